Source: an optimization exercise on an open RTL-to-GDS flow (aim: small area, a short achievable clock period and few clock cycles). Production flows keep margins and buffers that such runs may drop.
Function was checked by simulation only, so behaviour that the tests miss may differ from the original.
Runs are listed by start time; runs that overlapped did not see each other's results, and the first one shown may already differ from the original design.
Some runs may be left out. An edit can pass the tests and still lose a function that they never use.
No activity file was given, so power comes from the tool's default toggle rates.

$ cat design/flow/config.mk
export PLATFORM = sky130hd
export DESIGN_NAME = cpu_top
export DESIGN_NICKNAME = cpu_top
export VERILOG_FILES = /design/flow/design.v
export SDC_FILE = /design/flow/constraint.sdc
export NUM_CORES = 4
export LEC_CHECK = 0
export CAP_MARGIN = 20
export CORE_MARGIN = 2
export CORE_UTILIZATION = 30
export PLACE_DENSITY = 0.45
export SLEW_MARGIN = 20
$ cat design/flow/constraint.sdc
create_clock -name core_clock -period 10.0 [get_ports {clk}]
set_input_delay 2.0000 -clock core_clock [delete_from_list [all_inputs] [get_ports {clk}]]
set_output_delay 2.0000 -clock core_clock [all_outputs]
set_load 0.01 [all_outputs]
$ cat design/flow/design.v
`timescale 1ns / 1ps
module instruction_fetch (
    input   [32-1:0]     pc,          
    output  [11-1:0]  pc_aligned   
);
reg [11-1:0]  pc_aligned_reg;
reg [32-1:0]     pc_mask;
assign pc_aligned = pc_aligned_reg >> 2;
always @(*) begin
    pc_mask         =   (pc & 32'hfffffffc);
    pc_aligned_reg  =   pc_mask[0+:11];
end
endmodule
`timescale 1ns / 1ps
module program_counter (
    input                       clk,
    input                       rst_n,
    input   [32-1:0]     target_pc,
    input                       pc_src,
    input                       stall,
    output  [32-1:0]     pc
);
reg [32-1:0] pc_reg;
assign pc = pc_reg;
always @(posedge clk or negedge rst_n) begin
    if (rst_n == 1'd0) begin
        pc_reg  <=  32'h00000000;
    end
    else if (stall == 1'b1) begin
        pc_reg  <=  pc_reg;
    end
    else if (pc_src == 1'b1) begin
        pc_reg  <=  target_pc;
    end
    else begin
        pc_reg  <=  pc_reg + 32'd4;
    end
end
endmodule
`timescale 1ns / 1ps
module stage_ifid (
    input                       clk,
    input                       rst_n,
    input   [32-1:0]     current_pc_i,
    input   [32-1:0]   instruction_i,
    input                       stall,
    input                       flush,
    output  [32-1:0]     current_pc_o,
    output  [32-1:0]   instruction_o
);
reg [32-1:0]     current_pc_o_reg;
reg [32-1:0]   instruction_o_reg;
assign current_pc_o = current_pc_o_reg;
assign instruction_o = instruction_o_reg;
always @(posedge clk or negedge rst_n) begin
    if (rst_n == 1'd0) begin
        current_pc_o_reg    <=  32'h00000000;
    end
    else if (stall == 1'b1 || flush == 1'b1) begin
        current_pc_o_reg    <=  current_pc_o_reg;
    end
    else begin
        current_pc_o_reg    <=  current_pc_i;
    end
end
always @(posedge clk or negedge rst_n) begin
    if (rst_n == 1'd0) begin
        instruction_o_reg   <=  32'h00000000;
    end
    else if (stall == 1'b1) begin
        instruction_o_reg   <=  instruction_o_reg;
    end
    else if (flush == 1'b1) begin
        instruction_o_reg   <=  32'h00000013;
    end
    else begin
        instruction_o_reg   <=  instruction_i;
    end
end
endmodule
`timescale 1ns / 1ps
module instruction_decode (
    input   [32-1:0]       instruction,
    output                          branch_jump,
    output                          alu_src,
    output  [4-1:0]      alu_op,
    output                          mem_write,
    output                          mem_read,
    output  [3-1:0]   mem_mode,
    output                          mem_to_reg,
    output                          reg_write,
    output  [5-1:0]      reg_dest,
    output  [5-1:0]      reg_rs1,
    output                          reg_read1,
    output  [5-1:0]      reg_rs2,
    output                          reg_read2,
    output  [32-1:0]       imm,
    output                          env_exception,
    output                          bp_exception
);
reg                             branch_jump_reg;
reg                             alu_src_reg;
reg     [4-1:0]      alu_op_reg;
reg                             mem_write_reg;
reg                             mem_read_reg;
reg     [3-1:0]   mem_mode_reg;
reg                             mem_to_reg_reg;
reg                             reg_write_reg;
reg     [5-1:0]      reg_dest_reg;
reg     [5-1:0]      reg_rs1_reg;
reg                             reg_read1_reg;
reg     [5-1:0]      reg_rs2_reg;
reg                             reg_read2_reg;
reg     [32-1:0]       imm_reg;
reg                             env_exception_reg;
reg                             bp_exception_reg;
wire    [7-1:0]         opcode;
wire    [3-1:0]      funct3;
wire    [7-1:0]      funct7;
wire    [5-1:0]      rs1;
wire    [5-1:0]      rs2;
wire    [5-1:0]      rd;
wire    [32-1:0]       i_imm;       
wire    [32-1:0]       s_imm;       
wire    [32-1:0]       b_imm;       
wire    [32-1:0]       u_imm;       
wire    [32-1:0]       j_imm;       
assign  branch_jump     = branch_jump_reg;
assign  alu_src         = alu_src_reg;
assign  alu_op          = alu_op_reg;
assign  mem_write       = mem_write_reg;
assign  mem_read        = mem_read_reg;
assign  mem_mode        = mem_mode_reg;
assign  mem_to_reg      = mem_to_reg_reg;
assign  reg_write       = reg_write_reg;
assign  reg_dest        = reg_dest_reg;
assign  reg_rs1         = reg_rs1_reg;
assign  reg_read1       = reg_read1_reg;
assign  reg_rs2         = reg_rs2_reg;
assign  reg_read2       = reg_read2_reg;
assign  imm             = imm_reg;
assign  env_exception   = env_exception_reg;
assign  bp_exception    = bp_exception_reg;
assign  opcode          =   instruction[6:0];
assign  funct3          =   instruction[14:12];
assign  funct7          =   instruction[31:25];
assign  rs1             =   instruction[19:15];
assign  rs2             =   instruction[24:20];
assign  rd              =   instruction[11:7];
assign  i_imm           =   {{20{instruction[31]}},instruction[31:20]};
assign  s_imm           =   {{20{instruction[31]}},instruction[31:25],
                            instruction[11:7]};
assign  b_imm           =   {{20{instruction[31]}},instruction[7],
                            instruction[30:25],instruction[11:8],1'b0};
assign  u_imm           =   {instruction[31:12],12'd0};
assign  j_imm           =   {{12{instruction[31]}},instruction[19:12],
                            instruction[20],instruction[30:21],1'b0};
always @(*) begin
    if (opcode == 7'b1101111 || opcode == 7'b1100111 || opcode == 7'b1100011) begin
        branch_jump_reg =   1'b1;
    end
    else begin
        branch_jump_reg =   1'b0;
    end
end
always @(*) begin
    if (opcode == 7'b1100011 || opcode == 7'b0110011) begin
        alu_src_reg     =   1'b0;
    end
    else begin
        alu_src_reg     =   1'b1;
    end
end
always @(*) begin
    case (opcode)
        7'b0110111:                        alu_op_reg  =   4'd0;
        7'b0010111:                      alu_op_reg  =   4'd14;
        7'b1101111:                        alu_op_reg  =   4'd14;
        7'b1100111:                       alu_op_reg  =   4'd14;
        7'b1100011:      begin
            case (funct3)
                3'b000:             alu_op_reg  =   4'd10;
                3'b001:             alu_op_reg  =   4'd11;
                3'b100:             alu_op_reg  =   4'd8;
                3'b101:             alu_op_reg  =   4'd12;
                3'b110:            alu_op_reg  =   4'd9;
                3'b111:            alu_op_reg  =   4'd13;
                default :               alu_op_reg  =   4'd0;
            endcase
        end
        7'b0000011:                          alu_op_reg  =   4'd0;
        7'b0100011:                          alu_op_reg  =   4'd0;
        7'b0010011:      begin
            case (funct3)    
                3'b000:            alu_op_reg  =   4'd0;
                3'b010:            alu_op_reg  =   4'd8;
                3'b011:           alu_op_reg  =   4'd9;
                3'b100:            alu_op_reg  =   4'd4;
                3'b110:             alu_op_reg  =   4'd3;
                3'b111:            alu_op_reg  =   4'd2;
                3'b001:            alu_op_reg  =   4'd5;
                3'b101:    begin    
                    case (funct7)
                        7'b0000000:    alu_op_reg  =   4'd6;
                        7'b0100000:    alu_op_reg  =   4'd7;
                        default :       alu_op_reg  =   4'd0;
                    endcase
                end
            endcase
        end
        7'b0110011:      begin
            case (funct3)    
                3'b000: begin
                    case (funct7)
                        7'b0000000:     alu_op_reg  =   4'd0;
                        7'b0100000:     alu_op_reg  =   4'd1;
                        default :       alu_op_reg  =   4'd0;
                    endcase
                end
                3'b001:             alu_op_reg  =   4'd5;
                3'b010:             alu_op_reg  =   4'd8;
                3'b011:            alu_op_reg  =   4'd9;
                3'b100:             alu_op_reg  =   4'd4;
                3'b101:     begin
                    case (funct7)
                        7'b0000000:     alu_op_reg  =   4'd6;
                        7'b0100000:     alu_op_reg  =   4'd7;
                        default :       alu_op_reg  =   4'd0;
                    endcase
                end
                3'b110:              alu_op_reg  =   4'd3;
                3'b111:             alu_op_reg  =   4'd2;
            endcase
        end
        7'b0001111:                      alu_op_reg  =   4'd0;
        7'b1110011:                          alu_op_reg  =   4'd0;
        default :                       alu_op_reg  =   4'd0;
    endcase
end
always @(*) begin
    if (opcode == 7'b0100011) begin
        mem_write_reg   =   1'b1;
    end
    else begin
        mem_write_reg   =   1'b0;
    end
end
always @(*) begin
    if (opcode == 7'b0000011) begin
        mem_read_reg    =   1'b1;
    end
    else begin
        mem_read_reg    =   1'b0;
    end
end
always @(*) begin
    if (opcode == 7'b0000011 || opcode == 7'b0100011) begin
        case (funct3)
            3'b000: mem_mode_reg    =   3'd0;
            3'b001: mem_mode_reg    =   3'd1;
            3'b010: mem_mode_reg    =   3'd2;
            3'b100: mem_mode_reg    =   3'd3;
            3'b101: mem_mode_reg    =   3'd4;
            default :   mem_mode_reg    =   3'd0;
        endcase
    end
    else begin
        mem_mode_reg    =   3'd0;
    end
end
always @(*) begin
    if (opcode == 7'b0000011) begin
        mem_to_reg_reg  =   1'b1;
    end
    else begin
        mem_to_reg_reg  =   1'b0;
    end
end
always @(*) begin
    case (opcode)
        7'b0110111:    reg_write_reg   =   1'b1;
        7'b0010111:  reg_write_reg   =   1'b1;
        7'b1101111:    reg_write_reg   =   1'b1;
        7'b1100111:   reg_write_reg   =   1'b1;
        7'b0000011:      reg_write_reg   =   1'b1;
        7'b0010011:      reg_write_reg   =   1'b1;
        7'b0110011:      reg_write_reg   =   1'b1;
        7'b0001111:  reg_write_reg   =   1'b1;
        default :   reg_write_reg   =   1'b0;
    endcase
end
always @(*) begin
    case (opcode)
        7'b0110111:    reg_dest_reg    =   rd;
        7'b0010111:  reg_dest_reg    =   rd;
        7'b1101111:    reg_dest_reg    =   rd;
        7'b1100111:   reg_dest_reg    =   rd;
        7'b0000011:      reg_dest_reg    =   rd;
        7'b0010011:      reg_dest_reg    =   rd;
        7'b0110011:      reg_dest_reg    =   rd;
        7'b0001111:  reg_dest_reg    =   rd;
        default :   reg_dest_reg    =   5'd0;
    endcase
end
always @(*) begin
    case (opcode)
        7'b1100111:   reg_rs1_reg =   rs1;
        7'b1100011:      reg_rs1_reg =   rs1;
        7'b0000011:      reg_rs1_reg =   rs1;
        7'b0100011:      reg_rs1_reg =   rs1;
        7'b0010011:      reg_rs1_reg =   rs1;
        7'b0110011:      reg_rs1_reg =   rs1;
        7'b0001111:  reg_rs1_reg =   rs1;
        default :   reg_rs1_reg =   5'd0;
    endcase
end
always @(*) begin
    case (opcode)
        7'b1100111:   reg_read1_reg   =   1'b1;
        7'b1100011:      reg_read1_reg   =   1'b1;
        7'b0000011:      reg_read1_reg   =   1'b1;
        7'b0100011:      reg_read1_reg   =   1'b1;
        7'b0010011:      reg_read1_reg   =   1'b1;
        7'b0110011:      reg_read1_reg   =   1'b1;
        7'b0001111:  reg_read1_reg   =   1'b1;
        default :   reg_read1_reg   =   1'b0;
    endcase
end
always @(*) begin
    case (opcode)
        7'b1100011:      reg_rs2_reg =   rs2;
        7'b0100011:      reg_rs2_reg =   rs2;
        7'b0110011:      reg_rs2_reg =   rs2;
        default :   reg_rs2_reg =   5'd0;
    endcase
end
always @(*) begin
    case (opcode)
        7'b1100011:      reg_read2_reg   =   1'b1;
        7'b0100011:      reg_read2_reg   =   1'b1;
        7'b0110011:      reg_read2_reg   =   1'b1;
        default :   reg_read2_reg   =   1'b0;
    endcase
end
always @(*) begin
    case (opcode)
        7'b0110111:    imm_reg =   u_imm;
        7'b0010111:  imm_reg =   u_imm;
        7'b1101111:    imm_reg =   j_imm;
        7'b1100111:   imm_reg =   i_imm;
        7'b1100011:      imm_reg =   b_imm;
        7'b0000011:      imm_reg =   i_imm;
        7'b0100011:      imm_reg =   s_imm;
        7'b0010011:      imm_reg =   i_imm;
        default :   imm_reg =   32'h00000000;
    endcase
end
always @(*) begin
    if (instruction == 32'h00000073) begin
        env_exception_reg   =   1'b1;
    end
    else begin
        env_exception_reg   =   1'b0;
    end
end
always @(*) begin
    if (instruction == 32'h00100073) begin
        bp_exception_reg    =   1'b1;
    end
    else begin
        bp_exception_reg    =   1'b0;
    end
end
endmodule
`timescale 1ns / 1ps
module hazard_detection (
    input   [5-1:0]  id_rs1,
    input                       id_read1,
    input   [5-1:0]  id_rs2,
    input                       id_read2,
    input   [5-1:0]  idex_reg_rd,
    input                       idex_mem_read,
    input                       idex_reg_write,
    input   [5-1:0]  exmem_reg_rd,
    input                       exmem_mem_read,
    input   [32-1:0]   instruction,
    input                       env_exception,
    input                       bp_exception,
    output                      stall
);
reg                     stall_reg;
wire    [7-1:0] opcode;
assign stall    = stall_reg;
assign opcode   = instruction[6:0];
always @(*) begin
    if (env_exception == 1'b1) begin
        stall_reg   =   1'b1;
    end
    else if (bp_exception == 1'b1) begin
        stall_reg   =   1'b1;
    end
    else if (idex_mem_read == 1'b1 && 
            ((id_rs1 == idex_reg_rd && id_read1 == 1'b1) ||
             (id_rs2 == idex_reg_rd && id_read2 == 1'b1))) begin
        stall_reg   =   1'b1;
    end
    else if (opcode == 7'b1100111 || opcode == 7'b1100011) begin
        if (idex_reg_write == 1'b1 &&
            ((id_rs1 == idex_reg_rd && id_read1 == 1'b1) ||
            (id_rs2 == idex_reg_rd && id_read2 == 1'b1))) begin
            stall_reg   =   1'b1;
        end
        else if (exmem_mem_read == 1'b1 &&
            ((id_rs1 == exmem_reg_rd && id_read1 == 1'b1) ||
            (id_rs2 == exmem_reg_rd && id_read2 == 1'b1))) begin
            stall_reg   =   1'b1;
        end
        else begin
            stall_reg   =   1'b0;
        end
    end
    else begin
        stall_reg   =   1'b0;
    end
end
endmodule
`timescale 1ns / 1ps
module id_branch_jump (
    input                       alu_src,
    input   [4-1:0]  alu_op,
    input                       branch_jump,
    input   [32-1:0]     current_pc,
    input                       id_reg_read1,
    input   [5-1:0]  id_reg_rs1,
    input   [5-1:0]  id_reg_rs2,
    input   [5-1:0]  exmem_reg_dest,
    input   [5-1:0]  memwb_reg_dest,
    input                       exmem_reg_write,
    input                       memwb_reg_write,
    input   [32-1:0]   exmem_reg_wdata,
    input   [32-1:0]   wb_reg_wdata,
    input   [32-1:0]   reg_rdata1,
    input   [32-1:0]   reg_rdata2,
    input   [32-1:0]   imm,
    output  [32-1:0]     target_pc,
    output                      flush_pipeline,
    output                      pc_src
);
reg     [32-1:0]     target_pc_reg;
reg                         flush_pipeline_reg;
reg                         pc_src_reg;
wire    [32-1:0]   operand1;
reg     [32-1:0]   operand2;
reg     [32-1:0]   forwarding_rs1;
reg     [32-1:0]   forwarding_rs2;
reg     [32-1:0]   alu_result;
reg                         branch_flag;
assign target_pc        = target_pc_reg;
assign flush_pipeline   = flush_pipeline_reg;
assign pc_src           = pc_src_reg;
always @(*) begin
    if (exmem_reg_write == 1'b1 && 
        (exmem_reg_dest != 5'd0) &&
        (exmem_reg_dest == id_reg_rs1)) begin
        forwarding_rs1  =   exmem_reg_wdata;
    end
    else if (memwb_reg_write == 1'b1 && 
            (memwb_reg_dest != 5'd0) &&
            (memwb_reg_dest == id_reg_rs1)) begin
        forwarding_rs1  =   wb_reg_wdata;
    end
    else begin
        forwarding_rs1  =   reg_rdata1;
    end
end
always @(*) begin
    if (exmem_reg_write == 1'b1 && 
        (exmem_reg_dest != 5'd0) &&
        (exmem_reg_dest == id_reg_rs2)) begin
        forwarding_rs2  =   exmem_reg_wdata;
    end
    else if (memwb_reg_write == 1'b1 && 
            (memwb_reg_dest != 5'd0) &&
            (memwb_reg_dest == id_reg_rs2)) begin
        forwarding_rs2  =   wb_reg_wdata;
    end
    else begin
        forwarding_rs2  =   reg_rdata2;
    end
end
assign operand1 = forwarding_rs1;
always @(*) begin
    if (alu_src == 1'b1) begin
        operand2    =   imm;
    end
    else begin
        operand2    =   forwarding_rs2;
    end
end
always @(*) begin
    case (alu_op)
        4'd10:    branch_flag =   (operand1 == operand2);
        4'd11:   branch_flag =   (operand1 != operand2);
        4'd8:    begin    
                    branch_flag =   ({~operand1[31],operand1[30:0]} <
                                    {~operand2[31],operand2[30:0]});
        end
        4'd12:    begin    
                    branch_flag =   ({~operand1[31],operand1[30:0]} >=
                                    {~operand2[31],operand2[30:0]});
        end
        4'd9:   branch_flag =   (operand1 < operand2);
        4'd13:   branch_flag =   (operand1 >= operand2);
        default :   branch_flag =   1'b0;
    endcase
end
always @(*) begin
    if (branch_jump == 1'b1) begin
        if (alu_op == 4'd14 && id_reg_read1 == 1'b1) begin
            target_pc_reg   =   (operand1 + imm) & 32'hfffffffe;
        end
        else begin
            target_pc_reg   =   current_pc + imm;
        end
    end
    else begin
        target_pc_reg   =   32'h00000000;
    end
end
always @(*) begin
    if (branch_jump == 1'b1) begin
        if (alu_op == 4'd14) begin
            flush_pipeline_reg  =   1'b1;       
        end
        else begin
            flush_pipeline_reg  =   branch_flag;     
        end
    end
    else begin
        flush_pipeline_reg  =   1'b0;
    end
end
always @(*) begin
    if (branch_jump == 1'b1) begin
        if (alu_op == 4'd14) begin
            pc_src_reg  =   1'b1;   
        end
        else begin
            pc_src_reg  =   branch_flag;     
        end
    end
    else begin
        pc_src_reg  =   1'b0;
    end
end
endmodule
`timescale 1ns / 1ps
module id_control (
    input                           id_alu_src,
    input   [4-1:0]      id_alu_op,
    input                           id_mem_write,
    input                           id_mem_read,
    input   [3-1:0]   id_mem_mode,
    input                           id_mem_to_reg,
    input                           id_reg_write,
    input                           stall,
    output                          alu_src,
    output  [4-1:0]      alu_op,
    output                          mem_write,
    output                          mem_read,
    output  [3-1:0]   mem_mode,
    output                          mem_to_reg,
    output                          reg_write
);
reg                         alu_src_reg;
reg [4-1:0]      alu_op_reg;
reg                         mem_write_reg;
reg                         mem_read_reg;
reg [3-1:0]   mem_mode_reg;
reg                         mem_to_reg_reg;
reg                         reg_write_reg;
assign alu_src      = alu_src_reg;
assign alu_op       = alu_op_reg;
assign mem_write    = mem_write_reg;
assign mem_read     = mem_read_reg;
assign mem_mode     = mem_mode_reg;
assign mem_to_reg   = mem_to_reg_reg;
assign reg_write    = reg_write_reg;
always @(*) begin
    if (stall == 1'b1) begin
        alu_src_reg     =   1'b0;    
        alu_op_reg      =   4'd0;        
        mem_write_reg   =   1'b0;     
        mem_read_reg    =   1'b0;     
        mem_mode_reg    =   3'd0;       
        mem_to_reg_reg  =   1'b0;     
        reg_write_reg   =   1'b0;     
    end
    else begin
        alu_src_reg     =   id_alu_src;      
        alu_op_reg      =   id_alu_op;       
        mem_write_reg   =   id_mem_write;    
        mem_read_reg    =   id_mem_read;     
        mem_mode_reg    =   id_mem_mode;     
        mem_to_reg_reg  =   id_mem_to_reg;   
        reg_write_reg   =   id_reg_write;    
    end
end
endmodule
`timescale 1ns / 1ps
module stage_idex (
    input                           clk,     
    input                           rst_n,   
    input   [32-1:0]         pc_i,
    input                           branch_jump_i,
    input                           alu_src_i,
    input   [4-1:0]      alu_op_i,
    input                           mem_write_i,
    input                           mem_read_i,
    input   [3-1:0]   mem_mode_i,
    input                           mem_to_reg_i,
    input                           reg_write_i,
    input   [32-1:0]       reg_rdata1_i,    
    input   [32-1:0]       reg_rdata2_i,    
    input   [32-1:0]       imm_i,          
    input   [5-1:0]      rs1_i,           
    input   [5-1:0]      rs2_i,           
    input   [5-1:0]      rd_i,            
    output  [32-1:0]         pc_o,
    output                          branch_jump_o,
    output                          alu_src_o,
    output  [4-1:0]      alu_op_o,
    output                          mem_write_o,
    output                          mem_read_o,
    output  [3-1:0]   mem_mode_o,
    output                          mem_to_reg_o,
    output                          reg_write_o,
    output  [32-1:0]       reg_rdata1_o,    
    output  [32-1:0]       reg_rdata2_o,    
    output  [32-1:0]       imm_o,          
    output  [5-1:0]      rs1_o,           
    output  [5-1:0]      rs2_o,           
    output  [5-1:0]      rd_o            
);
reg [32-1:0]         pc_o_reg;
reg                         branch_jump_o_reg;
reg                         alu_src_o_reg;
reg [4-1:0]      alu_op_o_reg;
reg                         mem_write_o_reg;
reg                         mem_read_o_reg;
reg [3-1:0]   mem_mode_o_reg;
reg                         mem_to_reg_o_reg;
reg                         reg_write_o_reg;
reg [32-1:0]       reg_rdata1_o_reg;
reg [32-1:0]       reg_rdata2_o_reg;
reg [32-1:0]       imm_o_reg;
reg [5-1:0]      rs1_o_reg;
reg [5-1:0]      rs2_o_reg;
reg [5-1:0]      rd_o_reg;
assign pc_o             =  pc_o_reg;
assign branch_jump_o    =  branch_jump_o_reg;
assign alu_src_o        =  alu_src_o_reg;
assign alu_op_o         =  alu_op_o_reg;
assign mem_write_o      =  mem_write_o_reg;
assign mem_read_o       =  mem_read_o_reg;
assign mem_mode_o       =  mem_mode_o_reg;
assign mem_to_reg_o     =  mem_to_reg_o_reg;
assign reg_write_o      =  reg_write_o_reg;
assign reg_rdata1_o     =  reg_rdata1_o_reg;
assign reg_rdata2_o     =  reg_rdata2_o_reg;
assign imm_o            =  imm_o_reg;
assign rs1_o            =  rs1_o_reg;
assign rs2_o            =  rs2_o_reg;
assign rd_o             =  rd_o_reg;
always @(posedge clk or negedge rst_n) begin
    if (rst_n == 1'd0) begin
        pc_o_reg            <=  32'h00000000;
        branch_jump_o_reg   <=  1'b0;
        alu_src_o_reg       <=  1'b0;
        alu_op_o_reg        <=  4'd0;
        mem_write_o_reg     <=  1'b0;
        mem_read_o_reg      <=  1'b0;
        mem_mode_o_reg      <=  3'd0;
        mem_to_reg_o_reg    <=  1'b0;
        reg_write_o_reg     <=  1'b0;
        reg_rdata1_o_reg    <=  1'b0;
        reg_rdata2_o_reg    <=  1'b0;
        imm_o_reg           <=  32'h00000000;
        rs1_o_reg           <=  5'd0;
        rs2_o_reg           <=  5'd0;
        rd_o_reg            <=  5'd0;
    end
    else begin
        pc_o_reg            <=  pc_i;
        branch_jump_o_reg   <=  branch_jump_i;
        alu_src_o_reg       <=  alu_src_i;
        alu_op_o_reg        <=  alu_op_i;
        mem_write_o_reg     <=  mem_write_i;
        mem_read_o_reg      <=  mem_read_i;
        mem_mode_o_reg      <=  mem_mode_i;
        mem_to_reg_o_reg    <=  mem_to_reg_i;
        reg_write_o_reg     <=  reg_write_i;
        reg_rdata1_o_reg    <=  reg_rdata1_i;
        reg_rdata2_o_reg    <=  reg_rdata2_i;
        imm_o_reg           <=  imm_i;
        rs1_o_reg           <=  rs1_i;
        rs2_o_reg           <=  rs2_i;
        rd_o_reg            <=  rd_i;
    end
end
endmodule
`timescale 1ns / 1ps
module execution (
    input   [32-1:0]     pc,
    input                       branch_jump,
    input                       alu_src,     
    input   [4-1:0]  alu_op,
    input   [32-1:0]   imm,
    input   [32-1:0]   reg_rdata1,
    input   [32-1:0]   reg_rdata2,
    input   [5-1:0]  rs1,
    input   [5-1:0]  rs2,
    input                       exmem_reg_write,
    input                       memwb_reg_write,
    input   [5-1:0]  exmem_reg_rd,
    input   [5-1:0]  memwb_reg_rd,
    input   [32-1:0]   exmem_reg_wdata,
    input   [32-1:0]   wb_reg_wdata,
    output  [32-1:0]   alu_result,  
    output  [32-1:0]   mem_wdata    
);
reg     [32-1:0]   alu_result_reg;  
wire    [32-1:0]   operand1;
reg     [32-1:0]   operand2;
reg     [32-1:0]   forwarding_rs1;
reg     [32-1:0]   forwarding_rs2;
assign  alu_result  = alu_result_reg;
always @(*) begin
    if (exmem_reg_write == 1'b1 && 
        (exmem_reg_rd != 5'd0) &&
        (exmem_reg_rd == rs1)) begin
        forwarding_rs1  =   exmem_reg_wdata;
    end
    else if (memwb_reg_write == 1'b1 && 
            (memwb_reg_rd != 5'd0) &&
            (memwb_reg_rd == rs1)) begin
        forwarding_rs1  =   wb_reg_wdata;
    end
    else begin
        forwarding_rs1  =   reg_rdata1;
    end
end
always @(*) begin
    if (exmem_reg_write == 1'b1 && 
        (exmem_reg_rd != 5'd0) &&
        (exmem_reg_rd == rs2)) begin
        forwarding_rs2  =   exmem_reg_wdata;
    end
    else if (memwb_reg_write == 1'b1 && 
            (memwb_reg_rd != 5'd0) &&
            (memwb_reg_rd == rs2)) begin
        forwarding_rs2  =   wb_reg_wdata;
    end
    else begin
        forwarding_rs2  =   reg_rdata2;
    end
end
assign  operand1    = forwarding_rs1;
always @(*) begin
    if (alu_src == 1'b1) begin
        operand2    =   imm;
    end
    else begin
        operand2    =   forwarding_rs2;
    end
end
always @(*) begin
    case (alu_op)
        4'd0:   alu_result_reg  =   operand1 + operand2;
        4'd1:   alu_result_reg  =   operand1 - operand2;
        4'd2:   alu_result_reg  =   operand1 & operand2;
        4'd3:    alu_result_reg  =   operand1 | operand2;
        4'd4:   alu_result_reg  =   operand1 ^ operand2;
        4'd5:   alu_result_reg  =   operand1 << operand2[4:0];
        4'd6:   alu_result_reg  =   operand1 >> operand2[4:0];
        4'd7:   alu_result_reg  =   (operand1 >> operand2[4:0]) | 
                                ({32{operand1[31]}} << (32 - operand2[4:0]));
        4'd8:    begin
                    alu_result_reg  =   ({~operand1[31],operand1[30:0]} <
                                        {~operand2[31],operand2[30:0]});
        end
        4'd9:   alu_result_reg  =   (operand1 < operand2);
        4'd14: begin
            if (branch_jump) begin
                    alu_result_reg  =   pc + 4;          
            end
            else begin
                    alu_result_reg  =   pc + operand2;   
            end
        end
        default :   alu_result_reg  =   32'h00000000;
    endcase
end
assign  mem_wdata   = forwarding_rs2;
endmodule
`timescale 1ns / 1ps
module stage_exmem (
    input                           clk,     
    input                           rst_n,   
    input                           mem_write_i,
    input                           mem_read_i,
    input   [3-1:0]   mem_mode_i,
    input                           mem_to_reg_i,
    input   [32-1:0]       alu_result_i,
    input   [32-1:0]       mem_wdata_i,
    input   [5-1:0]      rd_i,
    input                           reg_write_i,
    output                          mem_write_o,
    output                          mem_read_o,
    output  [3-1:0]   mem_mode_o,
    output                          mem_to_reg_o,
    output  [32-1:0]       alu_result_o,
    output  [32-1:0]       mem_wdata_o,
    output  [5-1:0]      rd_o,
    output                          reg_write_o
);
reg                         mem_write_o_reg;
reg                         mem_read_o_reg;
reg [3-1:0]   mem_mode_o_reg;
reg                         mem_to_reg_o_reg;
reg [32-1:0]       alu_result_o_reg;
reg [32-1:0]       mem_wdata_o_reg;
reg [5-1:0]      rd_o_reg;
reg                         reg_write_o_reg;
assign mem_write_o  =   mem_write_o_reg;
assign mem_read_o   =   mem_read_o_reg;
assign mem_mode_o   =   mem_mode_o_reg;
assign mem_to_reg_o =   mem_to_reg_o_reg;
assign alu_result_o =   alu_result_o_reg;
assign mem_wdata_o  =   mem_wdata_o_reg;
assign rd_o         =   rd_o_reg;
assign reg_write_o  =   reg_write_o_reg;
always @(posedge clk or negedge rst_n) begin
    if (rst_n == 1'd0) begin
        mem_write_o_reg     <=  1'b0;
        mem_read_o_reg      <=  1'b0;
        mem_mode_o_reg      <=  3'd0;
        mem_to_reg_o_reg    <=  1'b0;
        alu_result_o_reg    <=  32'h00000000;
        mem_wdata_o_reg     <=  32'h00000000;
        rd_o_reg            <=  5'd0;
        reg_write_o_reg     <=  1'b0;
    end
    else begin
        mem_write_o_reg     <=  mem_write_i;
        mem_read_o_reg      <=  mem_read_i;
        mem_mode_o_reg      <=  mem_mode_i;
        mem_to_reg_o_reg    <=  mem_to_reg_i;
        alu_result_o_reg    <=  alu_result_i;
        mem_wdata_o_reg     <=  mem_wdata_i;
        rd_o_reg            <=  rd_i;
        reg_write_o_reg     <=  reg_write_i;
    end
end
endmodule
`timescale 1ns / 1ps
module memory_access (
    input   [32-1:0]       mem_wdata,
    input   [32-1:0]       mem_addr,
    input   [3-1:0]   mem_mode,
    input                           mem_write,
    input                           mem_read,
    output  [9-1:0]      dcache_addr,
    output                          dcache_ceb,
    output  [4-1:0]      dcache_bweb,
    output  [32-1:0]       dcache_wdata
);
reg [9-1:0]  dcache_addr_reg;
reg                     dcache_ceb_reg;
reg [4-1:0]  dcache_bweb_reg;
reg [32-1:0]   dcache_wdata_reg;
assign  dcache_addr     =   dcache_addr_reg;
assign  dcache_ceb      =   dcache_ceb_reg;
assign  dcache_bweb     =   dcache_bweb_reg;
assign  dcache_wdata    =   dcache_wdata_reg;
always @(*) begin
    if (mem_write == 1'b1 || mem_read == 1'b1) begin
        dcache_addr_reg =   (mem_addr[9-1:0] >> 2);
    end
    else begin
        dcache_addr_reg =   9'd0;
    end
end
always @(*) begin
    if (mem_write == 1'b1 || mem_read == 1'b1) begin
        dcache_ceb_reg  =   1'b1;
    end
    else begin
        dcache_ceb_reg  =   1'b0;
    end
end
always @(*) begin
    if (mem_write == 1'b1) begin
        case (mem_mode)
            3'd0:  begin
                case (mem_addr[1:0])     
                    2'b00:      dcache_bweb_reg     =   4'b0001;
                    2'b01:      dcache_bweb_reg     =   4'b0010;
                    2'b10:      dcache_bweb_reg     =   4'b0100;
                    2'b11:      dcache_bweb_reg     =   4'b1000;
                endcase
            end
            3'd1: begin
                case (mem_addr[1:0])     
                    2'b00:      dcache_bweb_reg     =   4'b0011;
                    2'b10:      dcache_bweb_reg     =   4'b1100;
                    default :   dcache_bweb_reg     =   4'b0000;
                endcase
            end
            3'd2:  dcache_bweb_reg =   4'b1111;
            default :   dcache_bweb_reg =   4'b0000;
        endcase
    end
    else begin
        dcache_bweb_reg =   4'b0000;
    end
end
always @(*) begin
    if (mem_write == 1'b1) begin
        case (mem_mode)
            3'd0:  begin
                case (mem_addr[1:0])
                    2'b00:  dcache_wdata_reg    =   mem_wdata;
                    2'b01:  dcache_wdata_reg    =   mem_wdata << 8;
                    2'b10:  dcache_wdata_reg    =   mem_wdata << 16;
                    2'b11:  dcache_wdata_reg    =   mem_wdata << 24;
                endcase
            end
            3'd1: begin
                case (mem_addr[1:0])
                    2'b00:  dcache_wdata_reg    =   mem_wdata;
                    2'b10:  dcache_wdata_reg    =   mem_wdata << 16;
                    default : dcache_wdata_reg  =   32'h00000000;
                endcase
            end
            3'd2:  begin
                dcache_wdata_reg    =   mem_wdata;
            end
            default :   dcache_wdata_reg    =   32'h00000000;
        endcase
    end
    else begin
        dcache_wdata_reg    =   32'h00000000;
    end
end
endmodule
`timescale 1ns / 1ps
module stage_memwb (
    input                           clk,     
    input                           rst_n,   
    input                           mem_read_i,
    input   [3-1:0]   mem_mode_i,
    input                           mem_to_reg_i,
    input   [5-1:0]      rd_i,
    input   [32-1:0]       alu_result_i,
    input                           reg_write_i,
    output                          mem_read_o,
    output  [3-1:0]   mem_mode_o,
    output                          mem_to_reg_o,
    output  [5-1:0]      rd_o,
    output  [32-1:0]       alu_result_o,
    output                          reg_write_o
);
reg                         mem_read_o_reg;
reg [3-1:0]   mem_mode_o_reg;
reg                         mem_to_reg_o_reg;
reg [5-1:0]      rd_o_reg;
reg [32-1:0]       alu_result_o_reg;
reg                         reg_write_o_reg;
assign mem_read_o   =   mem_read_o_reg;
assign mem_mode_o   =   mem_mode_o_reg;
assign mem_to_reg_o =   mem_to_reg_o_reg;
assign rd_o         =   rd_o_reg;
assign alu_result_o =   alu_result_o_reg;
assign reg_write_o  =   reg_write_o_reg;
always @(posedge clk or negedge rst_n) begin
    if (rst_n == 1'd0) begin
        mem_read_o_reg      <=  1'b0;
        mem_mode_o_reg      <=  3'd0;
        mem_to_reg_o_reg    <=  1'b0;
        rd_o_reg            <=  5'd0;
        alu_result_o_reg    <=  32'h00000000;
        reg_write_o_reg     <=  1'b0;
    end
    else begin
        mem_read_o_reg      <=  mem_read_i;
        mem_mode_o_reg      <=  mem_mode_i;
        mem_to_reg_o_reg    <=  mem_to_reg_i;
        rd_o_reg            <=  rd_i;
        alu_result_o_reg    <=  alu_result_i;
        reg_write_o_reg     <=  reg_write_i;
    end
end
endmodule
`timescale 1ns / 1ps
module writeback (
    input                           mem_read,
    input   [3-1:0]   mem_mode,    
    input                           mem_to_reg,
    input   [5-1:0]      rd,
    input   [32-1:0]       alu_result,
    input                           reg_web,
    input   [32-1:0]       mem_rdata,
    output                          reg_write,   
    output  [5-1:0]      reg_waddr,   
    output  [32-1:0]       reg_wdata
);
reg                     reg_write_reg;
reg [5-1:0]  reg_waddr_reg;
reg [32-1:0]   reg_wdata_reg;
assign reg_write = reg_write_reg;
assign reg_waddr = reg_waddr_reg;
assign reg_wdata = reg_wdata_reg;
always @(*) begin
    if (reg_web == 1'b1) begin
        reg_write_reg   =   1'b1;
    end
    else begin
        reg_write_reg   =   1'b0;
    end
end
always @(*) begin
    if (reg_web == 1'b1) begin
        reg_waddr_reg   =   rd;
    end
    else begin
        reg_waddr_reg   =   5'd0;
    end
end
always @(*) begin
    if (reg_web == 1'b1) begin
        if (mem_to_reg == 1'b1 && mem_read == 1'b1) begin
            case (mem_mode)
                3'd0:      begin
                    case (alu_result[1:0])  
                        2'b00:  reg_wdata_reg   =
                                    {{24{mem_rdata[7]}},mem_rdata[7:0]};
                        2'b01:  reg_wdata_reg   =
                                    {{24{mem_rdata[15]}},mem_rdata[15:8]};
                        2'b10:  reg_wdata_reg   =
                                    {{24{mem_rdata[23]}},mem_rdata[23:16]};
                        2'b11:  reg_wdata_reg   =
                                    {{24{mem_rdata[31]}},mem_rdata[31:24]};
                    endcase
                end
                3'd1:     begin
                    case (alu_result[1:0])  
                        2'b00:  reg_wdata_reg   =
                                    {{16{mem_rdata[15]}},mem_rdata[15:0]};
                        2'b10:  reg_wdata_reg   =
                                    {{16{mem_rdata[31]}},mem_rdata[31:16]};
                        default : reg_wdata_reg =   32'h00000000;
                    endcase
                end
                3'd2:      begin
                                reg_wdata_reg   =   mem_rdata;
                end
                3'd3:     begin
                    case (alu_result[1:0])  
                        2'b00:  reg_wdata_reg   =   {24'd0,mem_rdata[7:0]};
                        2'b01:  reg_wdata_reg   =   {24'd0,mem_rdata[15:8]};
                        2'b10:  reg_wdata_reg   =   {24'd0,mem_rdata[23:16]};
                        2'b11:  reg_wdata_reg   =   {24'd0,mem_rdata[31:24]};
                    endcase
                end
                3'd4:    begin
                    case (alu_result[1:0])  
                        2'b00:  reg_wdata_reg   =   {16'd0,mem_rdata[15:0]};
                        2'b10:  reg_wdata_reg   =   {16'd0,mem_rdata[31:16]};
                        default : reg_wdata_reg =   32'h00000000;
                    endcase
                end
                default :       reg_wdata_reg   =   32'h00000000;
            endcase
        end
        else begin
            reg_wdata_reg   =   alu_result;
        end
    end
    else begin
        reg_wdata_reg   =   32'h00000000;
    end
end
endmodule
`timescale 1ns / 1ps
module regfile (
    input                       clk,     
    input                       rst_n,   
    input   [5-1:0]  rs1_addr,
    input   [5-1:0]  rs2_addr,
    input                       rs1_en,  
    input                       rs2_en,
    input   [5-1:0]  waddr,
    input   [32-1:0]   wdata,
    input                       wen,  
    output  [32-1:0]   rs1_data,
    output  [32-1:0]   rs2_data
);
reg [32-1:0]   rf_mem [0:32-1];
reg [32-1:0]   rs1_data_reg;
reg [32-1:0]   rs2_data_reg;
integer                 i;   
assign rs1_data = rs1_data_reg;
assign rs2_data = rs2_data_reg;
always @(posedge clk or negedge rst_n) begin
    if (rst_n == 1'd0) begin
        for ( i = 0; i < 32; i = i + 1) begin
            rf_mem[i] <= 32'h00000000;
        end
    end
    else if ((wen == 1'b1) && (waddr != 5'd0)) begin
        rf_mem[waddr] <= wdata;
    end
end
always @(*) begin
    if (rs1_en == 1'b1) begin
        if ((wen == 1'b1) && (waddr != 5'd0) && 
            (waddr == rs1_addr)) begin
            rs1_data_reg    =   wdata;
        end
        else begin
            rs1_data_reg    =   rf_mem[rs1_addr];
        end
    end
    else begin
        rs1_data_reg = 32'h00000000;
    end
end
always @(*) begin
    if (rs2_en == 1'b1) begin
        if ((wen == 1'b1) && (waddr != 5'd0) && 
            (waddr == rs2_addr)) begin
            rs2_data_reg    =   wdata;
        end
        else begin
            rs2_data_reg    =   rf_mem[rs2_addr];
        end
    end
    else begin
        rs2_data_reg = 32'h00000000;
    end
end
endmodule
`timescale 1ns / 1ps
module cpu_top (
    input                       clk,
    input                       rst_n,
    output  [32-1:0]     ext_pc,
    input   [32-1:0]   imem_rdata,
    output  [9-1:0]  dmem_addr,
    output                      dmem_en,
    output  [4-1:0]  dmem_we,
    output  [32-1:0]   dmem_wdata,
    input   [32-1:0]   dmem_rdata
);
wire    [32-1:0]         target_pc;
wire                            pc_src;
wire                            stall;
wire    [32-1:0]         pc;
wire    [11-1:0]      pc_aligned;
wire    [32-1:0]       instruction;
wire                            flush;
wire    [32-1:0]         ifid_pc;
wire    [32-1:0]       ifid_instruction;
wire                            id_branch_jump;
wire                            id_alu_src;
wire    [4-1:0]      id_alu_op;
wire                            id_mem_write;
wire                            id_mem_read;
wire    [3-1:0]   id_mem_mode;
wire                            id_mem_to_reg;
wire                            id_reg_write;
wire    [5-1:0]      id_reg_dest;
wire    [5-1:0]      id_reg_rs1;
wire                            id_reg_read1;
wire    [5-1:0]      id_reg_rs2;
wire                            id_reg_read2;
wire    [32-1:0]       id_imm;
wire                            env_exception;
wire                            bp_exception;
wire                            control_alu_src;
wire    [4-1:0]      control_alu_op;
wire                            control_mem_write;
wire                            control_mem_read;
wire    [3-1:0]   control_mem_mode;
wire                            control_mem_to_reg;
wire                            control_reg_write;
wire    [32-1:0]         idex_pc;
wire                            idex_branch_jump;
wire                            idex_alu_src;
wire    [4-1:0]      idex_alu_op;
wire                            idex_mem_write;
wire                            idex_mem_read;
wire    [3-1:0]   idex_mem_mode;
wire                            idex_mem_to_reg;
wire                            idex_reg_write;
wire    [32-1:0]       idex_reg_rdata1;
wire    [32-1:0]       idex_reg_rdata2;
wire    [32-1:0]       idex_imm;
wire    [5-1:0]      idex_rs1;
wire    [5-1:0]      idex_rs2;
wire    [5-1:0]      idex_reg_rd;
wire    [32-1:0]       alu_result;
wire    [32-1:0]       mem_wdata;
wire                            exmem_mem_write;
wire                            exmem_mem_read;
wire    [3-1:0]   exmem_mem_mode;
wire                            exmem_mem_to_reg;
wire    [32-1:0]       exmem_alu_result;
wire    [32-1:0]       exmem_mem_wdata;
wire    [5-1:0]      exmem_reg_dest;
wire                            exmem_reg_write;
wire    [9-1:0]      mem_dcache_addr;
wire                            mem_dcache_ceb;
wire                            mem_dcache_web;
wire    [4-1:0]      mem_dcache_bweb;
wire    [32-1:0]       mem_dcache_wdata;
wire    [32-1:0]       mem_rdata;
wire                            memwb_mem_read;
wire    [3-1:0]   memwb_mem_mode;
wire                            memwb_mem_to_reg;
wire    [5-1:0]      memwb_reg_dest;
wire    [32-1:0]       memwb_alu_result;
wire                            memwb_reg_write;
wire    [32-1:0]       memwb_mem_rdata;
wire                            wb_reg_write;
wire    [5-1:0]      wb_reg_waddr;
wire    [32-1:0]       wb_reg_wdata;
wire    [32-1:0]       rs1_data;
wire    [32-1:0]       rs2_data;
wire    [32-1:0]       dcache_dout;
wire                            clk_cpu;
assign ext_pc       = pc;
program_counter u_program_counter(
    .clk       ( clk_cpu   ),
    .rst_n     ( rst_n     ),
    .target_pc ( target_pc ),
    .pc_src    ( pc_src    ),
    .stall     ( stall     ),
    .pc        ( pc        )
);
instruction_fetch u_instruction_fetch(
    .pc         ( pc            ),
    .pc_aligned ( pc_aligned    )
);
stage_ifid u_stage_ifid(
    .clk           ( clk_cpu          ),
    .rst_n         ( rst_n            ),
    .current_pc_i  ( pc               ),
    .instruction_i ( instruction      ),
    .stall         ( stall            ),
    .flush         ( flush            ),
    .current_pc_o  ( ifid_pc          ),
    .instruction_o ( ifid_instruction )
);
instruction_decode u_instruction_decode(
    .instruction   ( ifid_instruction ),
    .branch_jump   ( id_branch_jump   ),
    .alu_src       ( id_alu_src       ),
    .alu_op        ( id_alu_op        ),
    .mem_write     ( id_mem_write     ),
    .mem_read      ( id_mem_read      ),
    .mem_mode      ( id_mem_mode      ),
    .mem_to_reg    ( id_mem_to_reg    ),
    .reg_write     ( id_reg_write     ),
    .reg_dest      ( id_reg_dest      ),
    .reg_rs1       ( id_reg_rs1       ),
    .reg_read1     ( id_reg_read1     ),
    .reg_rs2       ( id_reg_rs2       ),
    .reg_read2     ( id_reg_read2     ),
    .imm           ( id_imm           ),
    .env_exception ( env_exception    ),
    .bp_exception  ( bp_exception     )
);
hazard_detection u_hazard_detection(
    .id_rs1         ( id_reg_rs1       ),
    .id_read1       ( id_reg_read1     ),
    .id_rs2         ( id_reg_rs2       ),
    .id_read2       ( id_reg_read2     ),
    .idex_reg_rd    ( idex_reg_rd      ),
    .idex_mem_read  ( idex_mem_read    ),
    .idex_reg_write ( idex_reg_write   ),
    .exmem_reg_rd   ( exmem_reg_dest   ),
    .exmem_mem_read ( exmem_mem_read   ),
    .instruction    ( ifid_instruction ),
    .env_exception  ( env_exception    ),
    .bp_exception   ( bp_exception     ),
    .stall          ( stall            )
);
id_branch_jump u_id_branch_jump(
    .alu_src         ( id_alu_src       ),
    .alu_op          ( id_alu_op        ),
    .branch_jump     ( id_branch_jump   ),
    .current_pc      ( ifid_pc          ),
    .id_reg_read1    ( id_reg_read1     ),
    .id_reg_rs1      ( id_reg_rs1       ),
    .id_reg_rs2      ( id_reg_rs2       ),
    .exmem_reg_dest  ( exmem_reg_dest   ),
    .memwb_reg_dest  ( memwb_reg_dest   ),
    .exmem_reg_write ( exmem_reg_write  ),
    .memwb_reg_write ( memwb_reg_write  ),
    .exmem_reg_wdata ( exmem_alu_result ),
    .wb_reg_wdata    ( wb_reg_wdata     ),
    .reg_rdata1      ( rs1_data         ),
    .reg_rdata2      ( rs2_data         ),
    .imm             ( id_imm           ),
    .target_pc       ( target_pc        ),
    .flush_pipeline  ( flush            ),
    .pc_src          ( pc_src           )
);
id_control u_id_control(
    .id_alu_src     ( id_alu_src          ),
    .id_alu_op      ( id_alu_op           ),
    .id_mem_write   ( id_mem_write        ),
    .id_mem_read    ( id_mem_read         ),
    .id_mem_mode    ( id_mem_mode         ),
    .id_mem_to_reg  ( id_mem_to_reg       ),
    .id_reg_write   ( id_reg_write        ),
    .stall          ( stall               ),
    .alu_src        ( control_alu_src     ),
    .alu_op         ( control_alu_op      ),
    .mem_write      ( control_mem_write   ),
    .mem_read       ( control_mem_read    ),
    .mem_mode       ( control_mem_mode    ),
    .mem_to_reg     ( control_mem_to_reg  ),
    .reg_write      ( control_reg_write   )
);
stage_idex u_stage_idex(
    .clk           ( clk_cpu            ),
    .rst_n         ( rst_n              ),
    .pc_i          ( ifid_pc            ),
    .branch_jump_i ( id_branch_jump     ),
    .alu_src_i     ( control_alu_src    ),
    .alu_op_i      ( control_alu_op     ),
    .mem_write_i   ( control_mem_write  ),
    .mem_read_i    ( control_mem_read   ),
    .mem_mode_i    ( control_mem_mode   ),
    .mem_to_reg_i  ( control_mem_to_reg ),
    .reg_write_i   ( control_reg_write  ),
    .reg_rdata1_i  ( rs1_data           ),
    .reg_rdata2_i  ( rs2_data           ),
    .imm_i         ( id_imm             ),
    .rs1_i         ( id_reg_rs1         ),
    .rs2_i         ( id_reg_rs2         ),
    .rd_i          ( id_reg_dest        ),
    .pc_o          ( idex_pc            ),
    .branch_jump_o ( idex_branch_jump   ),
    .alu_src_o     ( idex_alu_src       ),
    .alu_op_o      ( idex_alu_op        ),
    .mem_write_o   ( idex_mem_write     ),
    .mem_read_o    ( idex_mem_read      ),
    .mem_mode_o    ( idex_mem_mode      ),
    .mem_to_reg_o  ( idex_mem_to_reg    ),
    .reg_write_o   ( idex_reg_write     ),
    .reg_rdata1_o  ( idex_reg_rdata1    ),
    .reg_rdata2_o  ( idex_reg_rdata2    ),
    .imm_o         ( idex_imm           ),
    .rs1_o         ( idex_rs1           ),
    .rs2_o         ( idex_rs2           ),
    .rd_o          ( idex_reg_rd        )
);
execution u_execution(
    .pc              ( idex_pc          ),
    .branch_jump     ( idex_branch_jump ),
    .alu_src         ( idex_alu_src     ),
    .alu_op          ( idex_alu_op      ),
    .imm             ( idex_imm         ),
    .reg_rdata1      ( idex_reg_rdata1  ),
    .reg_rdata2      ( idex_reg_rdata2  ),
    .rs1             ( idex_rs1         ),
    .rs2             ( idex_rs2         ),
    .exmem_reg_write ( exmem_reg_write  ),
    .memwb_reg_write ( memwb_reg_write  ),
    .exmem_reg_rd    ( exmem_reg_dest   ),
    .memwb_reg_rd    ( memwb_reg_dest   ),
    .exmem_reg_wdata ( exmem_alu_result ),
    .wb_reg_wdata    ( wb_reg_wdata     ),
    .alu_result      ( alu_result       ),
    .mem_wdata       ( mem_wdata        )
);
stage_exmem u_stage_exmem(
    .clk          ( clk_cpu          ),
    .rst_n        ( rst_n            ),
    .mem_write_i  ( idex_mem_write   ),
    .mem_read_i   ( idex_mem_read    ),
    .mem_mode_i   ( idex_mem_mode    ),
    .mem_to_reg_i ( idex_mem_to_reg  ),
    .alu_result_i ( alu_result       ),
    .mem_wdata_i  ( mem_wdata        ),
    .rd_i         ( idex_reg_rd      ),
    .reg_write_i  ( idex_reg_write   ),
    .mem_write_o  ( exmem_mem_write  ),
    .mem_read_o   ( exmem_mem_read   ),
    .mem_mode_o   ( exmem_mem_mode   ),
    .mem_to_reg_o ( exmem_mem_to_reg ),
    .alu_result_o ( exmem_alu_result ),
    .mem_wdata_o  ( exmem_mem_wdata  ),
    .rd_o         ( exmem_reg_dest   ),
    .reg_write_o  ( exmem_reg_write  )
);
memory_access u_memory_access(
    .mem_wdata    ( exmem_mem_wdata  ),
    .mem_addr     ( exmem_alu_result ),
    .mem_mode     ( exmem_mem_mode   ),
    .mem_write    ( exmem_mem_write  ),
    .mem_read     ( exmem_mem_read   ),
    .dcache_addr  ( mem_dcache_addr  ),
    .dcache_ceb   ( mem_dcache_ceb   ),
    .dcache_bweb  ( mem_dcache_bweb  ),
    .dcache_wdata ( mem_dcache_wdata )
);
stage_memwb u_stage_memwb(
    .clk          ( clk_cpu          ),
    .rst_n        ( rst_n            ),
    .mem_read_i   ( exmem_mem_read   ),
    .mem_mode_i   ( exmem_mem_mode   ),
    .mem_to_reg_i ( exmem_mem_to_reg ),
    .rd_i         ( exmem_reg_dest   ),
    .alu_result_i ( exmem_alu_result ),
    .reg_write_i  ( exmem_reg_write  ),
    .mem_read_o   ( memwb_mem_read   ),
    .mem_mode_o   ( memwb_mem_mode   ),
    .mem_to_reg_o ( memwb_mem_to_reg ),
    .rd_o         ( memwb_reg_dest   ),
    .alu_result_o ( memwb_alu_result ),
    .reg_write_o  ( memwb_reg_write  )
);
writeback u_writeback(
    .mem_read   ( memwb_mem_read   ),
    .mem_mode   ( memwb_mem_mode   ),
    .mem_to_reg ( memwb_mem_to_reg ),
    .rd         ( memwb_reg_dest   ),
    .alu_result ( memwb_alu_result ),
    .reg_web    ( memwb_reg_write  ),
    .mem_rdata  ( dcache_dout      ),
    .reg_write  ( wb_reg_write     ),
    .reg_waddr  ( wb_reg_waddr     ),
    .reg_wdata  ( wb_reg_wdata     )
);
regfile u_regfile(
    .clk      ( clk_cpu      ),
    .rst_n    ( rst_n        ),
    .rs1_addr ( id_reg_rs1   ),
    .rs2_addr ( id_reg_rs2   ),
    .rs1_en   ( id_reg_read1 ),
    .rs2_en   ( id_reg_read2 ),
    .waddr    ( wb_reg_waddr ),
    .wdata    ( wb_reg_wdata ),
    .wen      ( wb_reg_write ),
    .rs1_data ( rs1_data     ),
    .rs2_data ( rs2_data     )
);
assign instruction      = imem_rdata;
assign dmem_addr        = mem_dcache_addr;
assign dmem_en          = mem_dcache_ceb;
assign dmem_we          = mem_dcache_bweb;
assign dmem_wdata       = mem_dcache_wdata;
assign dcache_dout      = dmem_rdata;
assign clk_cpu          = clk;
endmodule
$ cat design/flow/run.sh
#!/bin/bash
# synth_recipe.tcl (not shown) runs the flow's synth.tcl, then flattens the netlist and writes it again
# the make line also repeats each setting of config.mk as NAME=value (left out here)
make -C /OpenROAD-flow-scripts/flow DESIGN_CONFIG=/design/flow/config.mk WORK_HOME=/design/flow/orfs CLKGATE_MAP_FILE= SYNTH_SCRIPT=/design/flow/synth_recipe.tcl finish
==> summary.txt, run 1 <==
Routing
The final layout contains routed wiring with a total length of 484000 um. After detailed routing, the number of remaining DRC violations is 0. The count of vias placed by the detailed router is 81984. In this run the remaining antenna-violating nets after routing total 0. The initial DRC count is 13864. After detailed routing, the number of vias per cell comes to 6.47. The pre-antenna-repair detailed-routing pass consisted of 13 iterations. Dividing the detail-routed wire length by the instance count gives 38.3 um.

Critical path
The cell with the most instances on the worst path is o21ai_0. By startpoint and endpoint, the worst setup path is classified as flip-flop to flip-flop. The critical path data required time is 10.70 ns. The maximum fanout count along the critical path is 75. Data arrives at the worst endpoint at 10.00 ns. The count of buffer and inverter cells on the critical path is 2.

The worst setup path is launched from a flip-flop. The slowest stage of the critical path belongs to the cell nor2b_1. Grouping stages by cell kind, the critical path spends the most delay in simple AND/OR/NAND/NOR gates. On the worst path, the slowest cell contributes a delay of 0.93 ns. The worst setup path is captured at a flip-flop.

GRT
In this run the most used layer during global routing was met2. The number of global-route vias before repair came to 76572. The global routing usage on met1 is 0.474. The overall fraction of global-route tracks in use is 0.346. The initial antenna violation count is 35. The total overflow left after global routing is 0.

For met2 alone, demand over resource in global routing was 0.481. Entering global routing, the biggest net connects 151 pins. The met3 track demand over resource in global routing is 0.116. The first-pass GRT wire length is 658000 um.

Clock tree
TritonCTS built the clock tree. The CTS sink count is 1392. TritonCTS created 168 clock buffers. No sink is reached through more buffers than the 3 on the longest clock path. The clock transition at the registers of the reported paths is 0.06 ns. The post-cts repair resize count is 0. The clock tree root driver cell is clkbuf_16. Post-CTS timing repair inserted 0 buffers for setup.

The hold-fix buffer count after cts is 0. The H-tree was split into 4 levels. The worst-skew pair later-pin latency is 0.90 ns.

Pwr
The proportion of power drawn by flip-flops and latches is 0.442. Of the total power, the share spent switching nets is 0.277. The peak supply drop is 0.195 mV. Of the total power, the clock network draws 0.479.

The internal power summed over all cells is 9.86 mW. The share of total power dissipated in combinational logic is 0.079. The overall power consumption is 13.6 mW. In this run the power density over the cells is 147 nW/um^2. The switching power of the nets is 3.78 mW. For this design the static power due to leakage is 40.7 nW.

Timing
Setup repair after global routing left no endpoint under its margin. The max-slew violation count is 0. The aggregate negative setup slack is 0 ns. Headroom to the max-slew limit came out at 0.0864. The slew of the pin with the lowest slew margin is 1.37 ns.

Dividing the final minimum period by the clock period gives 0.930. The final hold violation count is 0. The worst path in the final design needs a cycle of 9.30 ns, including I/O delays and setup. Setup violations remaining at the end of the flow were counted as 0. The maximum achievable frequency is 108 MHz. The setup clock skew after layout is 0.0815 ns.

Die
The initial utilization of the core area, before any placement, comes to 0.302. After floorplanning, the core was divided into 189 placement rows. The total die area is 271000 um^2. The core area is 265000 um^2. From bottom edge to top edge, the die measures 521 um.

The I/O pin count is 144. The width of the die is 521 um.

Placed design
Buffers placed on the I/O ports in this run total 141. The placed cell count is 12346. Summed over all nets, the half-perimeter wirelength after detailed placement is 327000 um. Routability-driven placement finished with a final weighted congestion of 0.991.

Yosys
Synthesis inferred 1392 register bits. After synthesis the cells add up to 80000 um^2. For this run, the leading register cell type out of synthesis is dfrtp_1. The number of enable-type register cells in the synthesized netlist is 0. For this run, the number of Yosys warnings is 15. Dividing the synthesized area by the synthesized cell count gives 8.76 um^2. The unique cell type count in the Yosys netlist is 104. Counting every instance in the synthesized netlist gives 9141. The share of async-settable or async-resettable flops after synthesis is 1.00.

The share of the Yosys chip area taken by registers is 0.435.

Final layout
The filler-free cell count of the finished design is 12665. The fraction of layout cells with a size suffix above 1 is 0.103. The fill cell total of the finished layout is 27247. The register with the most flip-flops in the layout has 1024 of them. Ranked by flip-flop count, first place goes to u_regfile.rf_mem. The relative area change from synthesis to final layout is 15.6%. The number of nets in the layout is 9283.

Run
Max-cap violations in this run came to 0.

Status
The run finished with no timing, DRC or antenna violations.

Hold path
The min-delay analysis places its worst path in the category flip-flop to flip-flop.
## cell families after synthesis
logic type,count (synthesis),synth area share
buffers and inverters,966,0.0470
AOI/OAI and AO/OA,3336,0.275
xor gates and xnor gates,158,0.0175
other,1,0.0000468
muxes,240,0.0326
and+or+nand+nor,2817,0.156
adders and majority gates,231,0.0366
DFF,1392,0.435
## cells in the mapped netlist, drive strengths merged, types with 26 or more instances
cell / n / area (um^2)
nand2: 1529 / 5740
dfrtp: 1392 / 34800
o21ai: 1390 / 6980
clkbuf: 673 / 2530
nor2: 469 / 1760
a22oi: 403 / 3030
a21oi: 300 / 1500
a221oi: 297 / 2610
a22o: 271 / 2370
ha: 226 / 2830
nand4: 187 / 1170
inv: 161 / 609
mux2i: 150 / 1500
nor3: 142 / 722
nand3: 136 / 681
buf: 130 / 618
a21o: 108 / 811
xnor2: 101 / 900
mux2: 82 / 927
a222oi: 78 / 781
a31oi: 73 / 472
o211ai: 60 / 465
xor2: 57 / 499
nor2b: 55 / 344
a211oi: 48 / 360
a31o: 48 / 420
nand2b: 40 / 250
nor4: 38 / 268
and3: 36 / 225
and2: 34 / 213
o21a: 33 / 248
or3: 32 / 200
o21bai: 27 / 203
or4: 26 / 199
## area by class of cell
class | count | area (um^2) | share of cell area
Multi-Input combinational cell | 6784 | 42400 | 0.458
Sequential cell | 1392 | 34800 | 0.376
Clock buffer | 229 | 4730 | 0.0511
Timing Repair Buffer | 477 | 4480 | 0.0484
Tap cell | 3533 | 4420 | 0.0478
Clock inverter | 74 | 1030 | 0.0111
Inverter | 163 | 617 | 0.00666
Antenna cell | 13 | 32.5 | 0.000351
## final timing paths
check                                              startpoint                                 to  slack [ns]  cells past startpoint
max                        u_stage_ifid.instruction_o_reg[18]       u_program_counter.pc_reg[24]        0.70                     25
min                            u_stage_idex.mem_mode_o_reg[1]    u_stage_exmem.mem_mode_o_reg[1]        0.35                      0
max reg2reg                u_stage_ifid.instruction_o_reg[18]       u_program_counter.pc_reg[24]        0.70                     25
min reg2reg                    u_stage_idex.mem_mode_o_reg[1]    u_stage_exmem.mem_mode_o_reg[1]        0.35                      0
max in group asynchronous                               rst_n  u_stage_exmem.alu_result_o_reg[3]        6.64                      3
min in group asynchronous                               rst_n           u_regfile.rf_mem[23][28]        1.06                      1
## worst register-to-register path, cell delays in order, from the launching register on
cell,delay [ns]
dfrtp_1,0.54
nor2b_1,0.94
o211ai_2,0.75
nor2_4,0.88
buf_4,0.34
a22o_1,0.15
a221oi_1,0.04
and4_1,0.19
nand4_1,0.08
nor2_1,0.24
a211oi_1,0.84
nand2_1,0.10
o21ai_0,0.43
ha_1,0.26
nand4_1,0.26
nor4_1,0.75
nand2_1,0.16
and3b_1,0.23
o21ai_0,0.15
o311ai_0,0.17
nor3_2,0.33
buf_12,0.29
and2_0,0.57
o21ai_0,0.19
a21oi_1,0.18
nor3_1,0.07
## through the flow
step	cell area, um^2	setup slack [ns]	hold slack, ns	utilization
5_1_grt	92500	0.601	0.363	0.349
2_1_floorplan	80000	3.17	0.331	-
6_report	92600	0.698	0.347	0.349
3_5_place_dp	86700	1.12	0.335	0.327
4_1_cts	92500	1.18	0.348	0.348
3_3_place_gp	86700	1.11	0.338	0.327
## metal layers
metal	up-vias	wire length [um]
li1	33377	-
met1	41027	201000
met2	6062	193000
met3	1494	59800
met4	24	30200
met5	-	175
## power groups by stage
stage,clock [mW],combinational [mW],sequential (mW)
2_1_floorplan,0,0.561,5.99
3_3_place_gp,0,1.05,6.12
3_5_place_dp,0,1.05,6.12
4_1_cts,6.59,1.06,6.02
5_1_grt,6.81,1.16,6.04
6_report,6.53,1.08,6.03
## layout by cell type, fill, tap and decap left out, types with 106 or more instances in the layout
master           count
nand3_1            128
nand2_1           1506
inv_1              157
o21ai_0           1376
clkdlybuf4s50_1    140
a21oi_1            296
ha_1               226
a22oi_1            402
nor2_1             414
buf_4              293
a22o_1             271
a21o_1             106
nor3_1             119
clkbuf_16          169
dfrtp_1           1392
a221oi_1           296
mux2i_1            149
nand4_1            187
==> run 2: changes to the inputs <==
==> design/flow/design.v (replaced) <==
`timescale 1ns / 1ps
module cpu_top (
    input               clk,
    input               rst_n,
    output      [31:0]  ext_pc,
    input       [31:0]  imem_rdata,
    output      [8:0]   dmem_addr,
    output              dmem_en,
    output      [3:0]   dmem_we,
    output      [31:0]  dmem_wdata,
    input       [31:0]  dmem_rdata
);
reg  [31:0] pc_f;
reg         d_valid;
reg  [31:0] d_ins;
reg  [31:0] d_pc;
reg         e_wen, e_ld, e_mem, e_jalr;
reg  [3:0]  e_we;
reg  [4:0]  e_rd;
reg  [31:0] e_a, e_b;
reg  [11:0] e_imm;
reg         e_fa_m, e_fa_w, e_fb_m, e_fb_w;
reg  [3:0]  e_op;
reg         e_sub;
reg  [6:0]  e_ea;           
reg  [1:0]  e_off;          
reg  [2:0]  e_f3;
reg         m_wen, m_ld;
reg  [4:0]  m_rd;
reg  [31:0] m_res;
reg  [1:0]  m_off;
reg  [2:0]  m_f3;
reg         w_wen;
reg  [4:0]  w_rd;
reg  [31:0] w_res;
reg  [31:0] rf [1:31];
wire [31:0] alu_sum;
localparam OP_ADD  = 4'd0,  OP_SLT = 4'd1, OP_SLTU = 4'd2, OP_XOR = 4'd3,
           OP_OR   = 4'd4,  OP_AND = 4'd5, OP_SLL  = 4'd6, OP_SRL = 4'd7,
           OP_SRA  = 4'd8,  OP_PASSB = 4'd9;
wire [6:0] opc = d_ins[6:0];
wire [2:0] f3  = d_ins[14:12];
wire [4:0] rd  = d_ins[11:7];
wire [4:0] rs1 = d_ins[19:15];
wire [4:0] rs2 = d_ins[24:20];
wire is_lui   = (opc == 7'b0110111);
wire is_auipc = (opc == 7'b0010111);
wire is_jal   = (opc == 7'b1101111);
wire is_jalr  = (opc == 7'b1100111);
wire is_br    = (opc == 7'b1100011);
wire is_ld    = (opc == 7'b0000011);
wire is_st    = (opc == 7'b0100011);
wire is_opi   = (opc == 7'b0010011);
wire is_op    = (opc == 7'b0110011);
wire is_halt  = (d_ins == 32'h00000073) || (d_ins == 32'h00100073);
wire use1 = is_jalr | is_br | is_ld | is_st | is_opi | is_op;
wire use2 = is_br | is_st | is_op;
wire need1_d = is_br | is_ld | is_st;      
wire need2_d = is_br;                      
wire wr    = (is_lui | is_auipc | is_jal | is_jalr | is_ld | is_opi | is_op) &&
             (rd != 5'd0);
wire [31:0] imm_i = {{20{d_ins[31]}}, d_ins[31:20]};
wire [31:0] imm_s = {{20{d_ins[31]}}, d_ins[31:25], d_ins[11:7]};
wire [31:0] imm_b = {{20{d_ins[31]}}, d_ins[7], d_ins[30:25], d_ins[11:8], 1'b0};
wire [31:0] imm_u = {d_ins[31:12], 12'd0};
wire [31:0] imm_j = {{12{d_ins[31]}}, d_ins[19:12], d_ins[20], d_ins[30:21], 1'b0};
wire [31:0] rf1 = (rs1 == 5'd0) ? 32'd0 : rf[rs1];
wire [31:0] rf2 = (rs2 == 5'd0) ? 32'd0 : rf[rs2];
wire m1 = m_wen && !m_ld && (m_rd == rs1);
wire m2 = m_wen && !m_ld && (m_rd == rs2);
wire w1 = w_wen && (w_rd == rs1);
wire w2 = w_wen && (w_rd == rs2);
wire [31:0] v1 = m1 ? m_res : w1 ? w_res : rf1;
wire [31:0] v2 = m2 ? m_res : w2 ? w_res : rf2;
wire e1  = e_wen && (e_rd == rs1);
wire e2  = e_wen && (e_rd == rs2);
wire ml1 = m_wen && m_ld && (m_rd == rs1);
wire ml2 = m_wen && m_ld && (m_rd == rs2);
wire ld_use = e_ld && ((use1 && e1) || (use2 && e2));
wire d_dep  = (need1_d && (e1 || ml1)) || (need2_d && (e2 || ml2));
wire e_jr   = e_jalr;                     
wire hold   = d_valid && (ld_use || d_dep || is_halt);
wire        eq  = (v1 == v2);
wire        ltu = (v1 < v2);
wire        lts = ({~v1[31], v1[30:0]} < {~v2[31], v2[30:0]});
reg         cond;
always @(*) begin
    case (f3)
        3'b000:  cond = eq;
        3'b001:  cond = !eq;
        3'b100:  cond = lts;
        3'b101:  cond = !lts;
        3'b110:  cond = ltu;
        3'b111:  cond = !ltu;
        default: cond = 1'b0;
    endcase
end
wire [31:0] tgt     = d_pc + (is_jal ? imm_j : is_auipc ? imm_u : imm_b);
wire        d_taken = d_valid && (is_jal || (is_br && cond));
wire [8:0]  ea = v1[8:0] + (is_st ? imm_s[8:0] : imm_i[8:0]);
reg  [3:0]  we;
always @(*) begin
    case (f3[1:0])
        2'b00:   we = 4'b0001 << ea[1:0];
        2'b01:   we = (ea[1:0] == 2'b00) ? 4'b0011 :
                      (ea[1:0] == 2'b10) ? 4'b1100 : 4'b0000;
        2'b10:   we = 4'b1111;
        default: we = 4'b0001 << ea[1:0];
    endcase
end
reg [3:0] aop;
reg       asub;
always @(*) begin
    aop  = OP_ADD;
    asub = 1'b0;
    if (is_opi || is_op) begin
        case (f3)
            3'b000: begin aop = OP_ADD; asub = is_op & d_ins[30]; end
            3'b010: begin aop = OP_SLT;  asub = 1'b1; end
            3'b011: begin aop = OP_SLTU; asub = 1'b1; end
            3'b100: aop = OP_XOR;
            3'b110: aop = OP_OR;
            3'b111: aop = OP_AND;
            3'b001: aop = OP_SLL;
            3'b101: aop = d_ins[30] ? OP_SRA : OP_SRL;
        endcase
    end else begin
        aop = OP_PASSB;
    end
end
reg [31:0] bsel;
always @(*) begin
    if (is_op || is_st)            bsel = v2;
    else if (is_lui)               bsel = imm_u;
    else if (is_auipc)             bsel = tgt;
    else if (is_jal || is_jalr)    bsel = pc_f;         
    else                           bsel = imm_i;
end
wire pass = d_valid && !hold && !e_jr;
always @(posedge clk or negedge rst_n) begin
    if (!rst_n) begin
        pc_f    <= 32'd0;
        d_valid <= 1'b0;
    end else begin
        if (e_jr) begin
            pc_f    <= {alu_sum[31:1], 1'b0};
            d_valid <= 1'b0;
        end else if (!hold) begin
            if (d_taken) begin
                pc_f    <= tgt;
                d_valid <= 1'b0;
            end else begin
                pc_f    <= pc_f + 32'd4;
                d_valid <= 1'b1;
            end
        end
    end
end
always @(posedge clk) begin
    if (!hold) begin
        d_ins <= imem_rdata;
        d_pc  <= pc_f;
    end
end
always @(posedge clk or negedge rst_n) begin
    if (!rst_n) begin
        e_wen  <= 1'b0;
        e_ld   <= 1'b0;
        e_mem  <= 1'b0;
        e_jalr <= 1'b0;
        e_we   <= 4'd0;
    end else begin
        e_wen  <= pass & wr;
        e_ld   <= pass & is_ld;
        e_mem  <= pass & (is_ld | is_st);
        e_jalr <= pass & is_jalr;
        e_we   <= (pass & is_st) ? we : 4'd0;
    end
end
always @(posedge clk) begin
    e_rd   <= rd;
    e_a    <= v1;
    e_b    <= bsel;
    e_imm  <= d_ins[31:20];
    e_op   <= aop;
    e_sub  <= asub;
    e_fa_m <= use1 && e1;
    e_fa_w <= use1 && !e1 && ml1;
    e_fb_m <= (is_op || is_st) && e2;
    e_fb_w <= (is_op || is_st) && !e2 && ml2;
    e_ea   <= ea[8:2];
    e_off  <= ea[1:0];
    e_f3   <= f3;
end
wire [31:0] a = e_fa_m ? m_res : e_fa_w ? w_res : e_a;
wire [31:0] b = e_fb_m ? m_res : e_fb_w ? w_res : e_b;
wire [31:0] add_b   = e_jalr ? {{20{e_imm[11]}}, e_imm} : (e_sub ? ~b : b);
wire [32:0] alu_sum33 = {1'b0, a} + {1'b0, add_b} + {32'd0, e_sub};
assign alu_sum = alu_sum33[31:0];
wire        sltu_r  = ~alu_sum33[32];
wire        slt_r   = (a[31] ^ b[31]) ? a[31] : alu_sum[31];
wire        is_sll = (e_op == OP_SLL);
wire        fill   = (e_op == OP_SRA) & a[31];
reg  [31:0] sh_in, sh_rev;
integer k;
always @(*) begin
    for (k = 0; k < 32; k = k + 1) sh_in[k] = is_sll ? a[31-k] : a[k];
end
wire [31:0] sh1 = b[0] ? {{1{fill}},  sh_in[31:1]}  : sh_in;
wire [31:0] sh2 = b[1] ? {{2{fill}},  sh1[31:2]}    : sh1;
wire [31:0] sh4 = b[2] ? {{4{fill}},  sh2[31:4]}    : sh2;
wire [31:0] sh8 = b[3] ? {{8{fill}},  sh4[31:8]}    : sh4;
wire [31:0] shr = b[4] ? {{16{fill}}, sh8[31:16]}   : sh8;
always @(*) begin
    for (k = 0; k < 32; k = k + 1) sh_rev[k] = shr[31-k];
end
reg  [31:0] alu;
always @(*) begin
    case (e_op)
        OP_ADD:   alu = alu_sum;
        OP_SLT:   alu = {31'd0, slt_r};
        OP_SLTU:  alu = {31'd0, sltu_r};
        OP_XOR:   alu = a ^ b;
        OP_OR:    alu = a | b;
        OP_AND:   alu = a & b;
        OP_SLL:   alu = sh_rev;
        OP_SRL:   alu = shr;
        OP_SRA:   alu = shr;
        default:  alu = b;
    endcase
end
assign ext_pc     = pc_f;
assign dmem_addr  = {2'b00, e_ea};
assign dmem_en    = e_mem;
assign dmem_we    = e_we;
assign dmem_wdata = (e_f3[1:0] == 2'b00) ? {4{b[7:0]}} :
                    (e_f3[1:0] == 2'b01) ? {2{b[15:0]}} : b;
always @(posedge clk or negedge rst_n) begin
    if (!rst_n) begin
        m_wen <= 1'b0;
        m_ld  <= 1'b0;
    end else begin
        m_wen <= e_wen;
        m_ld  <= e_ld;
    end
end
always @(posedge clk) begin
    m_rd  <= e_rd;
    m_res <= alu;
    m_off <= e_off;
    m_f3  <= e_f3;
end
reg [31:0] ldata;
always @(*) begin
    case (m_f3[1:0])
        2'b00: begin
            case (m_off)
                2'b00: ldata = {{24{dmem_rdata[7]  & ~m_f3[2]}}, dmem_rdata[7:0]};
                2'b01: ldata = {{24{dmem_rdata[15] & ~m_f3[2]}}, dmem_rdata[15:8]};
                2'b10: ldata = {{24{dmem_rdata[23] & ~m_f3[2]}}, dmem_rdata[23:16]};
                2'b11: ldata = {{24{dmem_rdata[31] & ~m_f3[2]}}, dmem_rdata[31:24]};
            endcase
        end
        2'b01: begin
            case (m_off)
                2'b00:   ldata = {{16{dmem_rdata[15] & ~m_f3[2]}}, dmem_rdata[15:0]};
                2'b10:   ldata = {{16{dmem_rdata[31] & ~m_f3[2]}}, dmem_rdata[31:16]};
                default: ldata = 32'd0;
            endcase
        end
        2'b10:   ldata = dmem_rdata;
        default: begin
            case (m_off)
                2'b00: ldata = {{24{dmem_rdata[7]  & ~m_f3[2]}}, dmem_rdata[7:0]};
                2'b01: ldata = {{24{dmem_rdata[15] & ~m_f3[2]}}, dmem_rdata[15:8]};
                2'b10: ldata = {{24{dmem_rdata[23] & ~m_f3[2]}}, dmem_rdata[23:16]};
                2'b11: ldata = {{24{dmem_rdata[31] & ~m_f3[2]}}, dmem_rdata[31:24]};
            endcase
        end
    endcase
end
always @(posedge clk or negedge rst_n) begin
    if (!rst_n) w_wen <= 1'b0;
    else        w_wen <= m_wen;
end
always @(posedge clk) begin
    w_rd  <= m_rd;
    w_res <= m_ld ? ldata : m_res;
end
always @(posedge clk) begin
    if (w_wen) rf[w_rd] <= w_res;
end
endmodule
==> run 2 against run 1 <==
Against the previous run: die area fell by 13%; non-clock buffer count fell by 134; combinational power rose to 2.9 times the previous value; via count fell by 42%; sequential power rose by 7.1%; critical path depth down 7; register-to-register slack improved by 1.9 ns; first-iteration DRC count shrank 64%; maximum frequency grew 25%; synthesized cell count shrank 46%; largest cell class is now sequential cells; highest routed layer unchanged.
==> summary.txt, run 2 <==
Yosys
Counting instances in the post-synthesis netlist gives the leading cell types as edfxtp_1 (1056), mux4_2 (566), a21oi_1 (320). For this run, the number of Yosys warnings is 1. The share of async-settable or async-resettable flops after synthesis is 0.0341.

The mean post-synth cell area is 14.0 um^2. For this run, the register share of the synthesized area comes to 0.526. The cell count after synthesis came out at 4971. The count of state elements after synthesis is 1291. The combined area of all synthesized cells is 69700 um^2.

The leading cell type by number of instances after synthesis is edfxtp_1. In the post-synthesis netlist, the biggest area contributors are edfxtp_1 (46%), mux4_2 (18%), dfxtp_1 (5.5%). The leading register cell type out of synthesis is edfxtp_1. Of the post-synthesis cell area, the dominant cell type holds 0.455.

The top cell type by total area after synthesis is edfxtp_1. Yosys mapped the design onto 96 distinct sky130hd cell types. In this run, synthesis inferred 1056 flip-flops with an integrated enable.

Placed design
The sum of net half-perimeters after detailed placement is 182000 um. The number of buffers added on ports is 141. The routability-driven placement congestion ratio is 0.974. The placed cell count is 7970.

Clock tree
No sink is reached through more buffers than the 3 on the longest clock path. TritonCTS built the clock tree. The TritonCTS buffer count is 150. The depth of the CTS H-tree is 4. The hold-fix buffer count after cts is 0. At the later pin of the worst-skew pair, clock insertion delay measures 0.83 ns.

The CTS sink count is 1291. The clock transition at the registers of the reported paths is 0.06 ns. Gates resized during post-CTS repair numbered 0. The tree is rooted in a clkbuf_16. The number of buffers inserted to repair setup after CTS is 0.

Critical path
STA classifies the critical path endpoint as a flip-flop. The class of the most critical setup path is flip-flop to flip-flop. For the worst setup path, the data required time is 10.74 ns. STA puts the critical path data arrival time at 8.18 ns. The maximum fanout count along the critical path is 48.

The worst setup path is launched from a flip-flop.

Die
From bottom edge to top edge, the die measures 486 um. The die covers 236000 um^2. The I/O pin count is 144. The core area is 230000 um^2. The effective utilization at floorplan is 0.302. The initialized floorplan defines 176 standard-cell rows. The die is 486 um wide.

GRT
The largest net degree at the start of global routing is 127. The overall fraction of global-route tracks in use is 0.229. The number of global-route vias before repair was 47040.

The initial antenna violation count is 9. The remaining global-route overflow is 0. The first-pass GRT wire length is 381000 um.

Final layout
In the final layout, the share of cells above drive strength 1 is 0.226. rf holds more flip-flops than any other register. The net count of the finished layout is 5338.

The most frequent standard cell in the layout excluding fill and tap cells is edfxtp_1. Excluding fillers, the count of instances in the completed layout stands at 8246. The register with the most flip-flops in the layout has 992 of them. The fill cell total of the finished layout is 22168. The relative area change from synthesis to final layout is 15.1%. The library cells used most frequently in the layout, excluding fill and tap cells, are edfxtp_1 (1056), mux4_2 (566), a21oi_1 (320).

Pwr
The power density over cell area is 186 nW/um^2. The peak supply drop is 0.151 mV. In this run the static leakage power is 27.3 nW.

The net switching fraction of the power is 0.310. The proportion of power drawn by combinational gates is 0.206. The clock network fraction of design power is 0.361. The proportion of power drawn by flip-flops and latches is 0.433.

The analysis attributes to net switching a power of 4.63 mW. The internal power summed over all cells is 10.3 mW.

Timing
The max-slew violation count is 0. The clock period minus final worst setup slack is 7.44 ns. The slew of the pin with the lowest slew margin is 1.22 ns. The clock arrives with 0.0417 ns of skew. Setup repair after global routing left no endpoint under its margin. The relative slew slack is 0.162. Dividing the final minimum period by the clock period gives 0.744. The maximum achievable frequency is 134 MHz. After routing, the total negative slack on setup checks comes to 0 ns.

Setup violations remaining at the end of the flow were counted as 0. The final hold violation count is 0.

Routing
The detailed router finished its first iteration with 4924 violations. The final routed wire length divided by cell count is 33.4 um. The final layout contains routed wiring with a total length of 275000 um.

For this run, design rule violations remaining after detail routing come to 0. After detailed routing, the number of vias per cell comes to 5.76. The number of antenna-violating nets in the routed design is 0. The first detailed-routing pass took 6 iterations. The routed layout has 47502 vias.

Status
The run finished with no timing, DRC or antenna violations.

Run
The tool flagged a number of max-cap violations equal to 0.

Hold path
The worst hold-check path type is flip-flop to flip-flop.
[run 2: critical path, stage by stage, from the launching register on]
cell and delay, ns:
dfxtp_4 0.93, buf_4 0.47, buf_4 0.42, mux4_2 0.36
mux4_2 0.47, a21oi_1 0.47, o211ai_1 0.14, o21ai_0 0.47
ha_1 0.40, nand3_1 0.08, a21boi_0 0.10, o21bai_1 0.35
a31oi_1 0.23, o41ai_1 0.56, mux2i_1 0.34, a21boi_1 0.22
o21ai_1 0.71, mux2_2 0.41, o21ai_0 0.14
[run 2: routing by layer]
metal	share of wire	vias up	wire (um)	track usage
li1	-	20170	-	-
met1	0.42	24926	115000	0.302
met2	0.47	1935	131000	0.372
met3	0.062	463	17000	0.0361
met4	0.048	8	13300	0.101
met5	0.00019	-	53	0
[run 2: worst paths after layout]
kind,startpoint,endpoint,slack (ns),cells after the start
max,flip-flop,pc_f[2],2.56,18
min,e_f3[2],m_f3[2],0.33,0
max reg2reg,flip-flop,pc_f[2],2.56,18
min reg2reg,e_f3[2],m_f3[2],0.33,0
max in group asynchronous,rst_n,e_ld,8.22,2
min in group asynchronous,rst_n,pc_f[15],1.28,2
[run 2: cell families (layout without fill, tap and decap cells)]
family          count (synthesis)  count (layout)  synth area share
other cells                     1               6         0.0000538
buf+inv                       473             717            0.0276
flops                        1291            1291             0.526
mux                           942             942             0.239
fa+ha+maj                     177             177            0.0321
compound gates               1120            1120             0.104
simple gates                  829             829            0.0538
xor+xnor                      138             138            0.0174
[run 2: final cells by class]
| class | instances | area, um^2 | share of cell area |
|---|---|---|---|
| flip-flops and latches | 1291 | 36700 | 0.457 |
| multi-input cells | 3208 | 31500 | 0.393 |
| clock buffers | 194 | 4050 | 0.0505 |
| well taps | 3026 | 3790 | 0.0472 |
| repair buffers | 343 | 3110 | 0.0387 |
| clock inverters | 78 | 698 | 0.00871 |
| inverters | 102 | 383 | 0.00477 |
| diodes | 4 | 10.0 | 0.000125 |
[run 2: power groups by stage]
| stage | Clock [mW] | Sequential (mW) | Combinational, mW |
|---|---|---|---|
| floorplan | 0 | 6.43 | 1.72 |
| global placement | 0 | 6.57 | 3.03 |
| detailed placement | 0 | 6.57 | 3.03 |
| CTS | 5.50 | 6.46 | 3.05 |
| global route | 5.71 | 6.48 | 3.26 |
| finish | 5.39 | 6.46 | 3.08 |
[run 2: per-stage QoR]
stage,setup WS (ns),total power [mW],cell area (um^2),hold WS [ns],utilization
final,2.56,14.9,80200,0.333,0.348
after detailed placement,2.67,9.60,75400,0.319,0.327
after CTS,2.64,15.0,80200,0.336,0.348
after global placement,2.67,9.60,75400,0.330,0.327
after floorplan,4.30,8.15,69700,0.310,-
after global routing,2.24,15.4,80200,0.351,0.348
Testbench counts for the RTL of run 2, summed over its fixed seeds: cycles 73,843.
==> run 3: changes to the inputs <==
--- a/design/flow/design.v
+++ b/design/flow/design.v
@@ -15,4 +15,13 @@
 reg  [31:0] d_ins;
 reg  [31:0] d_pc;
+reg  [31:1] d_s1, d_s2;      
+reg  [31:1] f_s1, f_s2;
+integer q;
+always @(*) begin
+    for (q = 1; q < 32; q = q + 1) begin
+        f_s1[q] = (imem_rdata[19:15] == q);
+        f_s2[q] = (imem_rdata[24:20] == q);
+    end
+end
 reg         e_wen, e_ld, e_mem, e_jalr;
 reg  [3:0]  e_we;
@@ -26,4 +35,5 @@
 reg  [1:0]  e_off;          
 reg  [2:0]  e_f3;
+reg  [31:0] e_sd;           
 reg         m_wen, m_ld;
 reg  [4:0]  m_rd;
@@ -36,4 +46,5 @@
 reg  [31:0] rf [1:31];
 wire [31:0] alu_sum;
+reg  [31:0] ldata;
 localparam OP_ADD  = 4'd0,  OP_SLT = 4'd1, OP_SLTU = 4'd2, OP_XOR = 4'd3,
            OP_OR   = 4'd4,  OP_AND = 4'd5, OP_SLL  = 4'd6, OP_SRL = 4'd7,
@@ -65,6 +76,14 @@
 wire [31:0] imm_u = {d_ins[31:12], 12'd0};
 wire [31:0] imm_j = {{12{d_ins[31]}}, d_ins[19:12], d_ins[20], d_ins[30:21], 1'b0};
-wire [31:0] rf1 = (rs1 == 5'd0) ? 32'd0 : rf[rs1];
-wire [31:0] rf2 = (rs2 == 5'd0) ? 32'd0 : rf[rs2];
+reg  [31:0] rf1, rf2;
+integer r;
+always @(*) begin
+    rf1 = 32'd0;
+    rf2 = 32'd0;
+    for (r = 1; r < 32; r = r + 1) begin
+        rf1 = rf1 | ({32{d_s1[r]}} & rf[r]);
+        rf2 = rf2 | ({32{d_s2[r]}} & rf[r]);
+    end
+end
 wire m1 = m_wen && !m_ld && (m_rd == rs1);
 wire m2 = m_wen && !m_ld && (m_rd == rs2);
@@ -78,5 +97,6 @@
 wire ml2 = m_wen && m_ld && (m_rd == rs2);
 wire ld_use = e_ld && ((use1 && e1) || (use2 && e2));
-wire d_dep  = (need1_d && (e1 || ml1)) || (need2_d && (e2 || ml2));
+wire d_dep  = (need1_d && (e1 || ml1)) || (need2_d && (e2 || ml2)) ||
+              (is_st && e2);           
 wire e_jr   = e_jalr;                     
 wire hold   = d_valid && (ld_use || d_dep || is_halt);
@@ -131,5 +151,5 @@
 reg [31:0] bsel;
 always @(*) begin
-    if (is_op || is_st)            bsel = v2;
+    if (is_op)                     bsel = v2;
     else if (is_lui)               bsel = imm_u;
     else if (is_auipc)             bsel = tgt;
@@ -138,4 +158,7 @@
 end
 wire pass = d_valid && !hold && !e_jr;
+wire [31:0] sd = ml2 ? ldata : v2;
+wire        redir = d_taken && !hold && !e_jr;
+wire [31:0] pc_nt = e_jr ? {alu_sum[31:1], 1'b0} : hold ? pc_f : pc_f + 32'd4;
 always @(posedge clk or negedge rst_n) begin
     if (!rst_n) begin
@@ -143,16 +166,6 @@
         d_valid <= 1'b0;
     end else begin
-        if (e_jr) begin
-            pc_f    <= {alu_sum[31:1], 1'b0};
-            d_valid <= 1'b0;
-        end else if (!hold) begin
-            if (d_taken) begin
-                pc_f    <= tgt;
-                d_valid <= 1'b0;
-            end else begin
-                pc_f    <= pc_f + 32'd4;
-                d_valid <= 1'b1;
-            end
-        end
+        pc_f    <= redir ? tgt : pc_nt;
+        d_valid <= !e_jr && (hold ? d_valid : !redir);
     end
 end
@@ -160,4 +173,6 @@
     if (!hold) begin
         d_ins <= imem_rdata;
+        d_s1  <= f_s1;
+        d_s2  <= f_s2;
         d_pc  <= pc_f;
     end
@@ -187,6 +202,8 @@
     e_fa_m <= use1 && e1;
     e_fa_w <= use1 && !e1 && ml1;
-    e_fb_m <= (is_op || is_st) && e2;
-    e_fb_w <= (is_op || is_st) && !e2 && ml2;
+    e_fb_m <= is_op && e2;
+    e_fb_w <= is_op && !e2 && ml2;
+    e_sd   <= (f3[1:0] == 2'b00) ? {4{sd[7:0]}} :
+              (f3[1:0] == 2'b01) ? {2{sd[15:0]}} : sd;
     e_ea   <= ea[8:2];
     e_off  <= ea[1:0];
@@ -234,6 +251,5 @@
 assign dmem_en    = e_mem;
 assign dmem_we    = e_we;
-assign dmem_wdata = (e_f3[1:0] == 2'b00) ? {4{b[7:0]}} :
-                    (e_f3[1:0] == 2'b01) ? {2{b[15:0]}} : b;
+assign dmem_wdata = e_sd;
 always @(posedge clk or negedge rst_n) begin
     if (!rst_n) begin
@@ -251,5 +267,4 @@
     m_f3  <= e_f3;
 end
-reg [31:0] ldata;
 always @(*) begin
     case (m_f3[1:0])
--- a/design/flow/config.mk
+++ b/design/flow/config.mk
@@ -6,7 +6,9 @@
 export NUM_CORES = 4
 export LEC_CHECK = 0
+export ABC_AREA = 1
 export CAP_MARGIN = 20
 export CORE_MARGIN = 2
 export CORE_UTILIZATION = 30
 export PLACE_DENSITY = 0.45
+export SETUP_SLACK_MARGIN = 5
 export SLEW_MARGIN = 20
==> run 3 against run 2 <==
Against the previous run: still clean; sequential cell count rose by 84; die area rose by 2.6%; cell area is 5.5% higher; maximum frequency rose by 50%; total power grew 10%; worst hold slack lost 0.0079 ns; non-clock buffer count is 120 higher; sequential share of layout area grew 0.29 points; first-iteration DRC count grew 140%; via count grew 45%; routed wire length up 50%; count of clock-buffer cells in the layout grew 14.
==> summary.txt, run 3 <==
Yosys
After synthesis the cells add up to 71500 um^2. In the synthesized netlist the dominant register cell turns out to be edfxtp_1. Ranked by total cell area, the synthesized netlist is headed by edfxtp_1 (47%), nand2_1 (14%), dfxtp_1 (6.0%).

Dividing the synthesized area by the synthesized cell count gives 8.97 um^2. The share of synthesized area spent on multiplexers is 0.000140. Of the total synthesized cell area, the portion taken by XOR and XNOR cells is 0.0103. The cell count after synthesis is 7970. The number of enable-type register cells in the synthesized netlist is 1118. For this run, the register share of the synthesized area comes to 0.544. By count the netlist is led by nand2_1 (2584), edfxtp_1 (1118), nand3_1 (664). The top cell type by total area after synthesis is edfxtp_1. nand2_1 is the most common cell in the netlist. The number of warnings issued by yosys is 1.

The compound-gate portion of the synthesized area came to 0.112. The share of synthesized area in the top cell type comes to 0.469. The dominant combinational cell family by area after synthesis is simple AND/OR/NAND/NOR gates. The synthesized-area fraction occupied by and/or/nand/nor cells is 0.248. Yosys mapped the design onto 72 distinct sky130hd cell types. The share of async-settable or async-resettable flops after synthesis is 0.0320. The fraction of the mapped netlist area in adder cells is 0.0314. Synthesis inferred 1375 register bits.

Placed design
The number of buffers added on ports is 141. Once detailed placement completed, the half-perimeter wirelength came to 274000 um. The routability-driven placement congestion ratio is 0.975.

Hold path
The startpoint identified for the worst hold timing path is e_off[0]. The worst hold path belongs to the class flip-flop to flip-flop. The end of the worst hold path is m_off[0]. The depth of the worst hold-timing path is 0.

Timing
The setup clock skew after layout is 0.0738 ns. Setup repair after global routing could not meet its margin everywhere. The clock period minus final worst setup slack is 4.98 ns. The share of the cycle needed by the critical path after routing is 0.498.

The slew of the pin with the lowest slew margin is 1.23 ns. The aggregate negative setup slack is 0 ns. The max-slew violation count came to 0. The relative slew slack is 0.178. The maximum achievable frequency is 201 MHz.

The number of failing setup endpoints in the final timing report is 0. Hold is met by 0.325 ns. The final hold violation count is 0.

Pwr
Dividing total power by cell area gives a power density of 194 nW/um^2. IR analysis of the VDD net gives a maximum drop of 0.133 mV. For this design the static power due to leakage is 32.7 nW.

Clock tree
The CTS sink count is 1375. Clock-pin slew was measured on the worst setup and hold paths at 0.06 ns. TritonCTS built the clock tree. In this run the clock root is driven by a clkbuf_16. For the worst-skew pair, the clock arrives at the later sink with an insertion delay of 0.84 ns. The longest clock path from root to sink contains 3 buffers.

The TritonCTS buffer count is 163. Hold repair after CTS inserted 0 buffers. The depth of the CTS H-tree is 4.

Routing
The detailed-route DRC error count is 0. The number of antenna-violating nets in the routed design is 0. The number of iterations in the first detailed-routing pass is 7. For this block, the initial DRC count from the detailed router was 11610. Dividing the detail-routed wire length by the instance count gives 35.9 um. The via count normalized by instance count is 5.98.

For this block, the routed nets add up to 414000 um of wire. Summing over every cut layer, the via total after detailed routing is 68924.

Critical path
The largest single stage delay on the critical path is 0.67 ns. STA puts the critical path data arrival time at 5.70 ns. The class of the most critical setup path is flip-flop to flip-flop. Among all stages on the critical path, the largest delay is contributed by edfxtp_1.

The capturing point of the worst reg2reg path is pc_f[18]. At the worst endpoint, the required time is 10.72 ns. The cell with the most instances on the worst path is nand2_1. The startpoint of the worst-slack reg-to-reg timing path is d_s2[26]. The maximum fanout count along the critical path is 28.

The critical path endpoint category is a flip-flop. In this run the register-to-register setup slack is 5.02 ns. The path depth of the worst reg2reg path is 27. The element type at the critical path start is a flip-flop.

Die
The die covers 242000 um^2. The effective utilization at floorplan is 0.301. The floorplan step set the die height to 492 um. After floorplanning, the core was sized to cover 237000 um^2. The width of the die is 492 um.

The I/O pin count is 144. The floorplan row count is 179.

Final layout
The library cell used most frequently in the layout, excluding fill and tap cells, is nand2_1. The fill cell total of the finished layout is 24380. In the layout the commonest cells are nand2_1 (2572), edfxtp_1 (1118), nand3_1 (662). The number of flip-flops under the largest register name is 992. The fraction of layout cells with a size suffix above 1 is 0.0967.

The number of nets in the layout is 8450. Ranked by flip-flop count, first place goes to rf. From synthesis to final layout, the design area changed by 18.3%.

Run
The number of maximum-capacitance constraint violations is 0.

GRT
Across every metal layer, demand over resource in global routing totals 0.328. The initial antenna violation count is 22. The number of global-route vias before repair is 65338. The first-pass GRT wire length is 551000 um. The largest net degree at the start of global routing is 70. The remaining global-route overflow is 0.

Status
The flow ran to the end and the layout has no timing, DRC or antenna violations.
==> run 3: changes by cell type after synthesis, sizes merged, moves of 104 or more <==
cell and change:
nand2 +2322, nand3 +613, mux4 -566, inv +466
mux2i -275, nand4 +272, a221oi +166, o21ai +163
nor2 +124, a22o +104
==> run 3: area by class of cell <==
cell class / instances / area, um^2 / area share
Clock inverter: 93 / 1160 / 0.0137
Tap cell: 3167 / 3960 / 0.0468
Sequential cell: 1375 / 38900 / 0.460
Inverter: 571 / 2190 / 0.0259
Timing Repair inverter: 2 / 18.8 / 0.000222
Antenna cell: 11 / 27.5 / 0.000325
Timing Repair Buffer: 463 / 4320 / 0.0510
Multi-Input combinational cell: 5631 / 29600 / 0.350
Clock buffer: 208 / 4360 / 0.0516
==> run 3: per-layer routing <==
metal | GRT usage | routed length [um] | up-vias
met4 | 0.169 | 26600 | 14
met1 | 0.436 | 162000 | 33959
li1 | - | - | 28406
met2 | 0.487 | 174000 | 5361
met3 | 0.0893 | 51000 | 1184
met5 | 0 | 89 | -
==> run 3: critical path: cells and delay by family (launching register included) <==
family                   cells  cell delay, ns
buffers and inverters        4            1.12
adder cells (fa/ha/maj)      1            0.35
flip-flops                   1            0.67
AND/OR/NAND/NOR             19            1.85
AO/OA/AOI/OAI                3            0.78
==> run 3: worst max path at each step <==
stage / from / end / slack (ns) / depth (start not counted)
after floorplan: d_ins[3] / d_ins[0] / 5.46 / 8
after global placement: d_ins[21] / pc_f[19] / 3.16 / 24
after detailed placement: d_ins[22] / pc_f[9] / 3.20 / 24
after CTS: d_s1[30] / pc_f[9] / 5.00 / 26
after global routing: e_fb_m / m_res[12] / 4.94 / 22
final: d_s2[26] / pc_f[18] / 5.02 / 27
==> run 3: power breakdown <==
part	total, mW	internal [mW]	switching, mW
combinational	3.38	1.01	2.37
sequential	6.83	6.48	0.343
clock	6.23	3.57	2.67
==> run 3: stage by stage <==
step | total power [mW] | instance area (um^2) | instances | setup slack [ns] | utilization
global placement | 10.2 | 77300 | 11117 | 3.16 | 0.326
floorplan | 8.51 | 71500 | 7971 | 5.46 | -
CTS | 16.3 | 83700 | 11470 | 5.00 | 0.353
finish | 16.4 | 84600 | 11521 | 5.02 | 0.356
detailed placement | 10.1 | 77300 | 11119 | 3.20 | 0.326
global route | 16.9 | 84600 | 11511 | 4.94 | 0.356
==> run 3: kinds of logic (layout without fill, tap and decap cells) <==
group	count (synthesis)	after routing
xor gates and xnor gates	84	84
AOI/OAI and AO/OA	1211	1211
adders and majority gates	177	177
other	1	13
buffers and inverters	968	1337
and+or+nand+nor	4153	4156
DFF	1375	1375
muxes	1	1
==> run 3: timing repair <==
item	CTS	global route
gates resized for setup	102	139
cloned	2	6
endpoints found under the setup margin	68	68
setup buffers	48	34
pin swaps	16	24
Testbench counts for the RTL of run 3, summed over its fixed seeds: cycles 73,960.
==> run 4: changes to the inputs <==
--- a/design/flow/design.v
+++ b/design/flow/design.v
@@ -1,2 +1,11 @@
+module rf_ao222 (
+    input  [2:0]  s,
+    input  [31:0] a,
+    input  [31:0] b,
+    input  [31:0] c,
+    output [31:0] yn
+);
+assign yn = ~(({32{s[0]}} & a) | ({32{s[1]}} & b) | ({32{s[2]}} & c));
+endmodule
 `timescale 1ns / 1ps
 module cpu_top (
@@ -76,14 +85,20 @@
 wire [31:0] imm_u = {d_ins[31:12], 12'd0};
 wire [31:0] imm_j = {{12{d_ins[31]}}, d_ins[19:12], d_ins[20], d_ins[30:21], 1'b0};
-reg  [31:0] rf1, rf2;
-integer r;
-always @(*) begin
-    rf1 = 32'd0;
-    rf2 = 32'd0;
-    for (r = 1; r < 32; r = r + 1) begin
-        rf1 = rf1 | ({32{d_s1[r]}} & rf[r]);
-        rf2 = rf2 | ({32{d_s2[r]}} & rf[r]);
+wire [31:0] rf1, rf2;
+wire [31:0] yn1 [0:9];
+wire [31:0] yn2 [0:9];
+genvar gi;
+generate
+    for (gi = 0; gi < 10; gi = gi + 1) begin : g_rd
+        rf_ao222 u_r1 (.s(d_s1[3*gi+3:3*gi+1]), .a(rf[3*gi+1]), .b(rf[3*gi+2]),
+                       .c(rf[3*gi+3]), .yn(yn1[gi]));
+        rf_ao222 u_r2 (.s(d_s2[3*gi+3:3*gi+1]), .a(rf[3*gi+1]), .b(rf[3*gi+2]),
+                       .c(rf[3*gi+3]), .yn(yn2[gi]));
     end
-end
+endgenerate
+assign rf1 = ~(yn1[0] & yn1[1] & yn1[2] & yn1[3] & yn1[4] & yn1[5] & yn1[6] &
+               yn1[7] & yn1[8] & yn1[9]) | ({32{d_s1[31]}} & rf[31]);
+assign rf2 = ~(yn2[0] & yn2[1] & yn2[2] & yn2[3] & yn2[4] & yn2[5] & yn2[6] &
+               yn2[7] & yn2[8] & yn2[9]) | ({32{d_s2[31]}} & rf[31]);
 wire m1 = m_wen && !m_ld && (m_rd == rs1);
 wire m2 = m_wen && !m_ld && (m_rd == rs2);
--- a/design/flow/config.mk
+++ b/design/flow/config.mk
@@ -6,5 +6,4 @@
 export NUM_CORES = 4
 export LEC_CHECK = 0
-export ABC_AREA = 1
 export CAP_MARGIN = 20
 export CORE_MARGIN = 2
@@ -13,2 +12,3 @@
 export SETUP_SLACK_MARGIN = 5
 export SLEW_MARGIN = 20
+export SYNTH_HIERARCHICAL = 1
==> run 4 against run 3 <==
Against the previous run: still clean; global-route usage fell by 6.2 points; area after synthesis is 6.7% lower; final cell count shrank 24%; sequential power is essentially flat; worst hold slack got worse by 0.0078 ns; via count is 22% lower; cell area shrank 5.7%; combinational power rose by 3%; largest cell class unchanged; largest power group unchanged.
==> summary.txt, run 4 <==
Die
144 I/O pins were placed. The core area is 222000 um^2. The die covers 226000 um^2. From bottom edge to top edge, the die measures 476 um. The initial utilization of the core area, before any placement, comes to 0.301. Measured along the x axis, the die boundary spans 476 um. The floorplan row count is 173.

Clock tree
The clock transition at the registers of the reported paths is 0.07 ns. The H-tree generated during clock tree synthesis spans 4 levels. Clock latency on the worst-skew pair, taken at its later pin, is 0.81 ns. TritonCTS built the clock tree. The clock tree root driver cell is clkbuf_16.

Counting the buffers created by CTS gives 152. Clock tree synthesis found a total of 1375 sinks. The longest clock path from root to sink contains 3 buffers.

Pwr
The leakage power summed over all cells is 27.9 nW. The design draws 15.9 mW. The power density over cell area is 200 nW/um^2.

Across the VDD grid, the largest voltage drop is 0.185 mV.

Timing
After routing, the total negative slack on setup checks comes to 0 ns. Dividing the final minimum period by the clock period gives 0.579. The maximum achievable frequency is 173 MHz. The setup clock skew after layout is 0.0412 ns.

For the pin with the worst max-slew slack, the measured transition is 1.16 ns. The relative slew slack is 0.226. The number of failing setup endpoints in the final timing report is 0. Setup repair after global routing could not meet its margin everywhere. The clock period minus final worst setup slack is 5.79 ns. The final hold violation count is 0. The max-slew violation count is 0.

Yosys
Ranked by total cell area, the synthesized netlist is headed by edfxtp_1 (50%), a222oi_1 (9.7%), dfxtp_1 (6.4%). In the synthesized netlist, the number of instances is 5365. Of the post-synthesis cell area, the dominant cell type holds 0.503. The most used flip-flop cell after synthesis is edfxtp_1. The Yosys step of the flow raised 7 warnings. The number of enable-type register cells in the synthesized netlist is 1118. The largest total area in the synthesized netlist belongs to edfxtp_1.

Among all cell types in the netlist, the one instantiated most often is edfxtp_1. The count of state elements after synthesis is 1375. The share of synthesized area occupied by flip-flops and latches is 0.584. The share of async-settable or async-resettable flops after synthesis is 0.0320.

The synthesized netlist occupies a cell area of 66700 um^2. The unique cell type count in the Yosys netlist is 93. The mean post-synth cell area is 12.4 um^2. By count the netlist is led by edfxtp_1 (1118), a222oi_1 (646), nand2_1 (399).

Critical path
The critical path endpoint category is a flip-flop. The startpoint of the worst-slack reg-to-reg timing path is d_s1[16]. The number of buffers and inverters on the critical path is 4. The critical path's largest stage delay is 0.87 ns. The signal on the critical path passes through buf_12 > a222oi_1 > nand4_1 > a2111oi_4 > nand2_1 > o21ai_2 > a21oi_2 > ha_1 > nand4_1 > nor3_2 > a21boi_2 > o41a_1 > nor4_2 > mux2i_1 > a31o_2 > buf_6 > buf_6 > a21oi_4 > buf_6 > a311oi_2 > o211ai_1 > o211ai_1. The library cell contributing the largest single delay on the critical path is a2111oi_4. The critical path data required time is 10.72 ns. In this run the critical register-to-register path is captured at pc_f[29].

STA classifies the critical path startpoint as a flip-flop. The category of cells accounting for the largest share of critical-path delay is compound AO/OA/AOI/OAI gates. The class of the most critical setup path is flip-flop to flip-flop. In this run the worst path has a maximum fanout of 16. The minimum setup slack among reg-to-reg paths is 4.21 ns. Data arrives at the worst endpoint at 6.51 ns.

Counting cells, the worst reg-to-reg path comes to 22. The cell with the most instances on the worst path is buf_6.

Routing
The count of vias placed by the detailed router is 54010. The number of iterations in the first detailed-routing pass is 11. The count of nets left with antenna violations once routing finished came out at 0. The final routed wire length divided by cell count is 36.0 um. Dividing the detail-routed via count by the number of cells gives 6.19. Summed over all layers, the routed wires come to 314000 um. The initial DRC count is 10928. In the routed design, unresolved DRC markers number 0.

Status
The run finished with no timing, DRC or antenna violations.

Final layout
The number of nets in the layout is 5872. Compared with the post-synthesis result, the final layout area differs by 19.5%. In the layout the commonest cells are edfxtp_1 (1118), a222oi_1 (646), nand2_1 (390). The fraction of layout cells with a size suffix above 1 is 0.160.

The number of flip-flops under the largest register name is 992. Leaving out fill and tap cells, the most frequent cell in the layout is edfxtp_1. The register with the highest flop count is rf. The fill cell total of the finished layout is 21759.

Hold path
The worst hold path passes through 0 cells. The worst hold-check path type is flip-flop to flip-flop. For hold timing, the worst endpoint is m_off[0]. The source of the worst hold timing path is e_off[0].

GRT
The number of global-route vias before repair came to 51508. In the global route stage, overall resource usage came out at 0.267. The initial antenna violation count is 18. The first global-routing pass estimated 423000 um of wire.

The largest net degree at the start of global routing is 78. The remaining global-route overflow is 0.

Placed design
At the end of routability-driven placement, the weighted congestion stood at 0.961. Buffers placed on the I/O ports in this run total 141. The sum of net half-perimeters after detailed placement is 203000 um.

Run
The number of maximum-capacitance constraint violations is 0.
## run 4: cell count changes after synthesis, moves of 171 or more
cell / before / now
mux2i_1: 1 / 192
nand3_1: 664 / 54
o21ai_0: 355 / 180
inv_1: 546 / 134
a222oi_1: 0 / 646
a221oi_1: 199 / 28
nand2_1: 2584 / 399
## run 4: worst max-delay path by stage
stage | start | endpoint | slack, ns | depth (start not counted)
global route | d_s2[16] | pc_f[20] | 4.24 | 21
global placement | d_s2[17] | pc_f[25] | 3.58 | 19
detailed placement | d_s2[17] | pc_f[25] | 3.56 | 19
floorplan | w_res[0] | m_res[30] | 5.00 | 22
CTS | d_s1[25] | pc_f[23] | 4.52 | 20
finish | d_s1[16] | pc_f[29] | 4.21 | 22
## run 4: final cells by class
cell class	count	area, um^2	area share
flip-flops and latches	1375	39000	0.488
clock inverters	84	679	0.00852
diodes	4	10.0	0.000125
well taps	2975	3720	0.0467
multi-input cells	3442	26500	0.332
repair buffers	520	5140	0.0645
clock buffers	194	4220	0.0529
inverters	138	524	0.00657
## run 4: logic make-up (layout without fill, tap and decap cells)
kind of cell / Yosys count / after routing / share of synthesized area
fa+ha+maj: 177 / 177 / 0.0336
simple gates: 1201 / 1201 / 0.0825
other cells: 1 / 6 / 0.0000562
xor+xnor: 150 / 150 / 0.0197
flops: 1375 / 1375 / 0.584
compound gates: 1649 / 1649 / 0.192
buf+inv: 549 / 936 / 0.0470
mux: 263 / 263 / 0.0419
## run 4: power by group
group / total [mW] / switching [mW] / leakage (nW) / internal [mW]
clock network: 5.60 / 2.47 / 2.43 / 3.14
logic: 3.49 / 2.28 / 12.7 / 1.21
registers: 6.85 / 0.368 / 12.7 / 6.48
total: 15.9 / 5.12 / 27.9 / 10.8
## run 4: per-layer routing
metal  up-vias  routed length [um]  track usage
met5         -                 257            0
met4         8               18900        0.139
met2      3591              138000        0.408
met1     27231              123000        0.353
met3       668               33700       0.0587
li1      22512                   -            -
## run 4: Yosys stat by module, one instance, submodules excluded
| module | area (um^2) | copies in the design |
|---|---|---|
| cpu_top | 58700 | 1 |
| rf_ao222 | 403 | 20 |
## run 4: per-stage QoR
stage                     hold slack [ns]  instances  setup slack, ns  utilization  cell area [um^2]
after floorplan                     0.310       5366             5.00            -             66700
after global placement              0.312       8307             3.58        0.323             71500
after detailed placement            0.315       8308             3.56        0.323             71500
after CTS                           0.323       8677             4.52        0.354             78500
after global routing                0.337       8730             4.24        0.360             79800
final                               0.317       8732             4.21        0.360             79800
## run 4: repair_timing
item | 4_1_cts | 5_1_grt
resized for setup | 223 | 184
hold buffers | 0 | 0
setup endpoints to repair | 72 | 56
gates cloned | 11 | 8
buffers inserted | 80 | 43
pin swaps | 48 | 120
Testbench counts for the RTL of run 4, summed over its fixed seeds: cycles 73,960.
==> run 5: changes to the inputs <==
==> design/flow/flow/run.sh (new file) <==
#!/bin/bash
set -euo pipefail
MARGIN=$(cat flow/margin.txt)
bash standard.sh finish SETUP_SLACK_MARGIN=$MARGIN > flow_make.log 2>&1
==> design/flow/flow/margin.txt (new file) <==
6
==> design/flow/standard.sh (new file) <==
#!/bin/bash
# synth_recipe.tcl (not shown) runs the flow's synth.tcl, then flattens the netlist and writes it again
# the make line also repeats each setting of config.mk as NAME=value (left out here)
make -C /OpenROAD-flow-scripts/flow DESIGN_CONFIG=/design/flow/config.mk WORK_HOME=/design/flow/orfs CLKGATE_MAP_FILE= SYNTH_SCRIPT=/design/flow/synth_recipe.tcl "${@:-finish}"
--- a/design/flow/config.mk
+++ b/design/flow/config.mk
@@ -10,5 +10,4 @@
 export CORE_UTILIZATION = 30
 export PLACE_DENSITY = 0.45
-export SETUP_SLACK_MARGIN = 5
 export SLEW_MARGIN = 20
 export SYNTH_HIERARCHICAL = 1
removed: design/flow/run.sh
==> run 5 against run 4 <==
Against the previous run: area after synthesis is the same; register-to-register slack improved by 0.14 ns; still clean on timing, DRC and antenna; worst hold slack improved by 0.0084 ns; highest routed layer unchanged; non-clock buffer count grew 147; sequential power is 0.7% lower; largest cell class unchanged.
==> summary.txt, run 5 <==
Timing
The final hold violation count is 0. The maximum achievable frequency is 177 MHz. Setup violations remaining at the end of the flow were counted as 0. For the pin with the worst max-slew slack, the measured transition is 1.41 ns. Clock skew on the completed layout was measured at 0.0438 ns. The final setup slack of the worst path is 4.35 ns.

Setup repair after global routing could not meet its margin everywhere. The clock period could shrink to 5.65 ns. The max-slew violation count is 0. Summed over all failing endpoints, the final setup total negative slack is 0 ns. Measured against its own limit, the worst slew margin works out to 0.0585. The share of the cycle needed by the critical path after routing is 0.565.

Final layout
The fraction of layout cells with a size suffix above 1 is 0.219. The relative area change from synthesis to final layout is 24.9%. The register with the highest flop count is rf. The register with the most flip-flops in the layout has 992 of them. The net count of the finished layout is 6022. Fill cells in the final layout number 21399. The multi-input combinational cells in the finished layout cover a total of 28100 um^2. The most frequent standard cell in the layout excluding fill and tap cells is edfxtp_1. The sequential cell area in the final layout is 39000 um^2. The library cells used most frequently in the layout, excluding fill and tap cells, are edfxtp_1 (1118), a222oi_1 (646), nand2_1 (382).

Yosys
The fraction of post-synthesis cell area in the top cell type by area is 0.503. By count the netlist is led by edfxtp_1 (1118), a222oi_1 (646), nand2_1 (399). The portion of synthesized area spent on multiplexers is 0.0419. The compound-gate portion of the synthesized area is 0.192. Ranked by total cell area, the synthesized netlist is headed by edfxtp_1 (50%), a222oi_1 (9.7%), dfxtp_1 (6.4%). The combined area of all synthesized cells is 66700 um^2. The unique cell type count in the Yosys netlist is 93. The Yosys step of the flow raised 7 warnings.

The leading cell type by number of instances after synthesis is edfxtp_1. Counting every instance in the synthesized netlist gives 5365. The mean post-synth cell area is 12.4 um^2.

The synthesized-area fraction occupied by and/or/nand/nor cells is 0.0825. By area, the combinational part of the netlist is dominated by compound AO/OA/AOI/OAI gates. The share of synthesized area occupied by flip-flops and latches is 0.584. Of the total synthesized cell area, the portion taken by full adders, half adders and majority gates is 0.0336. After synthesis, the share of flip-flops with an asynchronous set or reset is 0.0320. For this run, the leading register cell type out of synthesis is edfxtp_1. The top cell type by total area after synthesis is edfxtp_1.

Of the total synthesized cell area, the portion taken by XOR and XNOR cells is 0.0197. Synthesis inferred 1375 register bits. The number of enable-type register cells in the synthesized netlist is 1118.

Routing
In this run the top signal layer used is met5. Wires add up to 320000 um. The count of vias placed by the detailed router is 55551. For this run, the detailed router's first-pass iteration total came to 12. The met1 routed wirelength after detailed routing is 126000 um. The final routed wire length divided by cell count is 36.0 um. The detailed-route DRC error count is 0.

The detailed route wirelength on metal3 is 34500 um. The via count normalized by instance count is 6.25. The initial DRC count is 11219.

The number of antenna-violating nets in the routed design is 0. The total met2 wirelength after detailed routing is 140000 um.

Critical path
The cell family contributing the most delay on the critical path is compound AO/OA/AOI/OAI gates. The data arrival time of the critical path is 6.35 ns. The worst register-to-register path has a depth of 22. The class of the most critical setup path is flip-flop to flip-flop. The library cell contributing the largest single delay on the critical path is nand4_1. The element type at the critical path start is a flip-flop. The critical path data required time is 10.70 ns. The number of buffers and inverters on the critical path is 6. The critical path endpoint category is a flip-flop. The critical path depth is 22.

Setup slack on the worst reg-to-reg path comes out at 4.35 ns. The startpoint of the worst-slack reg-to-reg timing path is d_s2[25]. In this design, the stage delay of the slowest critical-path cell is 0.71 ns. The capturing point of the worst reg2reg path is pc_f[18]. The critical path goes through buf_6 > buf_16 > a222oi_1 > nand4_1 > a2111oi_4 > mux2i_1 > mux2_4 > inv_4 > ha_4 > nand4_1 > buf_4 > a211oi_2 > o41a_1 > nor4_2 > mux2i_1 > a31o_2 > a21o_4 > buf_4 > buf_16 > nand2_1 > o211ai_1 > o21a_1. Along the worst path, the maximum fanout reaches 9.

Die
The floorplan row count is 173. The width of the die is 476 um. The die covers 226000 um^2. For this configuration, the core starts out at a cell density of 0.301.

The core area is 222000 um^2. The I/O pin count is 144. The die outline height is 476 um.

Placed design
The number of buffers added on ports is 141. Timing analysis after detailed placement gives a worst setup slack of 3.40 ns. The sum of net half-perimeters after detailed placement is 205000 um. The routability-driven placement congestion ratio is 0.937.

Clock tree
The clock drives 1375 sinks. The TritonCTS clock tree is yes. The clock tree root driver cell is clkbuf_16. The clock transition at the registers of the reported paths is 0.06 ns. TritonCTS created 152 clock buffers. The hold-fix buffer count after cts is 0. The worst-skew pair later-pin latency is 0.81 ns. The H-tree generated during clock tree synthesis spans 4 levels.

The worst-case clock buffer depth is 3.

Pwr
The peak supply drop is 0.178 mV. The analysis attributes to cell leakage a power of 29.2 nW. For this design the ratio of total power to cell area is 203 nW/um^2.

The overall power consumption is 16.9 mW.

Hold path
In this run the most critical hold path is launched from e_f3[2]. The worst hold path passes through 0 cells. The worst hold path terminates at m_f3[2].

The path class of the tightest hold or removal check is flip-flop to flip-flop.

Run
The number of maximum-capacitance constraint violations is 0.

GRT
Entering global routing, the biggest net connects 81 pins. The overall fraction of global-route tracks in use is 0.272. The number of global-route vias before repair is 52720. Summed over all layers, the global routing overflow is 0. The initial antenna violation count is 24. The first-pass GRT wire length is 432000 um.

Status
The run finished with no timing, DRC or antenna violations.
[run 5: cell counts after synthesis]
Identical to the previous run, type by type.
[run 5: final cells by class]
| type | instances | area share |
|---|---|---|
| timing repair inverter | 1 | 0.0000601 |
| timing repair buffer | 667 | 0.0818 |
| clock buffer | 185 | 0.0487 |
| antenna | 10 | 0.000300 |
| clock inverter | 93 | 0.0130 |
| tap | 2975 | 0.0447 |
| sequential | 1375 | 0.468 |
| multi-input combinational | 3444 | 0.337 |
| inverter | 138 | 0.00631 |
[run 5: worst max-delay path by stage]
stage	startpoint	endpoint
6_report	d_s2[25]	pc_f[18]
5_1_grt	d_s2[2]	pc_f[13]
4_1_cts	d_s2[26]	pc_f[11]
3_5_place_dp	d_s2[16]	pc_f[25]
3_3_place_gp	d_s2[8]	pc_f[25]
2_1_floorplan	d_ins[19]	pc_f[23]
[run 5: per-module statistics from Yosys (local to each module, per instance)]
| module | cells | flops+latches |
|---|---|---|
| rf_ao222 | 41 | 0 |
| cpu_top | 4545 | 1375 |
[run 5: routing by layer]
metal  GRT usage  vias to the layer above
met5           0                        -
met4       0.149                       10
met3      0.0621                      711
met2       0.413                     3719
met1       0.359                    28257
li1            -                    22854
[run 5: repair_timing]
item	in CTS	in global routing
setup buffers	196	67
pin swaps	174	168
gates cloned	25	7
endpoints found under the setup margin	187	132
gates resized for setup	565	180
[run 5: metrics by stage]
stage	instances	utilization	cell area [um^2]	hold WS, ns
2_1_floorplan	5366	-	67000	0.310
3_3_place_gp	8305	0.323	71600	0.310
3_5_place_dp	8305	0.323	71600	0.316
4_1_cts	8804	0.369	81800	0.329
5_1_grt	8880	0.376	83300	0.331
6_report	8888	0.376	83300	0.326
[run 5: kinds of logic (layout without fill, tap and decap cells)]
group | count (synthesis) | count (layout)
mux | 263 | 263
other cells | 1 | 12
xor+xnor | 150 | 150
flops | 1375 | 1375
simple gates | 1201 | 1203
buf+inv | 549 | 1084
compound gates | 1649 | 1649
fa+ha+maj | 177 | 177
[run 5: where the power goes]
| part | internal (mW) | switching (mW) | total (mW) |
|---|---|---|---|
| Combinational | 1.67 | 2.63 | 4.30 |
| Clock | 3.34 | 2.50 | 5.84 |
| Sequential | 6.49 | 0.310 | 6.80 |
| Total | 11.5 | 5.45 | 16.9 |
[run 5: worst register-to-register path, delay by kind of cell, from the launching register on]
| family | cells | cell delay, ns |
|---|---|---|
| muxes | 3 | 0.58 |
| buffers and inverters | 6 | 0.83 |
| DFF | 1 | 0.45 |
| adders and majority gates | 1 | 0.18 |
| AOI/OAI and AO/OA | 8 | 2.28 |
| and+or+nand+nor | 4 | 1.23 |
==> run 6: changes to the inputs <==
==> design/flow/design.v (replaced) <==
module rf_ao222 (
    input  [2:0]  s,
    input  [31:0] a,
    input  [31:0] b,
    input  [31:0] c,
    output [31:0] yn
);
assign yn = ~(({32{s[0]}} & a) | ({32{s[1]}} & b) | ({32{s[2]}} & c));
endmodule
`timescale 1ns / 1ps
module cpu_top (
    input               clk,
    input               rst_n,
    output      [31:0]  ext_pc,
    input       [31:0]  imem_rdata,
    output      [8:0]   dmem_addr,
    output              dmem_en,
    output      [3:0]   dmem_we,
    output      [31:0]  dmem_wdata,
    input       [31:0]  dmem_rdata
);
reg  [31:0] pc_f;
reg         d_valid;
reg  [31:0] d_ins;
reg  [31:0] d_pc;
reg  [33:1] d_s1, d_s2;
reg         e_wen, e_ld, e_mem, e_jalr;
reg         e_beq, e_bne, e_blt, e_bge, e_bltu, e_bgeu;
reg  [3:0]  e_we;
reg  [4:0]  e_rd;
reg  [31:0] e_a, e_b;
reg  [31:0] e_sd;            
reg         e_fa_m, e_fb_m;  
reg         e_sub;
reg         e_r_add, e_r_slt, e_r_sltu, e_r_xor, e_r_or, e_r_and;
reg         e_r_sll, e_r_sr, e_r_b, e_r_link;
reg         e_sra;
reg  [6:0]  e_ea;            
reg  [1:0]  e_off;           
reg  [2:0]  e_f3;
reg         m_wen, m_ld;
reg  [4:0]  m_rd;
reg  [31:0] m_res;
reg  [1:0]  m_off;
reg  [2:0]  m_f3;
reg         w_wen;
reg  [4:0]  w_rd;
reg  [31:0] w_res;
reg  [31:0] rf [1:31];
wire [31:0] alu_sum;
wire        e_jr;
reg  [31:0] ldata;
wire [6:0] opc = d_ins[6:0];
wire [2:0] f3  = d_ins[14:12];
wire [4:0] rd  = d_ins[11:7];
wire [4:0] rs1 = d_ins[19:15];
wire [4:0] rs2 = d_ins[24:20];
wire is_lui   = (opc == 7'b0110111);
wire is_auipc = (opc == 7'b0010111);
wire is_jal   = (opc == 7'b1101111);
wire is_jalr  = (opc == 7'b1100111);
wire is_br    = (opc == 7'b1100011);
wire is_ld    = (opc == 7'b0000011);
wire is_st    = (opc == 7'b0100011);
wire is_opi   = (opc == 7'b0010011);
wire is_op    = (opc == 7'b0110011);
wire is_halt  = (d_ins == 32'h00000073) || (d_ins == 32'h00100073);
wire use1    = is_jalr | is_br | is_ld | is_st | is_opi | is_op;
wire use2    = is_br | is_st | is_op;
wire need1_d = is_ld | is_st;              
wire wr      = (is_lui | is_auipc | is_jal | is_jalr | is_ld | is_opi | is_op) &&
               (rd != 5'd0);
wire [31:0] imm_i = {{20{d_ins[31]}}, d_ins[31:20]};
wire [31:0] imm_s = {{20{d_ins[31]}}, d_ins[31:25], d_ins[11:7]};
wire [31:0] imm_b = {{20{d_ins[31]}}, d_ins[7], d_ins[30:25], d_ins[11:8], 1'b0};
wire [31:0] imm_u = {d_ins[31:12], 12'd0};
wire [31:0] imm_j = {{12{d_ins[31]}}, d_ins[19:12], d_ins[20], d_ins[30:21], 1'b0};
wire [31:0] v1, v2;
wire [31:0] yn1 [0:10];
wire [31:0] yn2 [0:10];
genvar gi;
generate
    for (gi = 0; gi < 10; gi = gi + 1) begin : g_rd
        rf_ao222 u_r1 (.s(d_s1[3*gi+3:3*gi+1]), .a(rf[3*gi+1]), .b(rf[3*gi+2]),
                       .c(rf[3*gi+3]), .yn(yn1[gi]));
        rf_ao222 u_r2 (.s(d_s2[3*gi+3:3*gi+1]), .a(rf[3*gi+1]), .b(rf[3*gi+2]),
                       .c(rf[3*gi+3]), .yn(yn2[gi]));
    end
endgenerate
rf_ao222 u_r1x (.s(d_s1[33:31]), .a(rf[31]), .b(m_res), .c(w_res), .yn(yn1[10]));
rf_ao222 u_r2x (.s(d_s2[33:31]), .a(rf[31]), .b(m_res), .c(w_res), .yn(yn2[10]));
assign v1 = ~(yn1[0] & yn1[1] & yn1[2] & yn1[3] & yn1[4] & yn1[5] & yn1[6] &
              yn1[7] & yn1[8] & yn1[9] & yn1[10]);
assign v2 = ~(yn2[0] & yn2[1] & yn2[2] & yn2[3] & yn2[4] & yn2[5] & yn2[6] &
              yn2[7] & yn2[8] & yn2[9] & yn2[10]);
wire e1  = e_wen && (e_rd == rs1);
wire e2  = e_wen && (e_rd == rs2);
wire ml1 = m_wen && m_ld && (m_rd == rs1);
wire ml2 = m_wen && m_ld && (m_rd == rs2);
wire ld_use = e_ld && ((use1 && e1) || (use2 && e2));
wire d_dep  = (need1_d && (e1 || ml1)) ||
              (is_st && e2);             
wire hold   = d_valid && (ld_use || d_dep || is_halt);
wire [31:0] rv1 = ml1 ? ldata : v1;
wire [31:0] rv2 = ml2 ? ldata : v2;
wire [31:0] jal_tgt = d_pc + imm_j;
wire [31:0] br_tgt  = d_pc + imm_b;
wire        d_taken = d_valid && is_jal;
wire [8:0]  ea = v1[8:0] + (is_st ? imm_s[8:0] : imm_i[8:0]);
reg  [3:0]  we;
always @(*) begin
    case (f3[1:0])
        2'b00:   we = 4'b0001 << ea[1:0];
        2'b01:   we = (ea[1:0] == 2'b00) ? 4'b0011 :
                      (ea[1:0] == 2'b10) ? 4'b1100 : 4'b0000;
        2'b10:   we = 4'b1111;
        default: we = 4'b0001 << ea[1:0];
    endcase
end
wire alu_rr  = is_opi | is_op;
wire r_add   = (alu_rr & (f3 == 3'b000)) | is_auipc;
wire r_slt   = alu_rr & (f3 == 3'b010);
wire r_sltu  = alu_rr & (f3 == 3'b011);
wire r_xor   = alu_rr & (f3 == 3'b100);
wire r_or    = alu_rr & (f3 == 3'b110);
wire r_and   = alu_rr & (f3 == 3'b111);
wire r_sll   = alu_rr & (f3 == 3'b001);
wire r_sr    = alu_rr & (f3 == 3'b101);
wire r_b     = is_lui;
wire r_link  = is_jal | is_jalr;
wire pass = d_valid && !hold && !e_jr;     
wire        redir = d_taken && !hold;
wire [31:0] pc_nt = pc_f + {29'd0, !hold, 2'b00};
wire [31:0] pc_d  = redir ? jal_tgt : pc_nt;
wire [31:0] pc_e  = e_jalr ? {alu_sum[31:1], 1'b0} : e_sd;
always @(posedge clk or negedge rst_n) begin
    if (!rst_n) begin
        pc_f    <= 32'd0;
        d_valid <= 1'b0;
    end else begin
        pc_f    <= e_jr ? pc_e : pc_d;
        d_valid <= !e_jr && (hold ? d_valid : !redir);
    end
end
wire [4:0] n_rs1 = hold ? rs1 : imem_rdata[19:15];
wire [4:0] n_rs2 = hold ? rs2 : imem_rdata[24:20];
wire       n_e1  = e_wen && (e_rd == n_rs1);
wire       n_e2  = e_wen && (e_rd == n_rs2);
wire       n_m1  = m_wen && (m_rd == n_rs1);
wire       n_m2  = m_wen && (m_rd == n_rs2);
reg  [33:1] n_s1, n_s2;
integer q;
always @(*) begin
    for (q = 1; q < 32; q = q + 1) begin
        n_s1[q] = !n_e1 && !n_m1 && (n_rs1 == q);
        n_s2[q] = !n_e2 && !n_m2 && (n_rs2 == q);
    end
    n_s1[32] = n_e1 && !e_ld;
    n_s2[32] = n_e2 && !e_ld;
    n_s1[33] = !n_e1 && n_m1;
    n_s2[33] = !n_e2 && n_m2;
end
always @(posedge clk) begin
    if (!hold) begin
        d_ins <= imem_rdata;
        d_pc  <= pc_f;
    end
    d_s1 <= n_s1;
    d_s2 <= n_s2;
end
always @(posedge clk or negedge rst_n) begin
    if (!rst_n) begin
        e_wen  <= 1'b0;
        e_ld   <= 1'b0;
        e_mem  <= 1'b0;
        e_jalr <= 1'b0;
        e_beq  <= 1'b0;
        e_bne  <= 1'b0;
        e_blt  <= 1'b0;
        e_bge  <= 1'b0;
        e_bltu <= 1'b0;
        e_bgeu <= 1'b0;
        e_we   <= 4'd0;
    end else begin
        e_wen  <= pass & wr;
        e_ld   <= pass & is_ld;
        e_mem  <= pass & (is_ld | is_st);
        e_jalr <= pass & is_jalr;
        e_beq  <= pass & is_br & (f3 == 3'b000);
        e_bne  <= pass & is_br & (f3 == 3'b001);
        e_blt  <= pass & is_br & (f3 == 3'b100);
        e_bge  <= pass & is_br & (f3 == 3'b101);
        e_bltu <= pass & is_br & (f3 == 3'b110);
        e_bgeu <= pass & is_br & (f3 == 3'b111);
        e_we   <= (pass & is_st) ? we : 4'd0;
    end
end
always @(posedge clk) begin
    e_rd     <= rd;
    e_a      <= is_auipc ? d_pc : rv1;
    e_b      <= (is_op | is_br) ? rv2 : (is_lui | is_auipc) ? imm_u : imm_i;
    e_sd     <= is_br ? br_tgt :
                (is_jal | is_jalr) ? pc_f :               
                (f3[1:0] == 2'b00) ? {4{rv2[7:0]}} :
                (f3[1:0] == 2'b01) ? {2{rv2[15:0]}} : rv2;
    e_fa_m   <= use1 && e1;
    e_fb_m   <= (is_op | is_br) && e2;
    e_sub    <= is_op & d_ins[30] & (f3 == 3'b000);
    e_r_add  <= r_add;
    e_r_slt  <= r_slt;
    e_r_sltu <= r_sltu;
    e_r_xor  <= r_xor;
    e_r_or   <= r_or;
    e_r_and  <= r_and;
    e_r_sll  <= r_sll;
    e_r_sr   <= r_sr;
    e_r_b    <= r_b;
    e_r_link <= r_link;
    e_sra    <= d_ins[30];
    e_ea     <= ea[8:2];
    e_off    <= ea[1:0];
    e_f3     <= f3;
end
wire [31:0] a = e_fa_m ? m_res : e_a;
wire [31:0] b = e_fb_m ? m_res : e_b;
assign alu_sum = a + (b ^ {32{e_sub}}) + {31'd0, e_sub};
wire [31:0] bx = a ^ b;
wire        eq = ~|bx;
reg  [31:0] lt_l [0:5];
reg  [31:0] lt_e [0:5];
integer j, m;
always @(*) begin
    for (j = 0; j < 31; j = j + 1) begin
        lt_l[0][j] = ~a[j] & b[j];
        lt_e[0][j] = ~bx[j];
    end
    lt_l[0][31] = 1'b0;
    lt_e[0][31] = 1'b1;
    for (m = 1; m < 6; m = m + 1) begin
        for (j = 0; j < 32; j = j + 1) begin
            if (j < (32 >> m)) begin
                lt_l[m][j] = lt_l[m-1][2*j+1] | (lt_e[m-1][2*j+1] & lt_l[m-1][2*j]);
                lt_e[m][j] = lt_e[m-1][2*j+1] & lt_e[m-1][2*j];
            end else begin
                lt_l[m][j] = 1'b0;
                lt_e[m][j] = 1'b0;
            end
        end
    end
end
wire lt_lo = lt_l[5][0];
wire ltu   = (~a[31] & b[31]) | (~bx[31] & lt_lo);
wire lts   = ( a[31] & ~b[31]) | (~bx[31] & lt_lo);
assign e_jr = e_jalr | (e_beq & eq) | (e_bne & ~eq) | (e_blt & lts) |
              (e_bge & ~lts) | (e_bltu & ltu) | (e_bgeu & ~ltu);
wire        fill = e_r_sr & e_sra & a[31];
reg  [31:0] sh_in, sh_rev;
integer k;
always @(*) begin
    for (k = 0; k < 32; k = k + 1) sh_in[k] = e_r_sll ? a[31-k] : a[k];
end
wire [31:0] sh1 = b[0] ? {{1{fill}},  sh_in[31:1]}  : sh_in;
wire [31:0] sh2 = b[1] ? {{2{fill}},  sh1[31:2]}    : sh1;
wire [31:0] sh4 = b[2] ? {{4{fill}},  sh2[31:4]}    : sh2;
wire [31:0] sh8 = b[3] ? {{8{fill}},  sh4[31:8]}    : sh4;
wire [31:0] shr = b[4] ? {{16{fill}}, sh8[31:16]}   : sh8;
always @(*) begin
    for (k = 0; k < 32; k = k + 1) sh_rev[k] = shr[31-k];
end
wire [31:0] alu = ({32{e_r_add}}  & alu_sum) |
                  ({32{e_r_xor}}  & bx) |
                  ({32{e_r_or}}   & (a | b)) |
                  ({32{e_r_and}}  & (a & b)) |
                  ({32{e_r_sll}}  & sh_rev) |
                  ({32{e_r_sr}}   & shr) |
                  ({32{e_r_b}}    & b) |
                  ({32{e_r_link}} & e_sd) |
                  {31'd0, (e_r_slt & lts) | (e_r_sltu & ltu)};
assign ext_pc     = pc_f;
assign dmem_addr  = {2'b00, e_ea};
assign dmem_en    = e_mem;
assign dmem_we    = e_we;
assign dmem_wdata = e_sd;
always @(posedge clk or negedge rst_n) begin
    if (!rst_n) begin
        m_wen <= 1'b0;
        m_ld  <= 1'b0;
    end else begin
        m_wen <= e_wen;
        m_ld  <= e_ld;
    end
end
always @(posedge clk) begin
    m_rd  <= e_rd;
    m_res <= alu;
    m_off <= e_off;
    m_f3  <= e_f3;
end
always @(*) begin
    case (m_f3[1:0])
        2'b01: begin
            case (m_off)
                2'b00:   ldata = {{16{dmem_rdata[15] & ~m_f3[2]}}, dmem_rdata[15:0]};
                2'b10:   ldata = {{16{dmem_rdata[31] & ~m_f3[2]}}, dmem_rdata[31:16]};
                default: ldata = 32'd0;
            endcase
        end
        2'b10:   ldata = dmem_rdata;
        default: begin
            case (m_off)
                2'b00: ldata = {{24{dmem_rdata[7]  & ~m_f3[2]}}, dmem_rdata[7:0]};
                2'b01: ldata = {{24{dmem_rdata[15] & ~m_f3[2]}}, dmem_rdata[15:8]};
                2'b10: ldata = {{24{dmem_rdata[23] & ~m_f3[2]}}, dmem_rdata[23:16]};
                2'b11: ldata = {{24{dmem_rdata[31] & ~m_f3[2]}}, dmem_rdata[31:24]};
            endcase
        end
    endcase
end
always @(posedge clk or negedge rst_n) begin
    if (!rst_n) w_wen <= 1'b0;
    else        w_wen <= m_wen;
end
always @(posedge clk) begin
    w_rd  <= m_rd;
    w_res <= m_ld ? ldata : m_res;
end
always @(posedge clk) begin
    if (w_wen) rf[w_rd] <= w_res;
end
endmodule
==> design/flow/run.sh (new file) <==
#!/bin/bash
# synth_recipe.tcl (not shown) runs the flow's synth.tcl, then flattens the netlist and writes it again
# the make line also repeats each setting of config.mk as NAME=value (left out here)
make -C /OpenROAD-flow-scripts/flow DESIGN_CONFIG=/design/flow/config.mk WORK_HOME=/design/flow/orfs CLKGATE_MAP_FILE= SYNTH_SCRIPT=/design/flow/synth_recipe.tcl finish
--- a/design/flow/config.mk
+++ b/design/flow/config.mk
@@ -10,4 +10,5 @@
 export CORE_UTILIZATION = 30
 export PLACE_DENSITY = 0.45
+export SETUP_SLACK_MARGIN = 5
 export SLEW_MARGIN = 20
 export SYNTH_HIERARCHICAL = 1
removed: design/flow/flow/run.sh
removed: design/flow/flow/margin.txt
removed: design/flow/standard.sh
==> run 6 against run 5 <==
Against the previous run: still clean on timing, DRC and antenna; critical path depth is 8 lower; via count is 2.6% lower; routed wire length is 2.7% higher; maximum frequency is 14% higher; first-iteration DRC count is 8.7% higher; register-to-register slack better by 0.71 ns; critical path type unchanged.
==> summary.txt, run 6 <==
Yosys
For this run, the register share of the synthesized area comes to 0.574. The combined area of all synthesized cells is 66900 um^2. Ranked by instance count, the synthesized netlist is headed by edfxtp_1 (1056), a222oi_1 (707), nand2_1 (308). The Yosys step of the flow raised 11 warnings. Counting flops with a built-in enable in the synthesized netlist gives 1056. The top cell type by total area after synthesis is edfxtp_1. The share of async-settable or async-resettable flops after synthesis is 0.0363. Counting distinct cell types in the post-synthesis netlist gives 97. Averaged over all synthesized cells, the footprint is 12.8 um^2. The fraction of post-synthesis cell area in the top cell type by area is 0.474.

Synthesis produced a netlist whose cell count is 5231. Synthesis inferred 1378 register bits. By area the synthesized netlist is led by edfxtp_1 (47%), a222oi_1 (11%), dfxtp_1 (8.1%). Among all flip-flop cells after synthesis, the most frequent one is edfxtp_1. In the post-synthesis netlist, the cell with the most instances is edfxtp_1.

Routing
After detailed routing, the average wire length per cell comes to 38.8 um. The number of antenna-violating nets in the routed design is 0. The final wirelength is 329000 um.

For this run, design rule violations remaining after detail routing come to 0. The first detailed-routing pass ran for 13 iterations. Dividing the detail-routed via count by the number of cells gives 6.38. The initial DRC count is 12192.

The count of vias placed by the detailed router is 54079.

Timing
At the pin with the least slew margin, the transition time is 1.19 ns. Adding up every negative setup slack in the final design gives 0 ns. Setup repair after global routing left no endpoint under its margin. The final setup slack of the worst path is 5.06 ns. The share of the cycle needed by the critical path after routing is 0.494. Setup violations remaining at the end of the flow were counted as 0. The relative slew slack is 0.196.

The setup clock skew after layout is 0.0615 ns. The final hold violation count is 0. The max-slew violation count is 0. Derived from the worst setup path, the maximum achievable clock frequency is 202 MHz.

The smallest clock period supported by the final layout is computed as 4.94 ns.

Pwr
Across the VDD grid, the largest voltage drop is 0.189 mV. Of the total power, the clock network draws 0.376. The leakage power summed over all cells is 26.3 nW. Of the total power, the share spent switching nets is 0.319. The proportion of power drawn by combinational gates is 0.192. The power density over cell area is 209 nW/um^2. The internal power of the cells totals 10.9 mW. The share of total power dissipated in sequential elements is 0.431. Summed over all nets, the switching power comes to 5.12 mW.

Final layout
In the final layout, the registers with the most flip-flops are rf x992, d_s1 x33, d_s2 x33. In the final layout, the multi-input gates occupy 25900 um^2. The register with the most flip-flops in the layout has 992 of them. The sequential cell area in the final layout is 38500 um^2. The fill cell total of the finished layout is 21883. The fraction of layout cells with a size suffix above 1 is 0.122. The register with the most flip-flops in the final layout is rf.

The most frequent standard cell in the layout excluding fill and tap cells is edfxtp_1. The number of nets in the layout is 5611. The library cells used most frequently in the layout, excluding fill and tap cells, are edfxtp_1 (1056), a222oi_1 (707), nand2_1 (308).

The finished cells cover 76900 um^2. The relative area change from synthesis to final layout is 14.9%.

Hold path
The path class of the tightest hold or removal check is flip-flop to flip-flop.

Clock tree
Clock tree synthesis inserted a total of 158 buffers. The number of hold buffers added after CTS was 0. The worst-case clock buffer depth is 3. The worst-skew pair later-pin latency is 0.83 ns.

CTS built an H-tree with a depth of 4. The TritonCTS clock tree is yes. Counting every sink on the clock net gives 1378. The clock tree root driver cell is clkbuf_16. After clock tree synthesis, the clock-pin slew on the worst setup and hold paths is 0.06 ns.

GRT
The first-pass GRT wire length is 439000 um. Across every metal layer, demand over resource in global routing totals 0.277. The initial antenna violation count is 20. The remaining global-route overflow is 0. The number of global-route vias before repair is 50581. The largest net degree at the start of global routing is 59.

Placed design
In this run the cell area measured after placement is 71400 um^2. OpenSTA, run right after detailed placement, puts the worst setup slack at 4.64 ns. At the end of routability-driven placement, the weighted congestion stood at 0.954.

Once detailed placement completed, the half-perimeter wirelength came to 219000 um. The count of buffers added on input and output ports is 141.

Status
The run finished with no timing, DRC or antenna violations.

Critical path
The largest single stage delay on the critical path is 0.70 ns. The category of cells accounting for the largest share of critical-path delay is simple AND/OR/NAND/NOR gates. The setup path with the least slack is of type flip-flop to flip-flop. At the worst endpoint, the arrival time is 5.60 ns. The number of buffers and inverters on the critical path is 2. STA classifies the critical path endpoint as a flip-flop.

The maximum fanout count along the critical path is 58. Traced cell by cell, the critical path runs through buf_6 > mux2i_1 > inv_1 > ha_1 > nand2_1 > nor3_1 > a22o_1 > a41o_1 > a31oi_1 > or4_1 > nand2b_1 > o32ai_1 > o21ai_0 > nand3_1. The slowest stage of the critical path belongs to the cell mux2i_1. The minimum setup slack among reg-to-reg paths is 5.06 ns. The worst setup path is launched from a flip-flop.

STA puts the critical path data required time at 10.66 ns.

Die
The die outline height is 476 um. The die covers 227000 um^2. The core area is 222000 um^2. For this configuration, the core starts out at a cell density of 0.301.

The floorplan row count is 173. In this run the horizontal extent of the chip is 476 um. The I/O pin count is 144.

Run
Max-cap violations in this run came to 0.
run 6: cell count changes after synthesis, sizes merged, moves of 61 or more:
cell / before / now
a21oi: 338 / 248
edfxtp: 1118 / 1056
a222oi: 646 / 707
nand2: 399 / 309
a2111oi: 69 / 6
nor2: 383 / 298
run 6: per-module statistics from Yosys, one instance, submodules excluded:
module | flops+latches | times used | cell area (um^2)
cpu_top | 1378 | 1 | 58100
rf_ao222 | 0 | 22 | 403
run 6: per-layer routing:
metal,part of all wire,routed length (um),global-route usage,vias to the layer above
li1,-,-,-,22073
met1,0.38,126000,0.357,27532
met2,0.45,149000,0.435,3815
met3,0.11,36700,0.0680,645
met4,0.052,17100,0.130,14
met5,0.00026,84,0,-
run 6: power groups by stage:
stage	combinational (mW)	sequential, mW	clock [mW]
detailed placement	2.99	7.01	0
global placement	3.02	7.02	0
floorplan	1.66	6.69	0
CTS	3.01	6.89	6.10
finish	3.09	6.93	6.04
global route	3.24	6.91	6.32
run 6: final cells by class:
type | count | area share
Multi-Input combinational cell | 3344 | 0.337
Sequential cell | 1378 | 0.500
Antenna cell | 11 | 0.000358
Tap cell | 2975 | 0.0484
Timing Repair Buffer | 354 | 0.0391
Inverter | 119 | 0.00584
Clock inverter | 79 | 0.0125
Clock buffer | 210 | 0.0569
run 6: final timing paths:
check / startpoint / endpoint / depth (start not counted)
worst max-delay path: e_fa_m / m_res[29] / 14
worst min-delay path: e_f3[1] / m_f3[1] / 0
worst max register to register: e_fa_m / m_res[29] / 14
worst min register to register: e_f3[1] / m_f3[1] / 0
max in group asynchronous: rst_n / m_ld / 2
min in group asynchronous: rst_n / pc_f[5] / 2
run 6: cells by family after synthesis:
logic type,Yosys count,share of synthesized area
compound gates,1609,0.195
flops,1378,0.574
simple gates,1110,0.0807
buf+inv,513,0.0463
mux,243,0.0436
fa+ha+maj,190,0.0360
xor+xnor,187,0.0245
other cells,1,0.0000560
run 6: metrics by stage:
stage / power [mW] / hold slack, ns / cells / util
finish: 16.1 / 0.331 / 8470 / 0.346
floorplan: 8.35 / 0.310 / 5232 / -
CTS: 16.0 / 0.331 / 8450 / 0.346
global placement: 10.0 / 0.312 / 8155 / 0.321
global route: 16.5 / 0.335 / 8460 / 0.346
detailed placement: 10.0 / 0.314 / 8156 / 0.321
run 6: timing repair:
item | CTS | global route
buffers inserted | 2 | 9
pin swaps | 1 | 0
gates cloned | 3 | 0
endpoints found under the setup margin | 38 | 12
gates resized for setup | 7 | 4
Testbench counts for the RTL of run 6, summed over its fixed seeds: cycles 75,094.
==> run 7: changes to the inputs <==
==> design/flow/flow/run.sh (new file) <==
#!/bin/bash
set -euo pipefail
MARGIN=$(cat flow/margin.txt)
bash standard.sh finish SETUP_SLACK_MARGIN=$MARGIN > flow_make.log 2>&1
==> design/flow/flow/margin.txt (new file) <==
6.5
==> design/flow/standard.sh (new file) <==
#!/bin/bash
# synth_recipe.tcl (not shown) runs the flow's synth.tcl, then flattens the netlist and writes it again
# the make line also repeats each setting of config.mk as NAME=value (left out here)
make -C /OpenROAD-flow-scripts/flow DESIGN_CONFIG=/design/flow/config.mk WORK_HOME=/design/flow/orfs CLKGATE_MAP_FILE= SYNTH_SCRIPT=/design/flow/synth_recipe.tcl "${@:-finish}"
--- a/design/flow/config.mk
+++ b/design/flow/config.mk
@@ -10,5 +10,4 @@
 export CORE_UTILIZATION = 30
 export PLACE_DENSITY = 0.45
-export SETUP_SLACK_MARGIN = 5
 export SLEW_MARGIN = 20
 export SYNTH_HIERARCHICAL = 1
removed: design/flow/run.sh
==> run 7 against run 6 <==
Against the previous run: still clean on timing, DRC and antenna; sequential cell count unchanged; sequential power is 3.2% lower; critical path depth grew 4; sequential share of layout area shrank 3.0 points; critical endpoint is now pc_f[31]; highest routed layer unchanged.
==> summary.txt, run 7 <==
Routing
The detailed-route DRC error count is 0. Once detail routing completed, the nets flagged for antenna violations numbered 0. For this block, the via count after detailed routing is 56615.

The final routed wire length divided by cell count is 38.6 um. The via count normalized by instance count is 6.45. Wires add up to 338000 um. The initial DRC count is 12220.

The pre-antenna-repair detailed-routing pass consisted of 15 iterations.

Die
In this run the core area contains 173 standard-cell rows. The I/O pin count is 144. The effective utilization at floorplan is 0.301.

In this run the horizontal extent of the chip is 476 um. The core area is 222000 um^2. The die outline height is 476 um.

The die covers 227000 um^2.

Final layout
The number of flip-flops under the largest register name is 992. The register with the highest flop count is rf. The fraction of layout cells with a size suffix above 1 is 0.247. The relative area change from synthesis to final layout is 22.9%. In the final layout, the registers with the most flip-flops are rf x992, d_s1 x33, d_s2 x33. At the end of the flow, the number of nets in the layout was 5917. Fill cells in the final layout number 21600. The most frequent standard cell in the layout excluding fill and tap cells is edfxtp_1. The library cells used most frequently in the layout, excluding fill and tap cells, are edfxtp_1 (1056), a222oi_1 (707), buf_4 (424).

The sequential cell area in the final layout is 38700 um^2. Summing all multi-input logic gate instances after layout gives 28300 um^2.

Yosys
By area the synthesized netlist is led by edfxtp_1 (47%), a222oi_1 (11%), dfxtp_1 (8.1%). The number of enable-type register cells in the synthesized netlist is 1056. The leading register cell type out of synthesis is edfxtp_1. The combined area of all synthesized cells is 66900 um^2. Of the post-synthesis cell area, the dominant cell type holds 0.474. The number of warnings issued by yosys is 11. Counting every instance in the synthesized netlist gives 5231. The count of state elements after synthesis is 1378.

The share of synthesized area occupied by flip-flops and latches is 0.574. The unique cell type count in the Yosys netlist is 97. The leading cell type by number of instances after synthesis is edfxtp_1. A synthesized cell averages 12.8 um^2.

By count the netlist is led by edfxtp_1 (1056), a222oi_1 (707), nand2_1 (308). The share of async-settable or async-resettable flops after synthesis is 0.0363. The top cell type by total area after synthesis is edfxtp_1.

Critical path
The data arrival time of the critical path is 4.61 ns. The slowest stage of the critical path is the o31ai_1 cell. The maximum fanout count along the critical path is 7.

The category of cells accounting for the largest share of critical-path delay is compound AO/OA/AOI/OAI gates. Together, buffers and inverters on the worst path number 8. The signal on the critical path passes through buf_12 > buf_16 > buf_12 > mux2i_4 > buf_4 > ha_1 > inv_1 > a21oi_1 > o31ai_1 > a21oi_1 > a31oi_1 > or3_4 > mux2i_4 > nor2_2 > buf_6 > buf_6 > buf_16 > a221oi_1. The critical path data required time is 10.72 ns. The critical path is of the flip-flop to flip-flop type.

The element type at the critical path start is a flip-flop. For this run, the slowest stage of the critical path takes 0.42 ns. STA classifies the critical path endpoint as a flip-flop.

Placed design
The routability-driven placement congestion ratio is 0.976. The number of buffers added on ports is 141. Detailed placement ended at an HPWL of 218000 um.

Timing
The max-slew violation count is 0. The worst slack on hold paths is 0.328 ns. The slew of the pin with the lowest slew margin is 1.10 ns. The final hold violation count came to 0. The setup clock skew after layout is 0.0571 ns. The number of failing setup endpoints in the final timing report is 0. Headroom to the max-slew limit came out at 0.258. The aggregate negative setup slack is 0 ns. For this run, the top clock speed supported by timing is 257 MHz. Setup repair after global routing could not meet its margin everywhere. The share of the cycle needed by the critical path after routing is 0.389. Counting I/O delays and the setup requirement, the final critical path takes 3.89 ns.

Clock tree
The worst-case clock buffer depth is 3. For the worst-skew pair, the clock arrives at the later sink with an insertion delay of 0.84 ns. The clock tree root driver cell is clkbuf_16. The TritonCTS clock tree is yes. Buffers inserted to repair hold after CTS numbered 0. The H-tree was split into 4 levels. The clock transition at the registers of the reported paths is 0.07 ns.

Buffers inserted during clock tree synthesis total 157. The clock drives 1378 sinks.

GRT
The first-pass GRT wire length is 449000 um. The number of global-route vias before repair came to 52591. The initial antenna violation count came to 16.

Entering global routing, the biggest net connects 57 pins. The remaining global-route overflow is 0. Across every metal layer, demand over resource in global routing totals 0.282.

Pwr
The peak supply drop is 0.185 mV. The leakage power summed over all cells is 28.7 nW. The power density over cell area is 199 nW/um^2.

Status
The flow ran to the end and the layout has no timing, DRC or antenna violations.

Run
The tool flagged a number of max-cap violations equal to 0.

Hold path
The tightest min-delay check is of the flip-flop to flip-flop type.
==> run 7: cell counts after synthesis <==
Identical to the previous run, type by type.
==> run 7: repair_timing <==
action / 4_1_cts / 5_1_grt
gates cloned: 23 / 7
resized for setup: 732 / 209
buffers inserted: 204 / 83
pin swaps: 91 / 105
endpoints found under the setup margin: 341 / 170
==> run 7: path summary, 6_finish.rpt <==
| kind | startpoint | to | slack, ns | cells past startpoint |
|---|---|---|---|---|
| min in group asynchronous | rst_n | pc_f[9] | 1.35 | 2 |
| hold reg to reg | e_off[0] | m_off[0] | 0.33 | 0 |
| max in group asynchronous | rst_n | e_jalr | 8.05 | 2 |
| setup / recovery | e_fb_m | pc_f[31] | 6.11 | 18 |
| setup reg to reg | e_fb_m | pc_f[31] | 6.11 | 18 |
| hold / removal | e_off[0] | m_off[0] | 0.33 | 0 |
==> run 7: through the flow <==
step           power, mW  utilization  instances  cell area, um^2  setup WS, ns
6_report            16.4        0.370       8775            82300          6.11
5_1_grt             16.8        0.370       8767            82300          6.02
3_5_place_dp        9.92        0.323       8160            71700          4.83
4_1_cts             16.1        0.363       8676            80700          6.11
3_3_place_gp        9.94        0.323       8157            71700          4.79
2_1_floorplan       8.40            -       5232            67600          5.86
==> run 7: layer usage <==
metal | share of wire | up-vias | global-route usage | routed length [um]
met1 | 0.39 | 28779 | 0.369 | 130000
met5 | 0.00023 | - | 0 | 78
met3 | 0.11 | 851 | 0.0602 | 35800
met4 | 0.069 | 12 | 0.152 | 23400
met2 | 0.44 | 4240 | 0.435 | 149000
li1 | - | 22733 | - | -
==> run 7: worst reg2reg max path: stages (launching register included) <==
cell and delay (ns):
dfxtp_4 0.37, buf_12 0.14, buf_16 0.16, buf_12 0.12, mux2i_4 0.31, buf_4 0.17, ha_1 0.28, inv_1 0.08
a21oi_1 0.07, o31ai_1 0.42, a21oi_1 0.15, a31oi_1 0.18, or3_4 0.20, mux2i_4 0.33, nor2_2 0.08, buf_6 0.15
buf_6 0.14, buf_16 0.14, a221oi_1 0.28
==> run 7: per-module statistics from Yosys, one instance, submodules excluded <==
module    area (um^2)  flops+latches  cells
rf_ao222          403              0     41
cpu_top         58100           1378   4329
==> run 7: power breakdown <==
part | internal (mW) | switching, mW | total, mW
clock | 3.29 | 2.54 | 5.84
sequential | 6.38 | 0.326 | 6.71
combinational | 1.42 | 2.41 | 3.83
==> run 7: cells by family after synthesis <==
family          share of synthesized area
compound gates                      0.195
xor+xnor                           0.0245
fa+ha+maj                          0.0360
buf+inv                            0.0463
flops                               0.574
mux                                0.0436
other cells                     0.0000560
simple gates                       0.0807
==> run 7: layout make-up <==
class	instances	area share
clock inverters	78	0.00903
multi-input cells	3353	0.344
repair buffers	652	0.0722
flip-flops and latches	1378	0.470
inverters	119	0.00560
well taps	2975	0.0452
clock buffers	211	0.0534
diodes	9	0.000274
==> run 8: changes to the inputs <==
--- a/design/flow/config.mk
+++ b/design/flow/config.mk
@@ -9,4 +9,6 @@
 export CORE_MARGIN = 2
 export CORE_UTILIZATION = 30
+export CTS_CLUSTER_DIAMETER = 70
+export CTS_CLUSTER_SIZE = 40
 export PLACE_DENSITY = 0.45
 export SLEW_MARGIN = 20
==> run 8 against run 7 <==
Against the previous run: clock skew grew 0.013 ns; routed wire length shrank 0.82%; register-to-register slack lost 0.08 ns; highest routed layer unchanged.
==> summary.txt, run 8 <==
Status
The run finished with no timing, DRC or antenna violations.

Yosys
The unique cell type count in the Yosys netlist is 97. The fraction of post-synthesis cell area in the top cell type by area is 0.474. Among all flip-flop cells after synthesis, the most frequent one is edfxtp_1. The cell count after synthesis is 5231.

Of the synthesized area, sequential elements account for 0.574. Yosys printed 11 warnings. The leading cell type by number of instances after synthesis is edfxtp_1. Sorting the synthesized cells by how often they occur yields edfxtp_1 (1056), a222oi_1 (707), nand2_1 (308). The synthesized design contains 1378 register bits. In this run the cell area of the synthesized design comes to 66900 um^2. The average instance in the mapped netlist occupies 12.8 um^2. The share of async-settable or async-resettable flops after synthesis is 0.0363.

After synthesis, the cell types taking the most area are edfxtp_1 (47%), a222oi_1 (11%), dfxtp_1 (8.1%). Of all cell types, the one taking the most synthesized area is edfxtp_1. The number of enable-type register cells in the synthesized netlist is 1056.

Routing
The detailed-route DRC error count is 0. In this run, the number of DRC markers left after iteration 0 of detailed routing was 12333. The count of vias placed by the detailed router is 56094. The pre-antenna-repair detailed-routing pass consisted of 14 iterations.

The number of antenna-violating nets in the routed design is 0. The final routed wire length divided by cell count is 38.6 um. The routed design has 336000 um of wire. The via count normalized by instance count is 6.46.

Timing
For this run, the top clock speed supported by timing is 251 MHz. The setup clock skew after layout is 0.0698 ns. Setup repair after global routing could not meet its margin everywhere. For the pin with the worst max-slew slack, the measured transition is 1.16 ns. The number of failing setup endpoints in the final timing report is 0. Counting I/O delays and the setup requirement, the final critical path takes 3.98 ns. The share of the cycle needed by the critical path after routing is 0.398.

The final hold violation count is 0. The max-slew violation count is 0. The aggregate negative setup slack is 0 ns. The worst pin sits at a relative slew slack of 0.219.

Clock tree
The clock transition at the registers of the reported paths is 0.08 ns. The longest clock path from root to sink contains 3 buffers. The hold-fix buffer count after cts is 0.

The clock reaches the later pin of the worst-skew pair after 0.83 ns. The clock tree root driver cell is clkbuf_16. The CTS sink count is 1378. In this run the number of H-tree levels came out at 3. The TritonCTS buffer count is 103.

The TritonCTS clock tree is yes.

Die
The effective utilization at floorplan is 0.301. The total die area is 227000 um^2. After floorplanning, the core was divided into 173 placement rows. In this run the standard cell core region covers 222000 um^2. From bottom edge to top edge, the die measures 476 um.

Pin placement for this block handled 144 I/O pins. The width of the die is 476 um.

Placed design
The placed cell count is 8160. The number of buffers added on ports is 141. The routability-driven placement congestion ratio is 0.976. After legalization and detailed placement, the total HPWL measured 218000 um.

Critical path
The slowest stage of the critical path belongs to the cell dfxtp_4. The worst setup path is captured at a flip-flop. The path depth of the worst reg2reg path is 15.

The worst setup path is of the flip-flop to flip-flop kind. The cell that appears most often on the critical path is buf_12. The critical path goes through buf_12 > buf_12 > mux2i_4 > ha_4 > nor4_4 > nand3_2 > or3_4 > nor4_4 > mux2i_1 > nand2_2 > buf_12 > buf_6 > or2_4 > a211oi_2 > a21oi_2. Along the worst path, the maximum fanout reaches 7. The critical path data required time is 10.63 ns. On the worst path, the slowest cell contributes a delay of 0.47 ns. STA classifies the critical path startpoint as a flip-flop. The count of buffer and inverter cells on the critical path is 4. The critical path depth is 15.

The category of cells accounting for the largest share of critical-path delay is simple AND/OR/NAND/NOR gates. The data arrival time of the critical path is 4.61 ns.

Final layout
Of the cells placed in the final design, the portion with a size suffix greater than 1 is 0.246. At the end of the flow, the number of nets in the layout was 5874. The fill cell total of the finished layout is 21565. The filler-free cell count of the finished design is 8689.

The relative area change from synthesis to final layout is 21.7%. Leaving out fill and tap cells, the most frequent cells in the layout are edfxtp_1 (1056), a222oi_1 (707), buf_4 (418). The largest registers in the layout are rf x992, d_s1 x33, d_s2 x33. The most frequent standard cell in the layout excluding fill and tap cells is edfxtp_1. The number of flip-flops under the largest register name is 992. More flip-flops sit in one register than any other, and that register is rf.

Hold path
Along the worst hold path, the cell count comes to 0. The min-delay analysis places its worst path in the category flip-flop to flip-flop.

Pwr
The overall power consumption is 15.3 mW. The power density over cell area is 187 nW/um^2. The peak supply drop is 0.150 mV. The leakage power summed over all cells is 28.2 nW.

GRT
The initial antenna violation count is 16. The number of global-route vias before repair is 51859. The first global-routing pass estimated 447000 um of wire. The remaining global-route overflow is 0. The overall fraction of global-route tracks in use is 0.280. The largest net degree at the start of global routing is 57.

Run
The number of maximum-capacitance constraint violations is 0.
-- run 8: changes by cell type in the layout (fill, tap and decap cells not counted), moves of 21 or more --
cell,delta
clkinv_1,-24
clkinv_2,-22
clkbuf_16,-61
clkbuf_1,-34
clkdlybuf4s15_1,+34
buf_6,+21
buf_2,-37
-- run 8: layout make-up --
| type | count | area [um^2] | share of cell area |
|---|---|---|---|
| sequential | 1378 | 38700 | 0.475 |
| multi-input combinational | 3353 | 28700 | 0.352 |
| timing repair buffer | 663 | 6210 | 0.0762 |
| tap | 2975 | 3720 | 0.0457 |
| clock buffer | 110 | 2690 | 0.0330 |
| clock inverter | 85 | 1000 | 0.0123 |
| inverter | 119 | 457 | 0.00561 |
| antenna | 6 | 15.0 | 0.000184 |
-- run 8: where the power goes --
part           leakage (nW)  total [mW]  internal [mW]  switching (mW)
clock                  1.79        4.64           2.14            2.50
sequential             12.8        6.71           6.37           0.335
combinational          13.6        3.92           1.49            2.43
-- run 8: routing by layer --
layer / part of all wire / vias to the layer above / routed length, um / GRT usage
met2: 0.44 / 4126 / 149000 / 0.436
met3: 0.11 / 797 / 37000 / 0.0619
met5: 0.00029 / - / 97 / 0
met1: 0.38 / 28551 / 128000 / 0.366
met4: 0.064 / 16 / 21300 / 0.143
li1: - / 22604 / - / -
-- run 8: cell families after synthesis --
group / share of synthesized area
other: 0.0000560
AOI/OAI and AO/OA: 0.195
DFF: 0.574
adders and majority gates: 0.0360
and+or+nand+nor: 0.0807
muxes: 0.0436
buffers and inverters: 0.0463
xor gates and xnor gates: 0.0245
-- run 8: worst paths after layout --
path	to	startpoint	slack [ns]
worst max-delay path	pc_f[4]	e_fa_m	6.02
worst min-delay path	m_f3[2]	e_f3[2]	0.33
worst max register to register	pc_f[4]	e_fa_m	6.02
worst min register to register	m_f3[2]	e_f3[2]	0.33
max in group asynchronous	m_ld	rst_n	8.01
min in group asynchronous	pc_f[4]	rst_n	1.40
-- run 8: modules after synthesis (local to each module, per instance) --
module,copies in the design,area [um^2],flops+latches
rf_ao222,22,403,0
cpu_top,1,58100,1378
-- run 8: stage by stage --
stage / hold slack [ns] / utilization / area (um^2) / setup WS, ns
global placement: 0.314 / 0.323 / 71700 / 4.79
CTS: 0.333 / 0.357 / 79300 / 6.10
detailed placement: 0.315 / 0.323 / 71700 / 4.83
floorplan: 0.310 / - / 67600 / 5.86
finish: 0.332 / 0.367 / 81500 / 6.02
global route: 0.339 / 0.367 / 81400 / 6.00
-- run 8: timing repair --
action | in CTS | in global routing
gates resized for setup | 644 | 286
pin swaps | 95 | 96
buffers inserted | 208 | 94
endpoints found under the setup margin | 342 | 170
cloned | 22 | 4
==> run 9: changes to the inputs <==
==> design/flow/flow/margin.txt (replaced) <==
7
==> run 9 against run 8 <==
Against the previous run: largest cell class unchanged; utilization rose by 1.9 points; largest power group unchanged; worst hold slack improved by 0.0045 ns; highest routed layer unchanged; non-clock buffer count rose by 150; critical endpoint is now m_res[24]; total power rose by 4.4%; die area did not move; critical path depth fell by 1; critical path type unchanged; final cell count rose by 1.7%; still clean on timing, DRC and antenna; clock power rose by 1%; sequential power barely moved; clock skew rose by 0.0094 ns; combinational power rose by 15%.
==> summary.txt, run 9 <==
Clock tree
Clock latency on the worst-skew pair, taken at its later pin, is 0.83 ns. The TritonCTS clock tree is yes. The clock tree root driver cell is clkbuf_16. The H-tree generated during clock tree synthesis spans 3 levels.

The TritonCTS buffer count is 101. The longest clock path from root to sink contains 3 buffers. After clock tree synthesis, the clock-pin slew on the worst setup and hold paths is 0.08 ns. The CTS sink count is 1378. For this design, the CTS-stage hold fixing added 0 buffers.

Yosys
Ranked by instance count, the synthesized netlist is headed by edfxtp_1 (1056), a222oi_1 (707), nand2_1 (308). The number of warnings issued by yosys is 11. The unique cell type count in the Yosys netlist is 97. Of all cell types, the one taking the most synthesized area is edfxtp_1.

The leading cell type by number of instances after synthesis is edfxtp_1. Of the post-synthesis cell area, the dominant cell type holds 0.474. For this run, the register share of the synthesized area comes to 0.574.

The cell count after synthesis is 5231. In this run, synthesis inferred 1056 flip-flops with an integrated enable. After synthesis the netlist holds a flip-flop and latch count of 1378. The mean post-synth cell area is 12.8 um^2. In this run the cell area of the synthesized design comes to 66900 um^2. For this run, asynchronously set or reset flops after synthesis account for 0.0363.

By area the synthesized netlist is led by edfxtp_1 (47%), a222oi_1 (11%), dfxtp_1 (8.1%). The leading register cell type out of synthesis is edfxtp_1.

Routing
The number of antenna-violating nets in the routed design is 0. The number of iterations in the first detailed-routing pass is 14. After detailed routing, the number of vias per cell comes to 6.44. The count of vias placed by the detailed router is 56936.

For this run, design rule violations remaining after detail routing come to 0. After the first detailed-routing iteration, the DRC count stood at 12227. The final wirelength is 353000 um. Dividing the detail-routed wire length by the instance count gives 39.9 um.

Pwr
Of the total power, the share spent switching nets is 0.347. The internal power summed over all cells is 10.4 mW. For this design the ratio of total power to cell area is 186 nW/um^2. The clock network fraction of design power is 0.295. The share of total power dissipated in sequential elements is 0.423. The switching power of the nets is 5.52 mW. The overall power consumption is 15.9 mW. The worst-case IR drop observed on VDD is 0.143 mV. For this design the static power due to leakage is 29.7 nW.

Of the total power, combinational logic draws 0.282.

GRT
The overall fraction of global-route tracks in use is 0.296. Entering global routing, the biggest net connects 57 pins. The remaining global-route overflow is 0.

The number of global-route vias before repair is 53451. The first global-routing pass estimated 468000 um of wire. The initial antenna violation count was 11.

Timing
Setup repair after global routing could not meet its margin everywhere. The share of the cycle needed by the critical path after routing is 0.397. The worst pin sits at a relative slew slack of 0.248. For the pin with the worst max-slew slack, the measured transition is 1.12 ns. The setup clock skew after layout is 0.0792 ns. Static timing analysis puts the maximum clock frequency at 252 MHz. The number of failing setup endpoints in the final timing report is 0. The smallest clock period supported by the final layout is computed as 3.97 ns. The max-slew violation count came to 0.

Across all setup checks in the final design, the least slack found is 6.03 ns. The worst slack on hold paths is 0.337 ns. The aggregate negative setup slack is 0 ns. The final hold violation count is 0.

Critical path
The cell with the most instances on the worst path is a21oi_1. The minimum setup slack among reg-to-reg paths is 6.03 ns. The path depth of the worst reg2reg path is 14. The startpoint of the worst-slack reg-to-reg timing path is e_fa_m. At the worst endpoint, the arrival time is 4.59 ns. STA puts the critical path data required time at 10.62 ns.

The library cell contributing the largest single delay on the critical path is dfxtp_4. The worst setup path is captured at a flip-flop. The endpoint identified for the worst register-to-register timing path is m_res[24]. In this run the worst path has a maximum fanout of 12. The worst setup path is launched from a flip-flop.

The worst setup path is of the flip-flop to flip-flop kind. On the worst path, the slowest cell contributes a delay of 0.43 ns. The critical path goes through bufbuf_16 > mux2i_2 > inv_1 > ha_4 > or2_2 > a21oi_1 > a21oi_1 > a211o_1 > o221a_2 > buf_4 > buf_6 > a21oi_4 > xnor2_2 > a221o_1.

Status
The flow ran to the end and the layout has no timing, DRC or antenna violations.

Placed design
The routability-driven placement congestion ratio is 0.971. The number of buffers added on ports is 141. The instance area at placement is 72000 um^2.

The sum of net half-perimeters after detailed placement is 220000 um. Timing analysis after detailed placement gives a worst setup slack of 4.80 ns.

Final layout
The number of nets in the layout is 6021. The largest registers in the layout are rf x992, d_s1 x33, d_s2 x33. The register with the most flip-flops in the layout has 992 of them. The fraction of layout cells with a size suffix above 1 is 0.315.

The library cells used most frequently in the layout, excluding fill and tap cells, are edfxtp_1 (1056), a222oi_1 (707), buf_4 (461). The area growth from synthesis to layout is 28.0%. The library cell used most frequently in the layout, excluding fill and tap cells, is edfxtp_1. Counting flops per register, the top entry is rf. The finished cells cover 85600 um^2.

Die
During I/O placement, the number of pins put on the boundary was 144. The width of the die is 476 um. Measured along the y axis, the die boundary spans 476 um. The core region is 222000 um^2. The initialized floorplan defines 173 standard-cell rows. The effective utilization at floorplan is 0.301. The floorplan step defined a die boundary enclosing 227000 um^2.

Run
The number of maximum-capacitance constraint violations is 0.

Hold path
Counting instances, the worst hold path has a depth of 0. The min-delay analysis places its worst path in the category flip-flop to flip-flop. The worst hold path terminates at m_f3[0]. The source of the worst hold timing path is e_f3[0].
-- run 9: cell counts after synthesis --
No cell type changed its count.
-- run 9: power by group through the flow --
stage          clock (mW)  sequential, mW  combinational [mW]
2_1_floorplan           0            6.70                1.75
4_1_cts              4.74            6.72                4.05
3_3_place_gp            0            7.02                3.09
5_1_grt              4.94            6.74                4.63
6_report             4.69            6.74                4.49
3_5_place_dp            0            7.01                3.07
-- run 9: kinds of logic (layout without fill, tap and decap cells) --
kind of cell / count (synthesis) / in the layout / share of synthesized area
compound gates: 1609 / 1609 / 0.195
xor+xnor: 187 / 187 / 0.0245
fa+ha+maj: 190 / 190 / 0.0360
buf+inv: 513 / 1125 / 0.0463
flops: 1378 / 1378 / 0.574
mux: 243 / 244 / 0.0436
other cells: 1 / 9 / 0.0000560
simple gates: 1110 / 1119 / 0.0807
-- run 9: worst max path at each step --
stage,from,endpoint,slack (ns),cells after the start
floorplan,d_ins[6],pc_f[31],5.86,21
global placement,e_fb_m,pc_f[3],4.82,14
detailed placement,e_fb_m,pc_f[30],4.80,14
CTS,e_fb_m,m_res[28],6.11,14
global route,e_fb_m,m_res[28],5.97,14
finish,e_fa_m,m_res[24],6.03,14
-- run 9: critical path: cells and delay by family (launching register included) --
| family | cells | cell delay (ns) |
|---|---|---|
| compound gates | 6 | 1.45 |
| simple gates | 1 | 0.28 |
| mux | 1 | 0.36 |
| xor+xnor | 1 | 0.11 |
| fa+ha+maj | 1 | 0.32 |
| buf+inv | 4 | 0.78 |
| flops | 1 | 0.43 |
-- run 9: modules after synthesis (local to each module, per instance) --
module	flops+latches	times used
rf_ao222	0	22
cpu_top	1378	1
-- run 9: area by class of cell --
class / instances / area (um^2)
Tap cell: 2975 / 3720
Timing Repair inverter: 1 / 8.76
Clock buffer: 116 / 2700
Antenna cell: 7 / 17.5
Multi-Input combinational cell: 3351 / 30400
Sequential cell: 1378 / 38700
Timing Repair Buffer: 813 / 8650
Fill cell: 21193 / 136000
Inverter: 119 / 467
Clock inverter: 76 / 1020
-- run 9: routing by layer --
| layer | global-route usage | vias up | part of all wire | wire (um) |
|---|---|---|---|---|
| met1 | 0.375 | 29051 | 0.37 | 131000 |
| met3 | 0.0752 | 830 | 0.11 | 40100 |
| li1 | - | 22923 | - | - |
| met2 | 0.454 | 4124 | 0.44 | 155000 |
| met4 | 0.177 | 8 | 0.074 | 26100 |
| met5 | 0 | - | 0.00014 | 49 |
-- run 9: through the flow --
step                std cells   util
detailed placement       8145  0.324
global route             8832  0.386
finish                   8836  0.386
floorplan                5232      -
global placement         8144  0.324
CTS                      8729  0.376
-- run 9: what timing repair did --
item	CTS	global route
gates resized for setup	1365	320
pin swaps	198	170
gates cloned	45	1
setup buffers	347	99
setup endpoints to repair	419	306
==> run 10: changes to the inputs <==
==> design/flow/flow/margin.txt (replaced) <==
6.5
--- a/design/flow/config.mk
+++ b/design/flow/config.mk
@@ -8,8 +8,8 @@
 export CAP_MARGIN = 20
 export CORE_MARGIN = 2
-export CORE_UTILIZATION = 30
+export CORE_UTILIZATION = 75
 export CTS_CLUSTER_DIAMETER = 70
 export CTS_CLUSTER_SIZE = 40
-export PLACE_DENSITY = 0.45
+export PLACE_DENSITY = 0.87
 export SLEW_MARGIN = 20
 export SYNTH_HIERARCHICAL = 1
==> run 10 against run 9 <==
Against the previous run: area after synthesis is the same; synthesized cell count unchanged; the run now fails in global routing (5_1_grt).
==> summary.txt, run 10 <==
Status
It got as far as global routing (5_1_grt) and failed there. The tool reported: "[ERROR GRT-0232] Routing congestion too high. Check the congestion heatmap in the GUI". The run stopped with a tool error.

Yosys
In the post-synthesis netlist, the biggest area contributors are edfxtp_1 (47%), a222oi_1 (11%), dfxtp_1 (8.1%). The share of synthesized area occupied by flip-flops and latches is 0.574. The top cell type by total area after synthesis is edfxtp_1. The synthesized design contains 1378 register bits. The cell count after synthesis is 5231. The commonest cells after synthesis are edfxtp_1 (1056), a222oi_1 (707), nand2_1 (308).

During synthesis, Yosys emitted a total of 11 warnings. Among all cell types in the netlist, the one instantiated most often is edfxtp_1. Counting distinct cell types in the post-synthesis netlist gives 97. The synthesized design contains 1056 enable-type register cells. For this run, the leading register cell type out of synthesis is edfxtp_1. After synthesis, the mean cell area works out to 12.8 um^2.

For this run, asynchronously set or reset flops after synthesis account for 0.0363. The share of synthesized area in the top cell type comes to 0.474. The mapped netlist covers 66900 um^2.

Die
Row generation in the floorplan step produced 109 rows. For this configuration, the core starts out at a cell density of 0.757. The width of the die is 303 um. The die is 303 um tall. The I/O pin count is 144.

Clock tree
The TritonCTS buffer count is 57. The hold-fix buffer count after cts is 0. The clock tree root driver cell is clkbuf_16. The H-tree generated during clock tree synthesis spans 2 levels.

The worst-case clock buffer depth is 3. CTS saw 1378 sinks.

Placed design
Detailed placement ended at an HPWL of 191000 um. Timing analysis after detailed placement gives a worst setup slack of 4.59 ns. The routability-driven placement congestion ratio is 1.11. Once placement completed, the tool counted placed cells totaling 6304. During placement, the flow inserted port buffers numbering 141.

GRT
Global routing finished with a remaining overflow of 16. The overall fraction of global-route tracks in use is 0.824. Entering global routing, the biggest net connects 57 pins.
[run 10: cell counts after synthesis]
No cell type changed its count.
[run 10: logic make-up after synthesis]
kind of cell | Yosys count | share of synthesized area
AO/OA/AOI/OAI | 1609 | 0.195
XOR/XNOR | 187 | 0.0245
adder cells (fa/ha/maj) | 190 | 0.0360
buffers and inverters | 513 | 0.0463
flip-flops | 1378 | 0.574
multiplexers | 243 | 0.0436
other | 1 | 0.0000560
AND/OR/NAND/NOR | 1110 | 0.0807
[run 10: routing by layer]
layer / GRT usage / GRT overflow
met3: 0.736 / 3
met5: 0.450 / 1
met2: 0.936 / 4
met1: 0.830 / 0
met4: 0.802 / 8
[run 10: metrics by stage]
step | instance area [um^2] | hold slack, ns | power (mW)
floorplan | 67600 | 0.310 | 8.40
global placement | 69000 | 0.311 | 9.75
detailed placement | 69100 | 0.312 | 9.78
CTS | 74800 | 0.341 | 13.3
[run 10: what timing repair did]
item / in CTS
cloned: 16
setup endpoints to repair: 360
pin swaps: 83
setup buffers: 191
hold endpoints to repair: 0
resized for setup: 502
[run 10: worst max path at each step]
stage / start / end / slack (ns) / cells after the start
2_1_floorplan: d_ins[6] / pc_f[31] / 5.86 / 21
3_3_place_gp: dmem_rdata[19] / e_sd[11] / 4.52 / 8
3_5_place_dp: e_fb_m / pc_f[27] / 4.59 / 14
4_1_cts: e_fb_m / pc_f[28] / 6.03 / 17
[run 10: power groups by stage]
stage          logic, mW  clock network [mW]  registers, mW
4_1_cts             3.35                3.28           6.71
3_5_place_dp        2.83                   0           6.96
3_3_place_gp        2.79                   0           6.96
2_1_floorplan       1.70                   0           6.70
[run 10: Yosys stat by module, one instance, submodules excluded]
module | area (um^2) | cells inside | times used | flip-flops and latches
cpu_top | 58100 | 4329 | 1 | 1378
rf_ao222 | 403 | 41 | 22 | 0
==> run 11: changes to the inputs <==
==> design/flow/flow/margin.txt (replaced) <==
6.0
--- a/design/flow/config.mk
+++ b/design/flow/config.mk
@@ -8,8 +8,8 @@
 export CAP_MARGIN = 20
 export CORE_MARGIN = 2
-export CORE_UTILIZATION = 75
+export CORE_UTILIZATION = 30
 export CTS_CLUSTER_DIAMETER = 70
 export CTS_CLUSTER_SIZE = 40
-export PLACE_DENSITY = 0.87
+export PLACE_DENSITY = 0.45
 export SLEW_MARGIN = 20
 export SYNTH_HIERARCHICAL = 1
==> run 11 against run 10 <==
Against the previous run: now clean on timing, DRC and antenna; area after synthesis did not move; synthesized cell count unchanged.
==> summary.txt, run 11 <==
Clock tree
In this run, CTS created clock tree buffers numbering 101. The CTS sink count is 1378. Counting along the longest clock path gives a buffer depth of 3. The clock transition at the registers of the reported paths is 0.10 ns. The later pin in the worst-skew pair is clocked with a latency of 0.82 ns. The TritonCTS clock tree is yes. The depth of the CTS H-tree is 3. The hold-fix buffer count after cts is 0.

The tree is rooted in a clkbuf_16.

Final layout
The relative area change from synthesis to final layout is 15.5%. Ranked by flip-flop count, first place goes to rf. In the final layout, the registers with the most flip-flops are rf x992, d_s1 x33, d_s2 x33. The final standard cell utilization of the core is 0.348. After the last flow step, the layout net total stands at 5642. In the layout the commonest cells are edfxtp_1 (1056), a222oi_1 (707), nand2_1 (304). The register with the most flip-flops in the layout has 992 of them. The most frequent standard cell in the layout excluding fill and tap cells is edfxtp_1. The fraction of layout cells with a size suffix above 1 is 0.164.

Once layout is done, the placed cells without fillers occupy 77300 um^2. The filler-free cell count of the finished design is 8458.

Status
The flow ran to the end and the layout has no timing, DRC or antenna violations.

Timing
Dividing the final minimum period by the clock period gives 0.402. In the final timing run, aggregate negative setup slack is 0 ns. For the final database, setup skew stands at 0.0491 ns. Setup repair after global routing could not meet its margin everywhere. Across all setup checks in the final design, the least slack found is 5.98 ns. The number of failing setup endpoints in the final timing report is 0.

The relative slew slack is 0.182. The final hold violation count is 0. Counting I/O delays and the setup requirement, the final critical path takes 4.02 ns. For the pin with the worst max-slew slack, the measured transition is 1.22 ns. The maximum achievable frequency is 249 MHz. The max-slew violation count is 0.

Routing
The pre-antenna-repair detailed-routing pass consisted of 11 iterations. In this run the remaining antenna-violating nets after routing total 0. The count of vias placed by the detailed router is 54464. Dividing the detail-routed via count by the number of cells gives 6.44. The detailed-route DRC error count is 0. After detailed routing, the total wire length is 329000 um. After detailed routing, the average wire length per cell comes to 38.9 um. The detailed router finished its first iteration with 11360 violations.

GRT
The largest net degree at the start of global routing is 57. The initial antenna violation count is 22. The remaining global-route overflow is 0. Across every metal layer, demand over resource in global routing totals 0.277.

The number of global-route vias before repair came to 50673. The first-pass GRT wire length is 440000 um.

Pwr
The power density over cell area is 191 nW/um^2. Across the VDD grid, the largest voltage drop is 0.153 mV. In this run the static leakage power is 26.4 nW.

Yosys
Of the synthesized area, sequential elements account for 0.574. The Yosys step of the flow raised 11 warnings. The mean post-synth cell area is 12.8 um^2. The synthesized netlist occupies a cell area of 66900 um^2. The synthesized design contains 1378 register bits. The number of enable-type register cells in the synthesized netlist is 1056. The commonest cells after synthesis are edfxtp_1 (1056), a222oi_1 (707), nand2_1 (308). The cell count after synthesis is 5231. In the post-synthesis netlist, the cell with the most instances is edfxtp_1. After synthesis, the share of flip-flops with an asynchronous set or reset is 0.0363.

Ranked by total cell area, the synthesized netlist is headed by edfxtp_1 (47%), a222oi_1 (11%), dfxtp_1 (8.1%). The unique cell type count in the Yosys netlist is 97. The top cell type by total area after synthesis is edfxtp_1. The share of synthesized area in the top cell type comes to 0.474.

The leading register cell type out of synthesis is edfxtp_1.

Die
The I/O pin count is 144. The die covers 227000 um^2. The effective utilization at floorplan is 0.301.

The total area inside the core boundary comes to 222000 um^2. The width of the die is 476 um. The floorplan row count is 173. The die outline height is 476 um.

Critical path
The element type at the critical path start is an input port. The critical path endpoint category is a flip-flop. The class of the most critical setup path is input port to flip-flop. The critical path ends at e_sd[26]. The startpoint of the worst-slack reg-to-reg timing path is e_fb_m.

For the worst setup path, the data required time is 10.69 ns. The maximum fanout count along the critical path is 24. The capturing point of the worst reg2reg path is m_res[28]. The origin of the worst setup path is dmem_rdata[23]. The path depth of the worst reg2reg path is 15. The data arrival time of the critical path is 4.72 ns. The slowest stage of the critical path is the mux4_2 cell. The minimum setup slack among reg-to-reg paths is 5.99 ns. The signal on the critical path passes through clkdlybuf4s50_1 > mux4_2 > nand3b_1 > buf_12 > o21a_2 > nand2_1 > o41ai_2 > mux2i_1 > o211ai_1 > a21oi_1 > a21o_1. The critical path's largest stage delay is 0.49 ns.

Placed design
The placed cell count is 8150. Input and output buffers added on the ports amount to 141. The instance area at placement is 71400 um^2. At the end of routability-driven placement, the weighted congestion stood at 0.962. The sum of net half-perimeters after detailed placement is 214000 um. Timing analysis after detailed placement gives a worst setup slack of 4.61 ns.

Hold path
The worst hold-check path type is flip-flop to flip-flop.

Run
Across the run, the number of max-cap violations was 0.
[run 11: cell counts after synthesis]
No cell type changed its count.
[run 11: worst min path at each step]
stage	start	end	slack [ns]	depth (start not counted)
floorplan	e_f3[0]	m_f3[0]	0.31	0
global placement	e_off[0]	m_off[0]	0.32	0
CTS	e_off[0]	m_off[0]	0.33	0
detailed placement	e_f3[2]	m_f3[2]	0.31	0
global route	e_off[0]	m_off[0]	0.34	0
finish	e_off[0]	m_off[0]	0.33	0
[run 11: critical path: cells and delay by family]
kind,cells,cell delay (ns)
AO/OA/AOI/OAI,5,1.13
buffers and inverters,2,0.67
multiplexers,2,0.65
AND/OR/NAND/NOR,2,0.23
[run 11: layer usage]
layer | global-route usage | share of wire | wire [um]
met3 | 0.0695 | 0.11 | 37100
met2 | 0.422 | 0.44 | 144000
met5 | 0 | 0.00014 | 45
met1 | 0.361 | 0.39 | 127000
met4 | 0.145 | 0.063 | 20700
[run 11: cell type report]
class	instances	area, um^2
inverter	119	455
antenna	12	30.0
timing repair inverter	1	5.00
clock inverter	83	1170
fill	21874	145000
multi-input combinational	3345	26800
sequential	1378	38600
tap	2975	3720
timing repair buffer	440	4000
clock buffer	105	2590
[run 11: cells by family (layout without fill, tap and decap cells)]
logic type / count (synthesis) / in the layout / share of synthesized area
compound gates: 1609 / 1609 / 0.195
flops: 1378 / 1378 / 0.574
simple gates: 1110 / 1114 / 0.0807
buf+inv: 513 / 748 / 0.0463
mux: 243 / 243 / 0.0436
fa+ha+maj: 190 / 190 / 0.0360
xor+xnor: 187 / 187 / 0.0245
other cells: 1 / 14 / 0.0000560
[run 11: power by group]
group	total [mW]	internal (mW)	switching (mW)	leakage, nW
clock	4.69	2.11	2.58	1.81
sequential	6.91	6.36	0.545	12.8
combinational	3.20	1.19	2.01	11.8
total	14.8	9.66	5.14	26.4
[run 11: metrics by stage]
| stage | power, mW | hold WS, ns |
|---|---|---|
| floorplan | 8.36 | 0.310 |
| global placement | 9.92 | 0.316 |
| detailed placement | 9.90 | 0.313 |
| CTS | 14.7 | 0.334 |
| global route | 15.2 | 0.337 |
| finish | 14.8 | 0.334 |
[run 11: repair_timing]
item / 4_1_cts / 5_1_grt
setup endpoints to repair: 222 / 133
resized for setup: 190 / 92
setup buffers: 72 / 24
pin swaps: 25 / 30
cloned: 12 / 0
[run 11: modules after synthesis, one instance, submodules excluded]
module    flops+latches  cell area (um^2)  cells
rf_ao222              0               403     41
cpu_top            1378             58100   4329
==> run 12: changes to the inputs <==
--- a/design/flow/design.v
+++ b/design/flow/design.v
@@ -8,4 +8,12 @@
 assign yn = ~(({32{s[0]}} & a) | ({32{s[1]}} & b) | ({32{s[2]}} & c));
 endmodule
+module rf_ao22 (
+    input  [1:0]  s,
+    input  [31:0] a,
+    input  [31:0] b,
+    output [31:0] yn
+);
+assign yn = ~(({32{s[0]}} & a) | ({32{s[1]}} & b));
+endmodule
 `timescale 1ns / 1ps
 module cpu_top (
@@ -24,5 +32,5 @@
 reg  [31:0] d_ins;
 reg  [31:0] d_pc;
-reg  [33:1] d_s1, d_s2;
+reg  [32:1] d_s1, d_s2;
 reg         e_wen, e_ld, e_mem, e_jalr;
 reg         e_beq, e_bne, e_blt, e_bge, e_bltu, e_bgeu;
@@ -44,7 +52,4 @@
 reg  [1:0]  m_off;
 reg  [2:0]  m_f3;
-reg         w_wen;
-reg  [4:0]  w_rd;
-reg  [31:0] w_res;
 reg  [31:0] rf [1:31];
 wire [31:0] alu_sum;
@@ -88,6 +93,6 @@
     end
 endgenerate
-rf_ao222 u_r1x (.s(d_s1[33:31]), .a(rf[31]), .b(m_res), .c(w_res), .yn(yn1[10]));
-rf_ao222 u_r2x (.s(d_s2[33:31]), .a(rf[31]), .b(m_res), .c(w_res), .yn(yn2[10]));
+rf_ao22 u_r1x (.s(d_s1[32:31]), .a(rf[31]), .b(m_res), .yn(yn1[10]));
+rf_ao22 u_r2x (.s(d_s2[32:31]), .a(rf[31]), .b(m_res), .yn(yn2[10]));
 assign v1 = ~(yn1[0] & yn1[1] & yn1[2] & yn1[3] & yn1[4] & yn1[5] & yn1[6] &
               yn1[7] & yn1[8] & yn1[9] & yn1[10]);
@@ -147,17 +152,13 @@
 wire       n_e1  = e_wen && (e_rd == n_rs1);
 wire       n_e2  = e_wen && (e_rd == n_rs2);
-wire       n_m1  = m_wen && (m_rd == n_rs1);
-wire       n_m2  = m_wen && (m_rd == n_rs2);
-reg  [33:1] n_s1, n_s2;
+reg  [32:1] n_s1, n_s2;
 integer q;
 always @(*) begin
     for (q = 1; q < 32; q = q + 1) begin
-        n_s1[q] = !n_e1 && !n_m1 && (n_rs1 == q);
-        n_s2[q] = !n_e2 && !n_m2 && (n_rs2 == q);
+        n_s1[q] = !n_e1 && (n_rs1 == q);
+        n_s2[q] = !n_e2 && (n_rs2 == q);
     end
     n_s1[32] = n_e1 && !e_ld;
     n_s2[32] = n_e2 && !e_ld;
-    n_s1[33] = !n_e1 && n_m1;
-    n_s2[33] = !n_e2 && n_m2;
 end
 always @(posedge clk) begin
@@ -317,14 +318,6 @@
     endcase
 end
-always @(posedge clk or negedge rst_n) begin
-    if (!rst_n) w_wen <= 1'b0;
-    else        w_wen <= m_wen;
-end
-always @(posedge clk) begin
-    w_rd  <= m_rd;
-    w_res <= m_ld ? ldata : m_res;
-end
 always @(posedge clk) begin
-    if (w_wen) rf[w_rd] <= w_res;
+    if (m_wen) rf[m_rd] <= m_ld ? ldata : m_res;
 end
 endmodule
==> design/flow/flow/margin.txt (replaced) <==
6.5
==> run 12 against run 11 <==
Against the previous run: register-to-register slack worse by 0.12 ns; count of clock-buffer cells in the layout up 7; total power up 2.7%; first-iteration DRC count down 5.8%; cell area up 4.4%; routed wire length down 2.7%; critical endpoint is now pc_f[5]; largest cell class unchanged; highest routed layer unchanged.
==> summary.txt, run 12 <==
Status
The flow ran to the end and the layout has no timing, DRC or antenna violations.

Final layout
The fill cell total of the finished layout is 20889. Leaving out fill and tap cells, the most frequent cell in the layout is edfxtp_1. The finished cells cover 80700 um^2.

The number of flip-flops under the largest register name is 992. The final standard cell utilization of the core is 0.372. The fraction of layout cells with a size suffix above 1 is 0.258. The number of nets in the layout is 5761.

The library cells used most frequently in the layout, excluding fill and tap cells, are edfxtp_1 (1056), a222oi_1 (643), buf_4 (400). From synthesis to final layout, the design area changed by 23.3%. Ranked by flip-flop count, first place goes to rf.

After the flow finishes, the layout carries non-filler instances totaling 8465.

Critical path
STA puts the critical path data required time at 10.66 ns. STA classifies the critical path endpoint as a flip-flop. The cell with the most instances on the worst path is buf_6. The critical path's largest stage delay is 0.56 ns. The worst register-to-register path has a setup slack of 5.87 ns. Walking the worst path, the cells encountered are buf_16 > mux2i_4 > ha_1 > or4_1 > or3_4 > nor3_4 > mux2_4 > nor2_4 > o2111ai_4 > buf_6 > buf_6 > buf_6 > buf_16 > a211oi_2 > a21oi_1. The startpoint identified for the worst register-to-register timing path is e_fa_m. The largest individual stage delay along the critical path comes from the cell or4_1. Of all nets on the critical path, the largest fanout is 7. The setup path with the least slack is of type flip-flop to flip-flop. For the worst setup path, the data arrival time is 4.79 ns. The element type at the critical path start is a flip-flop. The origin of the worst setup path is e_fa_m.

Clock tree
The clock reaches the later pin of the worst-skew pair after 0.80 ns. CTS built an H-tree with a depth of 3. Clock tree synthesis inserted a total of 102 buffers. The TritonCTS clock tree is yes. Clock-pin slew was measured on the worst setup and hold paths at 0.09 ns.

CTS placed an instance of clkbuf_16 at the clock tree root. In this run the deepest clock path goes through 3 buffers. The clock net in this run drives a total of 1338 sinks.

Timing
The final hold violation count came to 0. The number of failing setup endpoints in the final timing report is 0. The clock period minus final worst setup slack is 4.13 ns. The setup clock skew after layout is 0.0462 ns. The max-slew violation count is 0.

Measured against its own limit, the worst slew margin works out to 0.244. The aggregate negative setup slack is 0 ns. Setup repair after global routing could not meet its margin everywhere.

The slew of the pin with the lowest slew margin is 1.13 ns. Dividing the final minimum period by the clock period gives 0.413. Static timing analysis puts the maximum clock frequency at 242 MHz.

Pwr
The net switching fraction of the power is 0.346. IR analysis of the VDD net gives a maximum drop of 0.178 mV. The internal portion of the total power is 9.94 mW. The share of total power dissipated in combinational logic is 0.259. The switching power of the nets is 5.26 mW. The leakage power summed over all cells is 27.9 nW.

The share of total power dissipated in the clock network is 0.307. The power density over cell area is 188 nW/um^2. The share of total power dissipated in sequential elements is 0.434.

Die
The floorplan step set the die height to 471 um. The floorplan has 171 rows. The die covers 222000 um^2. The width of the die is 471 um. The effective utilization at floorplan is 0.302. The I/O pin count is 144.

In this run the standard cell core region covers 217000 um^2.

Yosys
By count the netlist is led by edfxtp_1 (1056), a222oi_1 (643), nor2_1 (299). The top cell type by total area after synthesis is edfxtp_1. The synthesized design contains 1056 enable-type register cells.

The count of state elements after synthesis is 1338. The share of synthesized area occupied by flip-flops and latches is 0.574. Of the post-synthesis cell area, the dominant cell type holds 0.484. In the synthesized netlist the async set-or-reset flop fraction comes to 0.0366. Sorting the synthesized cells by area gives the leading types as edfxtp_1 (48%), a222oi_1 (9.8%), dfxtp_1 (7.1%).

The unique cell type count in the Yosys netlist is 82. The mean post-synth cell area is 12.8 um^2. By instance count, the leading cell after synthesis is edfxtp_1. During synthesis, Yosys emitted a total of 11 warnings. The cell count after synthesis is 5126. The leading register cell type out of synthesis is edfxtp_1. The combined area of all synthesized cells is 65500 um^2.

Placed design
The placed cell count is 7922. The sum of net half-perimeters after detailed placement is 214000 um. Buffers placed on the I/O ports in this run total 141.

The instance area at placement is 70400 um^2. Routability-driven placement finished with a final weighted congestion of 0.985.

GRT
For met3 alone, demand over resource in global routing was 0.0606. In the global route stage, met1 resource usage came out at 0.365. Summed over all layers, the global routing overflow is 0. In the global route stage, met2 resource usage came out at 0.420. The number of global-route vias before repair is 50218.

The overall fraction of global-route tracks in use is 0.276. The initial antenna violation count is 18. The first-pass GRT wire length is 430000 um.

The largest net degree at the start of global routing is 62. The peak-usage layer in the global routing report is met2.

Routing
Dividing the detail-routed wire length by the instance count gives 37.9 um. For this block, the initial DRC count from the detailed router was 10700. The count of vias placed by the detailed router is 53989.

In this run the remaining antenna-violating nets after routing total 0. After detailed routing, the number of remaining DRC violations is 0. In the routed layout, each cell is associated on average with a via count of 6.38. The number of iterations in the first detailed-routing pass is 11. The final wirelength is 320000 um.

Run
The number of maximum-capacitance constraint violations is 0.

Hold path
The source of the worst hold timing path is e_f3[1]. The worst hold-check path type is flip-flop to flip-flop.
==> run 12: cell count changes in the layout (fill, tap and decap cells not counted), sizes merged, moves of 22 or more <==
| cell | previous run | this run |
|---|---|---|
| clkdlybuf4s50 | 133 | 45 |
| a22oi | 40 | 90 |
| clkdlybuf4s15 | 0 | 44 |
| mux2 | 37 | 68 |
| dfxtp | 272 | 233 |
| nand2 | 309 | 276 |
| o41ai | 40 | 18 |
| a222oi | 707 | 643 |
| buf | 295 | 525 |
==> run 12: worst max-delay path, delay by kind of cell, from the launching register on <==
kind	cells	cell delay [ns]
AO/OA/AOI/OAI	3	0.43
AND/OR/NAND/NOR	4	1.36
buffers and inverters	5	0.77
flip-flops	1	0.51
adder cells (fa/ha/maj)	1	0.30
multiplexers	2	0.61
==> run 12: worst paths after layout <==
kind / endpoint / cells after the start
hold / removal: m_f3[1] / 0
setup reg to reg: pc_f[5] / 15
max in group asynchronous: e_we[2] / 2
hold reg to reg: m_f3[1] / 0
min in group asynchronous: pc_f[5] / 2
setup / recovery: pc_f[5] / 15
==> run 12: cell families (layout without fill, tap and decap cells) <==
family	after synthesis	count (layout)	synth area share
other	1	19	0.0000573
xor gates and xnor gates	181	181	0.0242
adders and majority gates	190	190	0.0368
muxes	271	271	0.0493
AOI/OAI and AO/OA	1558	1558	0.190
DFF	1338	1338	0.574
buffers and inverters	520	985	0.0465
and+or+nand+nor	1067	1069	0.0791
==> run 12: routing by layer <==
metal  vias up  wire length [um]
li1      22056                 -
met1     27580            125000
met2      3699            141000
met3       640             33500
met4        14             21000
met5         -               105
==> run 12: timing repair <==
action                     in CTS  in global routing
gates resized for setup       757                250
cloned                         28                  5
hold buffers                    0                  0
buffers inserted              245                 54
setup endpoints to repair    1090                333
pin swaps                     104                109
==> run 12: stage by stage <==
| stage | hold WS (ns) | setup WS, ns | total power, mW |
|---|---|---|---|
| 2_1_floorplan | 0.310 | 6.21 | 8.27 |
| 3_3_place_gp | 0.316 | 4.42 | 9.86 |
| 3_5_place_dp | 0.315 | 4.38 | 9.83 |
| 4_1_cts | 0.322 | 5.98 | 14.9 |
| 5_1_grt | 0.338 | 5.83 | 15.6 |
| 6_report | 0.326 | 5.87 | 15.2 |
==> run 12: cell type report <==
cell class	instances	area (um^2)	area share
clock inverter	81	1050	0.0130
inverter	132	504	0.00625
timing repair buffer	660	6590	0.0816
sequential	1338	37800	0.469
antenna	17	42.5	0.000527
tap	2854	3570	0.0442
clock buffer	112	2720	0.0337
multi-input combinational	3271	28400	0.352
==> run 12: modules after synthesis, one instance, submodules excluded <==
module,flops+latches,times used
cpu_top,1338,1
rf_ao222,0,20
rf_ao22,0,2
==> run 12: power groups by stage <==
| stage | Sequential, mW | Combinational, mW | Clock, mW |
|---|---|---|---|
| 2_1_floorplan | 6.51 | 1.76 | 0 |
| 3_3_place_gp | 6.86 | 3.00 | 0 |
| 3_5_place_dp | 6.85 | 2.98 | 0 |
| 4_1_cts | 6.57 | 3.61 | 4.72 |
| 5_1_grt | 6.59 | 4.10 | 4.92 |
| 6_report | 6.59 | 3.94 | 4.67 |
Testbench counts for the RTL of run 12, summed over its fixed seeds: cycles 75,094.
==> run 13: changes to the inputs <==
--- a/design/flow/design.v
+++ b/design/flow/design.v
@@ -8,12 +8,4 @@
 assign yn = ~(({32{s[0]}} & a) | ({32{s[1]}} & b) | ({32{s[2]}} & c));
 endmodule
-module rf_ao22 (
-    input  [1:0]  s,
-    input  [31:0] a,
-    input  [31:0] b,
-    output [31:0] yn
-);
-assign yn = ~(({32{s[0]}} & a) | ({32{s[1]}} & b));
-endmodule
 `timescale 1ns / 1ps
 module cpu_top (
@@ -32,5 +24,5 @@
 reg  [31:0] d_ins;
 reg  [31:0] d_pc;
-reg  [32:1] d_s1, d_s2;
+reg  [33:1] d_s1, d_s2;
 reg         e_wen, e_ld, e_mem, e_jalr;
 reg         e_beq, e_bne, e_blt, e_bge, e_bltu, e_bgeu;
@@ -52,4 +44,7 @@
 reg  [1:0]  m_off;
 reg  [2:0]  m_f3;
+reg         w_wen;
+reg  [4:0]  w_rd;
+reg  [31:0] w_res;
 reg  [31:0] rf [1:31];
 wire [31:0] alu_sum;
@@ -93,6 +88,6 @@
     end
 endgenerate
-rf_ao22 u_r1x (.s(d_s1[32:31]), .a(rf[31]), .b(m_res), .yn(yn1[10]));
-rf_ao22 u_r2x (.s(d_s2[32:31]), .a(rf[31]), .b(m_res), .yn(yn2[10]));
+rf_ao222 u_r1x (.s(d_s1[33:31]), .a(rf[31]), .b(m_res), .c(w_res), .yn(yn1[10]));
+rf_ao222 u_r2x (.s(d_s2[33:31]), .a(rf[31]), .b(m_res), .c(w_res), .yn(yn2[10]));
 assign v1 = ~(yn1[0] & yn1[1] & yn1[2] & yn1[3] & yn1[4] & yn1[5] & yn1[6] &
               yn1[7] & yn1[8] & yn1[9] & yn1[10]);
@@ -152,13 +147,17 @@
 wire       n_e1  = e_wen && (e_rd == n_rs1);
 wire       n_e2  = e_wen && (e_rd == n_rs2);
-reg  [32:1] n_s1, n_s2;
+wire       n_m1  = m_wen && (m_rd == n_rs1);
+wire       n_m2  = m_wen && (m_rd == n_rs2);
+reg  [33:1] n_s1, n_s2;
 integer q;
 always @(*) begin
     for (q = 1; q < 32; q = q + 1) begin
-        n_s1[q] = !n_e1 && (n_rs1 == q);
-        n_s2[q] = !n_e2 && (n_rs2 == q);
+        n_s1[q] = !n_e1 && !n_m1 && (n_rs1 == q);
+        n_s2[q] = !n_e2 && !n_m2 && (n_rs2 == q);
     end
     n_s1[32] = n_e1 && !e_ld;
     n_s2[32] = n_e2 && !e_ld;
+    n_s1[33] = !n_e1 && n_m1;
+    n_s2[33] = !n_e2 && n_m2;
 end
 always @(posedge clk) begin
@@ -318,6 +317,14 @@
     endcase
 end
+always @(posedge clk or negedge rst_n) begin
+    if (!rst_n) w_wen <= 1'b0;
+    else        w_wen <= m_wen;
+end
+always @(posedge clk) begin
+    w_rd  <= m_rd;
+    w_res <= m_ld ? ldata : m_res;
+end
 always @(posedge clk) begin
-    if (m_wen) rf[m_rd] <= m_ld ? ldata : m_res;
+    if (w_wen) rf[w_rd] <= w_res;
 end
 endmodule
==> design/flow/flow/run.sh (replaced) <==
#!/bin/bash
set -euo pipefail
MARGIN=$(cat flow/margin.txt)
bash standard.sh finish SETUP_SLACK_MARGIN=$MARGIN \
    "BUFFER_PORTS_ARGS=-buffer_cell sky130_fd_sc_hd__buf_2" > flow_make.log 2>&1
==> design/flow/flow/margin.txt (replaced) <==
6.0
--- a/design/flow/config.mk
+++ b/design/flow/config.mk
@@ -9,6 +9,6 @@
 export CORE_MARGIN = 2
 export CORE_UTILIZATION = 30
-export CTS_CLUSTER_DIAMETER = 70
-export CTS_CLUSTER_SIZE = 40
+export CTS_CLUSTER_DIAMETER = 60
+export CTS_CLUSTER_SIZE = 30
 export PLACE_DENSITY = 0.45
 export SLEW_MARGIN = 20
==> run 13 against run 12 <==
Against the previous run: maximum frequency decreased by 0.21%; global-route usage decreased by 0.34 points; clock power increased by 8.4%; routed wire length grew 1.3%; final cell count is 0.21% higher; largest cell class unchanged; highest routed layer unchanged.
==> summary.txt, run 13 <==
Status
The flow ran to the end and the layout has no timing, DRC or antenna violations.

Critical path
The critical path's largest stage delay is 0.90 ns. The library cell contributing the largest single delay on the critical path is o21ai_0. The signal on the critical path passes through buf_4 > xor2_1 > nor4_1 > nor3b_4 > buf_4 > or4_1 > o21ai_0 > buf_4 > o21ai_0. The origin of the worst setup path is d_ins[22]. The maximum fanout count along the critical path is 54.

The class of the most critical setup path is flip-flop to flip-flop. The critical path data required time is 10.58 ns. STA puts the critical path data arrival time at 4.71 ns. By instance count, the cell type seen most on the critical path is buf_4.

The kind of cell with the highest combined delay along the critical path is buffers and inverters. The count of buffer and inverter cells on the critical path is 3. The critical path endpoint category is a flip-flop. In this run the critical register-to-register path is launched from d_ins[22]. The element type at the critical path start is a flip-flop.

Yosys
The xor-xnor portion of the synthesized cell area is 0.0245. Summing every instance area after synthesis gives 66900 um^2. The count of state elements after synthesis is 1378. Of the post-synthesis cell area, the dominant cell type holds 0.474. The fraction of the mapped netlist area in adder cells is 0.0360.

The leading register cell type out of synthesis is edfxtp_1. The compound-gate portion of the synthesized area came to 0.195. The number of different library cells used by synthesis comes to 97. Yosys instantiated no cell more often than edfxtp_1. By area the synthesized netlist is led by edfxtp_1 (47%), a222oi_1 (11%), dfxtp_1 (8.1%). The mean post-synth cell area is 12.8 um^2. The cell count after synthesis is 5231. Counting instances in the post-synthesis netlist gives the leading cell types as edfxtp_1 (1056), a222oi_1 (707), nand2_1 (308). The number of enable-type register cells in the synthesized netlist is 1056. After synthesis, the share of flip-flops with an asynchronous set or reset is 0.0363. After synthesis, the largest family of logic cells by area is compound AO/OA/AOI/OAI gates.

The number of warnings issued by yosys is 11. The top cell type by total area after synthesis is edfxtp_1. The synthesized-area fraction occupied by and/or/nand/nor cells is 0.0807. Of the synthesized area, sequential elements account for 0.574. The share of synthesized area spent on multiplexers is 0.0436.

Placed design
The minimum setup slack after placement is 4.82 ns. Summing all placed instances gives a cell area of 70800 um^2. Port buffering added 141 buffers. The sum of net half-perimeters after detailed placement is 215000 um. After detailed placement, the design holds a cell count of 8165. Routability-driven placement finished with a final weighted congestion of 0.962.

Final layout
Of the cells placed in the final design, the portion with a size suffix greater than 1 is 0.183. The fill cell total of the finished layout is 21851. Counting flops per register, the top entry is rf. In the layout the commonest cells are edfxtp_1 (1056), a222oi_1 (707), nand2_1 (304). Compared with the post-synthesis result, the final layout area differs by 14.8%. The number of nets in the layout is 5652. The largest registers in the layout are rf x992, d_s1 x33, d_s2 x33. The number of flip-flops under the largest register name is 992. The finished layout holds 8483 standard cells, fillers aside. Leaving out fill and tap cells, the most frequent cell in the layout is edfxtp_1. The finished cells cover 76900 um^2.

Die
In this run the standard cell core region covers 222000 um^2. For this design the top-level I/O count stands at 144. The die is 476 um wide. The floorplan row count is 173.

Measured along the y axis, the die boundary spans 476 um. For this configuration, the core starts out at a cell density of 0.301. The total die area is 227000 um^2.

Routing
Before antenna repair, the detailed router went through 12 iterations. In this run, the number of DRC markers left after iteration 0 of detailed routing was 10988. Once detail routing completed, the nets flagged for antenna violations numbered 0. After detailed routing, the number of vias per cell comes to 6.42. The detailed-route DRC error count is 0. The final routed wire length divided by cell count is 38.3 um. The final wirelength is 325000 um. The count of vias placed by the detailed router is 54485.

Timing
Setup repair after global routing could not meet its margin everywhere. The number of failing setup endpoints in the final timing report is 0. The share of the cycle needed by the critical path after routing is 0.413. The worst slack on hold paths is 0.331 ns. Timing would allow up to 242 MHz. The routed design could run at a clock period as short as 4.13 ns. The setup clock skew after layout is 0.0550 ns. The relative slew slack is 0.222. The aggregate negative setup slack is 0 ns. The max-slew violation count is 0. The final hold violation count is 0. At the pin with the least slew margin, the transition time is 1.16 ns. The final setup slack of the worst path is 5.87 ns.

Hold path
The tightest min-delay check is of the flip-flop to flip-flop type. In this run the most critical hold path is launched from e_off[0].

Clock tree
TritonCTS built the clock tree. The TritonCTS buffer count is 118. The clock reaches the later pin of the worst-skew pair after 0.83 ns. The worst-case clock buffer depth is 3. In this run the clock root is driven by a clkbuf_16.

The hold-fix buffer count after cts is 0. CTS saw 1378 sinks. After clock tree synthesis, the clock-pin slew on the worst setup and hold paths is 0.08 ns. The clock tree synthesis step divided the H-tree into 3 levels.

Pwr
In this run the power density over the cells is 195 nW/um^2. The peak supply drop is 0.184 mV. Summed over all cells, the static leakage comes to 26.5 nW.

GRT
Entering global routing, the biggest net connects 57 pins. The number of global-route vias before repair was 50485. The remaining global-route overflow is 0.

The first-pass GRT wire length is 434000 um. Across every metal layer, demand over resource in global routing totals 0.273. The initial antenna violation count is 14.

Run
The tool flagged a number of max-cap violations equal to 0.
-- run 13: final timing paths --
path	end	depth (start not counted)	slack (ns)
min reg2reg	m_off[0]	0	0.33
min	m_off[0]	0	0.33
min in group asynchronous	pc_f[11]	2	1.36
max reg2reg	e_b[2]	9	5.87
max	e_b[2]	9	5.87
max in group asynchronous	e_jalr	2	8.08
-- run 13: kinds of logic after synthesis --
group / count (synthesis)
AOI/OAI and AO/OA: 1609
xor gates and xnor gates: 187
adders and majority gates: 190
buffers and inverters: 513
DFF: 1378
muxes: 243
other: 1
and+or+nand+nor: 1110
-- run 13: final cells by class --
type | instances | area, um^2 | area share
flip-flops and latches | 1378 | 38500 | 0.501
multi-input cells | 3345 | 26700 | 0.347
well taps | 2975 | 3720 | 0.0484
repair buffers | 432 | 3260 | 0.0424
clock buffers | 134 | 3100 | 0.0403
clock inverters | 92 | 1110 | 0.0144
inverters | 119 | 462 | 0.00601
diodes | 6 | 15.0 | 0.000195
repair inverters | 2 | 10.0 | 0.000130
-- run 13: what timing repair did --
action / 4_1_cts / 5_1_grt
pin swaps: 21 / 20
endpoints found under the hold margin: 0 / 0
gates cloned: 13 / 2
endpoints found under the setup margin: 147 / 120
setup buffers: 46 / 25
resized for setup: 116 / 100
-- run 13: routing by layer --
layer,part of all wire,GRT usage
met5,0.00014,0
met2,0.44,0.419
met1,0.39,0.357
met4,0.060,0.138
met3,0.11,0.0663
-- run 13: per-stage QoR --
step | util | total power [mW]
after detailed placement | 0.319 | 9.79
after CTS | 0.343 | 14.9
after global routing | 0.346 | 15.4
after global placement | 0.319 | 9.81
final | 0.346 | 15.0
after floorplan | - | 8.36
-- run 13: report_power, final --
group / internal, mW / leakage, nW / total (mW) / switching, mW
sequential: 6.35 / 12.8 / 6.87 / 0.518
combinational: 1.08 / 11.7 / 3.06 / 1.98
clock: 2.50 / 2.04 / 5.06 / 2.56
total: 9.93 / 26.5 / 15.0 / 5.06
-- run 13: Yosys stat by module (local to each module, per instance) --
module    cell area [um^2]  times used
cpu_top              58100           1
rf_ao222               403          22
Testbench counts for the RTL of run 13, summed over its fixed seeds: cycles 75,094.
==> run 14: changes to the inputs <==
--- a/design/flow/design.v
+++ b/design/flow/design.v
@@ -8,4 +8,12 @@
 assign yn = ~(({32{s[0]}} & a) | ({32{s[1]}} & b) | ({32{s[2]}} & c));
 endmodule
+module rf_ao22 (
+    input  [1:0]  s,
+    input  [31:0] a,
+    input  [31:0] b,
+    output [31:0] yn
+);
+assign yn = ~(({32{s[0]}} & a) | ({32{s[1]}} & b));
+endmodule
 `timescale 1ns / 1ps
 module cpu_top (
@@ -24,5 +32,5 @@
 reg  [31:0] d_ins;
 reg  [31:0] d_pc;
-reg  [33:1] d_s1, d_s2;
+reg  [32:1] d_s1, d_s2;
 reg         e_wen, e_ld, e_mem, e_jalr;
 reg         e_beq, e_bne, e_blt, e_bge, e_bltu, e_bgeu;
@@ -44,7 +52,4 @@
 reg  [1:0]  m_off;
 reg  [2:0]  m_f3;
-reg         w_wen;
-reg  [4:0]  w_rd;
-reg  [31:0] w_res;
 reg  [31:0] rf [1:31];
 wire [31:0] alu_sum;
@@ -88,6 +93,6 @@
     end
 endgenerate
-rf_ao222 u_r1x (.s(d_s1[33:31]), .a(rf[31]), .b(m_res), .c(w_res), .yn(yn1[10]));
-rf_ao222 u_r2x (.s(d_s2[33:31]), .a(rf[31]), .b(m_res), .c(w_res), .yn(yn2[10]));
+rf_ao22 u_r1x (.s(d_s1[32:31]), .a(rf[31]), .b(m_res), .yn(yn1[10]));
+rf_ao22 u_r2x (.s(d_s2[32:31]), .a(rf[31]), .b(m_res), .yn(yn2[10]));
 assign v1 = ~(yn1[0] & yn1[1] & yn1[2] & yn1[3] & yn1[4] & yn1[5] & yn1[6] &
               yn1[7] & yn1[8] & yn1[9] & yn1[10]);
@@ -147,17 +152,13 @@
 wire       n_e1  = e_wen && (e_rd == n_rs1);
 wire       n_e2  = e_wen && (e_rd == n_rs2);
-wire       n_m1  = m_wen && (m_rd == n_rs1);
-wire       n_m2  = m_wen && (m_rd == n_rs2);
-reg  [33:1] n_s1, n_s2;
+reg  [32:1] n_s1, n_s2;
 integer q;
 always @(*) begin
     for (q = 1; q < 32; q = q + 1) begin
-        n_s1[q] = !n_e1 && !n_m1 && (n_rs1 == q);
-        n_s2[q] = !n_e2 && !n_m2 && (n_rs2 == q);
+        n_s1[q] = !n_e1 && (n_rs1 == q);
+        n_s2[q] = !n_e2 && (n_rs2 == q);
     end
     n_s1[32] = n_e1 && !e_ld;
     n_s2[32] = n_e2 && !e_ld;
-    n_s1[33] = !n_e1 && n_m1;
-    n_s2[33] = !n_e2 && n_m2;
 end
 always @(posedge clk) begin
@@ -317,14 +318,6 @@
     endcase
 end
-always @(posedge clk or negedge rst_n) begin
-    if (!rst_n) w_wen <= 1'b0;
-    else        w_wen <= m_wen;
-end
-always @(posedge clk) begin
-    w_rd  <= m_rd;
-    w_res <= m_ld ? ldata : m_res;
-end
 always @(posedge clk) begin
-    if (w_wen) rf[w_rd] <= w_res;
+    if (m_wen) rf[m_rd] <= m_ld ? ldata : m_res;
 end
 endmodule
--- a/design/flow/config.mk
+++ b/design/flow/config.mk
@@ -8,8 +8,8 @@
 export CAP_MARGIN = 20
 export CORE_MARGIN = 2
-export CORE_UTILIZATION = 30
+export CORE_UTILIZATION = 40
 export CTS_CLUSTER_DIAMETER = 60
 export CTS_CLUSTER_SIZE = 30
-export PLACE_DENSITY = 0.45
+export PLACE_DENSITY = 0.55
 export SLEW_MARGIN = 20
 export SYNTH_HIERARCHICAL = 1
==> run 14 against run 13 <==
Against the previous run: still clean; cell area shrank 0.73%; clock skew grew 0.030 ns; synthesized cell count shrank 2.0%; via count shrank 1.3%; routed wire length shrank 8.0%; clock power shrank 4.3%; sequential power shrank 2%; largest cell class unchanged.
==> summary.txt, run 14 <==
Critical path
The category of cells accounting for the largest share of critical-path delay is simple AND/OR/NAND/NOR gates. In this run the number of cells on the critical path is 17. The data arrival time of the critical path is 4.88 ns. The library cell contributing the largest single delay on the critical path is or4_4. The path depth of the worst reg2reg path is 17. The cell with the most instances on the worst path is buf_12. The critical path goes through buf_12 > buf_16 > buf_8 > buf_6 > mux2i_4 > ha_4 > or4_4 > or3_4 > nor3_4 > mux2_4 > nor2_4 > o2111ai_4 > buf_12 > buf_12 > nor2_4 > and3_4 > and2_4.

STA classifies the critical path endpoint as a flip-flop. The count of buffer and inverter cells on the critical path is 6. The element type at the critical path start is a flip-flop. STA puts the critical path data required time at 10.71 ns.

The class of the most critical setup path is flip-flop to flip-flop. The largest single stage delay on the critical path is 0.51 ns. Along the worst path, the maximum fanout reaches 5.

Pwr
The power density over cell area is 194 nW/um^2. In this run the power spent charging and discharging nets is 5.11 mW. The proportion of power drawn by flip-flops and latches is 0.453. Summed over all cells, the static leakage comes to 26.6 nW. The peak supply drop is 0.159 mV. The internal portion of the total power is 9.67 mW. The net switching fraction of the power is 0.346. The proportion of power drawn by combinational gates is 0.219. The clock network fraction of design power is 0.327.

Final layout
In the layout the commonest cells are edfxtp_1 (1056), a222oi_1 (643), buf_4 (289). Of the cells placed in the final design, the portion with a size suffix greater than 1 is 0.215. With fillers left out, the area of the finished cells amounts to 76300 um^2. Ranked by flip-flop count, first place goes to rf. The relative area change from synthesis to final layout is 16.5%. Leaving out fill and tap cells, the most frequent cell in the layout is edfxtp_1. The register with the most flip-flops in the layout has 992 of them. The fill cell total of the finished layout is 14682. The filler-free cell count of the finished design is 7641. The net count of the finished layout is 5620.

Placed design
The number of buffers added on ports is 141. The sum of net half-perimeters after detailed placement is 197000 um. The routability-driven placement congestion ratio is 1.00.

The placed cell count is 7229. The instance area at placement is 68200 um^2.

Yosys
Summed over all instances, the cell type with the most area after synthesis is edfxtp_1. After synthesis the netlist holds a flip-flop and latch count of 1338. The cell count after synthesis came out at 5126. The compound-gate portion of the synthesized area is 0.190. For this run, asynchronously set or reset flops after synthesis account for 0.0366. A synthesized cell averages 12.8 um^2. By area the synthesized netlist is led by edfxtp_1 (48%), a222oi_1 (9.8%), dfxtp_1 (7.1%). Of the post-synthesis cell area, the dominant cell type holds 0.484. The combined area of all synthesized cells is 65500 um^2. The share of synthesized area spent on multiplexers is 0.0493.

The synthesized-area fraction occupied by and/or/nand/nor cells is 0.0791. The leading register cell type out of synthesis is edfxtp_1. By area, the combinational part of the netlist is dominated by compound AO/OA/AOI/OAI gates.

The leading cell type by number of instances after synthesis is edfxtp_1. The number of warnings issued by yosys is 11. Of the synthesized area, sequential elements account for 0.574. By count the netlist is led by edfxtp_1 (1056), a222oi_1 (643), nor2_1 (299). The number of enable-type register cells in the synthesized netlist is 1056.

The unique cell type count in the Yosys netlist is 82. The xor-xnor portion of the synthesized cell area is 0.0242. The fraction of the mapped netlist area in adder cells is 0.0368.

Die
The floorplan step set the die height to 409 um. The floorplan step defined a die boundary enclosing 167000 um^2. The I/O pin count is 144. The die is 409 um wide. The floorplan step defined a core boundary enclosing 163000 um^2. The effective utilization at floorplan is 0.403. The floorplan row count is 148.

Timing
Timing would allow up to 240 MHz. The clock period minus final worst setup slack is 4.17 ns. The slew of the pin with the lowest slew margin is 1.25 ns.

The share of the cycle needed by the critical path after routing is 0.417. The setup clock skew after layout is 0.0848 ns. The aggregate negative setup slack is 0 ns. Setup repair after global routing could not meet its margin everywhere. The relative slew slack is 0.146.

Setup violations remaining at the end of the flow were counted as 0. The max-slew violation count came to 0. The final hold violation count is 0.

GRT
The number of global-route vias before repair is 49141. For this run, the total global-route usage over all layers was measured as 0.342. Global routing finished with a remaining overflow of 0.

Entering global routing, the biggest net connects 62 pins. The initial antenna violation count is 13. The first-pass GRT wire length is 404000 um.

Routing
The final wirelength is 299000 um. The first detailed-routing pass ran for 13 iterations. The count of vias placed by the detailed router is 53794. The initial DRC count is 12249. The number of antenna-violating nets in the routed design is 0. For this run, design rule violations remaining after detail routing come to 0. Dividing the detail-routed via count by the number of cells gives 7.04.

In the final routed layout, each cell accounts on average for 39.1 um.

Clock tree
The CTS sink count is 1338. The clock tree root driver cell is clkbuf_16. The worst-skew pair later-pin latency is 0.82 ns. Clock tree synthesis inserted a total of 113 buffers. The clock passes through at most 3 buffers. The depth of the CTS H-tree is 3. After clock tree synthesis, the clock-pin slew on the worst setup and hold paths is 0.08 ns. The TritonCTS clock tree is yes.

Hold path
Along the worst hold path, the cell count comes to 0. The tightest min-delay check is of the flip-flop to flip-flop type.

Status
The flow ran to the end and the layout has no timing, DRC or antenna violations.

Run
The tool flagged a number of max-cap violations equal to 0.
run 14: changes by cell type after synthesis, moves of 17 or more:
cell,delta
a222oi_1,-64
a22oi_1,+51
dfxtp_1,-39
mux2_2,+32
nand2_1,-36
nor2b_1,-19
nor3_1,+17
o21ai_0,+19
o41ai_1,-23
run 14: area by class of cell:
class	instances	area (um^2)	share of cell area
multi-input cells	3277	27100	0.356
flip-flops and latches	1338	37600	0.493
repair buffers	502	4220	0.0553
inverters	132	504	0.00661
clock inverters	93	1160	0.0152
well taps	2175	2720	0.0357
clock buffers	119	2910	0.0381
diodes	5	12.5	0.000164
run 14: power groups by stage:
stage,clock network [mW],logic (mW),registers (mW)
finish,4.84,3.24,6.70
floorplan,0,1.69,6.50
CTS,4.87,3.02,6.67
global placement,0,2.83,6.80
global route,5.07,3.39,6.68
detailed placement,0,2.82,6.78
run 14: per-stage QoR:
| step | setup slack, ns | power (mW) | hold WS [ns] | utilization |
|---|---|---|---|---|
| after global placement | 4.07 | 9.62 | 0.322 | 0.419 |
| after floorplan | 5.98 | 8.20 | 0.310 | - |
| final | 5.83 | 14.8 | 0.351 | 0.469 |
| after global routing | 5.80 | 15.1 | 0.346 | 0.469 |
| after detailed placement | 3.98 | 9.61 | 0.319 | 0.420 |
| after CTS | 5.90 | 14.6 | 0.347 | 0.462 |
run 14: worst register-to-register path: cells and delay by family, from the launching register on:
| family | cells | cell delay (ns) |
|---|---|---|
| and+or+nand+nor | 7 | 1.89 |
| buffers and inverters | 6 | 0.79 |
| muxes | 2 | 0.58 |
| DFF | 1 | 0.42 |
| adders and majority gates | 1 | 0.23 |
| AOI/OAI and AO/OA | 1 | 0.17 |
run 14: metal layers:
| layer | wire length (um) | global-route usage | up-vias |
|---|---|---|---|
| met5 | 142 | 0 | - |
| met1 | 111000 | 0.460 | 26818 |
| li1 | - | - | 21755 |
| met2 | 129000 | 0.513 | 4481 |
| met4 | 19200 | 0.173 | 18 |
| met3 | 39600 | 0.0863 | 722 |
run 14: path summary, 6_finish.rpt:
check	from	to	slack (ns)
setup reg to reg	e_fa_m	e_bge	5.83
min in group asynchronous	rst_n	pc_f[20]	1.37
hold / removal	e_f3[0]	m_f3[0]	0.35
max in group asynchronous	rst_n	m_ld	7.99
hold reg to reg	e_f3[0]	m_f3[0]	0.35
setup / recovery	e_fa_m	e_bge	5.83
run 14: cell families after synthesis:
logic type	count (synthesis)
muxes	271
DFF	1338
xor gates and xnor gates	181
and+or+nand+nor	1067
other	1
buffers and inverters	520
adders and majority gates	190
AOI/OAI and AO/OA	1558
run 14: modules after synthesis, one instance, submodules excluded:
| module | cells | flops+latches | times used | area, um^2 |
|---|---|---|---|---|
| cpu_top | 4230 | 1338 | 1 | 56800 |
| rf_ao222 | 41 | 0 | 20 | 403 |
| rf_ao22 | 38 | 0 | 2 | 289 |
run 14: what timing repair did:
action / 4_1_cts / 5_1_grt
pin swaps: 41 / 46
gates resized for setup: 266 / 128
endpoints found under the setup margin: 300 / 146
setup buffers: 121 / 50
hold buffers: 0 / 0
gates cloned: 21 / 3
Testbench counts for the RTL of run 14, summed over its fixed seeds: cycles 75,094.
==> run 15: changes to the inputs <==
--- a/design/flow/config.mk
+++ b/design/flow/config.mk
@@ -8,8 +8,8 @@
 export CAP_MARGIN = 20
 export CORE_MARGIN = 2
-export CORE_UTILIZATION = 40
+export CORE_UTILIZATION = 30
 export CTS_CLUSTER_DIAMETER = 60
 export CTS_CLUSTER_SIZE = 30
-export PLACE_DENSITY = 0.55
+export PLACE_DENSITY = 0.45
 export SLEW_MARGIN = 20
 export SYNTH_HIERARCHICAL = 1
==> run 15 against run 14 <==
Against the previous run: routed wire length grew 4.2%; via count shrank 1.9%; non-clock buffer count shrank 28; sequential power is essentially flat; synthesized cell count is the same; area after synthesis is the same; die area grew 33%; count of clock-buffer cells in the layout grew 5; utilization shrank 12 points; final cell count grew 8.7%; first-iteration DRC count shrank 14%; largest cell class unchanged.
==> summary.txt, run 15 <==
Status
The run finished with no timing, DRC or antenna violations.

Timing
The max-slew violation count is 0. The setup clock skew after layout is 0.107 ns. The share of the cycle needed by the critical path after routing is 0.414. The slew of the pin with the lowest slew margin is 1.20 ns.

Setup repair after global routing could not meet its margin everywhere. Measured against its own limit, the worst slew margin works out to 0.200. The clock period minus final worst setup slack is 4.14 ns.

The aggregate negative setup slack is 0 ns. The maximum achievable frequency is 242 MHz. The number of failing setup endpoints in the final timing report is 0.

The final hold violation count is 0.

Yosys
The number of warnings issued by yosys is 11. Synthesis handed over a netlist of 5126 instances. The share of synthesized area in the top cell type comes to 0.484. The leading register cell type out of synthesis is edfxtp_1. The biggest area contributor in the post-synthesis netlist is edfxtp_1.

The synthesized netlist occupies a cell area of 65500 um^2. The share of async-settable or async-resettable flops after synthesis is 0.0366. In this run, synthesis inferred 1056 flip-flops with an integrated enable. The mean post-synth cell area is 12.8 um^2. The leading cell type by number of instances after synthesis is edfxtp_1. Yosys attributes the largest share of cell area to edfxtp_1 (48%), a222oi_1 (9.8%), dfxtp_1 (7.1%). By count the netlist is led by edfxtp_1 (1056), a222oi_1 (643), nor2_1 (299). The number of different library cells used by synthesis comes to 82. For this run, the register share of the synthesized area comes to 0.574. Synthesis inferred 1338 register bits.

GRT
The overall fraction of global-route tracks in use is 0.268. The largest net degree at the start of global routing is 61. The first-pass GRT wire length is 418000 um. The remaining global-route overflow is 0. The initial antenna violation count came to 21. The number of global-route vias before repair is 49391.

Routing
In this run the remaining antenna-violating nets after routing total 0. The final routed wire length divided by cell count is 37.5 um. The pre-antenna-repair detailed-routing pass consisted of 13 iterations.

For this block, the initial DRC count from the detailed router was 10581. The final wirelength is 312000 um. In the routed design, unresolved DRC markers number 0. Detailed routing inserted a total of 52768 vias.

The via count normalized by instance count is 6.35.

Pwr
The power density over cell area is 193 nW/um^2. The overall power consumption is 14.7 mW. The worst-case IR drop observed on VDD is 0.171 mV. The leakage power summed over all cells is 26.3 nW.

Final layout
The relative area change from synthesis to final layout is 16.7%. Counting flops per register, the top entry is rf. The number of flip-flops under the largest register name is 992. The number of nets in the layout is 5591. Of the cells placed in the final design, the portion with a size suffix greater than 1 is 0.206. The fill cell total of the finished layout is 21251.

The post-layout instance area is 76400 um^2. At the end of the flow the core is filled with cells to 0.352. The filler-free cell count of the finished design is 8307.

Leaving out fill and tap cells, the most frequent cells in the layout are edfxtp_1 (1056), a222oi_1 (643), buf_4 (280). The most frequent standard cell in the layout excluding fill and tap cells is edfxtp_1.

Critical path
The critical path endpoint category is a flip-flop. In this run the critical register-to-register path is captured at e_blt. The class of the most critical setup path is flip-flop to flip-flop. The worst register-to-register path has a setup slack of 5.86 ns. In this run the critical register-to-register path is launched from e_fa_m. Measured in cells, the most critical reg-to-reg path has a length of 15.

For the worst setup path, the data arrival time is 4.80 ns. The critical path data required time is 10.66 ns. In this run the worst path has a maximum fanout of 7.

STA classifies the critical path startpoint as a flip-flop.

Die
The total area inside the core boundary comes to 217000 um^2. The effective utilization at floorplan is 0.302. During I/O placement, the number of pins put on the boundary was 144. The die is 471 um wide. The die outline height is 471 um.

The floorplan row count is 171. The total die area is 222000 um^2.

Clock tree
CTS built an H-tree with a depth of 3. Clock latency on the worst-skew pair, taken at its later pin, is 0.82 ns. The root buffer cell chosen for the clock tree is clkbuf_16. The worst-case clock buffer depth is 3. The TritonCTS buffer count is 116. The TritonCTS clock tree is yes. Hold repair after CTS inserted 0 buffers. After clock tree synthesis, the clock-pin slew on the worst setup and hold paths is 0.08 ns. CTS saw 1338 sinks.

Placed design
Routability-driven placement finished with a final weighted congestion of 0.994. After legalization and detailed placement, the total HPWL measured 211000 um. The instance area at placement is 69200 um^2. The number of buffers added on ports is 141. The placed cell count is 7929.

Hold path
The worst hold path terminates at m_off[0]. The source of the worst hold timing path is e_off[0]. The worst hold path passes through 0 cells. The worst hold-check path type is flip-flop to flip-flop.

Run
The number of maximum-capacitance constraint violations is 0.
## run 15: per-module statistics from Yosys (local to each module, per instance)
| module | area [um^2] | times used |
|---|---|---|
| rf_ao22 | 289 | 2 |
| rf_ao222 | 403 | 20 |
| cpu_top | 56800 | 1 |
## run 15: worst max-delay path: stages, from the launching register on
cell       delay, ns
dfxtp_4         0.46
buf_4           0.17
mux2i_2         0.49
ha_1            0.36
nor3_2          0.16
nand3_2         0.17
or3_4           0.47
nor3_4          0.21
mux2_4          0.33
nor2_4          0.10
o2111ai_4       0.15
buf_6           0.17
buf_12          0.14
nor2_4          0.20
and3_4          0.24
and2_4          0.14
## run 15: worst max path at each step
stage,startpoint,endpoint,cells after the start
after detailed placement,d_ins[15],pc_f[31],17
after global placement,d_ins[15],pc_f[31],17
final,e_fa_m,e_blt,15
after floorplan,d_ins[12],pc_f[31],21
after global routing,d_ins[21],pc_f[31],14
after CTS,e_fb_m,m_res[30],18
## run 15: power by group
group	internal [mW]	switching [mW]
clock	2.40	2.53
combinational	1.09	2.02
sequential	6.18	0.514
## run 15: repair_timing
action | 4_1_cts | 5_1_grt
setup endpoints to repair | 159 | 132
setup buffers | 91 | 33
endpoints found under the hold margin | 0 | 0
gates cloned | 17 | 1
pin swaps | 24 | 50
resized for setup | 203 | 128
## run 15: kinds of logic (layout without fill, tap and decap cells)
group           Yosys count  count (layout)  synth area share
simple gates           1067            1071            0.0791
buf+inv                 520             827            0.0465
mux                     271             271            0.0493
fa+ha+maj               190             190            0.0368
other cells               1              17         0.0000573
compound gates         1558            1558             0.190
xor+xnor                181             181            0.0242
flops                  1338            1338             0.574
## run 15: final cells by class
| type | instances | area [um^2] | share of cell area |
|---|---|---|---|
| clock buffers | 124 | 2990 | 0.0391 |
| diodes | 15 | 37.5 | 0.000491 |
| flip-flops and latches | 1338 | 37700 | 0.493 |
| repair buffers | 474 | 3740 | 0.0490 |
| inverters | 132 | 498 | 0.00652 |
| well taps | 2854 | 3570 | 0.0467 |
| multi-input cells | 3273 | 26700 | 0.350 |
| clock inverters | 97 | 1140 | 0.0149 |
## run 15: metrics by stage
stage / setup WS [ns] / hold slack, ns
finish: 5.86 / 0.335
detailed placement: 4.30 / 0.318
global placement: 4.52 / 0.314
floorplan: 5.98 / 0.310
CTS: 5.88 / 0.336
global route: 5.83 / 0.341
## run 15: metal layers
layer  global-route usage  up-vias  wire [um]
met4                0.119        8      17200
met1                0.353    27032     121000
met5                    0        -         60
li1                     -    21732          -
met3               0.0491      548      31100
met2                0.428     3448     142000
==> run 16: changes to the inputs <==
--- a/design/flow/design.v
+++ b/design/flow/design.v
@@ -8,12 +8,4 @@
 assign yn = ~(({32{s[0]}} & a) | ({32{s[1]}} & b) | ({32{s[2]}} & c));
 endmodule
-module rf_ao22 (
-    input  [1:0]  s,
-    input  [31:0] a,
-    input  [31:0] b,
-    output [31:0] yn
-);
-assign yn = ~(({32{s[0]}} & a) | ({32{s[1]}} & b));
-endmodule
 `timescale 1ns / 1ps
 module cpu_top (
@@ -32,5 +24,5 @@
 reg  [31:0] d_ins;
 reg  [31:0] d_pc;
-reg  [32:1] d_s1, d_s2;
+reg  [33:1] d_s1, d_s2;
 reg         e_wen, e_ld, e_mem, e_jalr;
 reg         e_beq, e_bne, e_blt, e_bge, e_bltu, e_bgeu;
@@ -52,4 +44,7 @@
 reg  [1:0]  m_off;
 reg  [2:0]  m_f3;
+reg         w_wen;
+reg  [4:0]  w_rd;
+reg  [31:0] w_res;
 reg  [31:0] rf [1:31];
 wire [31:0] alu_sum;
@@ -93,6 +88,6 @@
     end
 endgenerate
-rf_ao22 u_r1x (.s(d_s1[32:31]), .a(rf[31]), .b(m_res), .yn(yn1[10]));
-rf_ao22 u_r2x (.s(d_s2[32:31]), .a(rf[31]), .b(m_res), .yn(yn2[10]));
+rf_ao222 u_r1x (.s(d_s1[33:31]), .a(rf[31]), .b(m_res), .c(w_res), .yn(yn1[10]));
+rf_ao222 u_r2x (.s(d_s2[33:31]), .a(rf[31]), .b(m_res), .c(w_res), .yn(yn2[10]));
 assign v1 = ~(yn1[0] & yn1[1] & yn1[2] & yn1[3] & yn1[4] & yn1[5] & yn1[6] &
               yn1[7] & yn1[8] & yn1[9] & yn1[10]);
@@ -152,13 +147,17 @@
 wire       n_e1  = e_wen && (e_rd == n_rs1);
 wire       n_e2  = e_wen && (e_rd == n_rs2);
-reg  [32:1] n_s1, n_s2;
+wire       n_m1  = m_wen && (m_rd == n_rs1);
+wire       n_m2  = m_wen && (m_rd == n_rs2);
+reg  [33:1] n_s1, n_s2;
 integer q;
 always @(*) begin
     for (q = 1; q < 32; q = q + 1) begin
-        n_s1[q] = !n_e1 && (n_rs1 == q);
-        n_s2[q] = !n_e2 && (n_rs2 == q);
+        n_s1[q] = !n_e1 && !n_m1 && (n_rs1 == q);
+        n_s2[q] = !n_e2 && !n_m2 && (n_rs2 == q);
     end
     n_s1[32] = n_e1 && !e_ld;
     n_s2[32] = n_e2 && !e_ld;
+    n_s1[33] = !n_e1 && n_m1;
+    n_s2[33] = !n_e2 && n_m2;
 end
 always @(posedge clk) begin
@@ -318,6 +317,14 @@
     endcase
 end
+always @(posedge clk or negedge rst_n) begin
+    if (!rst_n) w_wen <= 1'b0;
+    else        w_wen <= m_wen;
+end
+always @(posedge clk) begin
+    w_rd  <= m_rd;
+    w_res <= m_ld ? ldata : m_res;
+end
 always @(posedge clk) begin
-    if (m_wen) rf[m_rd] <= m_ld ? ldata : m_res;
+    if (w_wen) rf[w_rd] <= w_res;
 end
 endmodule
==> design/flow/flow/margin.txt (replaced) <==
6.2
==> run 16 against run 15 <==
Against the previous run: utilization fell by 0.11 points; register-to-register slack gained 0.12 ns; worst setup slack better by 0.12 ns; largest power group unchanged; still clean; worst hold slack worse by 0.0032 ns; critical path depth unchanged; final cell count is 2.7% higher; critical endpoint is now m_res[28].
==> summary.txt, run 16 <==
Yosys
In this run the cell area of the synthesized design comes to 66900 um^2. The number of warnings issued by yosys is 11. The mean post-synth cell area is 12.8 um^2. The top cell type by total area after synthesis is edfxtp_1. By area the synthesized netlist is led by edfxtp_1 (47%), a222oi_1 (11%), dfxtp_1 (8.1%). Ranked by instance count, the synthesized netlist is headed by edfxtp_1 (1056), a222oi_1 (707), nand2_1 (308).

The number of enable-type register cells in the synthesized netlist is 1056. The leading cell type by number of instances after synthesis is edfxtp_1. The cell count after synthesis is 5231.

For this run, the register share of the synthesized area comes to 0.574. Counting flops with an async set or reset pin after synthesis yields a share of 0.0363. Yosys mapped the design onto 97 distinct sky130hd cell types. The leading register cell type out of synthesis is edfxtp_1. The count of state elements after synthesis is 1378. The fraction of post-synthesis cell area in the top cell type by area is 0.474.

Timing
The clock period minus final worst setup slack is 4.02 ns. The number of failing setup endpoints in the final timing report is 0. The final hold violation count is 0.

For the pin with the worst max-slew slack, the measured transition is 1.18 ns. Of the available clock period, the critical path in the final layout requires 0.402. The max-slew violation count is 0. The clock arrives with 0.108 ns of skew. Setup repair after global routing could not meet its margin everywhere. The relative slew slack is 0.205.

The maximum achievable frequency is 249 MHz. The aggregate negative setup slack is 0 ns.

Routing
The number of iterations in the first detailed-routing pass is 14. The final routed wire length divided by cell count is 38.4 um. The count of vias placed by the detailed router is 54636. Dividing the detail-routed via count by the number of cells gives 6.41.

Once detail routing completed, the nets flagged for antenna violations numbered 0. In this run, the number of DRC markers left after iteration 0 of detailed routing was 11712. For this run, design rule violations remaining after detail routing come to 0. The final wirelength is 327000 um.

GRT
The number of global-route vias before repair is 51009. The first-pass GRT wire length is 437000 um. The overall fraction of global-route tracks in use is 0.274. The largest net degree at the start of global routing is 57.

The initial antenna violation count is 19. The total overflow left after global routing is 0.

Final layout
The fill cell total of the finished layout is 21743. The library cell used most frequently in the layout, excluding fill and tap cells, is edfxtp_1. In the final layout, the registers with the most flip-flops are rf x992, d_s1 x33, d_s2 x33.

The number of flip-flops under the largest register name is 992. The sequential cell area in the final layout is 38500 um^2. The number of nets in the layout is 5701. The fraction of layout cells with a size suffix above 1 is 0.203. The top cell types in the final layout, fill and taps aside, are edfxtp_1 (1056), a222oi_1 (707), nand2_1 (304). The register with the highest flop count is rf. The area growth from synthesis to layout is 16.5%. In the final layout, the multi-input gates occupy 27300 um^2.

Critical path
For the worst flop-to-flop path, the logic depth is 15. The critical path data required time is 10.64 ns. The minimum setup slack among reg-to-reg paths is 5.98 ns. The data arrival time of the critical path is 4.65 ns. The element type at the critical path start is a flip-flop. The setup path with the least slack is of type flip-flop to flip-flop. The startpoint identified for the worst register-to-register timing path is e_fb_m. The capturing point of the worst reg2reg path is m_res[28]. The maximum fanout count along the critical path is 6. The worst setup path is captured at a flip-flop.

Clock tree
The depth of the CTS H-tree is 3. The hold-fix buffer count after cts is 0. Counting the buffers created by CTS gives 115. The TritonCTS clock tree is yes.

Counting along the longest clock path gives a buffer depth of 3. The tree is rooted in a clkbuf_16. Clock-pin slew was measured on the worst setup and hold paths at 0.08 ns.

For this design, the sink count on the clock tree is 1378. The clock reaches the later pin of the worst-skew pair after 0.85 ns.

Run
Max-cap violations in this run came to 0.

Pwr
The completed layout was analyzed and its total power is 15.1 mW. The worst-case IR drop observed on VDD is 0.171 mV. The power density over cell area is 193 nW/um^2. The leakage power summed over all cells is 26.9 nW.

Die
The I/O pin count is 144. The effective utilization at floorplan is 0.301. The region available for standard cell placement spans 222000 um^2. The die outline height is 476 um. The floorplan row count is 173. The total die area is 227000 um^2. The width of the die is 476 um.

Hold path
The depth of the worst hold-timing path is 0. The source of the worst hold timing path is e_off[0]. The worst hold path terminates at m_off[0]. In this run the worst hold path is classified as flip-flop to flip-flop.

Placed design
After legalization and detailed placement, the total HPWL measured 211000 um. Routability-driven placement finished with a final weighted congestion of 0.969. The number of buffers added on ports is 141.

Status
The flow ran to the end and the layout has no timing, DRC or antenna violations.
-- run 16: modules after synthesis, one instance, submodules excluded --
module / flops+latches / times used / cells inside / area, um^2
rf_ao222: 0 / 22 / 41 / 403
cpu_top: 1378 / 1 / 4329 / 58100
-- run 16: area by class of cell --
cell class / instances / area share
Antenna cell: 7 / 0.000225
Inverter: 119 / 0.00584
Clock inverter: 101 / 0.0159
Timing Repair Buffer: 478 / 0.0480
Tap cell: 2975 / 0.0478
Sequential cell: 1378 / 0.494
Clock buffer: 119 / 0.0375
Timing Repair inverter: 1 / 0.0000642
Multi-Input combinational cell: 3352 / 0.351
-- run 16: per-stage QoR --
step	setup WS (ns)	hold WS [ns]	utilization	area [um^2]	std cells
2_1_floorplan	5.86	0.310	-	67200	5232
3_3_place_gp	4.52	0.316	0.319	70700	8150
3_5_place_dp	4.48	0.312	0.319	70800	8150
4_1_cts	6.00	0.334	0.347	77100	8494
5_1_grt	5.92	0.343	0.351	77900	8525
6_report	5.98	0.332	0.351	77900	8530
-- run 16: what timing repair did --
item,in CTS,in global routing
pin swaps,43,48
endpoints found under the setup margin,228,142
gates cloned,16,3
setup buffers,108,25
resized for setup,231,115
-- run 16: worst max path at each step --
stage | startpoint | to | slack, ns | cells after the start
2_1_floorplan | d_ins[6] | pc_f[31] | 5.86 | 21
3_3_place_gp | e_fa_m | pc_f[15] | 4.52 | 12
3_5_place_dp | e_fa_m | pc_f[30] | 4.48 | 12
4_1_cts | d_ins[22] | pc_f[31] | 6.00 | 18
5_1_grt | e_fb_m | m_res[28] | 5.92 | 15
6_report | e_fb_m | m_res[28] | 5.98 | 15
-- run 16: logic make-up after synthesis --
kind of cell | count (synthesis) | synth area share
AOI/OAI and AO/OA | 1609 | 0.195
DFF | 1378 | 0.574
and+or+nand+nor | 1110 | 0.0807
buffers and inverters | 513 | 0.0463
muxes | 243 | 0.0436
adders and majority gates | 190 | 0.0360
xor gates and xnor gates | 187 | 0.0245
other | 1 | 0.0000560
-- run 16: where the power goes --
part	switching (mW)	leakage [nW]	total (mW)	internal (mW)
clock network	2.59	1.98	5.03	2.44
logic	2.02	12.1	3.16	1.14
registers	0.519	12.8	6.87	6.35
total	5.13	26.9	15.1	9.93
-- run 16: worst max-delay path, stage by stage (launching register included) --
cell	delay [ns]
dfxtp_4	0.39
buf_12	0.15
mux2i_4	0.26
buf_12	0.13
xnor2_2	0.05
ha_1	0.31
nor2b_4	0.15
o31a_1	0.30
o41a_1	0.48
o211ai_1	0.19
buf_4	0.18
nor3_4	0.05
o221a_4	0.24
a221o_1	0.40
xor2_4	0.21
a221o_1	0.33
-- run 16: metal layers --
metal / track usage / vias up / wire (um)
met5: 0.00672 / - / 301
met4: 0.147 / 18 / 21600
met3: 0.0607 / 767 / 35300
met2: 0.430 / 3845 / 146000
met1: 0.352 / 27725 / 124000
li1: - / 22281 / -
Testbench counts for the RTL of run 16, summed over its fixed seeds: cycles 75,094.
==> run 17: changes to the inputs <==
==> design/flow/flow/margin.txt (replaced) <==
6.0
--- a/design/flow/config.mk
+++ b/design/flow/config.mk
@@ -8,8 +8,8 @@
 export CAP_MARGIN = 20
 export CORE_MARGIN = 2
-export CORE_UTILIZATION = 30
+export CORE_UTILIZATION = 40
 export CTS_CLUSTER_DIAMETER = 60
 export CTS_CLUSTER_SIZE = 30
-export PLACE_DENSITY = 0.45
+export PLACE_DENSITY = 0.55
 export SLEW_MARGIN = 20
 export SYNTH_HIERARCHICAL = 1
==> run 17 against run 16 <==
Against the previous run: largest cell class unchanged; count of clock-buffer cells in the layout grew 13; sequential power about the same; routed wire length shrank 4.9%; combinational power is 2% lower; die area decreased by 25%; final cell count shrank 9.1%; total power rose by 0.61%; via count up 1.6%.
==> summary.txt, run 17 <==
Status
The run finished with no timing, DRC or antenna violations.

Yosys
Of the synthesized area, sequential elements account for 0.574. Counting flops and latches in the post-synthesis netlist gives 1378. The mean post-synth cell area is 12.8 um^2. Yosys mapped the design onto 97 distinct sky130hd cell types.

The fraction of post-synthesis cell area in the top cell type by area is 0.474. The cell count after synthesis is 5231. In the post-synthesis netlist, the biggest area contributors are edfxtp_1 (47%), a222oi_1 (11%), dfxtp_1 (8.1%). The leading cell type by number of instances after synthesis is edfxtp_1. For this run, the leading register cell type out of synthesis is edfxtp_1. Summing every instance area after synthesis gives 66900 um^2. The number of enable-type register cells in the synthesized netlist is 1056. The number of warnings issued by yosys is 11. The top cell type by total area after synthesis is edfxtp_1. After synthesis, the share of flip-flops with an asynchronous set or reset is 0.0363. By count the netlist is led by edfxtp_1 (1056), a222oi_1 (707), nand2_1 (308).

Pwr
IR analysis of the VDD net gives a maximum drop of 0.186 mV. Power spread over the standard cell area amounts to 198 nW/um^2. The overall power consumption is 15.2 mW. For this design the static power due to leakage is 26.8 nW.

Critical path
The critical path in this run is classified as flip-flop to flip-flop. The maximum fanout count along the critical path is 8. The critical path endpoint category is a flip-flop.

For the worst setup path, the data arrival time is 4.76 ns. The worst setup path is launched from a flip-flop. The critical path data required time is 10.65 ns.

Final layout
In the layout the commonest cells are edfxtp_1 (1056), a222oi_1 (707), nand2_1 (306). Relative to the synthesized area, the layout overhead comes to 14.6%. In the final layout, the registers with the most flip-flops are rf x992, d_s1 x33, d_s2 x33. In the final design database the tool counted 5693 nets.

Leaving out fill and tap cells, the most frequent cell in the layout is edfxtp_1. The number of flip-flops under the largest register name is 992. In the final layout, the share of cells above drive strength 1 is 0.187. The register with the highest flop count is rf.

Placed design
The number of buffers added on ports is 141. The minimum setup slack after placement is 4.64 ns. The sum of net half-perimeters after detailed placement is 201000 um.

The routability-driven placement congestion ratio is 1.02.

Die
The die outline height is 413 um. The I/O pin count is 144. Measured along the x axis, the die boundary spans 413 um.

The die covers 171000 um^2. In this run the standard cell core region covers 167000 um^2. The floorplan row count is 150.

The effective utilization at floorplan is 0.402.

Timing
In this run the tightest slew margin relative to its limit is 0.131. The max-slew violation count is 0. Setup violations remaining at the end of the flow were counted as 0. Setup repair after global routing could not meet its margin everywhere. The aggregate negative setup slack is 0 ns.

The final setup slack of the worst path is 5.89 ns. The final hold violation count is 0. Between clock sinks in the finished design, the worst skew comes to 0.0674 ns. The clock period could shrink to 4.11 ns. The maximum achievable frequency is 243 MHz. The slew of the pin with the lowest slew margin is 1.29 ns. The share of the cycle needed by the critical path after routing is 0.411.

GRT
The first global-routing pass estimated 415000 um of wire. Summed over all layers, the global routing overflow is 0. The initial antenna violation count is 25. The number of global-route vias before repair is 50670. The overall fraction of global-route tracks in use is 0.349.

Entering global routing, the biggest net connects 56 pins.

Clock tree
The tree is rooted in a clkbuf_16. The CTS sink count is 1378. The hold-fix buffer count after cts is 0.

At the later pin of the worst-skew pair, clock insertion delay measures 0.83 ns. The TritonCTS buffer count is 115. TritonCTS built the clock tree. The H-tree was split into 3 levels. The clock transition at the registers of the reported paths is 0.08 ns. The worst-case clock buffer depth is 3.

Routing
The number of antenna-violating nets in the routed design is 0. The routed layout has 55497 vias. In the final routed layout, each cell accounts on average for 40.1 um.

The final wirelength is 311000 um. The detailed-route DRC error count is 0. The first detailed-routing pass took 13 iterations. The first routing iteration left 13884 violations. Using the TritonRoute via totals, the vias-per-cell ratio works out to 7.16.

Hold path
The worst hold-check path type is flip-flop to flip-flop.

Run
Across the run, the number of max-cap violations was 0.
[run 17: final cells by class]
class	instances	area, um^2
Clock buffer	132	3090
Antenna cell	12	30.0
Tap cell	2204	2760
Fill cell	15144	90000
Multi-Input combinational cell	3348	27000
Clock inverter	88	1230
Sequential cell	1378	38500
Inverter	119	455
Timing Repair Buffer	475	3670
[run 17: path summary, 6_finish.rpt]
kind / depth (start not counted) / slack (ns) / start / to
max reg2reg: 19 / 5.89 / e_fb_m / pc_f[16]
min in group asynchronous: 2 / 1.39 / rst_n / d_valid
max: 19 / 5.89 / e_fb_m / pc_f[16]
min: 0 / 0.32 / e_off[0] / m_off[0]
max in group asynchronous: 2 / 8.03 / rst_n / e_jalr
min reg2reg: 0 / 0.32 / e_off[0] / m_off[0]
[run 17: worst max-delay path: stages (launching register included)]
cell and delay [ns]:
dfxtp_4 0.41, buf_12 0.18, buf_12 0.11, mux2i_4 0.26, buf_12 0.18, clkinvlp_4 0.11
buf_12 0.15, ha_4 0.15, nor2b_4 0.11, o21bai_1 0.21, a21oi_2 0.12, o311ai_2 0.29
a31oi_1 0.14, or3_4 0.39, mux2i_4 0.23, buf_12 0.16, buf_12 0.12, or2_4 0.34
a211oi_2 0.22, a21oi_1 0.06
[run 17: logic make-up (layout without fill, tap and decap cells)]
logic type,count (synthesis),after routing,share of synthesized area
multiplexers,243,243,0.0436
adder cells (fa/ha/maj),190,190,0.0360
flip-flops,1378,1378,0.574
buffers and inverters,513,814,0.0463
AND/OR/NAND/NOR,1110,1117,0.0807
XOR/XNOR,187,187,0.0245
AO/OA/AOI/OAI,1609,1609,0.195
other,1,14,0.0000560
[run 17: timing repair]
| item | in CTS | in global routing |
|---|---|---|
| pin swaps | 14 | 42 |
| cloned | 9 | 8 |
| endpoints found under the hold margin | 0 | 0 |
| setup buffers | 53 | 78 |
| gates resized for setup | 113 | 154 |
| setup endpoints to repair | 206 | 73 |
[run 17: per-module statistics from Yosys (local to each module, per instance)]
module / flops+latches / cells / cell area (um^2)
rf_ao222: 0 / 41 / 403
cpu_top: 1378 / 4329 / 58100
[run 17: routing by layer]
| metal | wire [um] | vias to the layer above | track usage | share of wire |
|---|---|---|---|---|
| met3 | 43100 | 905 | 0.101 | 0.14 |
| met1 | 113000 | 27646 | 0.457 | 0.36 |
| met2 | 132000 | 4680 | 0.519 | 0.42 |
| met5 | 188 | - | 0 | 0.00060 |
| li1 | - | 22252 | - | - |
| met4 | 22700 | 14 | 0.192 | 0.073 |
[run 17: stage by stage]
stage	cell area, um^2	std cells	hold WS (ns)	utilization
finish	76700	7756	0.323	0.460
global route	76600	7745	0.334	0.460
CTS	75000	7658	0.327	0.450
detailed placement	69700	7376	0.315	0.418
global placement	69700	7376	0.312	0.418
floorplan	67100	5232	0.310	-
[run 17: power by group]
| part | switching (mW) | total [mW] | internal (mW) | leakage (nW) |
|---|---|---|---|---|
| clock | 2.52 | 5.17 | 2.64 | 2.06 |
| combinational | 2.00 | 3.10 | 1.10 | 12.0 |
| sequential | 0.533 | 6.88 | 6.35 | 12.8 |
| total | 5.06 | 15.2 | 10.1 | 26.8 |

-- afterwards: timing with drivers on the ports --
How much do the figures lean on ideal ports? The routed layouts below were timed once more, with nothing changed but the port constraints. Step 1: set_driving_cell puts a clkbuf_16 on clk and a buf_2 on each other input, an assumption about the parent block. Step 2, shift: input delay + t, output delay - t, t = (earliest + latest rising clock arrival at the registers) / 2. This alone moves slack from input paths to output paths. Three values: ideal ports, drivers, drivers and shift; two values: the first two.
run | t (ns) | setup slack, ns | hold slack, ns | latest minus earliest clock arrival (ns)
run 1 | 0.956 | 0.698 / 0.698 / 0.698 | 0.347 / 0.347 / 0.347 | 0.084 / 0.084
run 2 | 0.908 | 2.559 / 2.559 / 2.559 | 0.333 / 0.333 / 0.333 | 0.042 / 0.042
run 3 | 0.905 | 5.025 / 5.025 / 5.025 | 0.325 / 0.325 / 0.325 | 0.094 / 0.094
run 4 | 0.887 | 4.209 / 4.209 / 4.209 | 0.317 / 0.317 / 0.317 | 0.044 / 0.043
run 5 | 0.892 | 4.350 / 4.350 / 4.350 | 0.326 / 0.326 / 0.326 | 0.046 / 0.046
run 6 | 0.897 | 5.062 / 5.062 / 4.542 | 0.331 / 0.331 / 0.331 | 0.069 / 0.069
run 7 | 0.899 | 6.108 / 6.108 / 5.540 | 0.328 / 0.328 / 0.328 | 0.059 / 0.059
run 8 | 0.879 | 6.024 / 6.024 / 5.527 | 0.332 / 0.332 / 0.332 | 0.073 / 0.072
run 9 | 0.881 | 6.032 / 6.032 / 5.819 | 0.337 / 0.337 / 0.337 | 0.081 / 0.081
run 11 | 0.879 | 5.979 / 5.917 / 5.168 | 0.334 / 0.334 / 0.334 | 0.056 / 0.057
run 12 | 0.859 | 5.874 / 5.874 / 5.554 | 0.326 / 0.326 / 0.326 | 0.048 / 0.049
run 13 | 0.887 | 5.865 / 5.865 / 5.144 | 0.331 / 0.331 / 0.331 | 0.068 / 0.069
run 14 | 0.852 | 5.828 / 5.828 / 5.117 | 0.351 / 0.351 / 0.351 | 0.089 / 0.089
run 15 | 0.852 | 5.864 / 5.864 / 5.172 | 0.335 / 0.335 / 0.335 | 0.110 / 0.110
run 16 | 0.885 | 5.982 / 5.982 / 5.437 | 0.332 / 0.332 / 0.332 | 0.108 / 0.108
run 17 | 0.880 | 5.888 / 5.888 / 5.233 | 0.323 / 0.323 / 0.323 | 0.076 / 0.076
After both steps every run listed still meets setup and hold. The setup slack of run 11, which loses most, moves by -0.062 ns with the drivers and by -0.811 ns with both steps.
